What follows belongs to an exercise in optimizing a design on an open flow for small area, a short achievable clock period and few clock cycles per item; a production flow would make more cautious choices. At most, simulation tests tie the RTL to the original design; equivalence was not proved. The runs stand in the order in which they began. Some may have run side by side, so a run need not build on the results above it, and the first need not be the original design. Not every run is shown, and edits may drop behaviour that the tests do not exercise. For runs 2, 5, 6, 8, 11, 14, 15, 22, 23 and 31, only the layout was checked, not whether the RTL still works. Power figures rest on the tool's default switching activity, not on a simulated workload.

===== design.v =====
`timescale 1ns/1ns
module lcm#(
parameter DATA_W = 16)
(
input [DATA_W-1:0] A,
input [DATA_W-1:0] B,
input 			vld_in,
input			rst_n,
input 			clk,
output	wire	[DATA_W*2-1:0] 	lcm_out,
output	wire 	[DATA_W-1:0]	mcd_out,
output	reg					vld_out
);
reg	[DATA_W*2-1:0]	mcd,a_buf,b_buf;
reg [DATA_W*2-1:0]	mul_buf;
reg					mcd_vld;
reg	[1:0]			cur_st;
parameter IDLE= 2'b00,S0 = 2'b01, S1 = 2'b10, S2 = 2'b11;
always @(posedge clk or negedge rst_n)
	if (!rst_n) begin
		cur_st <= IDLE;
		mcd	  <= 0;
		mcd_vld <= 0;
		a_buf <= 0;
		b_buf <= 0;
		mul_buf <= 0;
		vld_out <= 1'b0;
	end
	else begin	
		case (cur_st)
		IDLE:if(vld_in) begin	
				a_buf <= A;
				b_buf <= B;
				cur_st <= S0;
				mul_buf <= A*B;
				mcd_vld <= 0;
				vld_out <= 1'b0;
				end
				else begin
				cur_st <= IDLE;
				mcd_vld <= 0;
				vld_out <= 1'b0;
				end
		S0:if(a_buf!=b_buf)begin
				if(a_buf>b_buf)begin
					a_buf<=a_buf-b_buf;
					b_buf<=b_buf;
				end
				else begin 
					b_buf <= b_buf - a_buf;
					a_buf <= a_buf;
					vld_out <= 1'b0;
				end
				cur_st <= S0;
				end
				else begin	
					cur_st <=S1;
					vld_out <= 1'b0;
					end
		S1:begin	
			mcd <= b_buf;
			mcd_vld <= 1'b1;
			cur_st	<= IDLE;
			vld_out <= 1'b1;
			end
		default:begin	
			cur_st<=IDLE;
			vld_out <= 1'b0;
			end
		endcase
	end
assign mcd_out = mcd;
assign lcm_out = mul_buf/mcd;
endmodule

===== run.sh =====
#!/bin/bash
# synth_recipe.tcl (not shown) runs the flow's synth.tcl, then flattens the netlist and writes it again
# the make line also repeats each setting of config.mk as NAME=value (left out here)
make -C /OpenROAD-flow-scripts/flow DESIGN_CONFIG=/design/flow/config.mk WORK_HOME=/design/flow/orfs CLKGATE_MAP_FILE= SYNTH_SCRIPT=/design/flow/synth_recipe.tcl finish

===== config.mk =====
export PLATFORM = sky130hd
export DESIGN_NAME = lcm
export DESIGN_NICKNAME = lcm
export VERILOG_FILES = /design/flow/design.v
export SDC_FILE = /design/flow/constraint.sdc
export NUM_CORES = 4
export LEC_CHECK = 0
export CAP_MARGIN = 20
export CORE_MARGIN = 2
export CORE_UTILIZATION = 40
export SLEW_MARGIN = 20

===== constraint.sdc =====
create_clock -name core_clock -period 100.0 [get_ports {clk}]
set_input_delay 20.0000 -clock core_clock [delete_from_list [all_inputs] [get_ports {clk}]]
set_output_delay 20.0000 -clock core_clock [all_outputs]
set_load 0.01 [all_outputs]

==> results.json, run 1 <==
{
  "run_status": "timing/DRC/antenna clean",
  "clockBufferDepth": 2,
  "finalCritPeriodShare_pct": 96.06,
  "path_delay_family": "compound AO/OA/AOI/OAI gates",
  "initial_core_util_pct": 40.43,
  "antenna_found_initial": 4,
  "antenna_left": 0,
  "wl_um": 178100,
  "drtPass1Iterations": 8,
  "cts_max_level": 4,
  "cp_slowest_cell": "clkdlybuf4s50_1",
  "reg2regPathDepth": 17,
  "via_per_inst": 6.094,
  "min_period_ns": 96.06,
  "drive_gt1_share_pct": 7.807,
  "ctsHoldBuffers": 0,
  "drcViolationCount": 0,
  "power_density_nw_per_um2": 9.487,
  "vias": 47550,
  "ios": 84,
  "area_delta_synth_final_pct": 9.131,
  "path_max_fanout": 42,
  "holdCritPathClass": "flop to flop",
  "worstMarginPinSlew_ns": 1.074,
  "grt_pass1_wl_um": 271000,
  "cts_tree": "done",
  "drv_cap": 0,
  "drt_iter0_drc": 4561,
  "fin_skew_ns": 0.01160,
  "crit_path_start_kind": "flop",
  "final_cell_area_um2": 49770,
  "placedCellCount": 7737,
  "synth-xor-area-share_pct": 7.874,
  "synth_edf_count": 0,
  "min_from": "vld_out",
  "insertion_delay_ns": 0.45,
  "rsz0062_at_grt": "false",
  "synthFlopType": "dfrtp_1",
  "yosys_warnings": 1,
  "grtUsageTotal_pct": 29.69,
  "hold_path_end": "vld_out",
  "r2r-end": "b_buf[3]",
  "n_fill_cell": 11500,
  "seqCellArea_um2": 3278,
  "hpwl_um": 139900,
  "crit_buf_inv": 43,
  "multiInputGateArea_um2": 40010,
  "synth_top_family_by_area": "adder cells",
  "synth_compound_area_share_pct": 26.40,
  "arrival_ns": 76.06,
  "grt_pass1_vias": 45170,
  "clk_pin_slew_worst_paths_ns": 0.06,
  "synthAdderAreaFrac_pct": 27.73,
  "final.setup.tns_ns": 0,
  "chipHeight_um": 341.7,
  "cts_sinks": 131,
  "finalSetupViolCount": 0,
  "syn-num-nets": 7202,
  "slew_headroom_pct": 28.36,
  "yosysSeqAreaShare_pct": 7.188,
  "syn_area_um2": 45600,
  "place_congestion": 1.011,
  "crit_required_ns": 80.00,
  "placed_area_um2": 48360,
  "avgSynthCellArea_um2": 7.269,
  "synthSimpleGateAreaFrac_pct": 22.25,
  "ys_seq_elements": 131,
  "final_hold_viol_count": 0,
  "total_leakage_power_uw": 0.02439,
  "netlist_instances": 6274,
  "core_area_um2": 112800,
  "r2r_start": "a_buf[2]",
  "critical_path_class": "flop to primary output",
  "crit_top_cell": "ha_1",
  "async_flop_share_pct": 100.0,
  "max_freq_mhz": 10.41,
  "worstSetupEndpointType": "primary output",
  "root_buffer": "clkbuf_16",
  "gr-total-overflow": 0,
  "critPathMaxStageDelay_ns": 0.51,
  "core.rowCount": 123,
  "rrSetupSlack_ns": 95.15,
  "grt_max_degree": 80,
  "numCtsBuffers": 17,
  "nNetsFinal": 7219,
  "peakVddDrop_v": 0.00003191,
  "synth.area.mux_share_pct": 2.242,
  "synthDistinctLibCells": 104,
  "dieWidth_um": 341.7,
  "port_buffers": 83,
  "hold_depth": 1,
  "layoutNonFillerInstCount": 7803,
  "routedWlPerCell_um": 22.82,
  "dieArea_um2": 116700,
  "drv_slew": 0
}
## cells in the mapped netlist, types with 50 or more instances
cell type	count	area (um^2)
nand2_1	746	2800
ha_1	697	8721
nor2_1	527	1978
a21oi_1	500	2502
inv_1	482	1809
o21ai_0	327	1637
xnor2_1	239	2093
clkbuf_1	212	795.8
fa_1	196	3924
a21o_1	187	1404
xor2_1	171	1498
nor3_1	165	825.8
nand3_1	151	755.7
and2_1	146	913.4
o21a_1	141	1059
dfrtp_1	131	3278
a31oi_1	83	519.3
a211oi_1	79	593.1
o31ai_1	66	495.5
nor2b_1	65	406.6
or3_1	65	406.6
o211ai_1	61	457.9
mux2_2	57	641.9
nand4_1	57	356.6
or2_2	52	325.3
nand2b_1	50	312.8
## logic make-up (layout without fill, tap and decap cells)
logic type | after synthesis | after routing
DFF | 131 | 131
muxes | 95 | 95
buffers and inverters | 749 | 776
xor gates and xnor gates | 410 | 410
and+or+nand+nor | 2169 | 2170
other | 0 | 1
adders and majority gates | 893 | 893
AOI/OAI and AO/OA | 1827 | 1827
## registers in the layout, summed over array words and instances (netlist names)
name,count
a_buf,32
b_buf,32
mcd,32
mul_buf,32
cur_st,2
vld_out,1
## report_power, final
part	switching (uW)	leakage [uW]	internal, uW
Clock	26.4	0.000276	37.1
Sequential	0	0.00165	53.0
Combinational	217	0.0225	139
## routing by layer
metal  track usage (%)  vias to the layer above  share of wire, %
li1                  -                    22440                 -
met1             41.84                    22690                45
met2             46.90                     2057                43
met3             3.633                      363               8.0
met4             9.490                        6               3.7
met5                 0                        -             0.026
## placed cells by master (no fill, tap or decap), types with 24 or more instances in the layout
cell type,count
nand2_1,742
ha_1,697
nor2_1,517
a21oi_1,492
inv_1,476
o21ai_0,317
xnor2_1,239
fa_1,196
a21o_1,187
xor2_1,171
buf_4,159
nor3_1,156
nand3_1,149
and2_1,143
o21a_1,141
dfrtp_1,131
clkdlybuf4s50_1,82
a31oi_1,76
a211oi_1,72
or3_1,64
nor2b_1,64
o211ai_1,61
o31ai_1,60
nand4_1,57
mux2_2,57
or2_2,52
nand2b_1,48
o21bai_1,41
and3_1,39
mux2i_1,36
nor4_1,28
a211o_1,25
o21ai_1,24
## per-stage QoR
stage	total power, uW	hold WS, ns	util, %	setup slack [ns]
after detailed placement	400.0	0.4732	42.87	-1.823
after floorplan	294.7	0.4582	-	9.625
after global placement	398.6	0.4662	42.87	-0.4976
final	472.2	0.4958	44.12	3.943
after CTS	467.0	0.4999	43.47	0.05432
after global routing	512.1	0.5190	44.12	0.03328
## worst max path at each step
stage / from / to / slack, ns / cells past startpoint
after floorplan: mcd[31] / lcm_out[0] / 9.62 / 331
after global placement: mcd[5] / lcm_out[0] / -0.50 / 312
after detailed placement: mcd[5] / lcm_out[0] / -1.82 / 312
after CTS: mcd[19] / lcm_out[0] / 0.05 / 315
after global routing: mcd[30] / lcm_out[0] / 0.03 / 323
final: mcd[30] / lcm_out[0] / 3.94 / 325
## worst reg2reg max path, stage by stage (launching register included)
cell and delay, ns:
dfrtp_1 0.34, inv_1 0.06, ha_1 0.40, nor2b_1 0.18, o21ai_0 0.23, a21oi_1 0.13, o21ai_0 0.16, nand2b_1 0.11
a31oi_1 0.30, o21ai_0 0.27, o41a_1 0.49, a211o_1 0.33, a31oi_1 0.35, o211ai_1 0.29, and2_2 0.28, buf_4 0.34
a211oi_1 0.36, a21oi_1 0.07
## timing repair
item                       4_1_cts  5_1_grt
resized for setup               21      118
setup endpoints to repair        2        3
buffers inserted                 3       29
gates cloned                     0        3
pin swaps                        1       11
## layout make-up
type	count	area share [%]
Clock buffer	18	0.8824
Antenna cell	1	0.005028
Clock inverter	12	0.2715
Sequential cell	131	6.587
Timing Repair inverter	2	0.02011
Timing Repair Buffer	249	4.264
Multi-Input combinational cell	5395	80.40
Tap cell	1500	3.771
Inverter	495	3.801
Testbench counts, summed over its fixed seeds: cycles 118,396, items 1,600.
==> inputs of run 2 (changes only) <==
==> design.v (replaced) <==
`timescale 1ns/1ns
module lcm#(
parameter DATA_W = 16)
(
input [DATA_W-1:0] A,
input [DATA_W-1:0] B,
input 			vld_in,
input			rst_n,
input 			clk,
output	wire	[DATA_W*2-1:0] 	lcm_out,
output	wire 	[DATA_W-1:0]	mcd_out,
output	reg					vld_out
);
localparam W = DATA_W;
localparam P = 2*DATA_W;
reg [W-1:0] u, v;
reg [P-1:0] pu, pv;
reg         busy;
wire [W-1:0] uv = u | v;
wire [W-1:0] m = uv & (~uv + 1'b1);
wire [W-1:0] u0 = u, v0 = v;
wire [P-1:0] pu0 = pu, pv0 = pv;
wire [W-1:0] u1, v1;
wire [P-1:0] pu1, pv1;
wire eu1 = ~|(u0 & m);
wire ev1 = ~eu1 & ~|(v0 & m);
assign u1 = eu1 ? (u0 >> 1) : u0;
assign pu1 = eu1 ? (pu0 << 1) : pu0;
assign v1 = ev1 ? (v0 >> 1) : v0;
assign pv1 = ev1 ? (pv0 << 1) : pv0;
wire [W-1:0] u2, v2;
wire [P-1:0] pu2, pv2;
wire [W-1:0] d2; wire lt2;
rsub #(W) sub2 (.a(u1), .b(v1), .d(d2), .lt(lt2));
wire [W-1:0] ad2;
cneg #(W) neg2 (.x(d2), .n(lt2), .y(ad2));
assign u2 = ad2;
assign v2 = lt2 ? u1 : v1;
assign pu2 = lt2 ? pv1 : pu1;
radd #(P) add2 (.a(pu1), .b(pv1), .s(pv2));
wire [W-1:0] u3, v3;
wire [P-1:0] pu3, pv3;
wire e3 = ~|(u2 & m);
assign u3 = e3 ? (u2 >> 1) : u2;
assign pu3 = e3 ? (pu2 << 1) : pu2;
assign v3 = v2;
assign pv3 = pv2;
wire [W-1:0] u4, v4;
wire [P-1:0] pu4, pv4;
wire [W-1:0] d4; wire lt4;
rsub #(W) sub4 (.a(u3), .b(v3), .d(d4), .lt(lt4));
wire [W-1:0] ad4;
cneg #(W) neg4 (.x(d4), .n(lt4), .y(ad4));
wire z4 = ~|u3;
wire l4 = lt4 & ~z4;
assign u4 = ad4 & {W{~z4}};
assign v4 = l4 ? u3 : v3;
assign pu4 = l4 ? pv3 : pu3;
radd #(P) add4 (.a(pv3), .b(pu3 & {P{~z4}}), .s(pv4));
wire done = ~|u4;
always @(posedge clk) begin
	if (vld_in) begin
		u  <= A;
		v  <= B;
		pu <= {P{1'b0}};
		pv <= {{W{1'b0}}, A};
	end
	else begin
		u  <= u4;
		v  <= v4;
		pu <= pu4;
		pv <= pv4;
	end
end
always @(posedge clk or negedge rst_n)
	if (!rst_n) begin
		busy    <= 1'b0;
		vld_out <= 1'b0;
	end
	else begin
		busy    <= vld_in | (busy & ~done);
		vld_out <= busy & ~vld_in & done;
	end
assign mcd_out = v;
assign lcm_out = pv;
endmodule
module radd #(parameter N = 32) (input [N-1:0] a, input [N-1:0] b, output [N-1:0] s);
wire [N:0] c;
assign c[0] = 1'b0;
genvar i;
generate for (i = 0; i < N; i = i + 1) begin : g
	assign s[i] = a[i] ^ b[i] ^ c[i];
	assign c[i+1] = (a[i] & b[i]) | (c[i] & (a[i] ^ b[i]));
end endgenerate
endmodule
module rsub #(parameter N = 16) (input [N-1:0] a, input [N-1:0] b, output [N-1:0] d, output lt);
wire [N:0] c;
assign c[0] = 1'b1;
genvar i;
generate for (i = 0; i < N; i = i + 1) begin : g
	assign d[i] = a[i] ^ ~b[i] ^ c[i];
	assign c[i+1] = (a[i] & ~b[i]) | (c[i] & (a[i] ^ ~b[i]));
end endgenerate
assign lt = ~c[N];
endmodule
module cneg #(parameter N = 16) (input [N-1:0] x, input n, output [N-1:0] y);
wire [N:0] seen;
assign seen[0] = 1'b0;
genvar i;
generate for (i = 0; i < N; i = i + 1) begin : g
	assign y[i] = x[i] ^ (n & seen[i]);
	assign seen[i+1] = seen[i] | x[i];
end endgenerate
endmodule
--- a/config.mk
+++ b/config.mk
@@ -5,6 +5,7 @@
 export SDC_FILE = /design/flow/constraint.sdc
 export NUM_CORES = 4
 export LEC_CHECK = 0
+export ABC_AREA = 1
 export CAP_MARGIN = 20
 export CORE_MARGIN = 2
 export CORE_UTILIZATION = 40
==> run 2 against run 1 <==
- cell count down 79%
- largest cell class unchanged
- worst hold slack worse by 0.017 ns
- still clean on timing, DRC and antenna
- design area down 80%
==> results.json, run 2 <==
{
  "drcViolationCount": 0,
  "cts_max_level": 3,
  "yosysSeqAreaShare_pct": 22.11,
  "hpwl_um": 19290,
  "min_from": "busy",
  "crit_buf_inv": 13,
  "crit_top_cell": "fa_1",
  "grt_max_degree": 67,
  "r2r_start": "u[0]",
  "critical_path_class": "flop to flop",
  "final_common_cell": "nand2_1",
  "critPathMaxStageDelay_ns": 0.49,
  "via_per_inst": 5.226,
  "clk_pin_slew_worst_paths_ns": 0.08,
  "cts_sinks": 98,
  "ios": 84,
  "synthDistinctLibCells": 41,
  "ctsResizeCount": 0,
  "hold_path_end": "busy",
  "avgSynthCellArea_um2": 6.883,
  "wl_um": 26380,
  "n_fill_cell": 2211,
  "initial_core_util_pct": 40.87,
  "worstSetupEndpointType": "flop",
  "drv_cap": 0,
  "rrSetupSlack_ns": 75.39,
  "crit_required_ns": 100.26,
  "drt_iter0_drc": 517,
  "async_flop_share_pct": 2.041,
  "drive_gt1_share_pct": 4.260,
  "core.rowCount": 54,
  "core_area_um2": 21820,
  "drtPass1Iterations": 6,
  "drv_slew": 0,
  "crit_path_start_kind": "flop",
  "holdCritPathClass": "flop to flop",
  "grtUsageTotal_pct": 23.04,
  "numCtsBuffers": 9,
  "insertedDiodeCount": 0,
  "ys_seq_elements": 98,
  "top_regs": "pu x32, pv x32",
  "max_freq_mhz": 40.64,
  "post_cts_buffers": 0,
  "min_period_ns": 24.61,
  "nNetsFinal": 1463,
  "netlist_instances": 1296,
  "cp_slowest_cell": "fa_1",
  "place_congestion": 0.9102,
  "yosys.area.top_type_share_pct": 21.55,
  "arrival_ns": 24.86,
  "run_status": "timing/DRC/antenna clean",
  "insertion_delay_ns": 0.36,
  "final_cell_mix": "nand2_1, o21ai_0, inv_1",
  "synthFlopType": "dfxtp_1",
  "path_max_fanout": 50,
  "finalCritPeriodShare_pct": 24.61,
  "syn-num-nets": 1426,
  "path_delay_family": "adder cells",
  "synth_most_common_cell": "nand2_1",
  "final_hold_viol_count": 0,
  "vias": 8456,
  "area_delta_synth_final_pct": 13.96,
  "synth_area_leaders": "dfxtp_1, fa_1, nand2_1",
  "syn_area_um2": 8920,
  "dieWidth_um": 153.3,
  "ctsHoldBuffers": 0,
  "antenna_left": 0,
  "yosys_warnings": 1,
  "r2r-end": "pv[31]",
  "finalSetupViolCount": 0,
  "rsz0062_at_grt": "false",
  "grt_pass1_wl_um": 43580,
  "dieArea_um2": 23510,
  "chipHeight_um": 153.3,
  "routedWlPerCell_um": 16.30,
  "placedCellCount": 1602,
  "slew_headroom_pct": 34.72,
  "synth_edf_count": 0,
  "hold_depth": 2,
  "root_buffer": "clkbuf_16",
  "port_buffers": 83,
  "layoutNonFillerInstCount": 1618,
  "clockBufferDepth": 2,
  "yosysTopAreaCell": "dfxtp_1",
  "cts_tree": "done",
  "grt_pass1_vias": 8540,
  "reg2regPathDepth": 91,
  "ys_top_cells_by_count": "nand2_1, o21ai_0, inv_1",
  "worstMarginPinSlew_ns": 0.9780,
  "antenna_found_initial": 0,
  "gr-total-overflow": 0,
  "final.setup.tns_ns": 0,
  "fin_skew_ns": 0.01040
}
-- run 2: cell types whose count changed in the layout (fill, tap and decap cells not counted), sizes merged, moves of 129 or more --
| cell | before | now |
|---|---|---|
| xor2 | 171 | 11 |
| o21a | 141 | 2 |
| a21oi | 502 | 38 |
| a21o | 187 | 0 |
| ha | 697 | 5 |
| nor3 | 168 | 1 |
| dfrtp | 131 | 2 |
| xnor2 | 239 | 7 |
| o21ai | 350 | 211 |
| and2 | 148 | 0 |
| buf | 167 | 13 |
| nand2 | 746 | 392 |
| nor2 | 529 | 100 |
| inv | 488 | 146 |
-- run 2: area by class of cell --
type | count | area (um^2) | area share, %
clock inverter | 5 | 60.06 | 0.5908
sequential | 98 | 1972 | 19.40
clock buffer | 11 | 242.7 | 2.388
inverter | 147 | 553.0 | 5.441
multi-input combinational | 982 | 6071 | 59.72
timing repair buffer | 95 | 915.9 | 9.010
tap | 280 | 350.3 | 3.447
-- run 2: kinds of logic (layout without fill, tap and decap cells) --
family,Yosys count,after routing,synth area share (%)
compound gates,267,267,15.63
flops,98,98,22.11
buf+inv,216,258,9.946
xor+xnor,18,18,1.767
mux,28,28,3.142
fa+ha+maj,95,95,20.90
simple gates,574,574,26.51
-- run 2: worst reg2reg max path, delay by kind of cell (launching register included) --
kind / cells / cell delay, ns
AO/OA/AOI/OAI: 2 / 0.28
XOR/XNOR: 1 / 0.21
adder cells (fa/ha/maj): 46 / 18.15
buffers and inverters: 13 / 1.70
flip-flops: 1 / 0.33
AND/OR/NAND/NOR: 29 / 3.81
-- run 2: stage by stage --
| step | worst slack, ns | hold slack [ns] | utilization [%] | instance area, um^2 |
|---|---|---|---|---|
| 3_3_place_gp | 75.72 | 0.4570 | 45.18 | 9861 |
| 5_1_grt | 74.00 | 0.4979 | 46.58 | 10160 |
| 6_report | 75.39 | 0.4791 | 46.58 | 10160 |
| 3_5_place_dp | 75.38 | 0.4613 | 45.18 | 9861 |
| 4_1_cts | 75.38 | 0.4793 | 46.57 | 10160 |
| 2_1_floorplan | 77.80 | 0.4422 | - | 8920 |
-- run 2: metal layers --
layer / global-route usage (%) / vias to the layer above / routed length [um]
li1: - / 4221 / -
met2: 39.82 / 226 / 12910
met5: 0 / - / 0
met1: 30.25 / 3965 / 11780
met4: 6.422 / 0 / 552
met3: 3.147 / 44 / 1132
-- run 2: worst max path at each step --
stage                     start     end  slack, ns  cells past startpoint
after floorplan            v[2]  pv[31]      77.80                     92
after global placement     u[0]  pv[31]      75.72                     91
after CTS                  u[0]  pv[31]      75.38                     88
final                      u[0]  pv[31]      75.39                     91
after detailed placement   u[0]  pv[31]      75.38                     88
after global routing       u[0]  pv[31]      74.00                     88
Power of run 2 is not shown: default switching activity piles up to over one toggle a cycle in this logic, so the estimate is an artifact.
==> inputs of run 3 (changes only) <==
--- a/design.v
+++ b/design.v
@@ -18,45 +18,67 @@
 reg         busy;
 wire [W-1:0] uv = u | v;
 wire [W-1:0] m = uv & (~uv + 1'b1);
+wire [W-1:0] m2 = {m[W-2:0], 1'b0};
 wire [W-1:0] u0 = u, v0 = v;
 wire [P-1:0] pu0 = pu, pv0 = pv;
+wire ou0 = |(u & m), ov0 = |(v & m);    
+wire z0 = 1'b0;                          
 wire [W-1:0] u1, v1;
 wire [P-1:0] pu1, pv1;
-wire eu1 = ~|(u0 & m);
-wire ev1 = ~eu1 & ~|(v0 & m);
+wire ou1, ov1, z1;
+wire eu1 = ~ou0;
+wire ev1 = ~ov0 & ou0;
 assign u1 = eu1 ? (u0 >> 1) : u0;
 assign pu1 = eu1 ? (pu0 << 1) : pu0;
 assign v1 = ev1 ? (v0 >> 1) : v0;
 assign pv1 = ev1 ? (pv0 << 1) : pv0;
+assign ou1 = eu1 ? |(u0 & m2) : 1'b1;
+assign ov1 = ev1 ? |(v0 & m2) : ov0;
+assign z1 = z0;
 wire [W-1:0] u2, v2;
 wire [P-1:0] pu2, pv2;
-wire [W-1:0] d2; wire lt2;
-rsub #(W) sub2 (.a(u1), .b(v1), .d(d2), .lt(lt2));
+wire ou2, ov2, z2;
+wire [W-1:0] d2; wire bo2, lt2, eq2;
+rsub #(W) sub2 (.a(u1), .b(v1), .d(d2), .lt(bo2));
+fcmp #(W) cmp2 (.a(u1), .b(v1), .lt(lt2), .eq(eq2));
 wire [W-1:0] ad2;
 cneg #(W) neg2 (.x(d2), .n(lt2), .y(ad2));
+wire l2 = lt2;
 assign u2 = ad2;
-assign v2 = lt2 ? u1 : v1;
-assign pu2 = lt2 ? pv1 : pu1;
 radd #(P) add2 (.a(pu1), .b(pv1), .s(pv2));
+assign v2 = l2 ? u1 : v1;
+assign pu2 = l2 ? pv1 : pu1;
+assign ou2 = ou1 ^ ov1;
+assign ov2 = l2 ? ou1 : ov1;
+assign z2 = z1 | eq2;
 wire [W-1:0] u3, v3;
 wire [P-1:0] pu3, pv3;
-wire e3 = ~|(u2 & m);
+wire ou3, ov3, z3;
+wire e3 = ~ou2;
 assign u3 = e3 ? (u2 >> 1) : u2;
 assign pu3 = e3 ? (pu2 << 1) : pu2;
 assign v3 = v2;
 assign pv3 = pv2;
+assign ou3 = e3 ? |(u2 & m2) : 1'b1;
+assign ov3 = ov2;
+assign z3 = z2;
 wire [W-1:0] u4, v4;
 wire [P-1:0] pu4, pv4;
-wire [W-1:0] d4; wire lt4;
-rsub #(W) sub4 (.a(u3), .b(v3), .d(d4), .lt(lt4));
+wire ou4, ov4, z4;
+wire [W-1:0] d4; wire bo4, lt4, eq4;
+rsub #(W) sub4 (.a(u3), .b(v3), .d(d4), .lt(bo4));
+assign lt4 = bo4;
+assign eq4 = ~|d4;
 wire [W-1:0] ad4;
 cneg #(W) neg4 (.x(d4), .n(lt4), .y(ad4));
-wire z4 = ~|u3;
-wire l4 = lt4 & ~z4;
-assign u4 = ad4 & {W{~z4}};
+wire l4 = lt4 & ~z3;
+assign u4 = ad4 & {W{~z3}};
+radd #(P) add4 (.a(pv3), .b(pu3 & {P{~z3}}), .s(pv4));
 assign v4 = l4 ? u3 : v3;
 assign pu4 = l4 ? pv3 : pu3;
-radd #(P) add4 (.a(pv3), .b(pu3 & {P{~z4}}), .s(pv4));
+assign ou4 = ou3 ^ ov3;
+assign ov4 = l4 ? ou3 : ov3;
+assign z4 = z3 | eq4;
 wire done = ~|u4;
 always @(posedge clk) begin
 	if (vld_in) begin
@@ -112,3 +134,18 @@
 	assign seen[i+1] = seen[i] | x[i];
 end endgenerate
 endmodule
+module fcmp #(parameter N = 16) (input [N-1:0] a, input [N-1:0] b, output lt, output eq);
+generate
+if (N == 1) begin : leaf
+	assign lt = ~a[0] & b[0];
+	assign eq = ~(a[0] ^ b[0]);
+end
+else begin : node
+	wire lth, eqh, ltl, eql;
+	fcmp #(N/2) hi (.a(a[N-1:N/2]), .b(b[N-1:N/2]), .lt(lth), .eq(eqh));
+	fcmp #(N/2) lo (.a(a[N/2-1:0]), .b(b[N/2-1:0]), .lt(ltl), .eq(eql));
+	assign lt = lth | (eqh & ltl);
+	assign eq = eqh & eql;
+end
+endgenerate
+endmodule
==> run 3 against run 2 <==
- still clean on timing, DRC and antenna
- global-route usage shrank 0.13 points
- die area grew 15%
- routed wire length grew 12%
- clock skew shrank 0.0010 ns
- register-to-register slack gained 7.3 ns
- synthesized cell count grew 24%
- cell count grew 22%
- non-clock buffer count grew 2
- fmax grew 13%
- first-iteration DRC count grew 35%
- largest cell class unchanged
==> results.json, run 3 <==
{
  "final_cell_mix": "nand2_1, inv_1, nand3_1",
  "dieWidth_um": 164.2,
  "core_area_um2": 25180,
  "dieArea_um2": 26970,
  "yosysTopAreaCell": "nand2_1",
  "post_cts_buffers": 0,
  "drv_cap": 0,
  "worstMarginPinSlew_ns": 0.8496,
  "grt_max_degree": 84,
  "ctsHoldBuffers": 0,
  "ctsResizeCount": 0,
  "arrival_ns": 22.10,
  "synthDistinctLibCells": 37,
  "ios": 84,
  "synth_edf_count": 0,
  "final_hold_viol_count": 0,
  "vias": 9878,
  "initial_core_util_pct": 40.78,
  "place_congestion": 0.8584,
  "avgSynthCellArea_um2": 6.386,
  "cts_tree": "done",
  "finalSetupViolCount": 0,
  "hold_depth": 2,
  "wl_um": 29440,
  "yosys_warnings": 1,
  "crit_required_ns": 100.25,
  "netlist_instances": 1608,
  "holdCritPathClass": "flop to flop",
  "final.setup.tns_ns": 0,
  "antenna_left": 0,
  "drtPass1Iterations": 5,
  "nNetsFinal": 1788,
  "min_from": "busy",
  "via_per_inst": 4.991,
  "grt_pass1_wl_um": 48740,
  "run_status": "timing/DRC/antenna clean",
  "syn-num-nets": 1752,
  "path_max_fanout": 83,
  "drv_slew": 0,
  "antenna_found_initial": 0,
  "gr-total-overflow": 0,
  "yosysSeqAreaShare_pct": 19.20,
  "cts_max_level": 3,
  "numCtsBuffers": 9,
  "yosys.area.top_type_share_pct": 20.62,
  "min_period_ns": 21.85,
  "area_delta_synth_final_pct": 12.29,
  "port_buffers": 83,
  "critical_path_class": "primary input to flop",
  "drcViolationCount": 0,
  "syn_area_um2": 10270,
  "pre_cts_slack_ns": 77.77,
  "synth_most_common_cell": "nand2_1",
  "top_regs": "pu x32, pv x32",
  "grtUsageTotal_pct": 22.91,
  "cts_sinks": 98,
  "max_freq_mhz": 45.77,
  "rrSetupSlack_ns": 82.69,
  "fin_skew_ns": 0.009373,
  "clk_pin_slew_worst_paths_ns": 0.07,
  "root_buffer": "clkbuf_16",
  "hpwl_um": 22170,
  "ys_seq_elements": 98,
  "ys_top_cells_by_count": "nand2_1, inv_1, nand3_1",
  "core.rowCount": 58,
  "rsz0062_at_grt": "false",
  "finalWorstSetupSlack_ns": 78.15,
  "drive_gt1_share_pct": 6.307,
  "worstSetupEndpointType": "flop",
  "crit_path_start_kind": "primary input",
  "insertedDiodeCount": 0,
  "clockBufferDepth": 2,
  "synth_area_leaders": "nand2_1, dfxtp_1, fa_1",
  "hold_path_end": "busy",
  "r2r_start": "u[0]",
  "async_flop_share_pct": 2.041,
  "synthFlopType": "dfxtp_1",
  "final_common_cell": "nand2_1",
  "chipHeight_um": 164.2,
  "insertion_delay_ns": 0.35,
  "drt_iter0_drc": 696,
  "slew_headroom_pct": 43.36,
  "finalCritPeriodShare_pct": 21.85,
  "r2r-end": "pv[31]",
  "grt_pass1_vias": 9594,
  "reg2regPathDepth": 62,
  "routedWlPerCell_um": 14.87
}
run 3: cell count changes after synthesis, moves of 15 or more:
cell / previous run / this run
o21ai_0: 177 / 81
o21ai_1: 34 / 76
nand2_1: 388 / 564
nand3_1: 46 / 118
inv_1: 138 / 227
o21ai_2: 0 / 27
mux2i_1: 28 / 0
ha_1: 5 / 20
run 3: logic make-up after synthesis:
logic type / Yosys count / synth area share, %
xor+xnor: 18 / 1.535
buf+inv: 305 / 12.16
fa+ha+maj: 109 / 19.79
compound gates: 226 / 12.42
simple gates: 852 / 34.90
flops: 98 / 19.20
run 3: worst max-delay path by stage:
| stage | from | depth (start not counted) | endpoint |
|---|---|---|---|
| floorplan | vld_in | 6 | pu[30] |
| global placement | vld_in | 8 | pu[2] |
| detailed placement | vld_in | 8 | pu[13] |
| CTS | vld_in | 8 | pu[13] |
| global route | vld_in | 8 | pu[11] |
| finish | vld_in | 8 | pu[2] |
run 3: area by class of cell:
class	count	area, um^2
well taps	330	412.9
repair buffers	97	930.9
inverters	233	874.6
clock buffers	12	256.5
flip-flops and latches	98	1972
clock inverters	4	27.53
multi-input cells	1205	7057
fillers	2625	13650
run 3: critical path, stage by stage:
cell and delay [ns]:
buf_2 0.07, buf_4 0.66, inv_1 0.65, buf_4 0.42
o21ai_0 0.11, inv_1 0.06, nand2_1 0.06, inv_1 0.03
run 3: per-layer routing:
metal	GRT usage [%]	share of wire (%)	up-vias	wire length, um
li1	-	-	5058	-
met1	31.78	48	4563	14000
met2	37.85	46	223	13510
met3	2.273	4.4	34	1307
met4	6.579	2.1	0	615
met5	0	0	-	0
run 3: through the flow:
stage | area, um^2 | cells | hold WS, ns | util, %
finish | 11530 | 1979 | 0.5058 | 45.79
global route | 11530 | 1979 | 0.5364 | 45.79
CTS | 11530 | 1979 | 0.5087 | 45.79
detailed placement | 11250 | 1963 | 0.4831 | 44.66
global placement | 11250 | 1963 | 0.4824 | 44.66
floorplan | 10270 | 1608 | 0.4629 | -
Testbench counts for the RTL of run 3, summed over its fixed seeds: cycles 13,657, items 1,600.
Power of run 3 is left out for the same reason.
==> inputs of run 4 (changes only) <==
--- a/config.mk
+++ b/config.mk
@@ -5,7 +5,6 @@
 export SDC_FILE = /design/flow/constraint.sdc
 export NUM_CORES = 4
 export LEC_CHECK = 0
-export ABC_AREA = 1
 export CAP_MARGIN = 20
 export CORE_MARGIN = 2
 export CORE_UTILIZATION = 40
==> run 4 against run 3 <==
- design area down 5.4%
- area after synthesis down 7.0%
- non-clock buffer count fell by 2
- setup slack gained 0.23 ns
- routed wire length shrank 2.6%
- clock skew grew 0.00076 ns
- flip-flop and latch count did not move
- synthesized cell count fell by 33%
- sequential share of layout area increased by 0.98 points
- first-iteration DRC count increased by 2.9%
- register-to-register slack got worse by 0.98 ns
- cell count down 27%
- critical path type is now flop to primary output
==> results.json, run 4 <==
{
  "run_status": "timing/DRC/antenna clean",
  "initial_core_util_pct": 40.69,
  "placed_area_um2": 10580,
  "crit_required_ns": 80.00,
  "synth_area_leaders": "dfxtp_1, fa_1, mux2i_1",
  "place_congestion": 0.8469,
  "cts_max_level": 3,
  "r2r_start": "u[9]",
  "post_cts_buffers": 0,
  "insertion_delay_ns": 0.37,
  "final_cell_mix": "mux2i_1, dfxtp_1, nand2_1",
  "critical_path_class": "flop to primary output",
  "syn-num-nets": 1220,
  "clockBufferDepth": 2,
  "hold_depth": 2,
  "finalCritPeriodShare_pct": 21.62,
  "synthFlopType": "dfxtp_1",
  "antenna_left": 0,
  "seqCellArea_um2": 1972,
  "drive_gt1_share_pct": 8.945,
  "fin_skew_ns": 0.01013,
  "vias": 8259,
  "final.setup.tns_ns": 0,
  "worstMarginPinSlew_ns": 0.9837,
  "holdCritPathClass": "flop to flop",
  "drv_slew": 0,
  "syn_area_um2": 9552,
  "crit_buf_inv": 1,
  "hpwl_um": 21010,
  "ctsHoldBuffers": 0,
  "worstSetupEndpointType": "primary output",
  "dieWidth_um": 158.5,
  "cts_tree": "done",
  "synthDistinctLibCells": 83,
  "core_area_um2": 23470,
  "grt_pass1_wl_um": 46040,
  "via_per_inst": 5.747,
  "finalSetupViolCount": 0,
  "ctsResizeCount": 0,
  "grt_max_degree": 77,
  "gr-total-overflow": 0,
  "antenna_found_initial": 0,
  "drt_iter0_drc": 716,
  "chipHeight_um": 158.5,
  "grt_pass1_vias": 8445,
  "netlist_instances": 1076,
  "n_fill_cell": 2286,
  "postLayoutCoreUtil_pct": 46.47,
  "drcViolationCount": 0,
  "min_from": "busy",
  "reg2regPathDepth": 53,
  "routedWlPerCell_um": 19.95,
  "clk_pin_slew_worst_paths_ns": 0.08,
  "final_cell_area_um2": 10910,
  "path_delay_family": "buffers and inverters",
  "crit_path_start_kind": "flop",
  "synth_edf_count": 0,
  "yosysTopAreaCell": "dfxtp_1",
  "async_flop_share_pct": 2.041,
  "critPathMaxStageDelay_ns": 0.63,
  "root_buffer": "clkbuf_16",
  "final_common_cell": "mux2i_1",
  "ys_seq_elements": 98,
  "final_hold_viol_count": 0,
  "grtUsageTotal_pct": 23.85,
  "port_buffers": 83,
  "hold_path_end": "busy",
  "nNetsFinal": 1257,
  "rsz0062_at_grt": "false",
  "top_regs": "pu x32, pv x32",
  "crit_path_cell_trace": "clkdlybuf4s50_1",
  "path_max_fanout": 11,
  "r2r-end": "pv[31]",
  "area_delta_synth_final_pct": 14.19,
  "arrival_ns": 1.62,
  "wl_um": 28670,
  "multiInputGateArea_um2": 7056,
  "synth_most_common_cell": "mux2i_1",
  "insertedDiodeCount": 0,
  "dieArea_um2": 25130,
  "core.rowCount": 56,
  "drtPass1Iterations": 5,
  "cts_sinks": 98,
  "max_freq_mhz": 46.26,
  "ys_top_cells_by_count": "mux2i_1, dfxtp_1, nand2_1",
  "slew_headroom_pct": 34.30,
  "avgSynthCellArea_um2": 8.877,
  "yosys.area.top_type_share_pct": 20.12,
  "drv_cap": 0,
  "yosysSeqAreaShare_pct": 20.64,
  "numCtsBuffers": 9,
  "rrSetupSlack_ns": 81.71,
  "yosys_warnings": 1,
  "cp_slowest_cell": "clkdlybuf4s50_1",
  "ios": 84,
  "min_period_ns": 21.62
}
## run 4: through the flow
| stage | hold slack, ns | worst slack (ns) | cells |
|---|---|---|---|
| CTS | 0.4811 | 78.37 | 1437 |
| finish | 0.4922 | 78.38 | 1437 |
| global placement | 0.4508 | 78.23 | 1421 |
| detailed placement | 0.4656 | 78.19 | 1421 |
| global route | 0.5144 | 78.34 | 1437 |
| floorplan | 0.4389 | 78.92 | 1076 |
## run 4: worst max-delay path by stage
stage	start	to	cells after the start
5_1_grt	v[5]	mcd_out[5]	1
4_1_cts	v[5]	mcd_out[5]	1
3_5_place_dp	vld_in	v[7]	4
6_report	v[5]	mcd_out[5]	1
3_3_place_gp	vld_in	v[7]	4
2_1_floorplan	vld_in	v[5]	6
## run 4: logic make-up (layout without fill, tap and decap cells)
group / count (synthesis) / in the layout / share of synthesized area, %
adder cells (fa/ha/maj): 109 / 109 / 21.27
AND/OR/NAND/NOR: 290 / 290 / 14.97
buffers and inverters: 132 / 174 / 5.737
XOR/XNOR: 20 / 20 / 1.978
multiplexers: 146 / 146 / 15.93
flip-flops: 98 / 98 / 20.64
AO/OA/AOI/OAI: 281 / 281 / 19.47
## run 4: area by class of cell
| type | count | share of cell area [%] |
|---|---|---|
| Sequential cell | 98 | 18.08 |
| Multi-Input combinational cell | 846 | 64.69 |
| Timing Repair Buffer | 95 | 8.420 |
| Inverter | 63 | 2.168 |
| Clock inverter | 7 | 0.9177 |
| Clock buffer | 9 | 2.065 |
| Tap cell | 319 | 3.660 |
## run 4: per-layer routing
layer	wire, um	GRT usage (%)	share of wire, %
met5	0	0	0
met4	722	8.537	2.5
met3	1445	3.157	5.0
met2	13280	38.90	46
met1	13220	32.47	46
Power of run 4 is left out for the same reason.
==> inputs of run 5 (changes only) <==
--- a/design.v
+++ b/design.v
@@ -65,21 +65,43 @@
 wire [W-1:0] u4, v4;
 wire [P-1:0] pu4, pv4;
 wire ou4, ov4, z4;
-wire [W-1:0] d4; wire bo4, lt4, eq4;
-rsub #(W) sub4 (.a(u3), .b(v3), .d(d4), .lt(bo4));
-assign lt4 = bo4;
-assign eq4 = ~|d4;
-wire [W-1:0] ad4;
-cneg #(W) neg4 (.x(d4), .n(lt4), .y(ad4));
-wire l4 = lt4 & ~z3;
-assign u4 = ad4 & {W{~z3}};
-radd #(P) add4 (.a(pv3), .b(pu3 & {P{~z3}}), .s(pv4));
-assign v4 = l4 ? u3 : v3;
-assign pu4 = l4 ? pv3 : pu3;
-assign ou4 = ou3 ^ ov3;
-assign ov4 = l4 ? ou3 : ov3;
-assign z4 = z3 | eq4;
-wire done = ~|u4;
+wire e4 = ~ou3;
+assign u4 = e4 ? (u3 >> 1) : u3;
+assign pu4 = e4 ? (pu3 << 1) : pu3;
+assign v4 = v3;
+assign pv4 = pv3;
+assign ou4 = e4 ? |(u3 & m2) : 1'b1;
+assign ov4 = ov3;
+assign z4 = z3;
+wire [W-1:0] u5, v5;
+wire [P-1:0] pu5, pv5;
+wire ou5, ov5, z5;
+wire [W-1:0] d5; wire bo5, lt5, eq5;
+rsub #(W) sub5 (.a(u4), .b(v4), .d(d5), .lt(bo5));
+assign lt5 = bo5;
+assign eq5 = ~|d5;
+wire [W-1:0] ad5;
+cneg #(W) neg5 (.x(d5), .n(lt5), .y(ad5));
+wire l5 = lt5 & ~z4;
+assign u5 = ad5 & {W{~z4}};
+radd #(P) add5 (.a(pv4), .b(pu4 & {P{~z4}}), .s(pv5));
+assign v5 = l5 ? u4 : v4;
+assign pu5 = l5 ? pv4 : pu4;
+assign ou5 = ou4 ^ ov4;
+assign ov5 = l5 ? ou4 : ov4;
+assign z5 = z4 | eq5;
+wire [W-1:0] u6, v6;
+wire [P-1:0] pu6, pv6;
+wire ou6, ov6, z6;
+wire e6 = ~ou5;
+assign u6 = e6 ? (u5 >> 1) : u5;
+assign pu6 = e6 ? (pu5 << 1) : pu5;
+assign v6 = v5;
+assign pv6 = pv5;
+assign ou6 = e6 ? |(u5 & m2) : 1'b1;
+assign ov6 = ov5;
+assign z6 = z5;
+wire done = ~|u6;
 always @(posedge clk) begin
 	if (vld_in) begin
 		u  <= A;
@@ -88,10 +110,10 @@
 		pv <= {{W{1'b0}}, A};
 	end
 	else begin
-		u  <= u4;
-		v  <= v4;
-		pu <= pu4;
-		pv <= pv4;
+		u  <= u6;
+		v  <= v6;
+		pu <= pu6;
+		pv <= pv6;
 	end
 end
 always @(posedge clk or negedge rst_n)
==> run 5 against run 4 <==
- still clean on timing, DRC and antenna
- global-route usage up 3.0 points
- via count up 26%
- cell count up 22%
- critical path type is now flop to flop
==> results.json, run 5 <==
{
  "synth_edf_count": 0,
  "ios": 84,
  "initial_core_util_pct": 40.66,
  "min_period_ns": 23.05,
  "multiInputGateArea_um2": 8760,
  "max_freq_mhz": 43.39,
  "cp-startpoint": "v[4]",
  "worstMarginPinSlew_ns": 0.9389,
  "drive_gt1_share_pct": 8.538,
  "arrival_ns": 23.35,
  "reg2regPathDepth": 68,
  "synthDistinctLibCells": 87,
  "port_buffers": 83,
  "final.setup.tns_ns": 0,
  "ctsHoldBuffers": 0,
  "vias": 10400,
  "holdCritPathClass": "flop to flop",
  "final_hold_viol_count": 0,
  "async_flop_share_pct": 2.041,
  "root_buffer": "clkbuf_16",
  "hpwl_um": 29590,
  "synth_top_family_by_area": "multiplexers",
  "dieArea_um2": 29680,
  "rsz0062_at_grt": "false",
  "synth_area_leaders": "dfxtp_1, mux2i_1, fa_1",
  "grt_max_degree": 61,
  "via_per_inst": 5.910,
  "cts_sinks": 98,
  "synthSimpleGateAreaFrac_pct": 19.00,
  "netlist_instances": 1349,
  "drtPass1Iterations": 8,
  "post_cts_buffers": 0,
  "postLayoutCoreUtil_pct": 45.67,
  "r2r_start": "v[4]",
  "worstSetupEndpointType": "flop",
  "synth-xor-area-share_pct": 2.706,
  "critical_path_class": "flop to flop",
  "r2r-end": "pv[31]",
  "run_status": "timing/DRC/antenna clean",
  "rrSetupSlack_ns": 76.95,
  "cts_tree": "done",
  "insertion_delay_ns": 0.36,
  "core_area_um2": 27860,
  "top_regs": "pu x32, pv x32",
  "fin_skew_ns": 0.01154,
  "slew_headroom_pct": 36.92,
  "syn_area_um2": 11330,
  "final_common_cell": "mux2i_1",
  "clk_pin_slew_worst_paths_ns": 0.08,
  "cp_slowest_cell": "or4b_1",
  "drv_slew": 0,
  "grt_pass1_wl_um": 60290,
  "chipHeight_um": 172.3,
  "antenna_found_initial": 0,
  "routedWlPerCell_um": 22.20,
  "crit_path_start_kind": "flop",
  "syn-num-nets": 1492,
  "gr-total-overflow": 0,
  "ys_top_cells_by_count": "mux2i_1, nor2_1, nand2_1",
  "synthAdderAreaFrac_pct": 17.83,
  "drcViolationCount": 0,
  "grt_pass1_vias": 10350,
  "yosys_warnings": 1,
  "dieWidth_um": 172.3,
  "nNetsFinal": 1520,
  "synthFlopType": "dfxtp_1",
  "avgSynthCellArea_um2": 8.398,
  "seqCellArea_um2": 1972,
  "finalSetupViolCount": 0,
  "numCtsBuffers": 9,
  "yosys.area.top_type_share_pct": 16.96,
  "drt_iter0_drc": 864,
  "place_congestion": 1.020,
  "synth_most_common_cell": "mux2i_1",
  "finalCritPeriodShare_pct": 23.05,
  "ys_seq_elements": 98,
  "core.rowCount": 61,
  "yosysTopAreaCell": "dfxtp_1",
  "area_delta_synth_final_pct": 12.32,
  "yosysSeqAreaShare_pct": 17.41,
  "crit_path_end": "pv[31]",
  "crit_top_cell": "fa_1",
  "insertedDiodeCount": 0,
  "synth_compound_area_share_pct": 16.28,
  "wl_um": 39080,
  "clockBufferDepth": 2,
  "n_fill_cell": 2739,
  "grtUsageTotal_pct": 26.84,
  "final_cell_mix": "mux2i_1, nor2_1, nand2_1",
  "cts_max_level": 3,
  "synth.area.mux_share_pct": 21.31,
  "crit_required_ns": 100.30,
  "drv_cap": 0,
  "critPathMaxStageDelay_ns": 0.65,
  "path_max_fanout": 52,
  "ctsResizeCount": 0,
  "antenna_left": 0
}
-- run 5: changes by cell type after synthesis, sizes merged, moves of 12 or more --
cell / change
nand2: +24
a21oi: +12
o21a: -28
mux2i: +88
nor2: +67
nand2b: +25
clkbuf: +22
xor2: +13
-- run 5: how the worst min path moves through the flow --
stage,end,startpoint,slack [ns],cells past startpoint
final,vld_out,busy,0.51,2
after global routing,vld_out,busy,0.55,2
after CTS,vld_out,busy,0.51,2
after detailed placement,vld_out,busy,0.50,2
after global placement,vld_out,busy,0.49,2
after floorplan,vld_out,busy,0.48,2
-- run 5: area by class of cell --
class	instances	share of cell area, %
multi-input cells	1101	68.85
flip-flops and latches	98	15.50
inverters	63	1.859
clock buffers	11	1.986
repair buffers	104	7.749
clock inverters	5	0.3442
well taps	378	3.717
-- run 5: metal layers --
metal  global-route usage [%]  part of all wire, %
met5                        0                    0
met4                    10.23                  3.6
met2                    42.78                   45
met1                    36.69                   44
met3                    4.051                  7.6
-- run 5: metrics by stage --
stage	setup slack (ns)	std cells	cell area, um^2	hold slack, ns
2_1_floorplan	77.47	1349	11330	0.4802
3_3_place_gp	77.33	1744	12430	0.4937
3_5_place_dp	77.12	1744	12430	0.5035
4_1_cts	77.03	1760	12720	0.5132
5_1_grt	75.98	1760	12720	0.5513
6_report	76.95	1760	12720	0.5091
-- run 5: logic make-up after synthesis --
family                     Yosys count
AOI/OAI and AO/OA                  282
adders and majority gates          108
buffers and inverters              150
DFF                                 98
muxes                              235
and+or+nand+nor                    441
xor gates and xnor gates            35
-- run 5: critical path, delay by kind of cell, from the launching register on --
family | cells | cell delay (ns)
xor gates and xnor gates | 2 | 0.37
adders and majority gates | 43 | 16.30
buffers and inverters | 7 | 1.28
AOI/OAI and AO/OA | 5 | 1.04
DFF | 1 | 0.37
muxes | 2 | 0.32
and+or+nand+nor | 9 | 3.27
Power of run 5 is left out for the same reason.
==> inputs of run 6 (changes only) <==
--- a/design.v
+++ b/design.v
@@ -101,7 +101,18 @@
 assign ou6 = e6 ? |(u5 & m2) : 1'b1;
 assign ov6 = ov5;
 assign z6 = z5;
-wire done = ~|u6;
+wire [W-1:0] u7, v7;
+wire [P-1:0] pu7, pv7;
+wire ou7, ov7, z7;
+wire e7 = ~ou6;
+assign u7 = e7 ? (u6 >> 1) : u6;
+assign pu7 = e7 ? (pu6 << 1) : pu6;
+assign v7 = v6;
+assign pv7 = pv6;
+assign ou7 = e7 ? |(u6 & m2) : 1'b1;
+assign ov7 = ov6;
+assign z7 = z6;
+wire done = ~|u7;
 always @(posedge clk) begin
 	if (vld_in) begin
 		u  <= A;
@@ -110,10 +121,10 @@
 		pv <= {{W{1'b0}}, A};
 	end
 	else begin
-		u  <= u6;
-		v  <= v6;
-		pu <= pu6;
-		pv <= pv6;
+		u  <= u7;
+		v  <= v7;
+		pu <= pu7;
+		pv <= pv7;
 	end
 end
 always @(posedge clk or negedge rst_n)
==> run 6 against run 5 <==
- setup slack got worse by 0.86 ns
- utilization fell by 0.36 points
- via count rose by 8.7%
- design area rose by 2.8%
- cell count rose by 5.2%
- die area rose by 4.2%
- routed wire length rose by 6.7%
- register-to-register slack got worse by 0.86 ns
- flip-flop and latch count did not move
- first-iteration DRC count rose by 20%
- critical path type unchanged
==> results.json, run 6 <==
{
  "run_status": "timing/DRC/antenna clean",
  "rrSetupSlack_ns": 76.09,
  "fin_skew_ns": 0.01062,
  "ys_seq_elements": 98,
  "crit_buf_inv": 8,
  "critPathMaxStageDelay_ns": 0.74,
  "clockBufferDepth": 2,
  "crit_top_cell": "fa_1",
  "wl_met1_um": 18960,
  "antenna_left": 0,
  "slew_headroom_pct": 23.28,
  "drt_iter0_drc": 1035,
  "synthFlopType": "dfxtp_1",
  "insertion_delay_ns": 0.37,
  "hpwl_um": 32180,
  "yosys.area.top_type_share_pct": 16.27,
  "post_cts_buffers": 0,
  "yosysTopAreaCell": "dfxtp_1",
  "antenna_found_initial": 0,
  "ios": 84,
  "min_from": "busy",
  "top_layer_used": "met4",
  "grt_pass1_wl_um": 64200,
  "drive_gt1_share_pct": 6.476,
  "path_max_fanout": 53,
  "r2r_start": "v[2]",
  "numCtsBuffers": 9,
  "grtUsageTotal_pct": 26.95,
  "n_fill_cell": 2940,
  "gr-total-overflow": 0,
  "cts_sinks": 98,
  "avgSynthCellArea_um2": 8.102,
  "grt_pass1_vias": 10790,
  "synth_most_common_cell": "mux2i_1",
  "ys_top_cells_by_count": "mux2i_1, nand2_1, nor2_1",
  "place_congestion": 0.9989,
  "wl_met2_um": 18460,
  "hold_depth": 1,
  "hold_path_end": "vld_out",
  "netlist_instances": 1458,
  "cp_slowest_cell": "a2111o_2",
  "worstSetupEndpointType": "flop",
  "wl_um": 41680,
  "final_common_cell": "mux2i_1",
  "initial_core_util_pct": 40.93,
  "drtPass1Iterations": 11,
  "path_delay_family": "adder cells",
  "nNetsFinal": 1606,
  "crit_required_ns": 100.30,
  "syn_area_um2": 11810,
  "routedWlPerCell_um": 22.52,
  "yosys_warnings": 1,
  "dieArea_um2": 30920,
  "max_freq_mhz": 41.82,
  "crit_path_start_kind": "flop",
  "drv_slew": 0,
  "async_flop_share_pct": 2.041,
  "drv_cap": 0,
  "area_delta_synth_final_pct": 10.69,
  "grt_max_degree": 69,
  "chipHeight_um": 175.8,
  "min_period_ns": 23.91,
  "insertedDiodeCount": 0,
  "r2r-end": "pv[31]",
  "syn-num-nets": 1601,
  "via_per_inst": 6.110,
  "reg2regPathDepth": 67,
  "arrival_ns": 24.21,
  "dieWidth_um": 175.8,
  "ctsResizeCount": 0,
  "top_regs": "pu x32, pv x32",
  "core.rowCount": 62,
  "ctsHoldBuffers": 0,
  "finalSetupViolCount": 0,
  "root_buffer": "clkbuf_16",
  "holdCritPathClass": "flop to flop",
  "final.setup.tns_ns": 0,
  "finalCritPeriodShare_pct": 23.91,
  "critical_path_class": "flop to flop",
  "vias": 11310,
  "synthDistinctLibCells": 86,
  "core_area_um2": 28860,
  "rsz0062_at_grt": "false",
  "final_cell_mix": "mux2i_1, nand2_1, nor2_1",
  "synth_edf_count": 0,
  "drcViolationCount": 0,
  "cts_tree": "done",
  "port_buffers": 83,
  "route.met3.wl_um": 2735,
  "final_hold_viol_count": 0,
  "worstMarginPinSlew_ns": 1.148,
  "synth_area_leaders": "dfxtp_1, mux2i_1, fa_1",
  "yosysSeqAreaShare_pct": 16.69,
  "clk_pin_slew_worst_paths_ns": 0.08,
  "cts_max_level": 3
}
==> run 6: cell families after synthesis <==
kind of cell / Yosys count / synth area share [%]
AOI/OAI and AO/OA: 358 / 18.90
xor gates and xnor gates: 36 / 2.669
adders and majority gates: 108 / 17.10
buffers and inverters: 166 / 6.048
DFF: 98 / 16.69
muxes: 227 / 19.81
and+or+nand+nor: 465 / 18.79
==> run 6: metrics by stage <==
step | area (um^2) | setup WS, ns | util [%] | std cells | hold WS, ns
after floorplan | 11810 | 78.05 | - | 1458 | 0.5024
after global placement | 12780 | 76.72 | 44.30 | 1836 | 0.5212
after detailed placement | 12780 | 76.27 | 44.30 | 1836 | 0.5242
after CTS | 13080 | 76.22 | 45.31 | 1851 | 0.5399
after global routing | 13080 | 75.15 | 45.31 | 1851 | 0.5745
final | 13080 | 76.09 | 45.31 | 1851 | 0.5331
==> run 6: worst max path at each step <==
stage | slack, ns | cells past startpoint | endpoint | from
5_1_grt | 75.15 | 67 | pv[31] | v[2]
4_1_cts | 76.22 | 67 | pv[31] | v[5]
2_1_floorplan | 78.05 | 77 | pv[31] | v[1]
6_report | 76.09 | 67 | pv[31] | v[2]
3_5_place_dp | 76.27 | 67 | pv[31] | u[5]
3_3_place_gp | 76.72 | 67 | pv[31] | u[5]
==> run 6: metal layers <==
| layer | GRT usage (%) | up-vias |
|---|---|---|
| met3 | 3.918 | 72 |
| met5 | 0 | - |
| met4 | 10.47 | 0 |
| li1 | - | 5238 |
| met1 | 37.93 | 5570 |
| met2 | 41.63 | 429 |
==> run 6: final cells by class <==
| cell class | count | area, um^2 | share of cell area [%] |
|---|---|---|---|
| well taps | 384 | 480.5 | 3.675 |
| clock inverters | 6 | 66.31 | 0.5072 |
| multi-input cells | 1194 | 9154 | 70.01 |
| repair buffers | 99 | 948.4 | 7.254 |
| inverters | 61 | 229.0 | 1.751 |
| flip-flops and latches | 98 | 1972 | 15.08 |
| clock buffers | 9 | 225.2 | 1.722 |
Power of run 6 is left out for the same reason.
==> inputs of run 7 (changes only) <==
==> design.v (replaced) <==
`timescale 1ns/1ns
module lcm#(
parameter DATA_W = 16)
(
input [DATA_W-1:0] A,
input [DATA_W-1:0] B,
input 			vld_in,
input			rst_n,
input 			clk,
output	wire	[DATA_W*2-1:0] 	lcm_out,
output	wire 	[DATA_W-1:0]	mcd_out,
output	reg					vld_out
);
localparam W = DATA_W;
localparam P = 2*DATA_W;
reg [W-1:0] u, v;
reg [P-1:0] pu, pv;
reg         busy;
wire [W-1:0] uv = u | v;
wire [W-1:0] m = uv & (~uv + 1'b1);
wire [W-1:0] u0 = u, v0 = v;
wire [P-1:0] pu0 = pu, pv0 = pv;
wire t1 = |(u0 & (m << 0));
wire t2 = |(u0 & (m << 1));
wire t3 = |(u0 & (m << 2));
wire t4 = |(u0 & (m << 3));
wire t5 = |(u0 & (m << 4));
wire t6 = |(v0 & (m << 0));
wire t7 = |(v0 & (m << 1));
wire t8 = |(v0 & (m << 2));
wire t9 = |(v0 & (m << 3));
wire t10 = |(v0 & (m << 4));
wire [W-1:0] u1, v1;
wire [P-1:0] pu1, pv1;
wire t11 = ~t1;
wire t12 = ~t6 & ~t11;
assign u1 = t11 ? (u0 >> 1) : u0;
assign pu1 = t11 ? (pu0 << 1) : pu0;
assign v1 = t12 ? (v0 >> 1) : v0;
assign pv1 = t12 ? (pv0 << 1) : pv0;
wire t13 = t11 ? t2 : t1;
wire t14 = t11 ? t3 : t2;
wire t15 = t11 ? t4 : t3;
wire t16 = t11 ? t5 : t4;
wire t17 = t12 ? t7 : t6;
wire t18 = t12 ? t8 : t7;
wire t19 = t12 ? t9 : t8;
wire t20 = t12 ? t10 : t9;
wire [W-1:0] u2, v2;
wire [P-1:0] pu2, pv2;
wire [W-1:0] d2; wire bo2, lt2, eq2;
rsub #(W) sub2 (.a(u1), .b(v1), .d(d2), .lt(bo2));
fcmp #(W) cmp2 (.a(u1), .b(v1), .lt(lt2), .eq(eq2));
wire [W-1:0] ad2;
cneg #(W) neg2 (.x(d2), .n(lt2), .y(ad2));
assign u2 = ad2;
radd #(P) add2 (.a(pu1), .b(pv1), .s(pv2));
assign v2 = lt2 ? u1 : v1;
assign pu2 = lt2 ? pv1 : pu1;
wire t21 = t13 ^ t17 ^ 1'b0;
wire t22 = (~t13 & t17) | (~(t13 ^ t17) & 1'b0);
wire t23 = t14 ^ t18 ^ t22;
wire t24 = (~t14 & t18) | (~(t14 ^ t18) & t22);
wire t25 = t15 ^ t19 ^ t24;
wire t26 = (~t15 & t19) | (~(t15 ^ t19) & t24);
wire t27 = t16 ^ t20 ^ t26;
wire t28 = (~t16 & t20) | (~(t16 ^ t20) & t26);
wire t29 = t21 ^ (lt2 & 1'b0);
wire t30 = 1'b0 | t21;
wire t31 = t23 ^ (lt2 & t30);
wire t32 = t30 | t23;
wire t33 = t25 ^ (lt2 & t32);
wire t34 = t32 | t25;
wire t35 = t27 ^ (lt2 & t34);
wire t36 = t34 | t27;
wire t37 = lt2 ? t13 : t17;
wire t38 = lt2 ? t14 : t18;
wire t39 = lt2 ? t15 : t19;
wire t40 = lt2 ? t16 : t20;
wire t41 = 1'b0 | eq2;
wire [W-1:0] u3, v3;
wire [P-1:0] pu3, pv3;
wire t42 = ~t29;
assign u3 = t42 ? (u2 >> 1) : u2;
assign pu3 = t42 ? (pu2 << 1) : pu2;
assign v3 = v2;
assign pv3 = pv2;
wire t43 = t42 ? t31 : t29;
wire t44 = t42 ? t33 : t31;
wire t45 = t42 ? t35 : t33;
wire [W-1:0] u4, v4;
wire [P-1:0] pu4, pv4;
wire t46 = ~t43;
assign u4 = t46 ? (u3 >> 1) : u3;
assign pu4 = t46 ? (pu3 << 1) : pu3;
assign v4 = v3;
assign pv4 = pv3;
wire t47 = t46 ? t44 : t43;
wire t48 = t46 ? t45 : t44;
wire [W-1:0] u5, v5;
wire [P-1:0] pu5, pv5;
wire [W-1:0] d5; wire bo5, lt5, eq5;
rsub #(W) sub5 (.a(u4), .b(v4), .d(d5), .lt(bo5));
assign lt5 = bo5;
assign eq5 = ~|d5;
wire [W-1:0] ad5;
cneg #(W) neg5 (.x(d5), .n(lt5), .y(ad5));
wire t49 = lt5 & ~t41;
assign u5 = ad5 & {W{~t41}};
radd #(P) add5 (.a(pv4), .b(pu4 & {P{~t41}}), .s(pv5));
assign v5 = t49 ? u4 : v4;
assign pu5 = t49 ? pv4 : pu4;
wire t50 = t47 ^ t37 ^ 1'b0;
wire t51 = (~t47 & t37) | (~(t47 ^ t37) & 1'b0);
wire t52 = t48 ^ t38 ^ t51;
wire t53 = (~t48 & t38) | (~(t48 ^ t38) & t51);
wire t54 = t41 | eq5;
wire [W-1:0] u6, v6;
wire [P-1:0] pu6, pv6;
wire t55 = |(u5 & (m << 0));
wire t56 = ~t55;
assign u6 = t56 ? (u5 >> 1) : u5;
assign pu6 = t56 ? (pu5 << 1) : pu5;
assign v6 = v5;
assign pv6 = pv5;
wire done = ~|u6;
always @(posedge clk) begin
	if (vld_in) begin
		u  <= A;
		v  <= B;
		pu <= {P{1'b0}};
		pv <= {{W{1'b0}}, A};
	end
	else begin
		u  <= u6;
		v  <= v6;
		pu <= pu6;
		pv <= pv6;
	end
end
always @(posedge clk or negedge rst_n)
	if (!rst_n) begin
		busy    <= 1'b0;
		vld_out <= 1'b0;
	end
	else begin
		busy    <= vld_in | (busy & ~done);
		vld_out <= busy & ~vld_in & done;
	end
assign mcd_out = v;
assign lcm_out = pv;
endmodule
module radd #(parameter N = 32) (input [N-1:0] a, input [N-1:0] b, output [N-1:0] s);
wire [N:0] c;
assign c[0] = 1'b0;
genvar i;
generate for (i = 0; i < N; i = i + 1) begin : g
	assign s[i] = a[i] ^ b[i] ^ c[i];
	assign c[i+1] = (a[i] & b[i]) | (c[i] & (a[i] ^ b[i]));
end endgenerate
endmodule
module rsub #(parameter N = 16) (input [N-1:0] a, input [N-1:0] b, output [N-1:0] d, output lt);
wire [N:0] c;
assign c[0] = 1'b1;
genvar i;
generate for (i = 0; i < N; i = i + 1) begin : g
	assign d[i] = a[i] ^ ~b[i] ^ c[i];
	assign c[i+1] = (a[i] & ~b[i]) | (c[i] & (a[i] ^ ~b[i]));
end endgenerate
assign lt = ~c[N];
endmodule
module cneg #(parameter N = 16) (input [N-1:0] x, input n, output [N-1:0] y);
wire [N:0] seen;
assign seen[0] = 1'b0;
genvar i;
generate for (i = 0; i < N; i = i + 1) begin : g
	assign y[i] = x[i] ^ (n & seen[i]);
	assign seen[i+1] = seen[i] | x[i];
end endgenerate
endmodule
module fcmp #(parameter N = 16) (input [N-1:0] a, input [N-1:0] b, output lt, output eq);
generate
if (N == 1) begin : leaf
	assign lt = ~a[0] & b[0];
	assign eq = ~(a[0] ^ b[0]);
end
else begin : node
	wire lth, eqh, ltl, eql;
	fcmp #(N/2) hi (.a(a[N-1:N/2]), .b(b[N-1:N/2]), .lt(lth), .eq(eqh));
	fcmp #(N/2) lo (.a(a[N/2-1:0]), .b(b[N/2-1:0]), .lt(ltl), .eq(eql));
	assign lt = lth | (eqh & ltl);
	assign eq = eqh & eql;
end
endgenerate
endmodule
==> flow/run.sh (new file) <==
#!/bin/bash
# The standard layout, with plain buf_1 cells as the port buffers
# (by default buffer_ports picks clkdlybuf4s50_1, which is bigger and slower).
set -o pipefail
export BUFFER_PORTS_ARGS="-buffer_cell sky130_fd_sc_hd__buf_1"
bash standard.sh > standard.log 2>&1
==> standard.sh (new file) <==
#!/bin/bash
# synth_recipe.tcl (not shown) runs the flow's synth.tcl, then flattens the netlist and writes it again
# the make line also repeats each setting of config.mk as NAME=value (left out here)
make -C /OpenROAD-flow-scripts/flow DESIGN_CONFIG=/design/flow/config.mk WORK_HOME=/design/flow/orfs CLKGATE_MAP_FILE= SYNTH_SCRIPT=/design/flow/synth_recipe.tcl "${@:-finish}"
removed: run.sh
==> run 7 against run 6 <==
- still clean on timing, DRC and antenna
- design area decreased by 8.8%
- routed wire length decreased by 9.3%
- critical path depth decreased by 61
- register-to-register slack improved by 5.5 ns
- clock skew increased by 0.012 ns
- cell count decreased by 4.6%
- setup slack improved by 1.6 ns
- area after synthesis decreased by 6.2%
- flip-flop and latch count unchanged
- count of clock-buffer cells in the layout increased by 2
- die area decreased by 6.0%
- sequential share of layout area increased by 1.5 points
==> results.json, run 7 <==
{
  "reg2regPathDepth": 54,
  "final_hold_viol_count": 0,
  "crit_required_ns": 100.25,
  "r2r_start": "u[6]",
  "hold_path_end": "vld_out",
  "synthDistinctLibCells": 82,
  "drtPass1Iterations": 6,
  "ctsHoldBuffers": 0,
  "slew_headroom_pct": 29.35,
  "drv_slew": 0,
  "avgSynthCellArea_um2": 7.975,
  "async_flop_share_pct": 2.041,
  "finalSetupViolCount": 0,
  "final_cell_mix": "nor2_1, mux2i_1, nand2_1",
  "arrival_ns": 22.60,
  "yosysTopAreaCell": "dfxtp_1",
  "post_cts_buffers": 0,
  "finalCritPeriodShare_pct": 22.35,
  "syn-num-nets": 1535,
  "yosys.area.top_type_share_pct": 17.34,
  "ys_top_cells_by_count": "nor2_1, mux2i_1, nand2_1",
  "holdCritPathClass": "flop to flop",
  "via_per_inst": 6.174,
  "final.setup.tns_ns": 0,
  "numCtsBuffers": 9,
  "drv_cap": 0,
  "synthFlopType": "dfxtp_1",
  "ctsResizeCount": 0,
  "worstMarginPinSlew_ns": 1.059,
  "r2r-end": "pv[31]",
  "insertedDiodeCount": 0,
  "netlist_instances": 1390,
  "worstSetupEndpointType": "flop",
  "synth_most_common_cell": "nor2_1",
  "grt_pass1_vias": 10620,
  "drive_gt1_share_pct": 5.599,
  "dieArea_um2": 29060,
  "root_buffer": "clkbuf_16",
  "drt_iter0_drc": 969,
  "chipHeight_um": 170.5,
  "holdWs_ns": 0.4630,
  "top_regs": "pu x32, pv x32",
  "cts_max_level": 3,
  "clockBufferDepth": 2,
  "core.rowCount": 60,
  "core_area_um2": 27100,
  "fin_skew_ns": 0.02221,
  "syn_area_um2": 11090,
  "ys_seq_elements": 98,
  "ios": 84,
  "min_period_ns": 22.35,
  "crit_path_start_kind": "primary input",
  "min_from": "busy",
  "hpwl_um": 28120,
  "critical_path_class": "primary input to flop",
  "antenna_found_initial": 0,
  "cts_tree": "done",
  "initial_core_util_pct": 40.90,
  "synth_edf_count": 0,
  "antenna_left": 0,
  "area_delta_synth_final_pct": 7.551,
  "grt_max_degree": 72,
  "grt_pass1_wl_um": 59440,
  "synth_area_leaders": "dfxtp_1, fa_1, mux2i_1",
  "cts_sinks": 98,
  "grtUsageTotal_pct": 26.24,
  "port_buffers": 83,
  "rrSetupSlack_ns": 81.57,
  "final_common_cell": "nor2_1",
  "insertion_delay_ns": 0.37,
  "routedWlPerCell_um": 21.43,
  "postLayoutCoreUtil_pct": 43.99,
  "hold_depth": 1,
  "vias": 10900,
  "yosysSeqAreaShare_pct": 17.79,
  "clk_pin_slew_worst_paths_ns": 0.09,
  "place_congestion": 0.9696,
  "rsz0062_at_grt": "false",
  "path_max_fanout": 71,
  "gr-total-overflow": 0,
  "run_status": "timing/DRC/antenna clean",
  "yosys_warnings": 1,
  "nNetsFinal": 1533,
  "drcViolationCount": 0,
  "max_freq_mhz": 44.74,
  "dieWidth_um": 170.5,
  "wl_um": 37820
}
-- run 7: changes by cell type after synthesis, sizes merged, moves of 19 or more --
cell	delta
a21oi	-36
a31oi	+19
clkbuf	+22
mux2	-28
mux2i	-50
nand2	-32
o211ai	-35
o22ai	+19
-- run 7: worst max-delay path, stage by stage --
cell and delay, ns:
clkbuf_2 0.07, buf_4 0.57, inv_1 0.71, nand2b_1 0.81, nor2_1 0.08, a221o_1 0.31
-- run 7: worst max-delay path by stage --
| stage | slack, ns | endpoint | from | cells after the start |
|---|---|---|---|---|
| 3_5_place_dp | 77.30 | pu[16] | vld_in | 6 |
| 2_1_floorplan | 78.80 | pu[10] | vld_in | 6 |
| 4_1_cts | 77.69 | pu[16] | vld_in | 6 |
| 3_3_place_gp | 77.33 | pu[16] | vld_in | 6 |
| 6_report | 77.65 | pu[16] | vld_in | 6 |
| 5_1_grt | 77.47 | pu[16] | vld_in | 6 |
-- run 7: metal layers --
layer	GRT usage [%]	share of wire, %
met1	34.49	42
met2	43.78	47
met3	4.023	7.5
met4	9.290	3.2
met5	0	0
-- run 7: kinds of logic (layout without fill, tap and decap cells) --
| group | after synthesis | count (layout) | share of synthesized area [%] |
|---|---|---|---|
| multiplexers | 149 | 149 | 13.75 |
| AO/OA/AOI/OAI | 380 | 380 | 22.35 |
| adder cells (fa/ha/maj) | 110 | 110 | 18.44 |
| flip-flops | 98 | 98 | 17.79 |
| buffers and inverters | 176 | 179 | 6.321 |
| AND/OR/NAND/NOR | 454 | 454 | 19.54 |
| XOR/XNOR | 23 | 23 | 1.817 |
-- run 7: per-stage QoR --
| stage | cells | instance area [um^2] | setup WS (ns) |
|---|---|---|---|
| floorplan | 1390 | 11090 | 78.80 |
| global placement | 1749 | 11590 | 77.33 |
| detailed placement | 1749 | 11590 | 77.30 |
| CTS | 1765 | 11920 | 77.69 |
| global route | 1765 | 11920 | 77.47 |
| finish | 1765 | 11920 | 77.65 |
-- run 7: cell type report --
cell class / count / area (um^2)
clock buffers: 11 / 242.7
flip-flops and latches: 98 / 1972
multi-input cells: 1116 / 8473
clock inverters: 5 / 85.08
well taps: 372 / 465.4
repair buffers: 102 / 455.4
inverters: 61 / 229.0
fillers: 2746 / 15180
Testbench counts for the RTL of run 7, summed over its fixed seeds: cycles 11,369, items 1,600.
Power of run 7 is left out for the same reason.
==> inputs of run 8 (changes only) <==
--- a/design.v
+++ b/design.v
@@ -123,7 +123,15 @@
 assign pu6 = t56 ? (pu5 << 1) : pu5;
 assign v6 = v5;
 assign pv6 = pv5;
-wire done = ~|u6;
+wire [W-1:0] u7, v7;
+wire [P-1:0] pu7, pv7;
+wire t57 = |(u6 & (m << 0));
+wire t58 = ~t57;
+assign u7 = t58 ? (u6 >> 1) : u6;
+assign pu7 = t58 ? (pu6 << 1) : pu6;
+assign v7 = v6;
+assign pv7 = pv6;
+wire done = ~|u7;
 always @(posedge clk) begin
 	if (vld_in) begin
 		u  <= A;
@@ -132,10 +140,10 @@
 		pv <= {{W{1'b0}}, A};
 	end
 	else begin
-		u  <= u6;
-		v  <= v6;
-		pu <= pu6;
-		pv <= pv6;
+		u  <= u7;
+		v  <= v7;
+		pu <= pu7;
+		pv <= pv7;
 	end
 end
 always @(posedge clk or negedge rst_n)
==> run 8 against run 7 <==
- routed wire length is 22% higher
- clock skew shrank 0.0022 ns
- sequential share of layout area is 1.5 points lower
- register-to-register slack better by 0.29 ns
- die area increased by 11%
- utilization shrank 0.99 points
- largest cell class unchanged
- critical path type unchanged
- via count rose by 17%
- area after synthesis is 12% higher
- critical path depth decreased by 1
- flip-flop and latch count unchanged
- still clean on timing, DRC and antenna
- setup slack gained 0.70 ns
==> results.json, run 8 <==
{
  "run_status": "timing/DRC/antenna clean",
  "max_freq_mhz": 46.18,
  "area_delta_synth_final_pct": 5.920,
  "async_flop_share_pct": 2.041,
  "final_cell_mix": "nand2_1, nor2_1, a21oi_1",
  "drt_iter0_drc": 1183,
  "drtPass1Iterations": 5,
  "grt_pass1_vias": 12300,
  "top_layer_used": "met4",
  "drive_gt1_share_pct": 6.633,
  "rsz0062_at_grt": "false",
  "pre_cts_slack_ns": 78.01,
  "yosys_warnings": 1,
  "place_congestion": 0.9511,
  "grt_max_degree": 65,
  "grt_pass1_wl_um": 72150,
  "yosys.area.top_type_share_pct": 15.52,
  "wl_met2_um": 22230,
  "top_regs": "pu x32, pv x32",
  "finalWorstSetupSlack_ns": 78.35,
  "finalCritPeriodShare_pct": 21.65,
  "synth_area_leaders": "dfxtp_1, fa_1, mux2i_1",
  "yosysTopAreaCell": "dfxtp_1",
  "nNetsFinal": 1739,
  "drcViolationCount": 0,
  "core.rowCount": 64,
  "path_max_fanout": 51,
  "port_buffers": 83,
  "routedWlPerCell_um": 23.22,
  "ys_seq_elements": 98,
  "grtUsageTotal_pct": 28.14,
  "post_cts_buffers": 0,
  "crit_path_start_kind": "primary input",
  "syn-num-nets": 1747,
  "initial_core_util_pct": 40.60,
  "cts_max_level": 3,
  "avgSynthCellArea_um2": 7.731,
  "placed_area_um2": 12830,
  "ctsHoldBuffers": 0,
  "vias": 12770,
  "antenna_found_initial": 0,
  "dieWidth_um": 180.0,
  "drv_cap": 0,
  "numCtsBuffers": 9,
  "fin_skew_ns": 0.01998,
  "cts_tree": "done",
  "chipHeight_um": 180.0,
  "final_hold_viol_count": 0,
  "holdCritPathClass": "flop to flop",
  "cts_sinks": 98,
  "ctsResizeCount": 0,
  "n_fill_cell": 3158,
  "ys_top_cells_by_count": "nand2_1, nor2_1, a21oi_1",
  "root_buffer": "clkbuf_16",
  "seqCellArea_um2": 1972,
  "syn_area_um2": 12390,
  "finalSetupViolCount": 0,
  "drv_slew": 0,
  "slew_headroom_pct": 24.82,
  "wl_met1_um": 19460,
  "core_area_um2": 30510,
  "final_cell_area_um2": 13120,
  "final_common_cell": "nand2_1",
  "min_period_ns": 21.65,
  "yosysSeqAreaShare_pct": 15.92,
  "multiInputGateArea_um2": 9600,
  "gr-total-overflow": 0,
  "wl_um": 46330,
  "final.setup.tns_ns": 0,
  "crit_required_ns": 100.29,
  "hpwl_um": 34470,
  "clockBufferDepth": 2,
  "antenna_left": 0,
  "clk_pin_slew_worst_paths_ns": 0.08,
  "netlist_instances": 1602,
  "worstSetupEndpointType": "flop",
  "insertion_delay_ns": 0.39,
  "route.met3.wl_um": 2991,
  "arrival_ns": 21.94,
  "dieArea_um2": 32390,
  "postLayoutCoreUtil_pct": 43.00,
  "critical_path_class": "primary input to flop",
  "synthFlopType": "dfxtp_1",
  "synth_edf_count": 0,
  "ios": 84,
  "worstMarginPinSlew_ns": 1.099,
  "via_per_inst": 6.403,
  "synth_most_common_cell": "nand2_1",
  "synthDistinctLibCells": 104
}
[run 8: layout make-up]
| type | count | area share (%) |
|---|---|---|
| antenna | 1 | 0.01907 |
| multi-input combinational | 1303 | 73.18 |
| timing repair buffer | 105 | 3.662 |
| sequential | 98 | 15.03 |
| tap | 396 | 3.777 |
| inverter | 77 | 2.203 |
| clock buffer | 11 | 1.850 |
| clock inverter | 4 | 0.2766 |
[run 8: critical path, cell delays in order]
cell,delay [ns]
clkbuf_4,0.37
nor2_1,0.65
nand2_1,0.51
o21bai_1,0.31
o221ai_1,0.08
[run 8: kinds of logic (layout without fill, tap and decap cells)]
kind of cell,after synthesis,in the layout,synth area share [%]
AND/OR/NAND/NOR,556,556,21.83
AO/OA/AOI/OAI,502,502,27.68
buffers and inverters,201,197,7.072
multiplexers,113,113,9.435
adder cells (fa/ha/maj),110,110,16.51
flip-flops,98,98,15.92
XOR/XNOR,22,22,1.556
other,0,1,0
[run 8: layer usage]
| metal | global-route usage [%] | vias up |
|---|---|---|
| li1 | - | 5820 |
| met1 | 36.96 | 6253 |
| met2 | 47.25 | 589 |
| met3 | 3.606 | 111 |
| met4 | 10.44 | 0 |
| met5 | 0 | - |
[run 8: metrics by stage]
step / hold slack [ns] / std cells
after floorplan: 0.5024 / 1602
after global placement: 0.5233 / 1979
after detailed placement: 0.5179 / 1979
after CTS: 0.5377 / 1994
after global routing: 0.5855 / 1994
final: 0.5366 / 1995
[run 8: path summary, 6_finish.rpt]
path                       startpoint       to  slack, ns  cells past startpoint
setup / recovery               vld_in   pu[21]      78.35                      5
hold / removal                   busy  vld_out       0.54                      1
setup reg to reg                 u[2]   pu[21]      81.86                     47
hold reg to reg                  busy  vld_out       0.54                      1
max in group asynchronous       rst_n     busy      80.48                      1
min in group asynchronous       rst_n  vld_out      19.40                      1
Power of run 8 is left out for the same reason.
==> inputs of run 9 (changes only) <==
--- a/design.v
+++ b/design.v
@@ -123,15 +123,7 @@
 assign pu6 = t56 ? (pu5 << 1) : pu5;
 assign v6 = v5;
 assign pv6 = pv5;
-wire [W-1:0] u7, v7;
-wire [P-1:0] pu7, pv7;
-wire t57 = |(u6 & (m << 0));
-wire t58 = ~t57;
-assign u7 = t58 ? (u6 >> 1) : u6;
-assign pu7 = t58 ? (pu6 << 1) : pu6;
-assign v7 = v6;
-assign pv7 = pv6;
-wire done = ~|u7;
+wire done = ~|u6;
 always @(posedge clk) begin
 	if (vld_in) begin
 		u  <= A;
@@ -140,10 +132,10 @@
 		pv <= {{W{1'b0}}, A};
 	end
 	else begin
-		u  <= u7;
-		v  <= v7;
-		pu <= pu7;
-		pv <= pv7;
+		u  <= u6;
+		v  <= v6;
+		pu <= pu6;
+		pv <= pv6;
 	end
 end
 always @(posedge clk or negedge rst_n)
--- a/config.mk
+++ b/config.mk
@@ -8,4 +8,4 @@
 export CAP_MARGIN = 20
 export CORE_MARGIN = 2
 export CORE_UTILIZATION = 40
-export SLEW_MARGIN = 20
+export SLEW_MARGIN = 60
==> run 9 against run 8 <==
- count of clock-buffer cells in the layout shrank 2
- synthesized cell count is 13% lower
- utilization rose by 1.4 points
- non-clock buffer count stayed put
- first-iteration DRC count decreased by 12%
- sequential share of layout area up 1.4 points
- critical endpoint is now pu[16]
- largest cell class unchanged
- highest routed layer unchanged
==> results.json, run 9 <==
{
  "ys_top_cells_by_count": "nor2_1, mux2i_1, nand2_1",
  "gr-total-overflow": 0,
  "antenna_left": 0,
  "port_buffers": 83,
  "min_from": "busy",
  "numCtsBuffers": 9,
  "reg2regPathDepth": 56,
  "placedCellCount": 1752,
  "final_cell_area_um2": 12040,
  "final_hold_viol_count": 0,
  "post_cts_buffers": 0,
  "min_period_ns": 21.76,
  "synth_edf_count": 0,
  "avgSynthCellArea_um2": 7.975,
  "grt_max_degree": 72,
  "drt_iter0_drc": 1044,
  "final_common_cell": "nor2_1",
  "synthFlopType": "dfxtp_1",
  "async_flop_share_pct": 2.041,
  "run_status": "timing/DRC/antenna clean",
  "dieWidth_um": 170.5,
  "syn_area_um2": 11090,
  "synthAdderAreaFrac_pct": 18.44,
  "cts_tree": "done",
  "rrSetupSlack_ns": 82.11,
  "drive_gt1_share_pct": 6.882,
  "max_freq_mhz": 45.96,
  "synth.area.mux_share_pct": 13.75,
  "synth_most_common_cell": "nor2_1",
  "root_buffer": "clkbuf_16",
  "initial_core_util_pct": 40.90,
  "final_cell_mix": "nor2_1, mux2i_1, nand2_1",
  "synth_area_leaders": "dfxtp_1, fa_1, mux2i_1",
  "worstMarginPinSlew_ns": 0.6326,
  "yosysSeqAreaShare_pct": 17.79,
  "chipHeight_um": 170.5,
  "hold_depth": 1,
  "holdCritPathClass": "flop to flop",
  "nNetsFinal": 1536,
  "yosys.area.top_type_share_pct": 17.34,
  "path_max_fanout": 71,
  "ctsResizeCount": 0,
  "cp_slowest_cell": "clkinv_2",
  "slew_headroom_pct": 57.77,
  "synth_compound_area_share_pct": 22.35,
  "insertion_delay_ns": 0.37,
  "core.rowCount": 60,
  "hold_path_end": "vld_out",
  "insertedDiodeCount": 0,
  "hpwl_um": 28280,
  "syn-num-nets": 1535,
  "crit_buf_inv": 3,
  "synthDistinctLibCells": 82,
  "drtPass1Iterations": 5,
  "path_delay_family": "buffers and inverters",
  "ios": 84,
  "fin_skew_ns": 0.02091,
  "critical_path_class": "primary input to flop",
  "via_per_inst": 6.182,
  "crit_path_start_kind": "primary input",
  "grt_pass1_wl_um": 59690,
  "r2r-end": "pv[31]",
  "vias": 10920,
  "yosysTopAreaCell": "dfxtp_1",
  "finalSetupViolCount": 0,
  "core_area_um2": 27100,
  "ys_seq_elements": 98,
  "ctsHoldBuffers": 0,
  "placed_area_um2": 11690,
  "rsz0062_at_grt": "false",
  "finalCritPeriodShare_pct": 21.76,
  "crit_path_cell_trace": "clkbuf_2 > clkbuf_8 > clkinv_2 > nand2b_2 > nor2_1 > a221o_1",
  "layoutNonFillerInstCount": 1767,
  "critPathMaxStageDelay_ns": 0.57,
  "yosys_warnings": 1,
  "area_delta_synth_final_pct": 8.612,
  "top_regs": "pu x32, pv x32",
  "synth-xor-area-share_pct": 1.817,
  "place_congestion": 0.9696,
  "worstSetupEndpointType": "flop",
  "netlist_instances": 1390,
  "crit_required_ns": 100.25,
  "final.setup.tns_ns": 0,
  "wl_um": 37900,
  "drcViolationCount": 0,
  "cts_max_level": 3,
  "clockBufferDepth": 2,
  "cts_sinks": 98,
  "dieArea_um2": 29060,
  "holdWs_ns": 0.4945,
  "routedWlPerCell_um": 21.45,
  "drv_cap": 0,
  "antenna_found_initial": 0,
  "clk_pin_slew_worst_paths_ns": 0.07,
  "drv_slew": 0,
  "synth_top_family_by_area": "compound AO/OA/AOI/OAI gates",
  "grtUsageTotal_pct": 26.32,
  "n_fill_cell": 2753,
  "synthSimpleGateAreaFrac_pct": 19.54,
  "arrival_ns": 22.01,
  "r2r_start": "u[5]",
  "grt_pass1_vias": 10680
}
run 9: cell types whose count changed after synthesis, sizes merged, moves of 16 or more:
cell and change:
a211oi -17, a21oi -37, inv -16, mux2i +37, nand2 -44, nor2 -29, o211ai -26, o221ai -19
run 9: metrics by stage:
step,worst slack [ns],utilization (%)
floorplan,78.80,-
global placement,77.33,42.78
detailed placement,78.10,43.13
CTS,78.48,44.30
global route,78.13,44.43
finish,78.24,44.43
run 9: kinds of logic (layout without fill, tap and decap cells):
group | Yosys count | after routing
simple gates | 454 | 454
buf+inv | 176 | 181
xor+xnor | 23 | 23
flops | 98 | 98
mux | 149 | 149
fa+ha+maj | 110 | 110
compound gates | 380 | 380
run 9: worst reg2reg max path: cells and delay by family (launching register included):
kind,cells,cell delay (ns)
flip-flops,1,0.50
AND/OR/NAND/NOR,7,2.20
XOR/XNOR,2,0.32
buffers and inverters,8,1.55
AO/OA/AOI/OAI,5,1.10
multiplexers,3,0.94
adder cells (fa/ha/maj),31,11.15
run 9: worst max-delay path by stage:
stage,startpoint,end,slack (ns),cells past startpoint
floorplan,vld_in,pu[10],78.80,6
finish,vld_in,pu[16],78.24,6
global placement,vld_in,pu[16],77.33,6
global route,vld_in,pu[16],78.13,6
CTS,vld_in,pu[16],78.48,6
detailed placement,vld_in,pu[16],78.10,6
run 9: final cells by class:
cell class | instances | area, um^2 | area share, %
clock buffers | 9 | 225.2 | 1.871
clock inverters | 6 | 90.09 | 0.7482
inverters | 61 | 230.2 | 1.912
multi-input cells | 1116 | 8557 | 71.07
flip-flops and latches | 98 | 1973 | 16.39
well taps | 372 | 465.4 | 3.866
repair buffers | 105 | 499.2 | 4.146
run 9: layer usage:
| metal | global-route usage (%) | wire length [um] | up-vias |
|---|---|---|---|
| met5 | 0 | 0 | - |
| met2 | 44.47 | 17910 | 483 |
| li1 | - | - | 5048 |
| met4 | 8.361 | 1002 | 0 |
| met3 | 3.884 | 2627 | 73 |
| met1 | 34.61 | 16360 | 5320 |
Testbench counts for the RTL of run 9, summed over its fixed seeds: cycles 11,369, items 1,600.
Power of run 9 is left out for the same reason.
==> inputs of run 10 (changes only) <==
--- a/config.mk
+++ b/config.mk
@@ -5,7 +5,8 @@
 export SDC_FILE = /design/flow/constraint.sdc
 export NUM_CORES = 4
 export LEC_CHECK = 0
+export ABC_AREA = 1
 export CAP_MARGIN = 20
 export CORE_MARGIN = 2
 export CORE_UTILIZATION = 40
-export SLEW_MARGIN = 60
+export SLEW_MARGIN = 20
==> run 10 against run 9 <==
- critical path type unchanged
- first-iteration DRC count decreased by 1.9%
- setup slack improved by 0.58 ns
- still clean on timing, DRC and antenna
- critical endpoint is now v[1]
- utilization decreased by 0.93 points
- largest cell class unchanged
- register-to-register slack got worse by 0.50 ns
- flip-flop and latch count unchanged
- global-route usage increased by 1.1 points
- critical path depth increased by 2
- routed wire length increased by 3.6%
- design area decreased by 0.19%
==> results.json, run 10 <==
{
  "run_status": "timing/DRC/antenna clean",
  "drv_slew": 0,
  "worstMarginPinSlew_ns": 0.8596,
  "synth-xor-area-share_pct": 1.333,
  "clockBufferDepth": 2,
  "clk_pin_slew_worst_paths_ns": 0.08,
  "holdCritPathClass": "flop to flop",
  "drcViolationCount": 0,
  "rrSetupSlack_ns": 81.61,
  "synthAdderAreaFrac_pct": 18.31,
  "synth_top_family_by_area": "simple AND/OR/NAND/NOR gates",
  "crit_path_start_kind": "primary input",
  "ios": 84,
  "r2r_start": "v[10]",
  "n_fill_cell": 3028,
  "dieWidth_um": 171.1,
  "synth_edf_count": 0,
  "drive_gt1_share_pct": 3.909,
  "crit_required_ns": 100.26,
  "holdWs_ns": 0.4880,
  "rsz0062_at_grt": "false",
  "insertion_delay_ns": 0.37,
  "yosysSeqAreaShare_pct": 17.66,
  "port_buffers": 83,
  "area_delta_synth_final_pct": 7.631,
  "ctsResizeCount": 0,
  "finalCritPeriodShare_pct": 21.18,
  "root_buffer": "clkbuf_16",
  "final_common_cell": "nand2_1",
  "nNetsFinal": 1982,
  "hpwl_um": 29470,
  "syn-num-nets": 1958,
  "ys_seq_elements": 98,
  "path_delay_family": "buffers and inverters",
  "core.rowCount": 61,
  "yosys_warnings": 1,
  "netlist_instances": 1813,
  "crit_path_cell_trace": "clkbuf_2 > buf_4 > clkinv_1 > buf_4 > o21ai_0 > inv_1 > nand2_1 > nand2_1",
  "place_congestion": 0.9478,
  "final.setup.tns_ns": 0,
  "cts_tree": "done",
  "synth.area.mux_share_pct": 0.3586,
  "core_area_um2": 27630,
  "async_flop_share_pct": 2.041,
  "cts_sinks": 98,
  "max_freq_mhz": 47.21,
  "cts_max_level": 3,
  "vias": 11970,
  "worstSetupEndpointType": "flop",
  "initial_core_util_pct": 40.41,
  "crit_buf_inv": 5,
  "routedWlPerCell_um": 17.69,
  "drtPass1Iterations": 5,
  "yosysTopAreaCell": "nand2_1",
  "syn_area_um2": 11170,
  "avgSynthCellArea_um2": 6.159,
  "slew_headroom_pct": 42.69,
  "numCtsBuffers": 9,
  "synthDistinctLibCells": 50,
  "critical_path_class": "primary input to flop",
  "finalSetupViolCount": 0,
  "antenna_found_initial": 0,
  "dieArea_um2": 29270,
  "grt_pass1_vias": 11410,
  "synthSimpleGateAreaFrac_pct": 39.55,
  "via_per_inst": 5.391,
  "critPathMaxStageDelay_ns": 0.56,
  "ctsHoldBuffers": 0,
  "synth_area_leaders": "nand2_1, dfxtp_1, fa_1",
  "synth_most_common_cell": "nand2_1",
  "min_from": "busy",
  "synthFlopType": "dfxtp_1",
  "gr-total-overflow": 0,
  "post_cts_buffers": 0,
  "grtUsageTotal_pct": 27.37,
  "antenna_left": 0,
  "ys_top_cells_by_count": "nand2_1, inv_1, nand3_1",
  "final_hold_viol_count": 0,
  "top_regs": "pu x32, pv x32",
  "drv_cap": 0,
  "drt_iter0_drc": 1024,
  "path_max_fanout": 65,
  "hold_path_end": "busy",
  "wl_um": 39260,
  "hold_depth": 2,
  "chipHeight_um": 171.1,
  "reg2regPathDepth": 60,
  "synth_compound_area_share_pct": 12.32,
  "grt_pass1_wl_um": 61800,
  "final_cell_mix": "nand2_1, inv_1, nand3_1",
  "yosys.area.top_type_share_pct": 21.99,
  "min_period_ns": 21.18,
  "insertedDiodeCount": 0,
  "grt_max_degree": 73,
  "r2r-end": "pv[31]",
  "fin_skew_ns": 0.01011,
  "arrival_ns": 21.44,
  "cp_slowest_cell": "buf_4"
}
==> run 10: cell count changes in the layout (fill, tap and decap cells not counted), sizes merged, moves of 11 or more <==
cell   before  now
a21o       19    0
a21oi      70   23
a22o       11    0
a31oi      29    3
inv        61  203
mux2       16    0
mux2i     133    4
nand2     131  660
nand3      41  195
nand4      24   42
nor2      141  114
nor3       29   13
nor4       21    1
o21ai     110  183
==> run 10: worst max path at each step <==
stage,start,endpoint,cells past startpoint
2_1_floorplan,vld_in,v[10],5
3_3_place_gp,vld_in,v[1],8
3_5_place_dp,vld_in,v[1],8
4_1_cts,vld_in,v[1],8
5_1_grt,vld_in,v[1],8
6_report,vld_in,v[1],8
==> run 10: stage by stage <==
stage,instance area (um^2),utilization [%],cells,worst slack (ns)
final,12020,43.50,2220,78.82
after global routing,12020,43.50,2220,78.66
after CTS,12020,43.50,2220,78.82
after detailed placement,11710,42.38,2204,78.45
after global placement,11710,42.38,2204,78.48
after floorplan,11170,-,1813,79.05
==> run 10: routing by layer <==
layer,global-route usage (%),vias to the layer above,share of wire (%)
met5,0,-,0
met4,12.79,0,4.3
met3,3.354,84,5.9
met2,44.65,405,46
met1,36.11,5609,44
li1,-,5871,-
==> run 10: area by class of cell <==
| class | instances | area (um^2) | area share, % |
|---|---|---|---|
| Clock buffer | 9 | 225.2 | 1.874 |
| Clock inverter | 7 | 83.83 | 0.6976 |
| Inverter | 205 | 769.5 | 6.403 |
| Multi-Input combinational cell | 1422 | 8046 | 66.95 |
| Sequential cell | 98 | 1972 | 16.41 |
| Tap cell | 378 | 473.0 | 3.935 |
| Timing Repair Buffer | 101 | 447.9 | 3.727 |
==> run 10: worst register-to-register path: cells and delay by family (launching register included) <==
family,cells,cell delay (ns)
fa+ha+maj,30,11.20
flops,1,0.42
buf+inv,7,1.31
simple gates,18,3.80
compound gates,5,1.54
==> run 10: kinds of logic after synthesis <==
family | Yosys count
AOI/OAI and AO/OA | 255
xor gates and xnor gates | 17
adders and majority gates | 110
buffers and inverters | 293
DFF | 98
muxes | 4
and+or+nand+nor | 1036
Power of run 10 is left out for the same reason.
==> inputs of run 11 (changes only) <==
--- a/design.v
+++ b/design.v
@@ -123,7 +123,15 @@
 assign pu6 = t56 ? (pu5 << 1) : pu5;
 assign v6 = v5;
 assign pv6 = pv5;
-wire done = ~|u6;
+wire [W-1:0] u7, v7;
+wire [P-1:0] pu7, pv7;
+wire t57 = |(u6 & (m << 0));
+wire t58 = ~t57;
+assign u7 = t58 ? (u6 >> 1) : u6;
+assign pu7 = t58 ? (pu6 << 1) : pu6;
+assign v7 = v6;
+assign pv7 = pv6;
+wire done = ~|u7;
 always @(posedge clk) begin
 	if (vld_in) begin
 		u  <= A;
@@ -132,10 +140,10 @@
 		pv <= {{W{1'b0}}, A};
 	end
 	else begin
-		u  <= u6;
-		v  <= v6;
-		pu <= pu6;
-		pv <= pv6;
+		u  <= u7;
+		v  <= v7;
+		pu <= pu7;
+		pv <= pv7;
 	end
 end
 always @(posedge clk or negedge rst_n)
==> run 11 against run 10 <==
- still clean on timing, DRC and antenna
- critical path depth shrank 1
- worst hold slack improved by 0.0081 ns
- count of clock-buffer cells in the layout grew 2
- design area is 4.1% higher
- register-to-register slack better by 0.36 ns
- fmax down 3.1%
- flip-flop and latch count did not move
- critical path type unchanged
- largest cell class unchanged
==> results.json, run 11 <==
{
  "critical_path_class": "primary input to flop",
  "gr-total-overflow": 0,
  "syn-num-nets": 2030,
  "netlist_instances": 1885,
  "yosys_warnings": 1,
  "synth_area_leaders": "nand2_1, dfxtp_1, fa_1",
  "min_period_ns": 21.87,
  "cts_sinks": 98,
  "drive_gt1_share_pct": 5.031,
  "drv_slew": 0,
  "final.setup.tns_ns": 0,
  "crit_path_start_kind": "primary input",
  "holdCritPathClass": "flop to flop",
  "yosysSeqAreaShare_pct": 16.89,
  "hpwl_um": 28910,
  "path_max_fanout": 80,
  "dieArea_um2": 30570,
  "drcViolationCount": 0,
  "root_buffer": "clkbuf_16",
  "drt_iter0_drc": 1036,
  "top_regs": "pu x32, pv x32",
  "grt_pass1_vias": 11770,
  "rsz0062_at_grt": "false",
  "cp_slowest_cell": "buf_4",
  "insertedDiodeCount": 0,
  "ios": 84,
  "fin_skew_ns": 0.01456,
  "path_delay_family": "buffers and inverters",
  "crit_path_cell_trace": "buf_2 > buf_4 > inv_1 > nand2_1 > inv_2 > nand2_1 > nand2_1",
  "initial_core_util_pct": 40.68,
  "cts_tree": "done",
  "grtUsageTotal_pct": 25.30,
  "max_freq_mhz": 45.73,
  "clk_pin_slew_worst_paths_ns": 0.07,
  "area_delta_synth_final_pct": 7.159,
  "crit_required_ns": 100.26,
  "grt_pass1_wl_um": 61220,
  "wl_um": 38370,
  "antenna_found_initial": 0,
  "nNetsFinal": 2048,
  "yosysTopAreaCell": "nand2_1",
  "n_fill_cell": 3132,
  "ctsResizeCount": 0,
  "synth_most_common_cell": "nand2_1",
  "placedCellCount": 2275,
  "layoutNonFillerInstCount": 2292,
  "crit_buf_inv": 4,
  "port_buffers": 83,
  "arrival_ns": 22.13,
  "avgSynthCellArea_um2": 6.194,
  "finalWorstSetupSlack_ns": 78.13,
  "core_area_um2": 28700,
  "crit_top_cell": "nand2_1",
  "core.rowCount": 62,
  "synth_edf_count": 0,
  "post_cts_buffers": 0,
  "synthFlopType": "dfxtp_1",
  "run_status": "timing/DRC/antenna clean",
  "worstSetupEndpointType": "flop",
  "syn_area_um2": 11670,
  "cts_max_level": 3,
  "dieWidth_um": 174.8,
  "finalCritPeriodShare_pct": 21.87,
  "worstMarginPinSlew_ns": 0.8930,
  "numCtsBuffers": 9,
  "via_per_inst": 5.373,
  "ys_top_cells_by_count": "nand2_1, inv_1, o21ai_0",
  "async_flop_share_pct": 2.041,
  "place_congestion": 0.9250,
  "yosys.area.top_type_share_pct": 22.06,
  "ctsHoldBuffers": 0,
  "critPathMaxStageDelay_ns": 0.67,
  "routedWlPerCell_um": 16.74,
  "grt_max_degree": 81,
  "ys_seq_elements": 98,
  "rrSetupSlack_ns": 81.97,
  "finalSetupViolCount": 0,
  "synthDistinctLibCells": 51,
  "pre_cts_slack_ns": 77.73,
  "clockBufferDepth": 2,
  "drtPass1Iterations": 8,
  "drv_cap": 0,
  "final_hold_viol_count": 0,
  "insertion_delay_ns": 0.37,
  "slew_headroom_pct": 40.46,
  "final_cell_mix": "nand2_1, inv_1, o21ai_0",
  "antenna_left": 0,
  "vias": 12310,
  "final_common_cell": "nand2_1",
  "chipHeight_um": 174.8
}
## run 11: final cells by class
class | instances | area, um^2 | area share, %
Clock inverter | 5 | 86.33 | 0.6901
Sequential cell | 98 | 1972 | 15.76
Timing Repair Buffer | 99 | 445.4 | 3.560
Multi-Input combinational cell | 1484 | 8499 | 67.94
Inverter | 211 | 794.5 | 6.351
Clock buffer | 11 | 232.7 | 1.860
Tap cell | 384 | 480.5 | 3.840
## run 11: cells by family (layout without fill, tap and decap cells)
| group | count (synthesis) | in the layout | synth area share, % |
|---|---|---|---|
| AOI/OAI and AO/OA | 317 | 317 | 14.55 |
| xor gates and xnor gates | 21 | 21 | 1.575 |
| adders and majority gates | 110 | 110 | 17.51 |
| buffers and inverters | 303 | 326 | 10.45 |
| DFF | 98 | 98 | 16.89 |
| muxes | 12 | 12 | 1.029 |
| and+or+nand+nor | 1024 | 1024 | 37.99 |
## run 11: per-layer routing
metal	track usage (%)	up-vias	part of all wire, %
li1	-	6091	-
met1	33.46	5708	45
met3	3.416	84	6.4
met2	41.81	431	45
met5	0	-	0
met4	10.03	0	3.8
## run 11: final timing paths
check,start,end,cells after the start
min in group asynchronous,rst_n,vld_out,1
min reg2reg,busy,busy,2
min,busy,busy,2
max in group asynchronous,rst_n,busy,1
max reg2reg,v[5],pv[31],62
max,vld_in,pu[15],7
## run 11: per-stage QoR
stage / hold WS [ns] / util, % / instance area (um^2)
2_1_floorplan: 0.4422 / - / 11670
3_3_place_gp: 0.4568 / 42.41 / 12170
5_1_grt: 0.5489 / 43.59 / 12510
4_1_cts: 0.4981 / 43.52 / 12490
6_report: 0.4961 / 43.59 / 12510
3_5_place_dp: 0.4762 / 42.41 / 12170
## run 11: worst reg2reg max path: cells and delay by family (launching register included)
| kind | cells | cell delay, ns |
|---|---|---|
| buf+inv | 10 | 2.70 |
| compound gates | 4 | 0.86 |
| fa+ha+maj | 31 | 11.21 |
| flops | 1 | 0.47 |
| xor+xnor | 2 | 0.35 |
| simple gates | 15 | 2.28 |
Power of run 11 is left out for the same reason.
==> inputs of run 12 (changes only) <==
--- a/design.v
+++ b/design.v
@@ -123,15 +123,7 @@
 assign pu6 = t56 ? (pu5 << 1) : pu5;
 assign v6 = v5;
 assign pv6 = pv5;
-wire [W-1:0] u7, v7;
-wire [P-1:0] pu7, pv7;
-wire t57 = |(u6 & (m << 0));
-wire t58 = ~t57;
-assign u7 = t58 ? (u6 >> 1) : u6;
-assign pu7 = t58 ? (pu6 << 1) : pu6;
-assign v7 = v6;
-assign pv7 = pv6;
-wire done = ~|u7;
+wire done = ~|u6;
 always @(posedge clk) begin
 	if (vld_in) begin
 		u  <= A;
@@ -140,10 +132,10 @@
 		pv <= {{W{1'b0}}, A};
 	end
 	else begin
-		u  <= u7;
-		v  <= v7;
-		pu <= pu7;
-		pv <= pv7;
+		u  <= u6;
+		v  <= v6;
+		pu <= pu6;
+		pv <= pv6;
 	end
 end
 always @(posedge clk or negedge rst_n)
==> flow/run.sh (replaced) <==
#!/bin/bash
# Own layout flow: the standard flow (standard.sh) with two changes:
#  1. synthesis maps the logic with ABC's area mapper (amap, script
#     flow/abc_area_map.script) instead of ORFS's abc_area.script; every other
#     synthesis step, the registers and their names are the standard flow's own
#     (synth_recipe.tcl is used unchanged, with the abc command wrapped);
#  2. the port buffers are plain buf_1 cells (buffer_ports would pick
#     clkdlybuf4s50_1, which is bigger and slower).
# Each tool's output goes to a log in this folder (and ORFS's own logs under
# orfs/logs).
set -euo pipefail
here=$(pwd)
scr="$here/flow/abc_area_map.script"
{
  cat <<EOT
proc abc {args} {
  set i [lsearch -exact \$args -script]
  if {\$i >= 0} { lset args [expr {\$i + 1}] {$scr} }
  yosys abc {*}\$args
}
EOT
  cat synth_recipe.tcl
} > my_synth.tcl
sed "s#SYNTH_SCRIPT=[^ ]*#SYNTH_SCRIPT=$here/my_synth.tcl#" standard.sh > my_standard.sh
grep -q "SYNTH_SCRIPT=$here/my_synth.tcl" my_standard.sh
export BUFFER_PORTS_ARGS="-buffer_cell sky130_fd_sc_hd__buf_1"
bash my_standard.sh > flow.log 2>&1
==> flow/abc_area_map.script (new file) <==
strash
dch
amap
topo
stime -c
buffer -c
upsize -c
dnsize -c
==> run 12 against run 11 <==
- still clean on timing, DRC and antenna
- flip-flop and latch count unchanged
- utilization increased by 0.25 points
- worst hold slack improved by 0.022 ns
- critical path depth decreased by 1
- setup slack got worse by 0.054 ns
- register-to-register slack got worse by 2.8 ns
==> results.json, run 12 <==
{
  "run_status": "timing/DRC/antenna clean",
  "top_regs": "pu x32, pv x32",
  "final.setup.tns_ns": 0,
  "rrSetupSlack_ns": 79.12,
  "crit_path_start_kind": "primary input",
  "finalCritPeriodShare_pct": 21.92,
  "crit_path_end": "pu[6]",
  "chipHeight_um": 157.1,
  "ctsResizeCount": 0,
  "yosys_warnings": 1,
  "nNetsFinal": 1352,
  "synth_area_leaders": "dfxtp_1, fa_1, o22ai_1",
  "slew_headroom_pct": 30.21,
  "insertion_delay_ns": 0.38,
  "via_per_inst": 6.087,
  "drcViolationCount": 0,
  "synth_edf_count": 0,
  "reg2regPathDepth": 81,
  "yosys.area.top_type_share_pct": 20.49,
  "rsz0062_at_grt": "false",
  "hpwl_um": 21800,
  "place_congestion": 0.8972,
  "insertedDiodeCount": 0,
  "initial_core_util_pct": 40.32,
  "r2r-end": "vld_out",
  "routedWlPerCell_um": 19.80,
  "vias": 9319,
  "critical_path_class": "primary input to flop",
  "drv_slew": 0,
  "arrival_ns": 22.20,
  "worstSetupEndpointType": "flop",
  "drtPass1Iterations": 5,
  "antenna_found_initial": 0,
  "synthFlopType": "dfxtp_1",
  "drv_cap": 0,
  "core.rowCount": 56,
  "grt_pass1_wl_um": 47960,
  "grt_max_degree": 63,
  "ys_top_cells_by_count": "o22ai_1, nor2_1, inv_1",
  "dieWidth_um": 157.1,
  "dieArea_um2": 24690,
  "final_hold_viol_count": 0,
  "area_delta_synth_final_pct": 8.725,
  "ys_seq_elements": 98,
  "crit_required_ns": 100.27,
  "async_flop_share_pct": 2.041,
  "r2r_start": "v[0]",
  "yosysTopAreaCell": "dfxtp_1",
  "grtUsageTotal_pct": 24.71,
  "min_period_ns": 21.92,
  "final_cell_mix": "o22ai_1, nor2_1, inv_1",
  "wl_um": 30320,
  "cts_max_level": 3,
  "clk_pin_slew_worst_paths_ns": 0.07,
  "numCtsBuffers": 9,
  "clockBufferDepth": 2,
  "holdCritPathClass": "flop to flop",
  "cp-startpoint": "vld_in",
  "syn-num-nets": 1329,
  "antenna_left": 0,
  "drive_gt1_share_pct": 5.033,
  "syn_area_um2": 9379,
  "port_buffers": 83,
  "avgSynthCellArea_um2": 7.921,
  "max_freq_mhz": 45.62,
  "synthDistinctLibCells": 53,
  "cts_sinks": 98,
  "gr-total-overflow": 0,
  "ctsHoldBuffers": 0,
  "synth_most_common_cell": "o22ai_1",
  "cts_tree": "done",
  "yosysSeqAreaShare_pct": 21.02,
  "netlist_instances": 1184,
  "path_max_fanout": 62,
  "worstMarginPinSlew_ns": 1.044,
  "finalSetupViolCount": 0,
  "ios": 84,
  "grt_pass1_vias": 9092,
  "post_cts_buffers": 0,
  "fin_skew_ns": 0.01691,
  "drt_iter0_drc": 689,
  "root_buffer": "clkbuf_16",
  "core_area_um2": 23260,
  "final_common_cell": "o22ai_1"
}
[run 12: routing by layer]
| layer | GRT usage [%] | up-vias | wire length [um] |
|---|---|---|---|
| met5 | 0 | - | 0 |
| met4 | 8.312 | 0 | 641 |
| met3 | 2.974 | 40 | 2079 |
| met2 | 41.23 | 336 | 14420 |
| met1 | 33.28 | 4525 | 13170 |
| li1 | - | 4418 | - |
[run 12: cell type report]
class | count | area (um^2)
Sequential cell | 98 | 1972
Fill cell | 2447 | 13070
Inverter | 122 | 460.4
Tap cell | 319 | 399.1
Clock inverter | 7 | 82.58
Timing Repair Buffer | 98 | 425.4
Clock buffer | 9 | 225.2
Multi-Input combinational cell | 878 | 6633
[run 12: cell families after synthesis]
group | count (synthesis) | synth area share (%)
DFF | 98 | 21.02
adders and majority gates | 110 | 21.80
buffers and inverters | 208 | 8.631
and+or+nand+nor | 272 | 12.86
AOI/OAI and AO/OA | 496 | 35.69
[run 12: stage by stage]
step                      hold slack [ns]  std cells  instance area [um^2]  util, %  setup slack [ns]
final                              0.5185       1531                 10200    43.84             78.08
after global routing               0.5396       1531                 10200    43.84             77.62
after CTS                          0.5226       1531                 10190    43.83             77.91
after detailed placement           0.5060       1515                  9887    42.50             77.54
after global placement             0.4891       1515                  9887    42.50             77.55
after floorplan                    0.4766       1184                  9379        -             79.02
[run 12: critical path, cell delays in order]
cell	delay [ns]
clkbuf_2	0.08
buf_4	0.30
inv_2	0.10
buf_4	0.51
nand2_1	0.80
o22ai_1	0.33
[run 12: worst min-delay path by stage]
stage | from | end | slack (ns) | cells past startpoint
after detailed placement | busy | vld_out | 0.51 | 1
after CTS | busy | vld_out | 0.52 | 1
after floorplan | busy | vld_out | 0.48 | 1
after global placement | busy | vld_out | 0.49 | 1
after global routing | busy | vld_out | 0.54 | 1
final | busy | vld_out | 0.52 | 1
Testbench counts for the RTL of run 12, summed over its fixed seeds: cycles 11,369, items 1,600.
Power of run 12 is left out for the same reason.
==> inputs of run 13 (changes only) <==
--- a/flow/run.sh
+++ b/flow/run.sh
@@ -5,7 +5,10 @@
 #     synthesis step, the registers and their names are the standard flow's own
 #     (synth_recipe.tcl is used unchanged, with the abc command wrapped);
 #  2. the port buffers are plain buf_1 cells (buffer_ports would pick
-#     clkdlybuf4s50_1, which is bigger and slower).
+#     clkdlybuf4s50_1, which is bigger and slower);
+#  3. before the resizer's repair_design (ORFS's PRE_RESIZE_TCL hook) a
+#     fanout limit is set (flow/fanout.tcl), so high-fanout nets get buffer
+#     trees.
 # Each tool's output goes to a log in this folder (and ORFS's own logs under
 # orfs/logs).
 set -euo pipefail
@@ -23,5 +26,6 @@
 } > my_synth.tcl
 sed "s#SYNTH_SCRIPT=[^ ]*#SYNTH_SCRIPT=$here/my_synth.tcl#" standard.sh > my_standard.sh
 grep -q "SYNTH_SCRIPT=$here/my_synth.tcl" my_standard.sh
+export PRE_RESIZE_TCL="$here/flow/fanout.tcl"
 export BUFFER_PORTS_ARGS="-buffer_cell sky130_fd_sc_hd__buf_1"
 bash my_standard.sh > flow.log 2>&1
==> flow/fanout.tcl (new file) <==
# Limit fanout while the resizer buffers nets, so that high-fanout nets
# (the load select from vld_in in particular) get a buffer tree.
set_max_fanout 12 [current_design]
==> run 13 against run 12 <==
- still clean
- routed wire length grew 11%
- global-route usage grew 3.0 points
- flip-flop and latch count is the same
- clock skew is 0.0079 ns lower
- design area increased by 8.2%
- count of clock-buffer cells in the layout did not move
- first-iteration DRC count rose by 15%
- non-clock buffer count up 84
- utilization rose by 3.6 points
- register-to-register slack got worse by 5.2 ns
==> results.json, run 13 <==
{
  "hpwl_um": 26800,
  "grtUsageTotal_pct": 27.74,
  "drv_slew": 0,
  "final_cell_mix": "o22ai_1, nor2_1, inv_1",
  "route.met3.wl_um": 2942,
  "routedWlPerCell_um": 20.93,
  "hold_path_end": "vld_out",
  "syn_area_um2": 9379,
  "netlist_instances": 1184,
  "ctsResizeCount": 0,
  "yosysTopAreaCell": "dfxtp_1",
  "drt_iter0_drc": 789,
  "cts_max_level": 3,
  "slew_headroom_pct": 49.55,
  "synthDistinctLibCells": 53,
  "clk_pin_slew_worst_paths_ns": 0.08,
  "arrival_ns": 26.35,
  "antenna_found_initial": 0,
  "post_cts_buffers": 0,
  "critical_path_class": "flop to flop",
  "cts_sinks": 98,
  "cts_tree": "done",
  "rsz0062_at_grt": "false",
  "multiInputGateArea_um2": 6630,
  "finalCritPeriodShare_pct": 26.12,
  "min_period_ns": 26.12,
  "core_area_um2": 23260,
  "initial_core_util_pct": 40.32,
  "yosys_warnings": 1,
  "r2r_start": "v[0]",
  "cp_slowest_cell": "clkdlybuf4s50_1",
  "seqCellArea_um2": 1972,
  "drive_gt1_share_pct": 4.630,
  "gr-total-overflow": 0,
  "wl_met1_um": 14000,
  "cp-startpoint": "v[0]",
  "wl_met2_um": 15870,
  "synth_most_common_cell": "o22ai_1",
  "grt_pass1_wl_um": 52580,
  "min_from": "busy",
  "final_hold_viol_count": 0,
  "yosysSeqAreaShare_pct": 21.02,
  "antenna_left": 0,
  "final_common_cell": "o22ai_1",
  "drcViolationCount": 0,
  "top_layer_used": "met4",
  "ys_seq_elements": 98,
  "async_flop_share_pct": 2.041,
  "rrSetupSlack_ns": 73.88,
  "yosys.area.top_type_share_pct": 20.49,
  "top_regs": "pu x32, pv x32",
  "ys_top_cells_by_count": "o22ai_1, nor2_1, inv_1",
  "grt_max_degree": 19,
  "worstMarginPinSlew_ns": 0.7544,
  "run_status": "timing/DRC/antenna clean",
  "worstSetupEndpointType": "flop",
  "drv_cap": 0,
  "root_buffer": "clkbuf_16",
  "synthFlopType": "dfxtp_1",
  "drtPass1Iterations": 5,
  "reg2regPathDepth": 89,
  "place_congestion": 0.8972,
  "insertion_delay_ns": 0.37,
  "insertedDiodeCount": 0,
  "avgSynthCellArea_um2": 7.921,
  "port_buffers": 83,
  "fin_skew_ns": 0.009017,
  "hold_depth": 1,
  "critPathMaxStageDelay_ns": 0.96,
  "synth_edf_count": 0,
  "ios": 84,
  "path_max_fanout": 12,
  "vias": 9776,
  "synth_area_leaders": "dfxtp_1, fa_1, o22ai_1",
  "final.setup.tns_ns": 0,
  "dieWidth_um": 157.1,
  "chipHeight_um": 157.1,
  "crit_path_start_kind": "flop",
  "n_fill_cell": 2368,
  "numCtsBuffers": 9,
  "grt_pass1_vias": 9673,
  "wl_um": 33800,
  "finalSetupViolCount": 0,
  "crit_required_ns": 100.23,
  "clockBufferDepth": 2,
  "syn-num-nets": 1329,
  "via_per_inst": 6.053,
  "area_delta_synth_final_pct": 17.66,
  "max_freq_mhz": 38.29,
  "core.rowCount": 56,
  "ctsHoldBuffers": 0,
  "r2r-end": "pu[3]",
  "dieArea_um2": 24690,
  "nNetsFinal": 1436,
  "holdCritPathClass": "flop to flop"
}
==> run 13: cell counts after synthesis <==
No cell type changed its count.
==> run 13: worst max-delay path by stage <==
stage | endpoint | slack (ns)
CTS | pu[18] | 74.09
detailed placement | pu[25] | 74.12
global placement | pu[31] | 77.55
global route | pu[2] | 72.38
finish | pu[3] | 73.88
floorplan | pu[16] | 79.02
==> run 13: logic make-up (layout without fill, tap and decap cells) <==
kind of cell / Yosys count / count (layout) / share of synthesized area, %
adder cells (fa/ha/maj): 110 / 110 / 21.80
AND/OR/NAND/NOR: 272 / 272 / 12.86
AO/OA/AOI/OAI: 496 / 496 / 35.69
flip-flops: 98 / 98 / 21.02
buffers and inverters: 208 / 320 / 8.631
==> run 13: cell type report <==
type	instances	share of cell area, %
clock buffers	9	2.041
clock inverters	7	0.7483
inverters	122	4.172
multi-input cells	878	60.08
flip-flops and latches	98	17.87
well taps	319	3.617
repair buffers	182	11.47
==> run 13: stage by stage <==
stage / util (%) / setup WS [ns] / hold WS, ns / instance area (um^2) / std cells
after floorplan: - / 79.02 / 0.4766 / 9379 / 1184
after global placement: 42.50 / 77.55 / 0.4891 / 9887 / 1515
after detailed placement: 46.12 / 74.12 / 0.5067 / 10730 / 1599
after CTS: 47.44 / 74.09 / 0.5237 / 11040 / 1615
after global routing: 47.44 / 72.38 / 0.5406 / 11040 / 1615
final: 47.44 / 73.88 / 0.5200 / 11040 / 1615
==> run 13: critical path: cells and delay by family (launching register included) <==
kind / cells / cell delay (ns)
adders and majority gates: 17 / 7.30
buffers and inverters: 30 / 9.46
DFF: 1 / 0.41
and+or+nand+nor: 19 / 4.78
AOI/OAI and AO/OA: 23 / 3.96
==> run 13: layer usage <==
| layer | global-route usage, % | up-vias |
|---|---|---|
| li1 | - | 4594 |
| met1 | 36.64 | 4695 |
| met2 | 46.16 | 432 |
| met3 | 4.708 | 55 |
| met4 | 9.307 | 0 |
| met5 | 0 | - |
Power of run 13 is left out for the same reason.
==> inputs of run 14 (changes only) <==
--- a/design.v
+++ b/design.v
@@ -17,7 +17,9 @@
 reg [P-1:0] pu, pv;
 reg         busy;
 wire [W-1:0] uv = u | v;
-wire [W-1:0] m = uv & (~uv + 1'b1);
+wire [W-1:0] below;    
+pfor #(W) pf (.x({uv[W-2:0], 1'b0}), .y(below));
+wire [W-1:0] m = uv & ~below;
 wire [W-1:0] u0 = u, v0 = v;
 wire [P-1:0] pu0 = pu, pv0 = pv;
 wire t1 = |(u0 & (m << 0));
@@ -123,7 +125,7 @@
 assign pu6 = t56 ? (pu5 << 1) : pu5;
 assign v6 = v5;
 assign pv6 = pv5;
-wire done = ~|u6;
+wire done = t54;    
 always @(posedge clk) begin
 	if (vld_in) begin
 		u  <= A;
@@ -178,6 +180,19 @@
 	assign seen[i+1] = seen[i] | x[i];
 end endgenerate
 endmodule
+module pfor #(parameter N = 16) (input [N-1:0] x, output [N-1:0] y);
+generate
+if (N == 1) begin : leaf
+	assign y = x;
+end
+else begin : node
+	wire [N/2-1:0] yl, yh;
+	pfor #(N/2) lo (.x(x[N/2-1:0]), .y(yl));
+	pfor #(N/2) hi (.x(x[N-1:N/2]), .y(yh));
+	assign y = {yh | {(N/2){yl[N/2-1]}}, yl};
+end
+endgenerate
+endmodule
 module fcmp #(parameter N = 16) (input [N-1:0] a, input [N-1:0] b, output lt, output eq);
 generate
 if (N == 1) begin : leaf
--- a/flow/run.sh
+++ b/flow/run.sh
@@ -5,10 +5,7 @@
 #     synthesis step, the registers and their names are the standard flow's own
 #     (synth_recipe.tcl is used unchanged, with the abc command wrapped);
 #  2. the port buffers are plain buf_1 cells (buffer_ports would pick
-#     clkdlybuf4s50_1, which is bigger and slower);
-#  3. before the resizer's repair_design (ORFS's PRE_RESIZE_TCL hook) a
-#     fanout limit is set (flow/fanout.tcl), so high-fanout nets get buffer
-#     trees.
+#     clkdlybuf4s50_1, which is bigger and slower).
 # Each tool's output goes to a log in this folder (and ORFS's own logs under
 # orfs/logs).
 set -euo pipefail
@@ -26,6 +23,5 @@
 } > my_synth.tcl
 sed "s#SYNTH_SCRIPT=[^ ]*#SYNTH_SCRIPT=$here/my_synth.tcl#" standard.sh > my_standard.sh
 grep -q "SYNTH_SCRIPT=$here/my_synth.tcl" my_standard.sh
-export PRE_RESIZE_TCL="$here/flow/fanout.tcl"
 export BUFFER_PORTS_ARGS="-buffer_cell sky130_fd_sc_hd__buf_1"
 bash my_standard.sh > flow.log 2>&1
removed: flow/fanout.tcl
==> run 14 against run 13 <==
- fmax is 20% higher
- sequential share of layout area is 1.8 points higher
- global-route usage is 2.9 points lower
- synthesized cell count is 1.3% lower
- clock skew is 0.0033 ns higher
- via count is 5.0% lower
- still clean
- design area is 9.0% lower
==> results.json, run 14 <==
{
  "yosys.area.top_type_share_pct": 20.86,
  "drcViolationCount": 0,
  "synth_most_common_cell": "o22ai_1",
  "gr-total-overflow": 0,
  "ctsHoldBuffers": 0,
  "max_freq_mhz": 45.89,
  "met3_usage_pct": 2.417,
  "clk_pin_slew_worst_paths_ns": 0.07,
  "worstSetupEndpointType": "flop",
  "cts_max_level": 3,
  "cts_tree": "done",
  "clockBufferDepth": 2,
  "grtUsageTotal_pct": 24.85,
  "antenna_found_initial": 0,
  "dieArea_um2": 24260,
  "ys_seq_elements": 98,
  "antenna_left": 0,
  "ctsResizeCount": 0,
  "ios": 84,
  "finalSetupViolCount": 0,
  "routedWlPerCell_um": 20.02,
  "synth.area.mux_share_pct": 0,
  "drtPass1Iterations": 6,
  "grt_pass1_wl_um": 48090,
  "synthDistinctLibCells": 46,
  "syn-num-nets": 1314,
  "core.rowCount": 55,
  "top_regs": "pu x32, pv x32",
  "worstMarginPinSlew_ns": 0.9033,
  "holdWs_ns": 0.5316,
  "grt_max_degree": 66,
  "crit_required_ns": 100.18,
  "yosysSeqAreaShare_pct": 21.40,
  "final_common_cell": "o22ai_1",
  "final_hold_viol_count": 0,
  "hold_path_end": "vld_out",
  "busiest_layer": "met2",
  "drv_slew": 0,
  "dieWidth_um": 155.8,
  "synth-xor-area-share_pct": 0.09506,
  "syn_area_um2": 9214,
  "use_met2_pct": 38.58,
  "place_congestion": 0.9109,
  "met1_usage_pct": 36.33,
  "slew_headroom_pct": 38.22,
  "min_from": "busy",
  "arrival_ns": 21.97,
  "rsz0062_at_grt": "false",
  "synth_compound_area_share_pct": 34.59,
  "cts_sinks": 98,
  "critical_path_class": "primary input to flop",
  "initial_core_util_pct": 40.70,
  "netlist_instances": 1169,
  "finalCritPeriodShare_pct": 21.79,
  "synthAdderAreaFrac_pct": 22.19,
  "r2r-end": "pv[31]",
  "final_cell_mix": "o22ai_1, nor2_1, nand2_1",
  "hold_depth": 1,
  "hpwl_um": 22130,
  "insertedDiodeCount": 0,
  "synth_area_leaders": "dfxtp_1, fa_1, o22ai_1",
  "async_flop_share_pct": 2.041,
  "drt_iter0_drc": 746,
  "post_cts_buffers": 0,
  "reg2regPathDepth": 62,
  "core_area_um2": 22640,
  "numCtsBuffers": 9,
  "crit_path_start_kind": "primary input",
  "area_delta_synth_final_pct": 9.044,
  "synth_top_family_by_area": "compound AO/OA/AOI/OAI gates",
  "avgSynthCellArea_um2": 7.882,
  "r2r_start": "u[0]",
  "path_max_fanout": 65,
  "drv_cap": 0,
  "holdCritPathClass": "flop to flop",
  "insertion_delay_ns": 0.35,
  "root_buffer": "clkbuf_16",
  "port_buffers": 83,
  "synthFlopType": "dfxtp_1",
  "drive_gt1_share_pct": 4.330,
  "min_period_ns": 21.79,
  "synthSimpleGateAreaFrac_pct": 13.69,
  "ys_top_cells_by_count": "o22ai_1, nor2_1, nand2_1",
  "final.setup.tns_ns": 0,
  "nNetsFinal": 1341,
  "synth_edf_count": 0,
  "run_status": "timing/DRC/antenna clean",
  "yosysTopAreaCell": "dfxtp_1",
  "via_per_inst": 6.247,
  "chipHeight_um": 155.8,
  "rrSetupSlack_ns": 81.22,
  "yosys_warnings": 1,
  "grt_pass1_vias": 9102,
  "vias": 9283,
  "fin_skew_ns": 0.01237,
  "wl_um": 29750
}
[run 14: cell types whose count changed in the layout (fill, tap and decap cells not counted), moves of 8 or more]
cell,before,now
inv_1,116,99
o21bai_1,8,0
o21ai_1,12,30
o21ai_0,59,49
nor2_1,127,118
clkdlybuf4s50_1,84,0
o22ai_1,207,194
o221ai_1,26,18
a21oi_1,50,60
nand2_1,90,106
[run 14: worst max-delay path by stage]
| stage | startpoint | endpoint | slack, ns | cells after the start |
|---|---|---|---|---|
| 6_report | vld_in | u[13] | 78.21 | 7 |
| 5_1_grt | vld_in | u[13] | 77.96 | 7 |
| 4_1_cts | vld_in | pu[10] | 78.22 | 7 |
| 3_5_place_dp | vld_in | pu[10] | 77.86 | 7 |
| 3_3_place_gp | vld_in | u[0] | 77.89 | 7 |
| 2_1_floorplan | vld_in | pu[23] | 78.78 | 6 |
[run 14: kinds of logic (layout without fill, tap and decap cells)]
| logic type | Yosys count | count (layout) |
|---|---|---|
| flip-flops | 98 | 98 |
| adder cells (fa/ha/maj) | 110 | 110 |
| AO/OA/AOI/OAI | 481 | 481 |
| XOR/XNOR | 1 | 1 |
| AND/OR/NAND/NOR | 290 | 290 |
| buffers and inverters | 189 | 221 |
[run 14: final cells by class]
class	instances	area [um^2]
fill	2290	12590
multi-input combinational	882	6549
sequential	98	1972
timing repair buffer	102	455.4
inverter	103	386.6
tap	285	356.6
clock buffer	11	242.7
clock inverter	5	85.08
[run 14: critical path, cell delays in order]
cell and delay [ns]:
clkbuf_2 0.07, buf_4 0.52, inv_1 0.08, buf_4 0.23, nand2_1 0.42, buf_4 0.43, o221ai_1 0.16
[run 14: through the flow]
step | setup slack, ns | util [%] | area [um^2] | cells
after global routing | 77.96 | 44.38 | 10050 | 1486
after CTS | 78.22 | 44.38 | 10050 | 1486
after detailed placement | 77.86 | 42.93 | 9719 | 1470
after floorplan | 78.78 | - | 9214 | 1169
final | 78.21 | 44.38 | 10050 | 1486
after global placement | 77.89 | 42.93 | 9719 | 1470
[run 14: routing by layer]
| layer | routed length (um) | up-vias |
|---|---|---|
| met3 | 1972 | 49 |
| li1 | - | 4365 |
| met2 | 13070 | 397 |
| met1 | 13960 | 4472 |
| met5 | 0 | - |
| met4 | 745 | 0 |
Power of run 14 is left out for the same reason.
==> inputs of run 15 (changes only) <==
--- a/flow/run.sh
+++ b/flow/run.sh
@@ -1,11 +1,14 @@
 #!/bin/bash
-# Own layout flow: the standard flow (standard.sh) with two changes:
+# Own layout flow: the standard flow (standard.sh) with three changes:
 #  1. synthesis maps the logic with ABC's area mapper (amap, script
 #     flow/abc_area_map.script) instead of ORFS's abc_area.script; every other
 #     synthesis step, the registers and their names are the standard flow's own
 #     (synth_recipe.tcl is used unchanged, with the abc command wrapped);
 #  2. the port buffers are plain buf_1 cells (buffer_ports would pick
-#     clkdlybuf4s50_1, which is bigger and slower).
+#     clkdlybuf4s50_1, which is bigger and slower);
+#  3. before the resizer's repair_design (ORFS's PRE_RESIZE_TCL hook) a
+#     fanout limit is set (flow/fanout.tcl), so high-fanout nets get buffer
+#     trees.
 # Each tool's output goes to a log in this folder (and ORFS's own logs under
 # orfs/logs).
 set -euo pipefail
@@ -23,5 +26,6 @@
 } > my_synth.tcl
 sed "s#SYNTH_SCRIPT=[^ ]*#SYNTH_SCRIPT=$here/my_synth.tcl#" standard.sh > my_standard.sh
 grep -q "SYNTH_SCRIPT=$here/my_synth.tcl" my_standard.sh
+export PRE_RESIZE_TCL="$here/flow/fanout.tcl"
 export BUFFER_PORTS_ARGS="-buffer_cell sky130_fd_sc_hd__buf_1"
 bash my_standard.sh > flow.log 2>&1
==> flow/fanout.tcl (new file) <==
# Limit fanout while the resizer buffers nets, so that high-fanout nets
# (the load select from vld_in in particular) get a buffer tree, and keep
# the resizer off the slow delay buffers.
set_dont_use [get_lib_cells */sky130_fd_sc_hd__clkdlybuf*]
set_dont_use [get_lib_cells */sky130_fd_sc_hd__dlygate*]
set_dont_use [get_lib_cells */sky130_fd_sc_hd__dlymetal*]
set_max_fanout 12 [current_design]
==> run 15 against run 14 <==
- largest cell class unchanged
- clock skew up 0.0027 ns
- flip-flop and latch count unchanged
- still clean
- count of clock-buffer cells in the layout unchanged
==> results.json, run 15 <==
{
  "run_status": "timing/DRC/antenna clean",
  "rsz0062_at_grt": "false",
  "synth_most_common_cell": "o22ai_1",
  "drt_iter0_drc": 1120,
  "top_regs": "pu x32, pv x32",
  "dieWidth_um": 155.8,
  "async_flop_share_pct": 2.041,
  "area_delta_synth_final_pct": 12.28,
  "final_common_cell": "o22ai_1",
  "clockBufferDepth": 2,
  "wl_um": 33170,
  "drv_cap": 0,
  "insertion_delay_ns": 0.36,
  "drtPass1Iterations": 6,
  "wl_met1_um": 14300,
  "numCtsBuffers": 9,
  "final_hold_viol_count": 0,
  "crit_path_start_kind": "primary input",
  "ctsResizeCount": 0,
  "placedCellCount": 1552,
  "fin_skew_ns": 0.01503,
  "cts_max_level": 3,
  "drive_gt1_share_pct": 4.131,
  "top_layer_used": "met4",
  "wl_met2_um": 14270,
  "pre_cts_slack_ns": 76.44,
  "grtUsageTotal_pct": 27.76,
  "ios": 84,
  "route.met3.wl_um": 3319,
  "port_buffers": 83,
  "yosys.area.top_type_share_pct": 20.86,
  "slew_headroom_pct": 37.74,
  "chipHeight_um": 155.8,
  "cts_sinks": 98,
  "synthFlopType": "dfxtp_1",
  "core.rowCount": 55,
  "min_period_ns": 23.25,
  "grt_pass1_wl_um": 52160,
  "synth_area_leaders": "dfxtp_1, fa_1, o22ai_1",
  "drv_slew": 0,
  "ctsHoldBuffers": 0,
  "yosysTopAreaCell": "dfxtp_1",
  "n_fill_cell": 2316,
  "antenna_left": 0,
  "core_area_um2": 22640,
  "via_per_inst": 6.284,
  "arrival_ns": 23.45,
  "crit_required_ns": 100.21,
  "worstSetupEndpointType": "flop",
  "dieArea_um2": 24260,
  "finalWorstSetupSlack_ns": 76.75,
  "ys_top_cells_by_count": "o22ai_1, nor2_1, nand2_1",
  "finalCritPeriodShare_pct": 23.25,
  "nNetsFinal": 1423,
  "cts_tree": "done",
  "yosys_warnings": 1,
  "path_max_fanout": 12,
  "hpwl_um": 26920,
  "holdCritPathClass": "flop to flop",
  "final.setup.tns_ns": 0,
  "syn_area_um2": 9214,
  "netlist_instances": 1169,
  "post_cts_buffers": 0,
  "syn-num-nets": 1314,
  "routedWlPerCell_um": 21.16,
  "finalSetupViolCount": 0,
  "vias": 9853,
  "yosysSeqAreaShare_pct": 21.40,
  "gr-total-overflow": 0,
  "drcViolationCount": 0,
  "initial_core_util_pct": 40.70,
  "worstMarginPinSlew_ns": 0.9339,
  "synthDistinctLibCells": 46,
  "ys_seq_elements": 98,
  "multiInputGateArea_um2": 6549,
  "synth_edf_count": 0,
  "seqCellArea_um2": 1972,
  "avgSynthCellArea_um2": 7.882,
  "max_freq_mhz": 43.02,
  "root_buffer": "clkbuf_16",
  "clk_pin_slew_worst_paths_ns": 0.07,
  "final_cell_mix": "o22ai_1, buf_1, nor2_1",
  "critical_path_class": "primary input to flop",
  "layoutNonFillerInstCount": 1568,
  "place_congestion": 0.9109,
  "grt_max_degree": 18,
  "antenna_found_initial": 0,
  "grt_pass1_vias": 9362,
  "insertedDiodeCount": 0
}
## run 15: cell counts after synthesis
No cell type changed its count.
## run 15: logic make-up after synthesis
family,synth area share (%)
and+or+nand+nor,13.69
DFF,21.40
adders and majority gates,22.19
xor gates and xnor gates,0.09507
buffers and inverters,8.039
AOI/OAI and AO/OA,34.59
## run 15: cell type report
type / instances / share of cell area (%)
Tap cell: 285 / 3.447
Clock buffer: 11 / 2.443
Sequential cell: 98 / 19.06
Inverter: 103 / 3.737
Clock inverter: 5 / 0.6289
Timing Repair Buffer: 184 / 7.378
Multi-Input combinational cell: 882 / 63.30
## run 15: worst paths after layout
path                            slack (ns)  startpoint      end  cells past startpoint
min in group asynchronous            19.42       rst_n  vld_out                      1
worst max register to register       79.03        u[0]   pv[31]                     67
worst max-delay path                 76.75      vld_in   pu[11]                     10
worst min-delay path                  0.53        busy  vld_out                      1
worst min register to register        0.53        busy  vld_out                      1
max in group asynchronous            80.45       rst_n     busy                      1
## run 15: stage by stage
| step | hold WS, ns | utilization, % | cell area [um^2] |
|---|---|---|---|
| 6_report | 0.5320 | 45.69 | 10340 |
| 5_1_grt | 0.5701 | 45.69 | 10340 |
| 4_1_cts | 0.5304 | 45.69 | 10340 |
| 3_5_place_dp | 0.5135 | 44.29 | 10030 |
| 3_3_place_gp | 0.5051 | 42.93 | 9719 |
| 2_1_floorplan | 0.4837 | - | 9214 |
## run 15: routing by layer
metal,GRT usage [%],up-vias
met4,11.84,0
li1,-,4539
met3,3.000,86
met2,42.33,585
met5,0,-
met1,39.96,4643
## run 15: worst max-delay path: stages
cell and delay (ns):
clkbuf_2 0.08, buf_4 0.12, buf_1 0.50, buf_1 0.55, buf_1 0.48, or2_2 0.21, buf_1 0.32, buf_1 0.51
buf_1 0.51, o22ai_1 0.18
Power of run 15 is left out for the same reason.
==> inputs of run 16 (changes only) <==
--- a/design.v
+++ b/design.v
@@ -50,11 +50,9 @@
 wire t20 = t12 ? t10 : t9;
 wire [W-1:0] u2, v2;
 wire [P-1:0] pu2, pv2;
-wire [W-1:0] d2; wire bo2, lt2, eq2;
-rsub #(W) sub2 (.a(u1), .b(v1), .d(d2), .lt(bo2));
+wire [W-1:0] d2, ad2; wire bo2, lt2, eq2;
 fcmp #(W) cmp2 (.a(u1), .b(v1), .lt(lt2), .eq(eq2));
-wire [W-1:0] ad2;
-cneg #(W) neg2 (.x(d2), .n(lt2), .y(ad2));
+rsub #(W) sub2 (.a(lt2 ? v1 : u1), .b(lt2 ? u1 : v1), .d(ad2), .lt(bo2));
 assign u2 = ad2;
 radd #(P) add2 (.a(pu1), .b(pv1), .s(pv2));
 assign v2 = lt2 ? u1 : v1;
@@ -101,11 +99,10 @@
 wire t48 = t46 ? t45 : t44;
 wire [W-1:0] u5, v5;
 wire [P-1:0] pu5, pv5;
-wire [W-1:0] d5; wire bo5, lt5, eq5;
+wire [W-1:0] d5, ad5; wire bo5, lt5, eq5;
 rsub #(W) sub5 (.a(u4), .b(v4), .d(d5), .lt(bo5));
 assign lt5 = bo5;
 assign eq5 = ~|d5;
-wire [W-1:0] ad5;
 cneg #(W) neg5 (.x(d5), .n(lt5), .y(ad5));
 wire t49 = lt5 & ~t41;
 assign u5 = ad5 & {W{~t41}};
@@ -125,19 +122,27 @@
 assign pu6 = t56 ? (pu5 << 1) : pu5;
 assign v6 = v5;
 assign pv6 = pv5;
+wire [W-1:0] u7, v7;
+wire [P-1:0] pu7, pv7;
+wire t57 = |(u6 & (m << 0));
+wire t58 = ~t57;
+assign u7 = t58 ? (u6 >> 1) : u6;
+assign pu7 = t58 ? (pu6 << 1) : pu6;
+assign v7 = v6;
+assign pv7 = pv6;
 wire done = t54;    
 always @(posedge clk) begin
-	if (vld_in) begin
+	if (!busy) begin
 		u  <= A;
 		v  <= B;
 		pu <= {P{1'b0}};
 		pv <= {{W{1'b0}}, A};
 	end
 	else begin
-		u  <= u6;
-		v  <= v6;
-		pu <= pu6;
-		pv <= pv6;
+		u  <= u7;
+		v  <= v7;
+		pu <= pu7;
+		pv <= pv7;
 	end
 end
 always @(posedge clk or negedge rst_n)
==> flow/run.sh (replaced) <==
#!/bin/bash
# Own layout flow: the standard flow (standard.sh) with two changes:
#  1. synthesis maps the logic with ABC's area mapper (amap, script
#     flow/abc_area_map.script) instead of ORFS's abc_area.script; every other
#     synthesis step, the registers and their names are the standard flow's own
#     (synth_recipe.tcl is used unchanged, with the abc command wrapped);
#  2. the port buffers are plain buf_1 cells (buffer_ports would pick
#     clkdlybuf4s50_1, which is bigger and slower).
# Each tool's output goes to a log in this folder (and ORFS's own logs under
# orfs/logs).
set -euo pipefail
here=$(pwd)
scr="$here/flow/abc_area_map.script"
{
  cat <<EOT
proc abc {args} {
  set i [lsearch -exact \$args -script]
  if {\$i >= 0} { lset args [expr {\$i + 1}] {$scr} }
  yosys abc {*}\$args
}
EOT
  cat synth_recipe.tcl
} > my_synth.tcl
sed "s#SYNTH_SCRIPT=[^ ]*#SYNTH_SCRIPT=$here/my_synth.tcl#" standard.sh > my_standard.sh
grep -q "SYNTH_SCRIPT=$here/my_synth.tcl" my_standard.sh
export BUFFER_PORTS_ARGS="-buffer_cell sky130_fd_sc_hd__buf_1"
bash my_standard.sh > flow.log 2>&1
removed: flow/fanout.tcl
==> run 16 against run 15 <==
- still clean on timing, DRC and antenna
- fmax rose by 10%
- design area down 0.93%
- routed wire length down 3.8%
- cell count decreased by 2.6%
- flip-flop and latch count unchanged
- critical path depth is 9 lower
- highest routed layer unchanged
==> results.json, run 16 <==
{
  "drtPass1Iterations": 6,
  "crit_buf_inv": 1,
  "yosys.area.top_type_share_pct": 20.26,
  "syn_area_um2": 9487,
  "finalCritPeriodShare_pct": 21.05,
  "n_fill_cell": 2452,
  "antenna_found_initial": 0,
  "grt_max_degree": 79,
  "holdCritPathClass": "flop to flop",
  "routedWlPerCell_um": 20.89,
  "top_regs": "pu x32, pv x32",
  "worstSetupEndpointType": "primary output",
  "final.setup.tns_ns": 0,
  "drcViolationCount": 0,
  "gr-total-overflow": 0,
  "run_status": "timing/DRC/antenna clean",
  "path_delay_family": "flip-flops",
  "place_congestion": 0.9659,
  "path_max_fanout": 4,
  "cts_tree": "done",
  "antenna_left": 0,
  "drive_gt1_share_pct": 4.136,
  "clk_pin_slew_worst_paths_ns": 0.08,
  "initial_core_util_pct": 40.54,
  "r2r_start": "v[0]",
  "numCtsBuffers": 9,
  "grt_pass1_vias": 9202,
  "worstMarginPinSlew_ns": 0.9295,
  "vias": 9822,
  "crit_cells": 1,
  "post_cts_buffers": 0,
  "max_freq_mhz": 47.51,
  "nNetsFinal": 1348,
  "hpwl_um": 23620,
  "synth_edf_count": 0,
  "crit_path_end": "mcd_out[10]",
  "critPathMaxStageDelay_ns": 0.49,
  "area_delta_synth_final_pct": 8.032,
  "ys_top_cells_by_count": "o22ai_1, o22a_1, inv_1",
  "chipHeight_um": 158,
  "drt_iter0_drc": 883,
  "yosysTopAreaCell": "dfxtp_1",
  "syn-num-nets": 1333,
  "drv_cap": 0,
  "arrival_ns": 1.05,
  "ctsResizeCount": 0,
  "slew_headroom_pct": 37.94,
  "synth_area_leaders": "dfxtp_1, fa_1, o22ai_1",
  "wl_um": 31920,
  "crit_path_start_kind": "flop",
  "synthFlopType": "dfxtp_1",
  "crit_required_ns": 80.00,
  "core_area_um2": 23400,
  "cts_sinks": 98,
  "synthDistinctLibCells": 53,
  "ios": 84,
  "r2r-end": "u[6]",
  "critical_path_class": "flop to primary output",
  "insertion_delay_ns": 0.36,
  "rsz0062_at_grt": "false",
  "grt_pass1_wl_um": 50430,
  "rrSetupSlack_ns": 79.80,
  "final_common_cell": "o22ai_1",
  "final_cell_mix": "o22ai_1, o22a_1, inv_1",
  "reg2regPathDepth": 71,
  "dieArea_um2": 24960,
  "avgSynthCellArea_um2": 7.979,
  "crit_path_cell_trace": "buf_1",
  "final_hold_viol_count": 0,
  "yosysSeqAreaShare_pct": 20.79,
  "root_buffer": "clkbuf_16",
  "port_buffers": 83,
  "cts_max_level": 3,
  "netlist_instances": 1189,
  "ctsHoldBuffers": 0,
  "min_period_ns": 21.05,
  "finalSetupViolCount": 0,
  "grtUsageTotal_pct": 25.75,
  "clockBufferDepth": 2,
  "core.rowCount": 56,
  "yosys_warnings": 1,
  "dieWidth_um": 158,
  "cp_slowest_cell": "dfxtp_1",
  "fin_skew_ns": 0.006931,
  "via_per_inst": 6.428,
  "synth_most_common_cell": "o22ai_1",
  "insertedDiodeCount": 0,
  "cp-startpoint": "v[10]",
  "async_flop_share_pct": 2.041,
  "ys_seq_elements": 98,
  "drv_slew": 0
}
[run 16: cell count changes in the layout (fill, tap and decap cells not counted), sizes merged, moves of 5 or more]
cell	change
a22o	-15
nor2	-38
fa	-14
a21oi	-39
inv	+8
o221ai	+7
a22oi	+12
buf	-81
or3	-5
o22a	+45
o22ai	+19
ha	+13
o21bai	+19
[run 16: area by class of cell]
class                      count  area, um^2  share of cell area, %
tap                          319       399.1                  3.895
clock inverter                 7       61.31                 0.5982
multi-input combinational    881        6716                  65.54
clock buffer                   9       225.2                  2.198
timing repair buffer         102       454.2                  4.432
inverter                     112       420.4                  4.102
sequential                    98        1972                  19.24
[run 16: worst register-to-register path, delay by kind of cell, from the launching register on]
kind | cells | cell delay (ns)
AND/OR/NAND/NOR | 23 | 5.64
adder cells (fa/ha/maj) | 19 | 7.57
flip-flops | 1 | 0.38
AO/OA/AOI/OAI | 19 | 3.48
buffers and inverters | 10 | 2.97
[run 16: kinds of logic after synthesis]
family                     Yosys count  share of synthesized area (%)
buffers and inverters              210                          8.744
adders and majority gates          109                          20.31
and+or+nand+nor                    238                          11.08
AOI/OAI and AO/OA                  532                          38.89
DFF                                 98                          20.79
xor gates and xnor gates             2                         0.1847
[run 16: worst min-delay path by stage]
stage | startpoint | to | cells past startpoint
after floorplan | busy | pv[15] | 3
after global placement | busy | u[15] | 1
after detailed placement | busy | u[15] | 1
after CTS | busy | u[15] | 1
after global routing | busy | u[15] | 1
final | busy | u[15] | 1
[run 16: stage by stage]
stage          instance area, um^2  setup WS [ns]  cells  utilization (%)  hold WS [ns]
2_1_floorplan                 9487          79.58   1189                -        0.6473
4_1_cts                      10250          78.95   1528            43.79        0.7738
3_5_place_dp                  9962          79.34   1512            42.57        0.7559
6_report                     10250          78.95   1528            43.79        0.7586
3_3_place_gp                  9962          79.33   1512            42.57        0.7585
5_1_grt                      10250          78.62   1528            43.79        0.8177
[run 16: routing by layer]
metal  global-route usage [%]  vias up  wire length [um]  part of all wire [%]
li1                         -     4539                 -                     -
met1                    35.73     4746             14010                    44
met2                    40.75      463             14430                    45
met3                    3.641       74              2371                   7.4
met4                    9.524        0              1111                   3.5
met5                        0        -                 0                     0
Testbench counts for the RTL of run 16, summed over its fixed seeds: cycles 10,955, items 1,600.
Power of run 16 is left out for the same reason.
==> inputs of run 17 (changes only) <==
--- a/design.v
+++ b/design.v
@@ -122,14 +122,6 @@
 assign pu6 = t56 ? (pu5 << 1) : pu5;
 assign v6 = v5;
 assign pv6 = pv5;
-wire [W-1:0] u7, v7;
-wire [P-1:0] pu7, pv7;
-wire t57 = |(u6 & (m << 0));
-wire t58 = ~t57;
-assign u7 = t58 ? (u6 >> 1) : u6;
-assign pu7 = t58 ? (pu6 << 1) : pu6;
-assign v7 = v6;
-assign pv7 = pv6;
 wire done = t54;    
 always @(posedge clk) begin
 	if (!busy) begin
@@ -139,10 +131,10 @@
 		pv <= {{W{1'b0}}, A};
 	end
 	else begin
-		u  <= u7;
-		v  <= v7;
-		pu <= pu7;
-		pv <= pv7;
+		u  <= u6;
+		v  <= v6;
+		pu <= pu6;
+		pv <= pv6;
 	end
 end
 always @(posedge clk or negedge rst_n)
==> run 17 against run 16 <==
- utilization grew 0.41 points
- non-clock buffer count shrank 2
- setup slack gained 0.081 ns
- flip-flop and latch count is the same
- die area shrank 3.9%
- area after synthesis shrank 4.0%
- via count shrank 7.2%
- still clean
- critical path type unchanged
- design area shrank 2.9%
- first-iteration DRC count shrank 3.2%
- count of clock-buffer cells in the layout is the same
- sequential share of layout area grew 0.58 points
==> results.json, run 17 <==
{
  "chipHeight_um": 154.9,
  "min_period_ns": 20.97,
  "synth_area_leaders": "dfxtp_1, fa_1, o22ai_1",
  "ctsHoldBuffers": 0,
  "path_delay_family": "flip-flops",
  "netlist_instances": 1147,
  "rsz0062_at_grt": "false",
  "synth_top_family_by_area": "compound AO/OA/AOI/OAI gates",
  "synthFlopType": "dfxtp_1",
  "synth_edf_count": 0,
  "final_hold_viol_count": 0,
  "cts_max_level": 3,
  "insertion_delay_ns": 0.37,
  "initial_core_util_pct": 40.48,
  "cp_slowest_cell": "dfxtp_1",
  "placed_area_um2": 9592,
  "area_delta_synth_final_pct": 9.188,
  "grt_pass1_wl_um": 48630,
  "cp-startpoint": "pv[13]",
  "crit_buf_inv": 1,
  "vias": 9117,
  "yosys.area.top_type_share_pct": 21.10,
  "grtUsageTotal_pct": 25.34,
  "worstMarginPinSlew_ns": 0.9072,
  "synth.area.mux_share_pct": 0,
  "numCtsBuffers": 9,
  "drtPass1Iterations": 6,
  "root_buffer": "clkbuf_16",
  "port_buffers": 83,
  "insertedDiodeCount": 0,
  "final.setup.tns_ns": 0,
  "synth_most_common_cell": "o22ai_1",
  "antenna_left": 0,
  "core_area_um2": 22500,
  "path_max_fanout": 3,
  "routedWlPerCell_um": 20.42,
  "synthSimpleGateAreaFrac_pct": 14.76,
  "drcViolationCount": 0,
  "min_from": "busy",
  "place_congestion": 0.8717,
  "synthAdderAreaFrac_pct": 21.15,
  "top_regs": "pu x32, pv x32",
  "yosysTopAreaCell": "dfxtp_1",
  "holdCritPathClass": "flop to flop",
  "final_cell_area_um2": 9947,
  "ys_seq_elements": 98,
  "crit_path_cell_trace": "buf_1",
  "avgSynthCellArea_um2": 7.942,
  "yosysSeqAreaShare_pct": 21.65,
  "drive_gt1_share_pct": 5.768,
  "cts_tree": "done",
  "r2r_start": "u[0]",
  "clk_pin_slew_worst_paths_ns": 0.08,
  "via_per_inst": 6.227,
  "drv_cap": 0,
  "ys_top_cells_by_count": "o22ai_1, nor2_1, inv_1",
  "gr-total-overflow": 0,
  "max_freq_mhz": 47.69,
  "yosys_warnings": 1,
  "synthDistinctLibCells": 59,
  "critical_path_class": "flop to primary output",
  "finalSetupViolCount": 0,
  "dieArea_um2": 24000,
  "core.rowCount": 55,
  "dieWidth_um": 154.9,
  "crit_path_start_kind": "flop",
  "worstSetupEndpointType": "primary output",
  "syn-num-nets": 1291,
  "run_status": "timing/DRC/antenna clean",
  "syn_area_um2": 9110,
  "final_common_cell": "o22ai_1",
  "antenna_found_initial": 0,
  "clockBufferDepth": 2,
  "post_cts_buffers": 0,
  "multiInputGateArea_um2": 6426,
  "n_fill_cell": 2280,
  "slew_headroom_pct": 39.15,
  "final_cell_mix": "o22ai_1, nor2_1, inv_1",
  "holdWs_ns": 0.6433,
  "synth_compound_area_share_pct": 34.16,
  "seqCellArea_um2": 1972,
  "grt_pass1_vias": 9116,
  "ios": 84,
  "fin_skew_ns": 0.01108,
  "wl_um": 29900,
  "hpwl_um": 21170,
  "drv_slew": 0,
  "arrival_ns": 0.97,
  "critPathMaxStageDelay_ns": 0.42,
  "async_flop_share_pct": 2.041,
  "drt_iter0_drc": 855,
  "ctsResizeCount": 0,
  "cts_sinks": 98,
  "finalCritPeriodShare_pct": 20.97,
  "grt_max_degree": 71,
  "crit_required_ns": 80.00,
  "synth-xor-area-share_pct": 0,
  "nNetsFinal": 1318
}
run 17: changes by cell type in the layout (fill, tap and decap cells not counted), sizes merged, moves of 9 or more:
cell,delta
o22a,-101
nor2,+31
nand2,-26
a22o,+25
nand2b,+23
or2,+14
o211ai,-9
run 17: kinds of logic (layout without fill, tap and decap cells):
family                     after synthesis  count (layout)
AOI/OAI and AO/OA                      462             462
and+or+nand+nor                        288             288
buffers and inverters                  190             222
adders and majority gates              109             109
DFF                                     98              98
run 17: final timing paths:
path                                     to  slack, ns  depth (start not counted)
worst min-delay path                 pv[15]       0.64                          2
min in group asynchronous              busy      19.40                          1
worst max-delay path            lcm_out[13]      79.03                          1
worst max register to register       pv[31]      80.73                         61
max in group asynchronous              busy      80.47                          1
worst min register to register       pv[15]       0.64                          2
run 17: area by class of cell:
| class | instances | area share [%] |
|---|---|---|
| clock buffers | 9 | 2.264 |
| multi-input cells | 859 | 64.60 |
| flip-flops and latches | 98 | 19.82 |
| inverters | 106 | 4.000 |
| clock inverters | 7 | 1.308 |
| repair buffers | 100 | 4.415 |
| well taps | 285 | 3.585 |
run 17: stage by stage:
| step | setup WS [ns] | util [%] | instances |
|---|---|---|---|
| finish | 79.03 | 44.20 | 1464 |
| global route | 78.99 | 44.20 | 1464 |
| CTS | 79.02 | 44.20 | 1464 |
| detailed placement | 79.42 | 42.62 | 1448 |
| global placement | 79.42 | 42.62 | 1448 |
| floorplan | 79.58 | - | 1147 |
run 17: metal layers:
metal / wire length, um / global-route usage (%) / part of all wire, % / vias to the layer above
li1: - / - / - / 4307
met1: 14040 / 36.07 / 47 / 4435
met2: 13500 / 40.51 / 45 / 330
met3: 1745 / 2.981 / 5.8 / 45
met4: 611 / 7.584 / 2.0 / 0
met5: 0 / 0 / 0 / -
Testbench counts for the RTL of run 17, summed over its fixed seeds: cycles 11,369, items 1,600.
Power of run 17 is left out for the same reason.
==> inputs of run 18 (changes only) <==
--- a/design.v
+++ b/design.v
@@ -122,6 +122,14 @@
 assign pu6 = t56 ? (pu5 << 1) : pu5;
 assign v6 = v5;
 assign pv6 = pv5;
+wire [W-1:0] u7, v7;
+wire [P-1:0] pu7, pv7;
+wire t57 = |(u6 & (m << 0));
+wire t58 = ~t57;
+assign u7 = t58 ? (u6 >> 1) : u6;
+assign pu7 = t58 ? (pu6 << 1) : pu6;
+assign v7 = v6;
+assign pv7 = pv6;
 wire done = t54;    
 always @(posedge clk) begin
 	if (!busy) begin
@@ -131,10 +139,10 @@
 		pv <= {{W{1'b0}}, A};
 	end
 	else begin
-		u  <= u6;
-		v  <= v6;
-		pu <= pu6;
-		pv <= pv6;
+		u  <= u7;
+		v  <= v7;
+		pu <= pu7;
+		pv <= pv7;
 	end
 end
 always @(posedge clk or negedge rst_n)
--- a/config.mk
+++ b/config.mk
@@ -8,5 +8,5 @@
 export ABC_AREA = 1
 export CAP_MARGIN = 20
 export CORE_MARGIN = 2
-export CORE_UTILIZATION = 40
+export CORE_UTILIZATION = 65
 export SLEW_MARGIN = 20
==> run 18 against run 17 <==
- fmax grew 0.10%
- setup slack gained 0.021 ns
- routed wire length shrank 2.5%
- cell count shrank 5.0%
- critical path type unchanged
- worst hold slack gained 0.083 ns
- area after synthesis grew 4.1%
- sequential share of layout area shrank 0.29 points
- highest routed layer unchanged
- largest cell class unchanged
==> results.json, run 18 <==
{
  "run_status": "timing/DRC/antenna clean",
  "core.rowCount": 44,
  "r2r_start": "u[0]",
  "post_cts_buffers": 0,
  "top_regs": "pu x32, pv x32",
  "min_period_ns": 20.95,
  "ios": 84,
  "cts_tree": "done",
  "hpwl_um": 20200,
  "arrival_ns": 0.95,
  "ctsHoldBuffers": 0,
  "cp_slowest_cell": "dfxtp_1",
  "finalSetupViolCount": 0,
  "cts_max_level": 3,
  "worstMarginPinSlew_ns": 1.039,
  "avgSynthCellArea_um2": 7.979,
  "final.setup.tns_ns": 0,
  "syn-num-nets": 1333,
  "numCtsBuffers": 9,
  "drt_iter0_drc": 1117,
  "chipHeight_um": 124.8,
  "min_from": "busy",
  "grt_max_degree": 79,
  "critical_path_class": "flop to primary output",
  "r2r-end": "u[1]",
  "hold_depth": 1,
  "path_max_fanout": 4,
  "dieWidth_um": 124.8,
  "routedWlPerCell_um": 20.95,
  "n_fill_cell": 1252,
  "reg2regPathDepth": 72,
  "crit_path_start_kind": "flop",
  "finalCritPeriodShare_pct": 20.95,
  "placed_area_um2": 9778,
  "synth_edf_count": 0,
  "insertion_delay_ns": 0.36,
  "fin_skew_ns": 0.01234,
  "final_cell_area_um2": 10100,
  "rrSetupSlack_ns": 79.20,
  "insertedDiodeCount": 0,
  "grt_pass1_vias": 9740,
  "async_flop_share_pct": 2.041,
  "grtUsageTotal_pct": 38.16,
  "synthDistinctLibCells": 53,
  "vias": 9952,
  "rsz0062_at_grt": "false",
  "yosysTopAreaCell": "dfxtp_1",
  "drive_gt1_share_pct": 3.977,
  "netlist_instances": 1189,
  "via_per_inst": 7.155,
  "dieArea_um2": 15580,
  "pre_cts_slack_ns": 79.43,
  "crit_required_ns": 80.00,
  "yosys_warnings": 1,
  "worstSetupEndpointType": "primary output",
  "grt_pass1_wl_um": 48690,
  "slew_headroom_pct": 30.66,
  "place_congestion": 0.9714,
  "syn_area_um2": 9487,
  "ctsResizeCount": 0,
  "nNetsFinal": 1346,
  "root_buffer": "clkbuf_16",
  "path_delay_family": "flip-flops",
  "port_buffers": 83,
  "final_hold_viol_count": 0,
  "core_area_um2": 14370,
  "finalWorstSetupSlack_ns": 79.05,
  "final_cell_mix": "o22ai_1, o22a_1, inv_1",
  "clockBufferDepth": 2,
  "area_delta_synth_final_pct": 6.423,
  "clk_pin_slew_worst_paths_ns": 0.08,
  "initial_core_util_pct": 66.02,
  "antenna_left": 0,
  "max_freq_mhz": 47.74,
  "yosysSeqAreaShare_pct": 20.79,
  "drv_cap": 0,
  "ys_seq_elements": 98,
  "gr-total-overflow": 0,
  "cts_sinks": 98,
  "synth_area_leaders": "dfxtp_1, fa_1, o22ai_1",
  "hold_path_end": "u[15]",
  "drv_slew": 0,
  "drtPass1Iterations": 6,
  "drcViolationCount": 0,
  "critPathMaxStageDelay_ns": 0.42,
  "holdCritPathClass": "flop to flop",
  "yosys.area.top_type_share_pct": 20.26,
  "crit_buf_inv": 1,
  "ys_top_cells_by_count": "o22ai_1, o22a_1, inv_1",
  "postLayoutCoreUtil_pct": 70.26,
  "antenna_found_initial": 0,
  "final_common_cell": "o22ai_1",
  "synth_most_common_cell": "o22ai_1",
  "wl_um": 29150,
  "synthFlopType": "dfxtp_1",
  "crit_path_cell_trace": "buf_1"
}
[run 18: cell count changes in the layout (fill, tap and decap cells not counted), sizes merged, moves of 14 or more]
cell / previous run / this run
nand2: 80 / 106
a22o: 26 / 1
or2: 16 / 2
nor2: 113 / 82
nand2b: 24 / 1
o22a: 34 / 135
[run 18: logic make-up after synthesis]
kind of cell,share of synthesized area [%]
AO/OA/AOI/OAI,38.89
XOR/XNOR,0.1847
adder cells (fa/ha/maj),20.31
buffers and inverters,8.744
flip-flops,20.79
AND/OR/NAND/NOR,11.08
[run 18: per-layer routing]
layer	share of wire [%]	GRT usage, %	routed length, um
met3	9.7	4.811	2817
met2	47	62.65	13650
met1	39	50.59	11510
met4	4.0	17.39	1168
met5	0	0	0
[run 18: through the flow]
step / hold slack, ns / instances
after global routing: 0.7457 / 1391
after floorplan: 0.6473 / 1189
after CTS: 0.7166 / 1391
after detailed placement: 0.6890 / 1375
after global placement: 0.6870 / 1375
final: 0.7266 / 1391
[run 18: area by class of cell]
| cell class | instances | area (um^2) | area share, % |
|---|---|---|---|
| timing repair buffer | 100 | 439.2 | 4.350 |
| inverter | 112 | 420.4 | 4.164 |
| multi-input combinational | 881 | 6716 | 66.53 |
| tap | 184 | 230.2 | 2.280 |
| sequential | 98 | 1972 | 19.53 |
| clock buffer | 10 | 239.0 | 2.367 |
| clock inverter | 6 | 78.83 | 0.7808 |
[run 18: worst max path at each step]
stage | slack (ns) | endpoint | from | depth (start not counted)
2_1_floorplan | 79.58 | mcd_out[10] | v[10] | 0
3_3_place_gp | 79.45 | mcd_out[10] | v[10] | 1
3_5_place_dp | 79.43 | mcd_out[10] | v[10] | 1
4_1_cts | 79.04 | mcd_out[10] | v[10] | 1
5_1_grt | 77.97 | u[1] | u[0] | 72
6_report | 79.05 | mcd_out[10] | v[10] | 1
Testbench counts for the RTL of run 18, summed over its fixed seeds: cycles 10,955, items 1,600.
Power of run 18 is left out for the same reason.
==> inputs of run 19 (changes only) <==
==> flow/abc_area_map.script (replaced) <==
strash
dc2
dch
amap
topo
stime -c
buffer -c
upsize -c
dnsize -c
--- a/config.mk
+++ b/config.mk
@@ -8,5 +8,5 @@
 export ABC_AREA = 1
 export CAP_MARGIN = 20
 export CORE_MARGIN = 2
-export CORE_UTILIZATION = 65
+export CORE_UTILIZATION = 40
 export SLEW_MARGIN = 20
==> run 19 against run 18 <==
- area after synthesis increased by 0.55%
- highest routed layer unchanged
- still clean on timing, DRC and antenna
- register-to-register slack got worse by 1.1 ns
- global-route usage down 11 points
- setup slack got worse by 0.94 ns
==> results.json, run 19 <==
{
  "top_regs": "pu x32, pv x32",
  "place_congestion": 1.017,
  "post_cts_buffers": 0,
  "finalCritPeriodShare_pct": 21.89,
  "critical_path_class": "flop to flop",
  "synth_area_leaders": "dfxtp_1, fa_1, o22ai_1",
  "cts_tree": "done",
  "finalSetupViolCount": 0,
  "min_period_ns": 21.89,
  "hold_path_end": "v[1]",
  "holdCritPathClass": "flop to flop",
  "synth_most_common_cell": "o22ai_1",
  "async_flop_share_pct": 2.041,
  "run_status": "timing/DRC/antenna clean",
  "clockBufferDepth": 2,
  "yosys.area.top_type_share_pct": 20.15,
  "pre_cts_slack_ns": 78.37,
  "dieWidth_um": 158.4,
  "hpwl_um": 24600,
  "ctsHoldBuffers": 0,
  "core_area_um2": 23470,
  "ys_seq_elements": 98,
  "insertedDiodeCount": 0,
  "min_from": "busy",
  "numCtsBuffers": 9,
  "slew_headroom_pct": 38.61,
  "vias": 9813,
  "grtUsageTotal_pct": 27.27,
  "core.rowCount": 56,
  "drcViolationCount": 0,
  "critPathMaxStageDelay_ns": 0.52,
  "synthFlopType": "dfxtp_1",
  "drv_slew": 0,
  "root_buffer": "clkbuf_16",
  "r2r-end": "u[11]",
  "wl_um": 33560,
  "cts_max_level": 3,
  "drt_iter0_drc": 959,
  "syn-num-nets": 1378,
  "clk_pin_slew_worst_paths_ns": 0.08,
  "netlist_instances": 1234,
  "port_buffers": 83,
  "cp_slowest_cell": "buf_4",
  "drtPass1Iterations": 6,
  "grt_pass1_wl_um": 53130,
  "max_freq_mhz": 45.68,
  "yosysTopAreaCell": "dfxtp_1",
  "rrSetupSlack_ns": 78.11,
  "arrival_ns": 22.17,
  "cts_sinks": 98,
  "antenna_left": 0,
  "syn_area_um2": 9539,
  "rsz0062_at_grt": "false",
  "final_hold_viol_count": 0,
  "finalWorstSetupSlack_ns": 78.11,
  "ctsResizeCount": 0,
  "initial_core_util_pct": 40.64,
  "crit_top_cell": "fa_1",
  "insertion_delay_ns": 0.36,
  "hold_depth": 2,
  "reg2regPathDepth": 87,
  "synthDistinctLibCells": 63,
  "drv_cap": 0,
  "gr-total-overflow": 0,
  "r2r_start": "v[0]",
  "chipHeight_um": 158.4,
  "ys_top_cells_by_count": "o22ai_1, nor2_1, inv_1",
  "final.setup.tns_ns": 0,
  "grt_pass1_vias": 9574,
  "fin_skew_ns": 0.01222,
  "via_per_inst": 6.191,
  "path_max_fanout": 49,
  "antenna_found_initial": 0,
  "grt_max_degree": 63,
  "synth_edf_count": 0,
  "routedWlPerCell_um": 21.18,
  "worstMarginPinSlew_ns": 0.9112,
  "final_common_cell": "o22ai_1",
  "crit_path_start_kind": "flop",
  "worstSetupEndpointType": "flop",
  "drive_gt1_share_pct": 5.924,
  "yosys_warnings": 1,
  "dieArea_um2": 25100,
  "final_cell_mix": "o22ai_1, nor2_1, inv_1",
  "nNetsFinal": 1405,
  "area_delta_synth_final_pct": 8.801,
  "crit_required_ns": 100.28,
  "ios": 84,
  "yosysSeqAreaShare_pct": 20.67,
  "avgSynthCellArea_um2": 7.730
}
-- run 19: cell types whose count changed after synthesis, sizes merged, moves of 9 or more --
| cell | previous run | this run |
|---|---|---|
| a22oi | 14 | 3 |
| nor2 | 82 | 176 |
| nand2 | 106 | 74 |
| a211oi | 3 | 12 |
| o22a | 135 | 47 |
| o22ai | 214 | 232 |
| o32ai | 2 | 18 |
| a21oi | 22 | 53 |
| inv | 111 | 136 |
| o21ai | 82 | 48 |
| clkbuf | 67 | 53 |
-- run 19: logic make-up (layout without fill, tap and decap cells) --
| kind of cell | count (synthesis) | after routing | synth area share, % |
|---|---|---|---|
| buffers and inverters | 225 | 257 | 9.431 |
| adders and majority gates | 109 | 109 | 20.20 |
| xor gates and xnor gates | 1 | 1 | 0.09183 |
| DFF | 98 | 98 | 20.67 |
| and+or+nand+nor | 306 | 306 | 14.40 |
| AOI/OAI and AO/OA | 495 | 495 | 35.20 |
-- run 19: how the worst max path moves through the flow --
stage	start	end	slack [ns]
after detailed placement	v[0]	u[11]	78.37
after global placement	u[0]	u[0]	78.53
final	v[0]	u[11]	78.11
after floorplan	v[13]	mcd_out[13]	79.54
after CTS	v[0]	u[11]	78.35
after global routing	v[0]	u[11]	76.55
-- run 19: critical path, delay by kind of cell (launching register included) --
family / cells / cell delay, ns
buf+inv: 14 / 3.11
flops: 1 / 0.40
compound gates: 24 / 5.39
fa+ha+maj: 19 / 7.63
simple gates: 30 / 5.20
-- run 19: cell type report --
type,instances,area [um^2]
Clock buffer,9,225.2
Clock inverter,7,111.4
Timing Repair Buffer,104,469.2
Multi-Input combinational cell,911,6688
Inverter,137,514.2
Sequential cell,98,1972
Fill cell,2443,13090
Tap cell,319,399.1
-- run 19: metrics by stage --
step	cell area, um^2	util (%)	cells	hold WS (ns)
floorplan	9539	-	1234	0.6365
global placement	10040	42.78	1569	0.7505
detailed placement	10040	42.78	1569	0.7560
CTS	10380	44.22	1585	0.7657
global route	10380	44.22	1585	0.8022
finish	10380	44.22	1585	0.7708
-- run 19: per-layer routing --
layer | vias to the layer above | GRT usage, % | wire [um]
met5 | - | 0 | 0
met4 | 0 | 7.636 | 782
met3 | 55 | 2.940 | 1849
met2 | 396 | 44.82 | 15570
met1 | 4760 | 38.08 | 15370
li1 | 4602 | - | -
Power of run 19 is left out for the same reason.
==> inputs of run 20 (changes only) <==
==> flow/abc_area_map.script (replaced) <==
strash
dch
amap
topo
==> run 20 against run 19 <==
- still clean
- routed wire length down 7.5%
- global-route usage decreased by 1.1 points
- worst hold slack got worse by 0.013 ns
- utilization rose by 2.1 points
- critical path depth is 12 lower
- design area shrank 1.7%
- critical path type unchanged
- largest cell class unchanged
==> results.json, run 20 <==
{
  "finalCritPeriodShare_pct": 21.12,
  "final.setup.tns_ns": 0,
  "hpwl_um": 22300,
  "crit_top_cell": "fa_1",
  "grt_max_degree": 79,
  "n_fill_cell": 2213,
  "cts_sinks": 98,
  "cp_slowest_cell": "buf_4",
  "min_period_ns": 21.12,
  "antenna_found_initial": 0,
  "insertedDiodeCount": 0,
  "drtPass1Iterations": 5,
  "via_per_inst": 6.457,
  "numCtsBuffers": 9,
  "avgSynthCellArea_um2": 8.284,
  "nNetsFinal": 1352,
  "routedWlPerCell_um": 20.80,
  "synthDistinctLibCells": 39,
  "final_cell_mix": "o22ai_1, o22a_1, clkinv_1",
  "top_regs": "pu x32, pv x32",
  "syn-num-nets": 1235,
  "yosys_warnings": 1,
  "netlist_instances": 1091,
  "synth_area_leaders": "dfxtp_1, fa_1, o22ai_1",
  "path_max_fanout": 50,
  "max_freq_mhz": 47.36,
  "vias": 9640,
  "worstMarginPinSlew_ns": 0.8182,
  "drive_gt1_share_pct": 3.462,
  "grt_pass1_vias": 9549,
  "port_buffers": 83,
  "top_layer_used": "met4",
  "ios": 84,
  "dieWidth_um": 154.3,
  "cts_tree": "done",
  "dieArea_um2": 23810,
  "gr-total-overflow": 0,
  "synth_edf_count": 0,
  "run_status": "timing/DRC/antenna clean",
  "yosys.area.top_type_share_pct": 21.27,
  "wl_um": 31050,
  "drv_slew": 0,
  "fin_skew_ns": 0.007999,
  "critPathMaxStageDelay_ns": 0.55,
  "cts_max_level": 3,
  "root_buffer": "clkbuf_16",
  "drv_cap": 0,
  "async_flop_share_pct": 2.041,
  "synth_most_common_cell": "o22ai_1",
  "worstSetupEndpointType": "flop",
  "crit_required_ns": 100.27,
  "rsz0062_at_grt": "false",
  "final_common_cell": "o22ai_1",
  "grt_pass1_wl_um": 49880,
  "finalSetupViolCount": 0,
  "slew_headroom_pct": 45.22,
  "initial_core_util_pct": 41.03,
  "synthFlopType": "dfxtp_1",
  "place_congestion": 0.9362,
  "wl_met1_um": 12880,
  "yosysTopAreaCell": "dfxtp_1",
  "antenna_left": 0,
  "ys_seq_elements": 98,
  "wl_met2_um": 14600,
  "holdCritPathClass": "flop to flop",
  "clk_pin_slew_worst_paths_ns": 0.07,
  "arrival_ns": 21.38,
  "chipHeight_um": 154.3,
  "critical_path_class": "flop to flop",
  "area_delta_synth_final_pct": 12.90,
  "grtUsageTotal_pct": 26.13,
  "ctsResizeCount": 0,
  "syn_area_um2": 9037,
  "final_hold_viol_count": 0,
  "crit_path_start_kind": "flop",
  "clockBufferDepth": 2,
  "drcViolationCount": 0,
  "yosysSeqAreaShare_pct": 21.82,
  "drt_iter0_drc": 793,
  "core_area_um2": 22030,
  "core.rowCount": 54,
  "route.met3.wl_um": 2368,
  "insertion_delay_ns": 0.36,
  "placed_area_um2": 9910,
  "post_cts_buffers": 0,
  "ys_top_cells_by_count": "o22ai_1, o22a_1, clkinv_1",
  "ctsHoldBuffers": 0,
  "final_cell_area_um2": 10200
}
-- run 20: changes by cell type after synthesis, sizes merged, moves of 18 or more --
cell    change
o22ai      -18
buf        -35
clkinv    +111
clkbuf     -53
inv       -136
o21ai      +34
nand2      +32
a21oi      -31
nor2       -94
o22a       +88
-- run 20: stage by stage --
step	instances	setup slack, ns	hold WS (ns)	utilization (%)
after floorplan	1091	70.02	0.5439	-
after global placement	1477	79.27	0.7591	44.99
after detailed placement	1477	79.08	0.7616	44.99
after CTS	1493	79.00	0.7679	46.32
after global routing	1493	77.39	0.7851	46.32
final	1493	78.88	0.7580	46.32
-- run 20: path summary, 6_finish.rpt --
kind,start,to,slack [ns],cells past startpoint
worst max-delay path,v[0],u[2],78.88,75
worst min-delay path,busy,pv[14],0.76,2
worst max register to register,v[0],u[2],78.88,75
worst min register to register,busy,pv[14],0.76,2
max in group asynchronous,rst_n,busy,80.47,1
min in group asynchronous,rst_n,vld_out,19.41,1
-- run 20: final cells by class --
class                      count  area, um^2  share of cell area [%]
timing repair buffer         106       484.2                   4.746
multi-input combinational    881        6683                   65.49
clock inverter                 5       61.31                  0.6009
tap                          280       350.3                   3.433
clock buffer                  11       232.7                   2.281
sequential                    98        1972                   19.33
inverter                     112       420.4                   4.120
-- run 20: kinds of logic after synthesis --
logic type | after synthesis | synth area share (%)
AO/OA/AOI/OAI | 532 | 40.72
XOR/XNOR | 2 | 0.1939
adder cells (fa/ha/maj) | 109 | 21.32
buffers and inverters | 112 | 4.652
flip-flops | 98 | 21.82
AND/OR/NAND/NOR | 238 | 11.30
-- run 20: metal layers --
| metal | GRT usage, % | vias to the layer above |
|---|---|---|
| li1 | - | 4533 |
| met3 | 4.175 | 80 |
| met1 | 33.49 | 4596 |
| met5 | 0 | - |
| met4 | 10.58 | 0 |
| met2 | 44.16 | 431 |
-- run 20: worst max-delay path, delay by kind of cell (launching register included) --
| kind | cells | cell delay [ns] |
|---|---|---|
| compound gates | 20 | 4.25 |
| simple gates | 21 | 4.70 |
| fa+ha+maj | 18 | 7.25 |
| flops | 1 | 0.34 |
| buf+inv | 16 | 4.44 |
Power of run 20 is left out for the same reason.
==> inputs of run 21 (changes only) <==
==> flow/abc_area_map.script (replaced) <==
strash
dch
amap
topo
stime -c
buffer -c
upsize -c
dnsize -c
--- a/config.mk
+++ b/config.mk
@@ -9,4 +9,5 @@
 export CAP_MARGIN = 20
 export CORE_MARGIN = 2
 export CORE_UTILIZATION = 40
+export CTS_BUF_LIST = sky130_fd_sc_hd__clkbuf_8
 export SLEW_MARGIN = 20
==> run 21 against run 20 <==
- critical path depth shrank 74
- sequential share of layout area up 0.11 points
- global-route usage shrank 0.42 points
- clock skew is 0.0027 ns higher
- register-to-register slack gained 0.94 ns
- cell count rose by 2.3%
- synthesized cell count is 9.0% higher
- non-clock buffer count is 4 lower
- via count up 2.0%
- utilization decreased by 3.0 points
- setup slack better by 0.028 ns
- worst hold slack better by 0.012 ns
- critical path type is now flop to primary output
==> results.json, run 21 <==
{
  "run_status": "timing/DRC/antenna clean",
  "synthDistinctLibCells": 53,
  "clockBufferDepth": 2,
  "min_period_ns": 21.09,
  "area_delta_synth_final_pct": 6.964,
  "wl_met2_um": 14380,
  "reg2regPathDepth": 70,
  "netlist_instances": 1189,
  "ctsHoldBuffers": 0,
  "core_area_um2": 23400,
  "ys_top_cells_by_count": "o22ai_1, o22a_1, inv_1",
  "yosysSeqAreaShare_pct": 20.79,
  "min_from": "busy",
  "worstMarginPinSlew_ns": 0.9477,
  "antenna_left": 0,
  "drcViolationCount": 0,
  "finalSetupViolCount": 0,
  "cp_slowest_cell": "dfxtp_1",
  "hold_depth": 1,
  "drt_iter0_drc": 843,
  "yosys.area.top_type_share_pct": 20.26,
  "numCtsBuffers": 9,
  "finalWorstSetupSlack_ns": 78.91,
  "rsz0062_at_grt": "false",
  "final_cell_mix": "o22ai_1, o22a_1, inv_1",
  "drive_gt1_share_pct": 4.136,
  "avgSynthCellArea_um2": 7.979,
  "pre_cts_slack_ns": 79.34,
  "async_flop_share_pct": 2.041,
  "clk_pin_slew_worst_paths_ns": 0.11,
  "yosysTopAreaCell": "dfxtp_1",
  "n_fill_cell": 2459,
  "cts_sinks": 98,
  "root_buffer": "clkbuf_8",
  "drtPass1Iterations": 5,
  "holdWs_ns": 0.7702,
  "final_hold_viol_count": 0,
  "slew_headroom_pct": 36.73,
  "critPathMaxStageDelay_ns": 0.50,
  "ctsResizeCount": 0,
  "worstSetupEndpointType": "primary output",
  "drv_cap": 0,
  "hold_path_end": "u[15]",
  "synth_edf_count": 0,
  "synthFlopType": "dfxtp_1",
  "cts_max_level": 3,
  "hpwl_um": 23620,
  "nNetsFinal": 1348,
  "drv_slew": 0,
  "crit_required_ns": 80.00,
  "top_layer_used": "met4",
  "place_congestion": 0.9659,
  "insertedDiodeCount": 0,
  "routedWlPerCell_um": 20.84,
  "postLayoutCoreUtil_pct": 43.36,
  "crit_path_start_kind": "flop",
  "r2r-end": "u[11]",
  "synth_area_leaders": "dfxtp_1, fa_1, o22ai_1",
  "r2r_start": "v[0]",
  "via_per_inst": 6.434,
  "core.rowCount": 56,
  "grtUsageTotal_pct": 25.71,
  "chipHeight_um": 158,
  "route.met3.wl_um": 2490,
  "wl_um": 31840,
  "holdCritPathClass": "flop to flop",
  "wl_met1_um": 13880,
  "post_cts_buffers": 0,
  "yosys_warnings": 1,
  "dieArea_um2": 24960,
  "ys_seq_elements": 98,
  "dieWidth_um": 158,
  "cts_tree": "done",
  "antenna_found_initial": 0,
  "port_buffers": 83,
  "ios": 84,
  "synth_most_common_cell": "o22ai_1",
  "path_delay_family": "flip-flops",
  "path_max_fanout": 4,
  "initial_core_util_pct": 40.54,
  "gr-total-overflow": 0,
  "syn_area_um2": 9487,
  "crit_buf_inv": 1,
  "max_freq_mhz": 47.42,
  "crit_path_cell_trace": "buf_1",
  "grt_pass1_wl_um": 50310,
  "rrSetupSlack_ns": 79.82,
  "vias": 9831,
  "final_common_cell": "o22ai_1",
  "syn-num-nets": 1333,
  "arrival_ns": 1.09,
  "critical_path_class": "flop to primary output",
  "finalCritPeriodShare_pct": 21.09,
  "grt_max_degree": 79,
  "insertion_delay_ns": 0.40,
  "final.setup.tns_ns": 0,
  "grt_pass1_vias": 9200,
  "fin_skew_ns": 0.01067,
  "top_regs": "pu x32, pv x32"
}
run 21: through the flow:
| step | cell area, um^2 | cells |
|---|---|---|
| 2_1_floorplan | 9487 | 1189 |
| 3_3_place_gp | 9962 | 1512 |
| 3_5_place_dp | 9962 | 1512 |
| 4_1_cts | 10150 | 1528 |
| 5_1_grt | 10150 | 1528 |
| 6_report | 10150 | 1528 |
run 21: per-layer routing:
| layer | up-vias | GRT usage, % |
|---|---|---|
| met5 | - | 0 |
| met3 | 71 | 3.668 |
| met2 | 479 | 40.62 |
| li1 | 4540 | - |
| met4 | 0 | 9.695 |
| met1 | 4741 | 35.64 |
run 21: kinds of logic (layout without fill, tap and decap cells):
group	after synthesis	after routing	share of synthesized area [%]
AO/OA/AOI/OAI	532	532	38.89
XOR/XNOR	2	2	0.1847
adder cells (fa/ha/maj)	109	109	20.31
buffers and inverters	210	230	8.744
flip-flops	98	98	20.79
AND/OR/NAND/NOR	238	238	11.08
run 21: layout make-up:
cell class                 instances  area [um^2]  area share, %
clock inverter                     7        61.31         0.6042
tap                              319        399.1          3.933
clock buffer                       9        123.9          1.221
inverter                         112        420.4          4.143
timing repair buffer             102        454.2          4.476
sequential                        98         1972          19.43
multi-input combinational        881         6716          66.19
run 21: how the worst max path moves through the flow:
stage / cells after the start / end / from / slack [ns]
after floorplan: 0 / mcd_out[10] / v[10] / 79.58
after global placement: 1 / mcd_out[10] / v[10] / 79.33
after detailed placement: 1 / mcd_out[10] / v[10] / 79.34
after CTS: 1 / mcd_out[10] / v[10] / 78.89
after global routing: 70 / pu[9] / v[0] / 78.61
final: 1 / mcd_out[10] / v[10] / 78.91
Power of run 21 is left out for the same reason.
==> inputs of run 22 (changes only) <==
--- a/design.v
+++ b/design.v
@@ -99,37 +99,43 @@
 wire t48 = t46 ? t45 : t44;
 wire [W-1:0] u5, v5;
 wire [P-1:0] pu5, pv5;
-wire [W-1:0] d5, ad5; wire bo5, lt5, eq5;
-rsub #(W) sub5 (.a(u4), .b(v4), .d(d5), .lt(bo5));
-assign lt5 = bo5;
-assign eq5 = ~|d5;
-cneg #(W) neg5 (.x(d5), .n(lt5), .y(ad5));
-wire t49 = lt5 & ~t41;
-assign u5 = ad5 & {W{~t41}};
-radd #(P) add5 (.a(pv4), .b(pu4 & {P{~t41}}), .s(pv5));
-assign v5 = t49 ? u4 : v4;
-assign pu5 = t49 ? pv4 : pu4;
-wire t50 = t47 ^ t37 ^ 1'b0;
-wire t51 = (~t47 & t37) | (~(t47 ^ t37) & 1'b0);
-wire t52 = t48 ^ t38 ^ t51;
-wire t53 = (~t48 & t38) | (~(t48 ^ t38) & t51);
-wire t54 = t41 | eq5;
+wire t49 = ~t47;
+assign u5 = t49 ? (u4 >> 1) : u4;
+assign pu5 = t49 ? (pu4 << 1) : pu4;
+assign v5 = v4;
+assign pv5 = pv4;
+wire t50 = t49 ? t48 : t47;
 wire [W-1:0] u6, v6;
 wire [P-1:0] pu6, pv6;
-wire t55 = |(u5 & (m << 0));
-wire t56 = ~t55;
-assign u6 = t56 ? (u5 >> 1) : u5;
-assign pu6 = t56 ? (pu5 << 1) : pu5;
-assign v6 = v5;
-assign pv6 = pv5;
+wire [W-1:0] d6, ad6; wire bo6, lt6, eq6;
+rsub #(W) sub6 (.a(u5), .b(v5), .d(d6), .lt(bo6));
+assign lt6 = bo6;
+assign eq6 = ~|d6;
+cneg #(W) neg6 (.x(d6), .n(lt6), .y(ad6));
+wire t51 = lt6 & ~t41;
+assign u6 = ad6 & {W{~t41}};
+radd #(P) add6 (.a(pv5), .b(pu5 & {P{~t41}}), .s(pv6));
+assign v6 = t51 ? u5 : v5;
+assign pu6 = t51 ? pv5 : pu5;
+wire t52 = t50 ^ t37 ^ 1'b0;
+wire t53 = (~t50 & t37) | (~(t50 ^ t37) & 1'b0);
+wire t54 = t41 | eq6;
 wire [W-1:0] u7, v7;
 wire [P-1:0] pu7, pv7;
-wire t57 = |(u6 & (m << 0));
-wire t58 = ~t57;
-assign u7 = t58 ? (u6 >> 1) : u6;
-assign pu7 = t58 ? (pu6 << 1) : pu6;
+wire t55 = |(u6 & (m << 0));
+wire t56 = ~t55;
+assign u7 = t56 ? (u6 >> 1) : u6;
+assign pu7 = t56 ? (pu6 << 1) : pu6;
 assign v7 = v6;
 assign pv7 = pv6;
+wire [W-1:0] u8, v8;
+wire [P-1:0] pu8, pv8;
+wire t57 = |(u7 & (m << 0));
+wire t58 = ~t57;
+assign u8 = t58 ? (u7 >> 1) : u7;
+assign pu8 = t58 ? (pu7 << 1) : pu7;
+assign v8 = v7;
+assign pv8 = pv7;
 wire done = t54;    
 always @(posedge clk) begin
 	if (!busy) begin
@@ -139,10 +145,10 @@
 		pv <= {{W{1'b0}}, A};
 	end
 	else begin
-		u  <= u7;
-		v  <= v7;
-		pu <= pu7;
-		pv <= pv7;
+		u  <= u8;
+		v  <= v8;
+		pu <= pu8;
+		pv <= pv8;
 	end
 end
 always @(posedge clk or negedge rst_n)
--- a/config.mk
+++ b/config.mk
@@ -9,5 +9,5 @@
 export CAP_MARGIN = 20
 export CORE_MARGIN = 2
 export CORE_UTILIZATION = 40
-export CTS_BUF_LIST = sky130_fd_sc_hd__clkbuf_8
+export CTS_BUF_LIST = sky130_fd_sc_hd__clkbuf_4 sky130_fd_sc_hd__clkbuf_8
 export SLEW_MARGIN = 20
==> run 22 against run 21 <==
- still clean
- die area rose by 4.9%
- sequential share of layout area fell by 0.89 points
- via count up 9.9%
- routed wire length is 19% higher
==> results.json, run 22 <==
{
  "drv_cap": 0,
  "worstSetupEndpointType": "flop",
  "synth_most_common_cell": "o22ai_1",
  "path_delay_family": "adder cells",
  "syn_area_um2": 9967,
  "slew_headroom_pct": 18.74,
  "arrival_ns": 21.77,
  "grtUsageTotal_pct": 28.71,
  "cts_sinks": 98,
  "critPathMaxStageDelay_ns": 0.70,
  "crit_path_start_kind": "flop",
  "post_cts_buffers": 0,
  "insertedDiodeCount": 0,
  "antenna_found_initial": 0,
  "ys_seq_elements": 98,
  "port_buffers": 83,
  "rsz0062_at_grt": "false",
  "critical_path_class": "flop to flop",
  "place_congestion": 0.9640,
  "ctsHoldBuffers": 0,
  "final_cell_mix": "o22ai_1, inv_1, nor2_1",
  "core_area_um2": 24390,
  "run_status": "timing/DRC/antenna clean",
  "async_flop_share_pct": 2.041,
  "insertion_delay_ns": 0.41,
  "fin_skew_ns": 0.02460,
  "finalSetupViolCount": 0,
  "drv_slew": 0,
  "nNetsFinal": 1425,
  "chipHeight_um": 161.9,
  "root_buffer": "clkbuf_8",
  "dieWidth_um": 161.9,
  "crit_buf_inv": 15,
  "synthAdderAreaFrac_pct": 19.53,
  "synth-xor-area-share_pct": 0.2511,
  "holdCritPathClass": "flop to flop",
  "cts_max_level": 3,
  "synthDistinctLibCells": 60,
  "wl_um": 38040,
  "min_period_ns": 21.52,
  "final_cell_area_um2": 10630,
  "initial_core_util_pct": 40.86,
  "drcViolationCount": 0,
  "grt_max_degree": 52,
  "grt_pass1_wl_um": 59190,
  "antenna_left": 0,
  "yosys_warnings": 1,
  "drtPass1Iterations": 6,
  "synth.area.mux_share_pct": 0,
  "yosys.area.top_type_share_pct": 19.28,
  "via_per_inst": 6.712,
  "vias": 10800,
  "synth_area_leaders": "dfxtp_1, fa_1, o22ai_1",
  "yosysSeqAreaShare_pct": 19.78,
  "final.setup.tns_ns": 0,
  "finalCritPeriodShare_pct": 21.52,
  "yosysTopAreaCell": "dfxtp_1",
  "routedWlPerCell_um": 23.64,
  "clk_pin_slew_worst_paths_ns": 0.13,
  "gr-total-overflow": 0,
  "final_common_cell": "o22ai_1",
  "holdWs_ns": 0.8847,
  "placedCellCount": 1593,
  "final_hold_viol_count": 0,
  "synthSimpleGateAreaFrac_pct": 12.45,
  "numCtsBuffers": 9,
  "core.rowCount": 57,
  "synthFlopType": "dfxtp_1",
  "top_regs": "pu x32, pv x32",
  "area_delta_synth_final_pct": 6.690,
  "drt_iter0_drc": 1316,
  "ctsResizeCount": 0,
  "grt_pass1_vias": 10500,
  "netlist_instances": 1268,
  "synth_edf_count": 0,
  "worstMarginPinSlew_ns": 1.208,
  "syn-num-nets": 1413,
  "drive_gt1_share_pct": 6.381,
  "synth_top_family_by_area": "compound AO/OA/AOI/OAI gates",
  "path_max_fanout": 49,
  "crit_required_ns": 100.26,
  "layoutNonFillerInstCount": 1609,
  "avgSynthCellArea_um2": 7.860,
  "crit_top_cell": "fa_1",
  "dieArea_um2": 26200,
  "ios": 84,
  "placed_area_um2": 10450,
  "clockBufferDepth": 2,
  "cts_tree": "done",
  "ys_top_cells_by_count": "o22ai_1, inv_1, nor2_1",
  "max_freq_mhz": 46.48,
  "synth_compound_area_share_pct": 38.68,
  "cp_slowest_cell": "inv_2",
  "hpwl_um": 27380
}
## run 22: cell types whose count changed after synthesis, sizes merged, moves of 9 or more
| cell | before | now |
|---|---|---|
| o221ai | 26 | 46 |
| a222oi | 0 | 9 |
| nor2 | 82 | 122 |
| a22o | 1 | 30 |
| nand2 | 106 | 71 |
| or2 | 2 | 28 |
| o22ai | 214 | 241 |
| o21ai | 82 | 61 |
| o22a | 135 | 65 |
| inv | 111 | 129 |
| a21oi | 22 | 37 |
## run 22: cells by family (layout without fill, tap and decap cells)
logic type,count (synthesis),after routing
AO/OA/AOI/OAI,554,554
AND/OR/NAND/NOR,272,272
buffers and inverters,232,249
adder cells (fa/ha/maj),110,110
flip-flops,98,98
XOR/XNOR,2,2
## run 22: cell type report
class                   instances  area (um^2)
clock buffers                  12        152.6
fillers                      2545        13760
repair buffers                102        454.2
clock inverters                 4        36.28
well taps                     324        405.4
multi-input cells             938         7122
inverters                     131        491.7
flip-flops and latches         98         1972
## run 22: tightest hold or removal path, cell delays in order, from the launching register on
cell	delay [ns]
dfrtp_1	0.66
nand2_1	0.15
nand2_1	0.04
## run 22: path summary, 6_finish.rpt
| kind | startpoint | to | slack, ns | depth (start not counted) |
|---|---|---|---|---|
| worst max-delay path | u[0] | pu[21] | 78.48 | 75 |
| worst min-delay path | busy | pv[14] | 0.88 | 2 |
| worst max register to register | u[0] | pu[21] | 78.48 | 75 |
| worst min register to register | busy | pv[14] | 0.88 | 2 |
| max in group asynchronous | rst_n | busy | 80.52 | 1 |
| min in group asynchronous | rst_n | vld_out | 19.36 | 1 |
## run 22: per-stage QoR
| stage | worst slack [ns] | utilization (%) |
|---|---|---|
| 6_report | 78.48 | 43.60 |
| 5_1_grt | 77.17 | 43.60 |
| 4_1_cts | 78.83 | 43.60 |
| 3_5_place_dp | 78.90 | 42.82 |
| 3_3_place_gp | 79.15 | 42.82 |
| 2_1_floorplan | 79.61 | - |
## run 22: layer usage
metal	global-route usage [%]	vias up	wire, um
met5	0	-	0
met4	12.79	0	1750
met3	4.648	125	3128
met2	46.36	639	17640
met1	37.95	5202	15530
li1	-	4834	-
Power of run 22 is left out for the same reason.
==> inputs of run 23 (changes only) <==
==> design.v (replaced) <==
`timescale 1ns/1ns
module lcm#(
parameter DATA_W = 16)
(
input [DATA_W-1:0] A,
input [DATA_W-1:0] B,
input 			vld_in,
input			rst_n,
input 			clk,
output	wire	[DATA_W*2-1:0] 	lcm_out,
output	wire 	[DATA_W-1:0]	mcd_out,
output	reg					vld_out
);
localparam W = DATA_W;
localparam P = 2*DATA_W;
reg [W-1:0] u, v;
reg [P-1:0] pu, pv;
reg         busy;
wire [W-1:0] uv = u | v;
wire [W-1:0] below;    
pfor #(W) pf (.x({uv[W-2:0], 1'b0}), .y(below));
wire [W-1:0] m = uv & ~below;
wire [W-1:0] u0 = u, v0 = v;
wire [P-1:0] pu0 = pu, pv0 = pv;
wire t1 = |(u0 & (m << 0));
wire t2 = |(u0 & (m << 1));
wire t3 = |(u0 & (m << 2));
wire t4 = |(u0 & (m << 3));
wire t5 = |(u0 & (m << 4));
wire t6 = |(v0 & (m << 0));
wire t7 = |(v0 & (m << 1));
wire t8 = |(v0 & (m << 2));
wire t9 = |(v0 & (m << 3));
wire t10 = |(v0 & (m << 4));
wire [W-1:0] u1, v1;
wire [P-1:0] pu1, pv1;
wire [W-1:0] d1, ad1; wire bo1, lt1, eq1;
fcmp #(W) cmp1 (.a(u0), .b(v0), .lt(lt1), .eq(eq1));
rsub #(W) sub1 (.a(lt1 ? v0 : u0), .b(lt1 ? u0 : v0), .d(ad1), .lt(bo1));
assign u1 = ad1;
radd #(P) add1 (.a(pu0), .b(pv0), .s(pv1));
assign v1 = lt1 ? u0 : v0;
assign pu1 = lt1 ? pv0 : pu0;
wire t11 = t1 ^ t6 ^ 1'b0;
wire t12 = (~t1 & t6) | (~(t1 ^ t6) & 1'b0);
wire t13 = t2 ^ t7 ^ t12;
wire t14 = (~t2 & t7) | (~(t2 ^ t7) & t12);
wire t15 = t3 ^ t8 ^ t14;
wire t16 = (~t3 & t8) | (~(t3 ^ t8) & t14);
wire t17 = t4 ^ t9 ^ t16;
wire t18 = (~t4 & t9) | (~(t4 ^ t9) & t16);
wire t19 = t5 ^ t10 ^ t18;
wire t20 = (~t5 & t10) | (~(t5 ^ t10) & t18);
wire t21 = t11 ^ (lt1 & 1'b0);
wire t22 = 1'b0 | t11;
wire t23 = t13 ^ (lt1 & t22);
wire t24 = t22 | t13;
wire t25 = t15 ^ (lt1 & t24);
wire t26 = t24 | t15;
wire t27 = t17 ^ (lt1 & t26);
wire t28 = t26 | t17;
wire t29 = t19 ^ (lt1 & t28);
wire t30 = t28 | t19;
wire t31 = lt1 ? t1 : t6;
wire t32 = lt1 ? t2 : t7;
wire t33 = lt1 ? t3 : t8;
wire t34 = lt1 ? t4 : t9;
wire t35 = lt1 ? t5 : t10;
wire t36 = 1'b0 | eq1;
wire [W-1:0] u2, v2;
wire [P-1:0] pu2, pv2;
wire t37 = ~t21;
assign u2 = t37 ? (u1 >> 1) : u1;
assign pu2 = t37 ? (pu1 << 1) : pu1;
assign v2 = v1;
assign pv2 = pv1;
wire t38 = t37 ? t23 : t21;
wire t39 = t37 ? t25 : t23;
wire t40 = t37 ? t27 : t25;
wire t41 = t37 ? t29 : t27;
wire [W-1:0] u3, v3;
wire [P-1:0] pu3, pv3;
wire t42 = ~t38;
assign u3 = t42 ? (u2 >> 1) : u2;
assign pu3 = t42 ? (pu2 << 1) : pu2;
assign v3 = v2;
assign pv3 = pv2;
wire t43 = t42 ? t39 : t38;
wire t44 = t42 ? t40 : t39;
wire t45 = t42 ? t41 : t40;
wire [W-1:0] u4, v4;
wire [P-1:0] pu4, pv4;
wire [W-1:0] d4, ad4; wire bo4, lt4, eq4;
rsub #(W) sub4 (.a(u3), .b(v3), .d(d4), .lt(bo4));
assign lt4 = bo4;
assign eq4 = ~|d4;
cneg #(W) neg4 (.x(d4), .n(lt4), .y(ad4));
wire t46 = lt4 & ~t36;
assign u4 = ad4 & {W{~t36}};
radd #(P) add4 (.a(pv3), .b(pu3 & {P{~t36}}), .s(pv4));
assign v4 = t46 ? u3 : v3;
assign pu4 = t46 ? pv3 : pu3;
wire t47 = t43 ^ t31 ^ 1'b0;
wire t48 = (~t43 & t31) | (~(t43 ^ t31) & 1'b0);
wire t49 = t44 ^ t32 ^ t48;
wire t50 = (~t44 & t32) | (~(t44 ^ t32) & t48);
wire t51 = t45 ^ t33 ^ t50;
wire t52 = (~t45 & t33) | (~(t45 ^ t33) & t50);
wire t53 = t47 & ~t36;
wire t54 = t49 & ~t36;
wire t55 = t51 & ~t36;
wire t56 = t46 ? t43 : t31;
wire t57 = t46 ? t44 : t32;
wire t58 = t46 ? t45 : t33;
wire t59 = t36 | eq4;
wire [W-1:0] u5, v5;
wire [P-1:0] pu5, pv5;
wire t60 = ~t53;
assign u5 = t60 ? (u4 >> 1) : u4;
assign pu5 = t60 ? (pu4 << 1) : pu4;
assign v5 = v4;
assign pv5 = pv4;
wire t61 = t60 ? t54 : t53;
wire t62 = t60 ? t55 : t54;
wire [W-1:0] u6, v6;
wire [P-1:0] pu6, pv6;
wire t63 = ~t61;
assign u6 = t63 ? (u5 >> 1) : u5;
assign pu6 = t63 ? (pu5 << 1) : pu5;
assign v6 = v5;
assign pv6 = pv5;
wire t64 = t63 ? t62 : t61;
wire [W-1:0] u7, v7;
wire [P-1:0] pu7, pv7;
wire t65 = ~t64;
wire t66 = ~t56 & ~t65;
assign u7 = t65 ? (u6 >> 1) : u6;
assign pu7 = t65 ? (pu6 << 1) : pu6;
assign v7 = t66 ? (v6 >> 1) : v6;
assign pv7 = t66 ? (pv6 << 1) : pv6;
wire t67 = t66 ? t57 : t56;
wire t68 = t66 ? t58 : t57;
wire done = t59;    
always @(posedge clk) begin
	if (!busy) begin
		u  <= A;
		v  <= B;
		pu <= {P{1'b0}};
		pv <= {{W{1'b0}}, A};
	end
	else begin
		u  <= u7;
		v  <= v7;
		pu <= pu7;
		pv <= pv7;
	end
end
always @(posedge clk or negedge rst_n)
	if (!rst_n) begin
		busy    <= 1'b0;
		vld_out <= 1'b0;
	end
	else begin
		busy    <= vld_in | (busy & ~done);
		vld_out <= busy & ~vld_in & done;
	end
assign mcd_out = v;
assign lcm_out = pv;
endmodule
module radd #(parameter N = 32) (input [N-1:0] a, input [N-1:0] b, output [N-1:0] s);
wire [N:0] c;
assign c[0] = 1'b0;
genvar i;
generate for (i = 0; i < N; i = i + 1) begin : g
	assign s[i] = a[i] ^ b[i] ^ c[i];
	assign c[i+1] = (a[i] & b[i]) | (c[i] & (a[i] ^ b[i]));
end endgenerate
endmodule
module rsub #(parameter N = 16) (input [N-1:0] a, input [N-1:0] b, output [N-1:0] d, output lt);
wire [N:0] c;
assign c[0] = 1'b1;
genvar i;
generate for (i = 0; i < N; i = i + 1) begin : g
	assign d[i] = a[i] ^ ~b[i] ^ c[i];
	assign c[i+1] = (a[i] & ~b[i]) | (c[i] & (a[i] ^ ~b[i]));
end endgenerate
assign lt = ~c[N];
endmodule
module cneg #(parameter N = 16) (input [N-1:0] x, input n, output [N-1:0] y);
wire [N:0] seen;
assign seen[0] = 1'b0;
genvar i;
generate for (i = 0; i < N; i = i + 1) begin : g
	assign y[i] = x[i] ^ (n & seen[i]);
	assign seen[i+1] = seen[i] | x[i];
end endgenerate
endmodule
module pfor #(parameter N = 16) (input [N-1:0] x, output [N-1:0] y);
generate
if (N == 1) begin : leaf
	assign y = x;
end
else begin : node
	wire [N/2-1:0] yl, yh;
	pfor #(N/2) lo (.x(x[N/2-1:0]), .y(yl));
	pfor #(N/2) hi (.x(x[N-1:N/2]), .y(yh));
	assign y = {yh | {(N/2){yl[N/2-1]}}, yl};
end
endgenerate
endmodule
module fcmp #(parameter N = 16) (input [N-1:0] a, input [N-1:0] b, output lt, output eq);
generate
if (N == 1) begin : leaf
	assign lt = ~a[0] & b[0];
	assign eq = ~(a[0] ^ b[0]);
end
else begin : node
	wire lth, eqh, ltl, eql;
	fcmp #(N/2) hi (.a(a[N-1:N/2]), .b(b[N-1:N/2]), .lt(lth), .eq(eqh));
	fcmp #(N/2) lo (.a(a[N/2-1:0]), .b(b[N/2-1:0]), .lt(ltl), .eq(eql));
	assign lt = lth | (eqh & ltl);
	assign eq = eqh & eql;
end
endgenerate
endmodule
==> run 23 against run 22 <==
- sequential share of layout area down 0.80 points
- global-route usage down 3.8 points
- non-clock buffer count down 4
- worst hold slack worse by 0.078 ns
- clock skew down 0.0089 ns
- synthesized cell count up 6.5%
- area after synthesis up 5.9%
- via count down 4.2%
- first-iteration DRC count down 17%
- flip-flop and latch count unchanged
- utilization down 0.84 points
- highest routed layer is now met5
- count of clock-buffer cells in the layout down 2
==> results.json, run 23 <==
{
  "rsz0062_at_grt": "false",
  "n_fill_cell": 2712,
  "root_buffer": "clkbuf_8",
  "synth_most_common_cell": "o22ai_1",
  "grtUsageTotal_pct": 24.90,
  "slew_headroom_pct": 36.91,
  "fin_skew_ns": 0.01565,
  "nNetsFinal": 1504,
  "vias": 10350,
  "avgSynthCellArea_um2": 7.816,
  "final_hold_viol_count": 0,
  "numCtsBuffers": 9,
  "worstSetupEndpointType": "primary output",
  "insertedDiodeCount": 0,
  "postLayoutCoreUtil_pct": 42.76,
  "run_status": "timing/DRC/antenna clean",
  "max_freq_mhz": 47.49,
  "wl_um": 34930,
  "cts_sinks": 98,
  "port_buffers": 83,
  "chipHeight_um": 166.4,
  "arrival_ns": 1.06,
  "via_per_inst": 6.163,
  "antenna_left": 0,
  "crit_path_start_kind": "flop",
  "area_delta_synth_final_pct": 5.312,
  "cp_slowest_cell": "dfxtp_1",
  "dieWidth_um": 166.4,
  "path_max_fanout": 5,
  "hpwl_um": 25250,
  "clk_pin_slew_worst_paths_ns": 0.10,
  "crit_path_cell_trace": "buf_1",
  "syn-num-nets": 1515,
  "crit_required_ns": 80.00,
  "yosys_warnings": 1,
  "critPathMaxStageDelay_ns": 0.48,
  "async_flop_share_pct": 2.041,
  "synthDistinctLibCells": 60,
  "drcViolationCount": 0,
  "drv_slew": 0,
  "r2r_start": "v[0]",
  "finalCritPeriodShare_pct": 21.06,
  "yosysSeqAreaShare_pct": 18.69,
  "final_common_cell": "o22ai_1",
  "clockBufferDepth": 2,
  "routedWlPerCell_um": 20.80,
  "drtPass1Iterations": 6,
  "finalSetupViolCount": 0,
  "reg2regPathDepth": 56,
  "critical_path_class": "flop to primary output",
  "grt_pass1_vias": 10020,
  "ctsHoldBuffers": 0,
  "syn_area_um2": 10550,
  "cts_max_level": 3,
  "rrSetupSlack_ns": 81.96,
  "yosys.area.top_type_share_pct": 18.21,
  "synth_area_leaders": "dfxtp_1, fa_1, o22ai_1",
  "min_from": "pu[0]",
  "path_delay_family": "flip-flops",
  "netlist_instances": 1350,
  "post_cts_buffers": 0,
  "final_cell_mix": "o22ai_1, inv_1, nor2_1",
  "hold_path_end": "pu[0]",
  "final.setup.tns_ns": 0,
  "core_area_um2": 25980,
  "gr-total-overflow": 0,
  "ys_seq_elements": 98,
  "ctsResizeCount": 0,
  "core.rowCount": 59,
  "drive_gt1_share_pct": 6.771,
  "ios": 84,
  "yosysTopAreaCell": "dfxtp_1",
  "top_regs": "pu x32, pv x32",
  "insertion_delay_ns": 0.40,
  "drt_iter0_drc": 1093,
  "ys_top_cells_by_count": "o22ai_1, inv_1, nor2_1",
  "drv_cap": 0,
  "synthFlopType": "dfxtp_1",
  "cts_tree": "done",
  "initial_core_util_pct": 40.61,
  "grt_max_degree": 52,
  "finalWorstSetupSlack_ns": 78.94,
  "grt_pass1_wl_um": 55550,
  "synth_edf_count": 0,
  "dieArea_um2": 27690,
  "antenna_found_initial": 1,
  "worstMarginPinSlew_ns": 0.9225,
  "pre_cts_slack_ns": 79.35,
  "holdCritPathClass": "flop to flop",
  "min_period_ns": 21.06,
  "crit_buf_inv": 1,
  "hold_depth": 3,
  "r2r-end": "pv[31]",
  "place_congestion": 0.8902
}
-- run 23: cell types whose count changed in the layout (fill, tap and decap cells not counted), sizes merged, moves of 10 or more --
cell    previous run  this run
o21bai            19        39
ha                34        51
a22oi             22        49
a22o              30         9
o22ai            241       189
inv              130       160
a221oi             4        20
nor4              17         7
a21oi             37        49
nor2             122       138
o221ai            46        20
-- run 23: how the worst max path moves through the flow --
stage / from / to / slack, ns / cells past startpoint
global placement: A[0] / u[0] / 79.36 / 3
floorplan: v[1] / mcd_out[1] / 79.51 / 1
CTS: v[14] / mcd_out[14] / 78.94 / 1
detailed placement: A[0] / u[0] / 79.35 / 3
global route: v[14] / mcd_out[14] / 78.90 / 1
finish: v[14] / mcd_out[14] / 78.94 / 1
-- run 23: tightest hold or removal path: cells and delay by family, from the launching register on --
kind | cells | cell delay [ns]
compound gates | 1 | 0.11
fa+ha+maj | 1 | 0.16
flops | 1 | 0.36
simple gates | 1 | 0.13
-- run 23: stage by stage --
step / cell area [um^2] / instances / hold slack (ns)
2_1_floorplan: 10550 / 1350 / 0.6774
3_3_place_gp: 10870 / 1663 / 0.7431
3_5_place_dp: 10870 / 1663 / 0.7534
4_1_cts: 11110 / 1679 / 0.7712
5_1_grt: 11110 / 1679 / 0.8434
6_report: 11110 / 1679 / 0.8067
-- run 23: area by class of cell --
cell class / count / area [um^2] / area share (%)
inverters: 165 / 621.8 / 5.596
repair buffers: 98 / 424.2 / 3.817
multi-input cells: 967 / 7436 / 66.92
flip-flops and latches: 98 / 1972 / 17.75
well taps: 335 / 419.2 / 3.772
clock buffers: 10 / 137.6 / 1.239
clock inverters: 6 / 101.3 / 0.9121
-- run 23: cell families (layout without fill, tap and decap cells) --
group                    Yosys count  after routing  synth area share [%]
flip-flops                        98             98                 18.69
buffers and inverters            285            279                 11.38
AND/OR/NAND/NOR                  297            297                 12.75
AO/OA/AOI/OAI                    538            538                 35.98
adder cells (fa/ha/maj)          130            130                 21.04
XOR/XNOR                           2              2                0.1660
-- run 23: metal layers --
layer | part of all wire (%) | up-vias | track usage [%]
li1 | - | 4882 | -
met5 | 0.026 | - | 0
met2 | 44 | 463 | 37.75
met4 | 2.7 | 2 | 8.321
met3 | 7.7 | 63 | 4.515
met1 | 46 | 4938 | 35.75
Power of run 23 is left out for the same reason.
==> inputs of run 24 (changes only) <==
==> design.v: back to that of run 16 <==
--- a/config.mk
+++ b/config.mk
@@ -6,8 +6,8 @@
 export NUM_CORES = 4
 export LEC_CHECK = 0
 export ABC_AREA = 1
-export CAP_MARGIN = 20
+export CAP_MARGIN = 0
 export CORE_MARGIN = 2
 export CORE_UTILIZATION = 40
 export CTS_BUF_LIST = sky130_fd_sc_hd__clkbuf_4 sky130_fd_sc_hd__clkbuf_8
-export SLEW_MARGIN = 20
+export SLEW_MARGIN = 0
==> run 24 against run 23 <==
- global-route usage rose by 0.82 points
- critical path depth did not move
- first-iteration DRC count fell by 23%
- worst hold slack got worse by 0.037 ns
- critical path type unchanged
- largest cell class unchanged
==> results.json, run 24 <==
{
  "finalWorstSetupSlack_ns": 78.91,
  "pre_cts_slack_ns": 79.34,
  "hpwl_um": 23620,
  "critical_path_class": "flop to primary output",
  "drv_slew": 0,
  "initial_core_util_pct": 40.54,
  "grt_max_degree": 79,
  "ctsResizeCount": 0,
  "synth_most_common_cell": "o22ai_1",
  "worstSetupEndpointType": "primary output",
  "nNetsFinal": 1348,
  "ys_top_cells_by_count": "o22ai_1, o22a_1, inv_1",
  "synthFlopType": "dfxtp_1",
  "antenna_left": 0,
  "yosysTopAreaCell": "dfxtp_1",
  "path_delay_family": "flip-flops",
  "n_fill_cell": 2459,
  "cts_max_level": 3,
  "area_delta_synth_final_pct": 6.964,
  "critPathMaxStageDelay_ns": 0.50,
  "dieArea_um2": 24960,
  "antenna_found_initial": 0,
  "netlist_instances": 1189,
  "insertedDiodeCount": 0,
  "routedWlPerCell_um": 20.84,
  "min_period_ns": 21.09,
  "ys_seq_elements": 98,
  "run_status": "timing/DRC/antenna clean",
  "synth_edf_count": 0,
  "cp_slowest_cell": "dfxtp_1",
  "final_cell_mix": "o22ai_1, o22a_1, inv_1",
  "numCtsBuffers": 9,
  "place_congestion": 0.9659,
  "holdCritPathClass": "flop to flop",
  "min_from": "busy",
  "layoutNonFillerInstCount": 1528,
  "yosysSeqAreaShare_pct": 20.79,
  "fin_skew_ns": 0.01067,
  "yosys.area.top_type_share_pct": 20.26,
  "max_freq_mhz": 47.42,
  "async_flop_share_pct": 2.041,
  "r2r_start": "v[0]",
  "drtPass1Iterations": 5,
  "drcViolationCount": 0,
  "postLayoutCoreUtil_pct": 43.36,
  "avgSynthCellArea_um2": 7.979,
  "met1_usage_pct": 35.64,
  "cp-startpoint": "v[10]",
  "worstMarginPinSlew_ns": 0.9477,
  "grt_pass1_vias": 9200,
  "busiest_layer": "met2",
  "crit_buf_inv": 1,
  "port_buffers": 83,
  "final_hold_viol_count": 0,
  "final.setup.tns_ns": 0,
  "core_area_um2": 23400,
  "finalCritPeriodShare_pct": 21.09,
  "drive_gt1_share_pct": 4.136,
  "chipHeight_um": 158,
  "synth_area_leaders": "dfxtp_1, fa_1, o22ai_1",
  "crit_path_cell_trace": "buf_1",
  "path_max_fanout": 4,
  "drv_cap": 0,
  "syn_area_um2": 9487,
  "cts_tree": "done",
  "drt_iter0_drc": 843,
  "use_met2_pct": 40.62,
  "cts_sinks": 98,
  "rsz0062_at_grt": "false",
  "clk_pin_slew_worst_paths_ns": 0.11,
  "crit_path_start_kind": "flop",
  "ctsHoldBuffers": 0,
  "clockBufferDepth": 2,
  "top_regs": "pu x32, pv x32",
  "core.rowCount": 56,
  "dieWidth_um": 158,
  "yosys_warnings": 1,
  "met3_usage_pct": 3.668,
  "grt_pass1_wl_um": 50310,
  "placedCellCount": 1512,
  "gr-total-overflow": 0,
  "wl_um": 31840,
  "insertion_delay_ns": 0.40,
  "grtUsageTotal_pct": 25.71,
  "root_buffer": "clkbuf_8",
  "syn-num-nets": 1333,
  "final_common_cell": "o22ai_1",
  "ios": 84,
  "finalSetupViolCount": 0,
  "synthDistinctLibCells": 53,
  "slew_headroom_pct": 36.73,
  "vias": 9831,
  "via_per_inst": 6.434,
  "post_cts_buffers": 0,
  "crit_required_ns": 80.00,
  "arrival_ns": 1.09
}
run 24: per-layer routing:
layer | routed length (um) | part of all wire (%) | up-vias
met3 | 2490 | 7.8 | 71
met5 | 0 | 0 | -
li1 | - | - | 4540
met4 | 1089 | 3.4 | 0
met1 | 13880 | 44 | 4741
met2 | 14380 | 45 | 479
run 24: kinds of logic after synthesis:
kind of cell               Yosys count  synth area share [%]
buffers and inverters              210                 8.744
AOI/OAI and AO/OA                  532                 38.89
and+or+nand+nor                    238                 11.08
DFF                                 98                 20.79
adders and majority gates          109                 20.31
xor gates and xnor gates             2                0.1847
run 24: final timing paths:
check,cells past startpoint,slack (ns),end
setup / recovery,1,78.91,mcd_out[10]
hold / removal,1,0.77,u[15]
setup reg to reg,70,79.82,u[11]
hold reg to reg,1,0.77,u[15]
max in group asynchronous,1,80.51,busy
min in group asynchronous,1,19.36,vld_out
run 24: final cells by class:
cell class / instances / area [um^2] / area share (%)
Tap cell: 319 / 399.1 / 3.933
Timing Repair Buffer: 102 / 454.2 / 4.476
Sequential cell: 98 / 1972 / 19.43
Clock inverter: 7 / 61.31 / 0.6042
Clock buffer: 9 / 123.9 / 1.221
Inverter: 112 / 420.4 / 4.143
Multi-Input combinational cell: 881 / 6716 / 66.19
run 24: through the flow:
| stage | hold slack, ns | instance area, um^2 |
|---|---|---|
| 2_1_floorplan | 0.6473 | 9487 |
| 3_3_place_gp | 0.7585 | 9962 |
| 3_5_place_dp | 0.7559 | 9962 |
| 4_1_cts | 0.7835 | 10150 |
| 5_1_grt | 0.8292 | 10150 |
| 6_report | 0.7702 | 10150 |
Testbench counts for the RTL of run 24, summed over its fixed seeds: cycles 10,955, items 1,600.
Power of run 24 is left out for the same reason.
==> inputs of run 25 (changes only) <==
--- a/config.mk
+++ b/config.mk
@@ -6,8 +6,8 @@
 export NUM_CORES = 4
 export LEC_CHECK = 0
 export ABC_AREA = 1
-export CAP_MARGIN = 0
+export CAP_MARGIN = 20
 export CORE_MARGIN = 2
 export CORE_UTILIZATION = 40
 export CTS_BUF_LIST = sky130_fd_sc_hd__clkbuf_4 sky130_fd_sc_hd__clkbuf_8
-export SLEW_MARGIN = 0
+export SLEW_MARGIN = 20
==> run 25 against run 24 <==
- critical path depth did not move
- flip-flop and latch count did not move
- register-to-register slack barely moved
- critical path type unchanged
==> results.json, run 25 <==
{
  "rsz0062_at_grt": "false",
  "gr-total-overflow": 0,
  "place_congestion": 0.9659,
  "core_area_um2": 23400,
  "yosys_warnings": 1,
  "port_buffers": 83,
  "ctsHoldBuffers": 0,
  "min_period_ns": 21.09,
  "path_delay_family": "flip-flops",
  "final.setup.tns_ns": 0,
  "crit_path_start_kind": "flop",
  "fin_skew_ns": 0.01067,
  "netlist_instances": 1189,
  "area_delta_synth_final_pct": 6.964,
  "drv_slew": 0,
  "synth_area_leaders": "dfxtp_1, fa_1, o22ai_1",
  "synth_most_common_cell": "o22ai_1",
  "path_max_fanout": 4,
  "initial_core_util_pct": 40.54,
  "finalSetupViolCount": 0,
  "numCtsBuffers": 9,
  "cp_slowest_cell": "dfxtp_1",
  "ios": 84,
  "yosysTopAreaCell": "dfxtp_1",
  "crit_buf_inv": 1,
  "critPathMaxStageDelay_ns": 0.50,
  "holdCritPathClass": "flop to flop",
  "yosys.area.top_type_share_pct": 20.26,
  "slew_headroom_pct": 36.73,
  "final_hold_viol_count": 0,
  "critical_path_class": "flop to primary output",
  "ys_seq_elements": 98,
  "antenna_found_initial": 0,
  "max_freq_mhz": 47.42,
  "grt_pass1_vias": 9200,
  "routedWlPerCell_um": 20.84,
  "n_fill_cell": 2459,
  "nNetsFinal": 1348,
  "drcViolationCount": 0,
  "root_buffer": "clkbuf_8",
  "wl_um": 31840,
  "worstMarginPinSlew_ns": 0.9477,
  "final_common_cell": "o22ai_1",
  "dieArea_um2": 24960,
  "rrSetupSlack_ns": 79.82,
  "finalCritPeriodShare_pct": 21.09,
  "grt_max_degree": 79,
  "avgSynthCellArea_um2": 7.979,
  "post_cts_buffers": 0,
  "syn-num-nets": 1333,
  "synth_edf_count": 0,
  "synthFlopType": "dfxtp_1",
  "drive_gt1_share_pct": 4.136,
  "worstSetupEndpointType": "primary output",
  "cts_sinks": 98,
  "vias": 9831,
  "hpwl_um": 23620,
  "ctsResizeCount": 0,
  "core.rowCount": 56,
  "clk_pin_slew_worst_paths_ns": 0.11,
  "ys_top_cells_by_count": "o22ai_1, o22a_1, inv_1",
  "insertedDiodeCount": 0,
  "synthDistinctLibCells": 53,
  "crit_required_ns": 80.00,
  "crit_path_cell_trace": "buf_1",
  "insertion_delay_ns": 0.40,
  "arrival_ns": 1.09,
  "antenna_left": 0,
  "final_cell_mix": "o22ai_1, o22a_1, inv_1",
  "async_flop_share_pct": 2.041,
  "postLayoutCoreUtil_pct": 43.36,
  "dieWidth_um": 158,
  "top_regs": "pu x32, pv x32",
  "grt_pass1_wl_um": 50310,
  "via_per_inst": 6.434,
  "cts_tree": "done",
  "drt_iter0_drc": 843,
  "clockBufferDepth": 2,
  "drtPass1Iterations": 5,
  "grtUsageTotal_pct": 25.71,
  "yosysSeqAreaShare_pct": 20.79,
  "syn_area_um2": 9487,
  "drv_cap": 0,
  "cts_max_level": 3,
  "run_status": "timing/DRC/antenna clean",
  "chipHeight_um": 158
}
## run 25: cell counts after synthesis
No cell type changed its count.
## run 25: final cells by class
cell class / count / area [um^2] / area share [%]
inverters: 112 / 420.4 / 4.143
clock buffers: 9 / 123.9 / 1.221
multi-input cells: 881 / 6716 / 66.19
flip-flops and latches: 98 / 1972 / 19.43
well taps: 319 / 399.1 / 3.933
repair buffers: 102 / 454.2 / 4.476
clock inverters: 7 / 61.31 / 0.6042
## run 25: final timing paths
kind	start	endpoint	cells past startpoint
setup / recovery	v[10]	mcd_out[10]	1
hold / removal	busy	u[15]	1
setup reg to reg	v[0]	u[11]	70
hold reg to reg	busy	u[15]	1
max in group asynchronous	rst_n	busy	1
min in group asynchronous	rst_n	vld_out	1
## run 25: cell families after synthesis
group	Yosys count	synth area share, %
compound gates	532	38.89
xor+xnor	2	0.1847
fa+ha+maj	109	20.31
buf+inv	210	8.744
flops	98	20.79
simple gates	238	11.08
## run 25: routing by layer
| metal | wire (um) | share of wire (%) | global-route usage, % | up-vias |
|---|---|---|---|---|
| met4 | 1089 | 3.4 | 9.695 | 0 |
| met5 | 0 | 0 | 0 | - |
| met2 | 14380 | 45 | 40.62 | 479 |
| met3 | 2490 | 7.8 | 3.668 | 71 |
| met1 | 13880 | 44 | 35.64 | 4741 |
| li1 | - | - | - | 4540 |
## run 25: through the flow
stage / cells / hold WS [ns] / area (um^2) / setup slack (ns)
final: 1528 / 0.7702 / 10150 / 78.91
after global routing: 1528 / 0.8292 / 10150 / 78.61
after CTS: 1528 / 0.7835 / 10150 / 78.89
after detailed placement: 1512 / 0.7559 / 9962 / 79.34
after global placement: 1512 / 0.7585 / 9962 / 79.33
after floorplan: 1189 / 0.6473 / 9487 / 79.58
Power of run 25 is left out for the same reason.
==> inputs of run 26 (changes only) <==
==> flow/abc_area_map.script (replaced) <==
strash
dch -f
amap
topo
stime -c
buffer -c
upsize -c
dnsize -c
==> run 26 against run 25 <==
- setup slack better by 0.0034 ns
- still clean
- routed wire length is 0.82% higher
- highest routed layer unchanged
- flip-flop and latch count stayed put
- synthesized cell count is 2.2% lower
- count of clock-buffer cells in the layout is 2 higher
==> results.json, run 26 <==
{
  "final_cell_mix": "o22ai_1, inv_1, dfxtp_1",
  "netlist_instances": 1163,
  "max_freq_mhz": 47.43,
  "ios": 84,
  "port_buffers": 83,
  "syn_area_um2": 9393,
  "synthDistinctLibCells": 55,
  "initial_core_util_pct": 40.38,
  "grtUsageTotal_pct": 26.44,
  "avgSynthCellArea_um2": 8.076,
  "worstSetupEndpointType": "primary output",
  "final_hold_viol_count": 0,
  "gr-total-overflow": 0,
  "crit_buf_inv": 1,
  "antenna_found_initial": 0,
  "synthFlopType": "dfxtp_1",
  "cp_slowest_cell": "dfxtp_1",
  "cp-startpoint": "v[1]",
  "synth_most_common_cell": "o22ai_1",
  "ys_seq_elements": 98,
  "cts_sinks": 98,
  "post_cts_buffers": 0,
  "async_flop_share_pct": 2.041,
  "routedWlPerCell_um": 21.29,
  "crit_cells": 1,
  "grt_pass1_wl_um": 51900,
  "syn-num-nets": 1307,
  "nNetsFinal": 1328,
  "yosys_warnings": 1,
  "drv_cap": 0,
  "place_congestion": 0.9812,
  "critical_path_class": "flop to primary output",
  "fin_skew_ns": 0.01139,
  "ctsHoldBuffers": 0,
  "ctsResizeCount": 0,
  "yosysTopAreaCell": "dfxtp_1",
  "final.setup.tns_ns": 0,
  "grt_max_degree": 80,
  "dieWidth_um": 157.2,
  "finalSetupViolCount": 0,
  "clk_pin_slew_worst_paths_ns": 0.11,
  "synth_area_leaders": "dfxtp_1, o22ai_1, fa_1",
  "critPathMaxStageDelay_ns": 0.50,
  "numCtsBuffers": 9,
  "drt_iter0_drc": 1037,
  "run_status": "timing/DRC/antenna clean",
  "slew_headroom_pct": 36.47,
  "r2r-end": "pu[9]",
  "finalCritPeriodShare_pct": 21.09,
  "r2r_start": "v[1]",
  "path_delay_family": "flip-flops",
  "hpwl_um": 23000,
  "synth_edf_count": 0,
  "insertedDiodeCount": 0,
  "clockBufferDepth": 2,
  "grt_pass1_vias": 9641,
  "drcViolationCount": 0,
  "holdCritPathClass": "flop to flop",
  "arrival_ns": 1.09,
  "dieArea_um2": 24720,
  "insertion_delay_ns": 0.39,
  "core_area_um2": 23260,
  "cts_max_level": 3,
  "crit_path_end": "mcd_out[1]",
  "rrSetupSlack_ns": 79.10,
  "cts_tree": "done",
  "wl_um": 32110,
  "chipHeight_um": 157.2,
  "yosysSeqAreaShare_pct": 20.99,
  "min_period_ns": 21.09,
  "reg2regPathDepth": 72,
  "crit_path_start_kind": "flop",
  "rsz0062_at_grt": "false",
  "drtPass1Iterations": 6,
  "antenna_left": 0,
  "crit_path_cell_trace": "buf_1",
  "core.rowCount": 56,
  "drive_gt1_share_pct": 6.812,
  "worstMarginPinSlew_ns": 0.9516,
  "yosys.area.top_type_share_pct": 20.46,
  "top_regs": "pu x32, pv x32",
  "vias": 9757,
  "area_delta_synth_final_pct": 7.167,
  "min_from": "busy",
  "via_per_inst": 6.470,
  "final_common_cell": "o22ai_1",
  "root_buffer": "clkbuf_8",
  "path_max_fanout": 6,
  "drv_slew": 0,
  "ys_top_cells_by_count": "o22ai_1, inv_1, dfxtp_1",
  "crit_required_ns": 80.00
}
==> run 26: cell count changes after synthesis, moves of 13 or more <==
cell,before,now
o21ai_1,43,16
nand2_1,105,57
o22a_1,135,89
clkbuf_1,67,54
o22ai_1,213,269
or2_2,2,27
==> run 26: worst min path at each step <==
stage	slack (ns)	depth (start not counted)	endpoint
floorplan	0.65	3	pv[14]
global placement	0.75	1	vld_out
detailed placement	0.76	2	pv[14]
CTS	0.78	2	pv[14]
global route	0.80	1	vld_out
finish	0.77	1	vld_out
==> run 26: cell type report <==
| type | count | area [um^2] |
|---|---|---|
| clock buffers | 11 | 151.4 |
| clock inverters | 5 | 61.31 |
| fillers | 2400 | 13200 |
| inverters | 114 | 427.9 |
| multi-input cells | 862 | 6623 |
| flip-flops and latches | 98 | 1972 |
| well taps | 319 | 399.1 |
| repair buffers | 99 | 431.7 |
==> run 26: worst register-to-register path, delay by kind of cell (launching register included) <==
kind	cells	cell delay, ns
AOI/OAI and AO/OA	21	4.39
adders and majority gates	19	7.43
and+or+nand+nor	22	5.57
buffers and inverters	10	2.93
DFF	1	0.40
==> run 26: logic make-up (layout without fill, tap and decap cells) <==
group / Yosys count / in the layout / synth area share [%]
flops: 98 / 98 / 20.99
fa+ha+maj: 109 / 109 / 20.51
simple gates: 222 / 222 / 11.12
buf+inv: 203 / 229 / 8.845
compound gates: 531 / 531 / 38.52
==> run 26: routing by layer <==
layer | vias to the layer above | GRT usage (%) | routed length (um)
met5 | - | 0 | 0
met4 | 0 | 9.091 | 947
met3 | 64 | 4.295 | 2678
met2 | 512 | 42.73 | 14600
met1 | 4697 | 35.87 | 13880
li1 | 4484 | - | -
==> run 26: metrics by stage <==
step / std cells / hold WS, ns / utilization (%) / area [um^2] / worst slack (ns)
after floorplan: 1163 / 0.6502 / - / 9393 / 79.58
after global placement: 1492 / 0.7548 / 42.36 / 9853 / 79.33
after detailed placement: 1492 / 0.7552 / 42.36 / 9853 / 79.33
after CTS: 1508 / 0.7770 / 43.27 / 10070 / 78.89
after global routing: 1508 / 0.8046 / 43.27 / 10070 / 77.76
final: 1508 / 0.7704 / 43.27 / 10070 / 78.91
Power of run 26 is left out for the same reason.
==> inputs of run 27 (changes only) <==
==> flow/abc_area_map.script (replaced) <==
strash
ifraig
scorr
dc2
strash
dch -f
amap -m
topo
stime -c
buffer -c
upsize -c
dnsize -c
==> run 27 against run 26 <==
- area after synthesis up 3.0%
- sequential share of layout area is 0.67 points lower
- clock skew up 0.011 ns
- setup slack better by 0.0095 ns
- non-clock buffer count unchanged
- design area increased by 3.6%
- still clean on timing, DRC and antenna
- die area rose by 2.9%
- critical path type unchanged
- first-iteration DRC count is 2.0% higher
==> results.json, run 27 <==
{
  "run_status": "timing/DRC/antenna clean",
  "critPathMaxStageDelay_ns": 0.49,
  "gr-total-overflow": 0,
  "chipHeight_um": 159.5,
  "synth_compound_area_share_pct": 34.23,
  "ios": 84,
  "insertedDiodeCount": 0,
  "synth_area_leaders": "dfxtp_1, fa_1, o22ai_1",
  "ys_seq_elements": 98,
  "rrSetupSlack_ns": 79.23,
  "hold_depth": 3,
  "place_congestion": 0.8805,
  "post_cts_buffers": 0,
  "yosysSeqAreaShare_pct": 20.38,
  "synth_edf_count": 0,
  "finalSetupViolCount": 0,
  "insertion_delay_ns": 0.40,
  "cts_tree": "done",
  "crit_path_end": "mcd_out[15]",
  "drive_gt1_share_pct": 7.132,
  "grt_pass1_wl_um": 53430,
  "crit_required_ns": 80.00,
  "ctsResizeCount": 0,
  "nNetsFinal": 1415,
  "arrival_ns": 1.08,
  "grt_max_degree": 64,
  "drv_slew": 0,
  "synth_top_family_by_area": "compound AO/OA/AOI/OAI gates",
  "grtUsageTotal_pct": 26.14,
  "crit_cells": 1,
  "final.setup.tns_ns": 0,
  "holdCritPathClass": "flop to flop",
  "antenna_found_initial": 0,
  "yosysTopAreaCell": "dfxtp_1",
  "synthSimpleGateAreaFrac_pct": 16.75,
  "yosys_warnings": 1,
  "core_area_um2": 23610,
  "synthAdderAreaFrac_pct": 19.91,
  "cts_max_level": 3,
  "antenna_left": 0,
  "vias": 10020,
  "synth-xor-area-share_pct": 0,
  "crit_path_cell_trace": "buf_1",
  "r2r_start": "u[0]",
  "async_flop_share_pct": 2.041,
  "clockBufferDepth": 2,
  "critical_path_class": "flop to primary output",
  "avgSynthCellArea_um2": 7.759,
  "via_per_inst": 6.283,
  "fin_skew_ns": 0.02286,
  "port_buffers": 83,
  "top_regs": "pu x32, pv x32",
  "n_fill_cell": 2445,
  "final_common_cell": "nor2_1",
  "min_period_ns": 21.08,
  "ys_top_cells_by_count": "nor2_1, o22ai_1, inv_1",
  "yosys.area.top_type_share_pct": 19.86,
  "routedWlPerCell_um": 21.08,
  "cp_slowest_cell": "dfxtp_1",
  "syn-num-nets": 1391,
  "drcViolationCount": 0,
  "synthFlopType": "dfxtp_1",
  "slew_headroom_pct": 29.51,
  "max_freq_mhz": 47.45,
  "rsz0062_at_grt": "false",
  "ctsHoldBuffers": 0,
  "syn_area_um2": 9676,
  "synth.area.mux_share_pct": 0,
  "final_hold_viol_count": 0,
  "dieArea_um2": 25450,
  "reg2regPathDepth": 76,
  "drt_iter0_drc": 1058,
  "r2r-end": "u[6]",
  "numCtsBuffers": 9,
  "grt_pass1_vias": 9548,
  "crit_path_start_kind": "flop",
  "area_delta_synth_final_pct": 7.746,
  "finalCritPeriodShare_pct": 21.08,
  "cp-startpoint": "v[15]",
  "path_max_fanout": 4,
  "final_cell_mix": "nor2_1, o22ai_1, inv_1",
  "core.rowCount": 56,
  "dieWidth_um": 159.5,
  "worstSetupEndpointType": "primary output",
  "hpwl_um": 23820,
  "root_buffer": "clkbuf_8",
  "synth_most_common_cell": "nor2_1",
  "worstMarginPinSlew_ns": 1.046,
  "drtPass1Iterations": 10,
  "drv_cap": 0,
  "synthDistinctLibCells": 60,
  "netlist_instances": 1247,
  "clk_pin_slew_worst_paths_ns": 0.12,
  "cts_sinks": 98,
  "path_delay_family": "flip-flops",
  "wl_um": 33620,
  "initial_core_util_pct": 40.98,
  "crit_buf_inv": 1
}
[run 27: cell count changes after synthesis, sizes merged, moves of 17 or more]
cell	delta
nor2	+112
a31oi	+20
a22oi	-17
o22ai	-113
nand2	+18
a22o	+17
[run 27: final cells by class]
| class | count | area [um^2] | share of cell area, % |
|---|---|---|---|
| Timing Repair Buffer | 99 | 431.7 | 4.141 |
| Clock buffer | 10 | 137.6 | 1.320 |
| Inverter | 127 | 478.0 | 4.585 |
| Multi-Input combinational cell | 936 | 6913 | 66.31 |
| Tap cell | 319 | 399.1 | 3.829 |
| Sequential cell | 98 | 1972 | 18.92 |
| Clock inverter | 6 | 93.84 | 0.9001 |
[run 27: how the worst min path moves through the flow]
stage	to	slack (ns)	start
after detailed placement	v[2]	0.78	busy
after global routing	pv[14]	0.84	busy
after global placement	v[6]	0.78	busy
final	pv[14]	0.79	busy
after CTS	pv[14]	0.80	busy
after floorplan	u[15]	0.66	busy
[run 27: kinds of logic after synthesis]
logic type | after synthesis
AO/OA/AOI/OAI | 467
buffers and inverters | 213
adder cells (fa/ha/maj) | 109
AND/OR/NAND/NOR | 360
flip-flops | 98
[run 27: per-layer routing]
| layer | GRT usage [%] | part of all wire, % | vias to the layer above |
|---|---|---|---|
| met1 | 36.47 | 44 | 4798 |
| met2 | 40.73 | 45 | 526 |
| met5 | 0 | 0 | - |
| met3 | 3.855 | 7.8 | 77 |
| met4 | 10.25 | 3.4 | 0 |
| li1 | - | - | 4620 |
[run 27: stage by stage]
step | hold WS [ns] | area [um^2] | utilization, % | instances | setup slack [ns]
6_report | 0.7866 | 10430 | 44.15 | 1595 | 78.92
5_1_grt | 0.8384 | 10430 | 44.15 | 1595 | 77.91
4_1_cts | 0.7973 | 10430 | 44.15 | 1595 | 78.92
3_5_place_dp | 0.7824 | 10190 | 43.17 | 1579 | 79.37
3_3_place_gp | 0.7791 | 10190 | 43.17 | 1579 | 79.36
2_1_floorplan | 0.6644 | 9676 | - | 1247 | 79.58
Power of run 27 is left out for the same reason.
==> inputs of run 28 (changes only) <==
==> flow/abc_area_map.script (replaced) <==
strash
dch
amap
topo
stime -c
buffer -c
upsize -c
dnsize -c
--- a/config.mk
+++ b/config.mk
@@ -10,4 +10,5 @@
 export CORE_MARGIN = 2
 export CORE_UTILIZATION = 40
 export CTS_BUF_LIST = sky130_fd_sc_hd__clkbuf_4 sky130_fd_sc_hd__clkbuf_8
+export PLACE_DENSITY = 0.8
 export SLEW_MARGIN = 20
==> run 28 against run 27 <==
- synthesized cell count fell by 4.7%
- worst hold slack improved by 0.043 ns
- critical path depth did not move
- routed wire length shrank 6.5%
- design area down 2.8%
- critical endpoint unchanged
- global-route usage fell by 0.71 points
==> results.json, run 28 <==
{
  "nNetsFinal": 1346,
  "insertion_delay_ns": 0.40,
  "crit_required_ns": 80.00,
  "final_common_cell": "o22ai_1",
  "post_cts_buffers": 0,
  "fin_skew_ns": 0.01206,
  "cts_max_level": 3,
  "crit_path_start_kind": "flop",
  "vias": 10100,
  "drv_cap": 0,
  "rrSetupSlack_ns": 79.33,
  "drcViolationCount": 0,
  "final.setup.tns_ns": 0,
  "synth_compound_area_share_pct": 38.89,
  "root_buffer": "clkbuf_8",
  "synth_most_common_cell": "o22ai_1",
  "arrival_ns": 1.15,
  "drive_gt1_share_pct": 3.977,
  "syn-num-nets": 1333,
  "hold_depth": 2,
  "yosysTopAreaCell": "dfxtp_1",
  "ctsHoldBuffers": 0,
  "area_delta_synth_final_pct": 6.832,
  "path_max_fanout": 3,
  "synthSimpleGateAreaFrac_pct": 11.08,
  "core_area_um2": 23400,
  "grt_max_degree": 79,
  "synthDistinctLibCells": 53,
  "final_cell_mix": "o22ai_1, o22a_1, inv_1",
  "final_hold_viol_count": 0,
  "finalCritPeriodShare_pct": 21.15,
  "via_per_inst": 6.617,
  "yosys.area.top_type_share_pct": 20.26,
  "gr-total-overflow": 0,
  "slew_headroom_pct": 36.78,
  "netlist_instances": 1189,
  "top_regs": "pu x32, pv x32",
  "grtUsageTotal_pct": 25.42,
  "run_status": "timing/DRC/antenna clean",
  "antenna_left": 0,
  "grt_pass1_wl_um": 50310,
  "synthAdderAreaFrac_pct": 20.31,
  "synth_top_family_by_area": "compound AO/OA/AOI/OAI gates",
  "holdCritPathClass": "flop to flop",
  "crit_buf_inv": 1,
  "r2r-end": "u[4]",
  "ctsResizeCount": 0,
  "initial_core_util_pct": 40.54,
  "grt_pass1_vias": 9890,
  "r2r_start": "u[0]",
  "drtPass1Iterations": 8,
  "hold_path_end": "pv[14]",
  "max_freq_mhz": 47.27,
  "pre_cts_slack_ns": 79.32,
  "critPathMaxStageDelay_ns": 0.56,
  "drv_slew": 0,
  "cts_tree": "done",
  "reg2regPathDepth": 74,
  "synth.area.mux_share_pct": 0,
  "numCtsBuffers": 9,
  "rsz0062_at_grt": "false",
  "finalWorstSetupSlack_ns": 78.85,
  "worstMarginPinSlew_ns": 0.9472,
  "cp_slowest_cell": "dfxtp_1",
  "async_flop_share_pct": 2.041,
  "finalSetupViolCount": 0,
  "synth-xor-area-share_pct": 0.1846,
  "synth_area_leaders": "dfxtp_1, fa_1, o22ai_1",
  "syn_area_um2": 9487,
  "antenna_found_initial": 0,
  "ys_top_cells_by_count": "o22ai_1, o22a_1, inv_1",
  "dieWidth_um": 158,
  "place_congestion": 0.9406,
  "ios": 84,
  "min_period_ns": 21.15,
  "crit_path_cell_trace": "buf_1",
  "critical_path_class": "flop to primary output",
  "hpwl_um": 22650,
  "yosysSeqAreaShare_pct": 20.79,
  "synthFlopType": "dfxtp_1",
  "insertedDiodeCount": 0,
  "port_buffers": 83,
  "wl_um": 31440,
  "routedWlPerCell_um": 20.60,
  "avgSynthCellArea_um2": 7.979,
  "path_delay_family": "flip-flops",
  "yosys_warnings": 1,
  "chipHeight_um": 158,
  "min_from": "busy",
  "worstSetupEndpointType": "primary output",
  "core.rowCount": 56,
  "cts_sinks": 98,
  "clk_pin_slew_worst_paths_ns": 0.10,
  "drt_iter0_drc": 1238,
  "ys_seq_elements": 98,
  "clockBufferDepth": 2,
  "dieArea_um2": 24960,
  "synth_edf_count": 0
}
run 28: cell families (layout without fill, tap and decap cells):
group	count (synthesis)	in the layout
AO/OA/AOI/OAI	532	532
AND/OR/NAND/NOR	238	238
buffers and inverters	210	228
adder cells (fa/ha/maj)	109	109
flip-flops	98	98
XOR/XNOR	2	2
run 28: area by class of cell:
cell class	count	area [um^2]
clock buffers	12	152.6
clock inverters	4	33.78
fillers	2365	13270
inverters	112	421.7
multi-input cells	881	6716
flip-flops and latches	98	1972
well taps	319	399.1
repair buffers	100	439.2
run 28: metrics by stage:
step                      hold slack [ns]  std cells  instance area (um^2)  utilization [%]
after floorplan                    0.6473       1189                  9487                -
after global placement             0.8042       1510                  9947            42.50
after detailed placement           0.8163       1510                  9947            42.50
after CTS                          0.8235       1526                 10130            43.30
after global routing               0.8832       1526                 10130            43.31
final                              0.8298       1526                 10130            43.31
run 28: worst max path at each step:
| stage | from | endpoint | slack, ns | depth (start not counted) |
|---|---|---|---|---|
| 2_1_floorplan | v[10] | mcd_out[10] | 79.58 | 0 |
| 3_3_place_gp | v[15] | mcd_out[15] | 79.32 | 1 |
| 3_5_place_dp | v[15] | mcd_out[15] | 79.32 | 1 |
| 4_1_cts | v[15] | mcd_out[15] | 78.89 | 1 |
| 5_1_grt | u[0] | u[4] | 78.20 | 72 |
| 6_report | v[15] | mcd_out[15] | 78.85 | 1 |
run 28: layer usage:
| layer | global-route usage (%) | share of wire, % | vias to the layer above |
|---|---|---|---|
| met1 | 31.80 | 38 | 4776 |
| met3 | 6.132 | 11 | 154 |
| met2 | 40.56 | 45 | 646 |
| met5 | 0 | 0 | - |
| met4 | 13.56 | 5.3 | 0 |
| li1 | - | - | 4521 |
Power of run 28 is left out for the same reason.
==> inputs of run 29 (changes only) <==
--- a/config.mk
+++ b/config.mk
@@ -8,7 +8,7 @@
 export ABC_AREA = 1
 export CAP_MARGIN = 20
 export CORE_MARGIN = 2
-export CORE_UTILIZATION = 40
+export CORE_UTILIZATION = 55
 export CTS_BUF_LIST = sky130_fd_sc_hd__clkbuf_4 sky130_fd_sc_hd__clkbuf_8
-export PLACE_DENSITY = 0.8
+export PLACE_DENSITY = 0.75
 export SLEW_MARGIN = 20
==> run 29 against run 28 <==
- register-to-register slack better by 0.53 ns
- global-route usage is 7.9 points higher
- sequential share of layout area is 0.17 points higher
- cell count is 6.0% lower
- via count is 2.0% lower
- utilization is 16 points higher
- setup slack better by 0.13 ns
- critical path type unchanged
- highest routed layer unchanged
==> results.json, run 29 <==
{
  "numCtsBuffers": 9,
  "syn_area_um2": 9487,
  "placedCellCount": 1419,
  "synth_edf_count": 0,
  "core.rowCount": 48,
  "drcViolationCount": 0,
  "synth.area.mux_share_pct": 0,
  "drv_cap": 0,
  "min_period_ns": 21.03,
  "avgSynthCellArea_um2": 7.979,
  "async_flop_share_pct": 2.041,
  "vias": 9898,
  "crit_buf_inv": 1,
  "path_delay_family": "flip-flops",
  "ys_top_cells_by_count": "o22ai_1, o22a_1, inv_1",
  "grtUsageTotal_pct": 33.33,
  "cts_sinks": 98,
  "port_buffers": 83,
  "synthDistinctLibCells": 53,
  "clockBufferDepth": 2,
  "top_regs": "pu x32, pv x32",
  "gr-total-overflow": 0,
  "holdCritPathClass": "flop to flop",
  "ios": 84,
  "finalSetupViolCount": 0,
  "synth-xor-area-share_pct": 0.1846,
  "antenna_found_initial": 0,
  "grt_pass1_wl_um": 48510,
  "place_congestion": 0.9502,
  "synth_top_family_by_area": "compound AO/OA/AOI/OAI gates",
  "netlist_instances": 1189,
  "yosysSeqAreaShare_pct": 20.79,
  "arrival_ns": 1.03,
  "insertedDiodeCount": 0,
  "hpwl_um": 21350,
  "cp_slowest_cell": "dfxtp_1",
  "hold_depth": 2,
  "core_area_um2": 17060,
  "ctsResizeCount": 0,
  "insertion_delay_ns": 0.40,
  "chipHeight_um": 135.3,
  "worstSetupEndpointType": "primary output",
  "crit_path_cell_trace": "buf_1",
  "grt_max_degree": 79,
  "clk_pin_slew_worst_paths_ns": 0.11,
  "yosys.area.top_type_share_pct": 20.26,
  "slew_headroom_pct": 42.19,
  "final_cell_mix": "o22ai_1, o22a_1, inv_1",
  "grt_pass1_vias": 9646,
  "yosys_warnings": 1,
  "critPathMaxStageDelay_ns": 0.45,
  "max_freq_mhz": 47.56,
  "reg2regPathDepth": 69,
  "final.setup.tns_ns": 0,
  "synth_area_leaders": "dfxtp_1, fa_1, o22ai_1",
  "worstMarginPinSlew_ns": 0.8672,
  "syn-num-nets": 1333,
  "rsz0062_at_grt": "false",
  "dieWidth_um": 135.3,
  "rrSetupSlack_ns": 79.86,
  "drv_slew": 0,
  "hold_path_end": "pv[14]",
  "drtPass1Iterations": 6,
  "yosysTopAreaCell": "dfxtp_1",
  "drt_iter0_drc": 928,
  "via_per_inst": 6.898,
  "cts_tree": "done",
  "root_buffer": "clkbuf_8",
  "synth_most_common_cell": "o22ai_1",
  "antenna_left": 0,
  "wl_um": 29820,
  "final_hold_viol_count": 0,
  "area_delta_synth_final_pct": 5.882,
  "finalCritPeriodShare_pct": 21.03,
  "ys_seq_elements": 98,
  "r2r_start": "u[0]",
  "min_from": "busy",
  "post_cts_buffers": 0,
  "initial_core_util_pct": 55.62,
  "fin_skew_ns": 0.01107,
  "dieArea_um2": 18320,
  "crit_path_start_kind": "flop",
  "path_max_fanout": 4,
  "critical_path_class": "flop to primary output",
  "drive_gt1_share_pct": 4.215,
  "synth_compound_area_share_pct": 38.89,
  "r2r-end": "u[4]",
  "cts_max_level": 3,
  "final_common_cell": "o22ai_1",
  "synthFlopType": "dfxtp_1",
  "ctsHoldBuffers": 0,
  "run_status": "timing/DRC/antenna clean",
  "synthSimpleGateAreaFrac_pct": 11.08,
  "synthAdderAreaFrac_pct": 20.31,
  "layoutNonFillerInstCount": 1435,
  "routedWlPerCell_um": 20.78,
  "crit_required_ns": 80.00,
  "nNetsFinal": 1349
}
[run 29: cell count changes in the layout (fill, tap and decap cells not counted), sizes merged]
cell | previous run | this run
buf | 100 | 103
[run 29: final cells by class]
| type | instances | area, um^2 |
|---|---|---|
| Fill cell | 1631 | 7012 |
| Clock buffer | 12 | 158.9 |
| Timing Repair Buffer | 103 | 461.7 |
| Tap cell | 225 | 281.5 |
| Clock inverter | 4 | 33.78 |
| Multi-Input combinational cell | 881 | 6716 |
| Inverter | 112 | 420.4 |
| Sequential cell | 98 | 1972 |
[run 29: worst max path at each step]
| stage | startpoint | endpoint | cells after the start |
|---|---|---|---|
| 2_1_floorplan | v[10] | mcd_out[10] | 0 |
| 3_3_place_gp | pv[12] | lcm_out[12] | 1 |
| 3_5_place_dp | v[0] | mcd_out[0] | 1 |
| 4_1_cts | v[0] | mcd_out[0] | 1 |
| 5_1_grt | u[0] | u[6] | 71 |
| 6_report | v[10] | mcd_out[10] | 1 |
[run 29: per-stage QoR]
stage / cell area (um^2) / hold slack, ns / worst slack (ns) / util, %
2_1_floorplan: 9487 / 0.6473 / 79.58 / -
3_3_place_gp: 9852 / 0.7428 / 79.44 / 57.76
3_5_place_dp: 9852 / 0.7616 / 79.41 / 57.76
4_1_cts: 10040 / 0.7858 / 78.96 / 58.89
5_1_grt: 10040 / 0.8248 / 78.82 / 58.89
6_report: 10040 / 0.7895 / 78.97 / 58.89
[run 29: per-layer routing]
layer	vias up	share of wire [%]	global-route usage [%]
li1	4520	-	-
met3	109	8.6	4.639
met2	547	46	53.27
met4	0	5.1	19.50
met1	4722	40	43.23
met5	-	0	0
[run 29: cells by family (layout without fill, tap and decap cells)]
kind of cell | Yosys count | after routing
compound gates | 532 | 532
simple gates | 238 | 238
buf+inv | 210 | 231
fa+ha+maj | 109 | 109
flops | 98 | 98
xor+xnor | 2 | 2
Power of run 29 is left out for the same reason.
==> inputs of run 30 (changes only) <==
--- a/design.v
+++ b/design.v
@@ -99,35 +99,33 @@
 wire t48 = t46 ? t45 : t44;
 wire [W-1:0] u5, v5;
 wire [P-1:0] pu5, pv5;
-wire [W-1:0] d5, ad5; wire bo5, lt5, eq5;
-rsub #(W) sub5 (.a(u4), .b(v4), .d(d5), .lt(bo5));
-assign lt5 = bo5;
-assign eq5 = ~|d5;
-cneg #(W) neg5 (.x(d5), .n(lt5), .y(ad5));
-wire t49 = lt5 & ~t41;
-assign u5 = ad5 & {W{~t41}};
-radd #(P) add5 (.a(pv4), .b(pu4 & {P{~t41}}), .s(pv5));
-assign v5 = t49 ? u4 : v4;
-assign pu5 = t49 ? pv4 : pu4;
-wire t50 = t47 ^ t37 ^ 1'b0;
-wire t51 = (~t47 & t37) | (~(t47 ^ t37) & 1'b0);
-wire t52 = t48 ^ t38 ^ t51;
-wire t53 = (~t48 & t38) | (~(t48 ^ t38) & t51);
-wire t54 = t41 | eq5;
+wire t49 = ~t47;
+assign u5 = t49 ? (u4 >> 1) : u4;
+assign pu5 = t49 ? (pu4 << 1) : pu4;
+assign v5 = v4;
+assign pv5 = pv4;
+wire t50 = t49 ? t48 : t47;
 wire [W-1:0] u6, v6;
 wire [P-1:0] pu6, pv6;
-wire t55 = |(u5 & (m << 0));
-wire t56 = ~t55;
-assign u6 = t56 ? (u5 >> 1) : u5;
-assign pu6 = t56 ? (pu5 << 1) : pu5;
-assign v6 = v5;
-assign pv6 = pv5;
+wire [W-1:0] d6, ad6; wire bo6, lt6, eq6;
+rsub #(W) sub6 (.a(u5), .b(v5), .d(d6), .lt(bo6));
+assign lt6 = bo6;
+assign eq6 = ~|d6;
+cneg #(W) neg6 (.x(d6), .n(lt6), .y(ad6));
+wire t51 = lt6 & ~t41;
+assign u6 = ad6 & {W{~t41}};
+radd #(P) add6 (.a(pv5), .b(pu5 & {P{~t41}}), .s(pv6));
+assign v6 = t51 ? u5 : v5;
+assign pu6 = t51 ? pv5 : pu5;
+wire t52 = t50 ^ t37 ^ 1'b0;
+wire t53 = (~t50 & t37) | (~(t50 ^ t37) & 1'b0);
+wire t54 = t41 | eq6;
 wire [W-1:0] u7, v7;
 wire [P-1:0] pu7, pv7;
-wire t57 = |(u6 & (m << 0));
-wire t58 = ~t57;
-assign u7 = t58 ? (u6 >> 1) : u6;
-assign pu7 = t58 ? (pu6 << 1) : pu6;
+wire t55 = |(u6 & (m << 0));
+wire t56 = ~t55;
+assign u7 = t56 ? (u6 >> 1) : u6;
+assign pu7 = t56 ? (pu6 << 1) : pu6;
 assign v7 = v6;
 assign pv7 = pv6;
 wire done = t54;    
--- a/config.mk
+++ b/config.mk
@@ -8,7 +8,6 @@
 export ABC_AREA = 1
 export CAP_MARGIN = 20
 export CORE_MARGIN = 2
-export CORE_UTILIZATION = 55
+export CORE_UTILIZATION = 40
 export CTS_BUF_LIST = sky130_fd_sc_hd__clkbuf_4 sky130_fd_sc_hd__clkbuf_8
-export PLACE_DENSITY = 0.75
 export SLEW_MARGIN = 20
==> run 30 against run 29 <==
- count of clock-buffer cells in the layout fell by 2
- global-route usage fell by 7.3 points
- area after synthesis increased by 0.21%
- critical path depth stayed put
- via count shrank 0.45%
- fmax hardly changed
- critical endpoint is now lcm_out[7]
- non-clock buffer count fell by 1
- critical path type unchanged
- first-iteration DRC count is 12% lower
- utilization down 15 points
- routed wire length rose by 6.9%
==> results.json, run 30 <==
{
  "run_status": "timing/DRC/antenna clean",
  "ctsHoldBuffers": 0,
  "synth_most_common_cell": "o22ai_1",
  "yosys.area.top_type_share_pct": 20.22,
  "arrival_ns": 1.02,
  "via_per_inst": 6.276,
  "root_buffer": "clkbuf_8",
  "max_freq_mhz": 47.57,
  "final.setup.tns_ns": 0,
  "top_layer_used": "met4",
  "grt_pass1_vias": 9890,
  "place_congestion": 0.9844,
  "rrSetupSlack_ns": 81.05,
  "routedWlPerCell_um": 20.29,
  "min_from": "busy",
  "drtPass1Iterations": 8,
  "hold_path_end": "vld_out",
  "cts_max_level": 3,
  "synth_area_leaders": "dfxtp_1, fa_1, o22ai_1",
  "synthDistinctLibCells": 63,
  "dieWidth_um": 158.2,
  "cts_tree": "done",
  "antenna_found_initial": 0,
  "rsz0062_at_grt": "false",
  "holdCritPathClass": "flop to flop",
  "grt_max_degree": 78,
  "vias": 9853,
  "path_max_fanout": 3,
  "critPathMaxStageDelay_ns": 0.45,
  "final_hold_viol_count": 0,
  "worstMarginPinSlew_ns": 0.8433,
  "nNetsFinal": 1392,
  "yosys_warnings": 1,
  "clockBufferDepth": 2,
  "reg2regPathDepth": 59,
  "yosysTopAreaCell": "dfxtp_1",
  "placed_area_um2": 9973,
  "grt_pass1_wl_um": 50830,
  "drv_slew": 0,
  "crit_required_ns": 80.00,
  "dieArea_um2": 25020,
  "fin_skew_ns": 0.01361,
  "netlist_instances": 1228,
  "area_delta_synth_final_pct": 7.002,
  "drive_gt1_share_pct": 5.596,
  "top_regs": "pu x32, pv x32",
  "synth_edf_count": 0,
  "finalSetupViolCount": 0,
  "core_area_um2": 23400,
  "hold_depth": 1,
  "ctsResizeCount": 0,
  "r2r_start": "u[0]",
  "async_flop_share_pct": 2.041,
  "drcViolationCount": 0,
  "gr-total-overflow": 0,
  "final_cell_mix": "o22ai_1, nand2_1, inv_1",
  "finalCritPeriodShare_pct": 21.02,
  "crit_buf_inv": 1,
  "port_buffers": 83,
  "numCtsBuffers": 9,
  "syn-num-nets": 1373,
  "synthFlopType": "dfxtp_1",
  "critical_path_class": "flop to primary output",
  "grtUsageTotal_pct": 26.03,
  "initial_core_util_pct": 40.62,
  "core.rowCount": 56,
  "n_fill_cell": 2443,
  "clk_pin_slew_worst_paths_ns": 0.11,
  "post_cts_buffers": 0,
  "path_delay_family": "flip-flops",
  "route.met3.wl_um": 2140,
  "chipHeight_um": 158.2,
  "wl_met2_um": 15380,
  "holdWs_ns": 0.7933,
  "drv_cap": 0,
  "min_period_ns": 21.02,
  "slew_headroom_pct": 43.07,
  "ios": 84,
  "crit_path_cell_trace": "buf_1",
  "final_common_cell": "o22ai_1",
  "ys_top_cells_by_count": "o22ai_1, nand2_1, inv_1",
  "cts_sinks": 98,
  "syn_area_um2": 9507,
  "yosysSeqAreaShare_pct": 20.74,
  "hpwl_um": 22880,
  "insertion_delay_ns": 0.40,
  "antenna_left": 0,
  "wl_met1_um": 13150,
  "wl_um": 31860,
  "insertedDiodeCount": 0,
  "avgSynthCellArea_um2": 7.742,
  "cp_slowest_cell": "dfxtp_1",
  "drt_iter0_drc": 816,
  "ys_seq_elements": 98,
  "worstSetupEndpointType": "primary output",
  "r2r-end": "pv[31]",
  "final_cell_area_um2": 10170,
  "crit_path_start_kind": "flop"
}
-- run 30: cell types whose count changed in the layout (fill, tap and decap cells not counted), moves of 8 or more --
cell,previous run,this run
a21oi_1,21,35
a22o_1,1,11
nor2_1,81,110
nand2_1,105,124
a22oi_1,14,22
o22a_1,135,24
a222oi_1,0,19
-- run 30: metrics by stage --
stage	worst slack, ns	util (%)	cells
3_5_place_dp	79.41	42.62	1555
5_1_grt	78.90	43.47	1570
4_1_cts	78.95	43.47	1570
6_report	78.98	43.47	1570
3_3_place_gp	79.42	42.62	1555
2_1_floorplan	79.61	-	1228
-- run 30: kinds of logic after synthesis --
| logic type | synth area share, % |
|---|---|
| buffers and inverters | 9.318 |
| DFF | 20.74 |
| and+or+nand+nor | 13.89 |
| adders and majority gates | 20.48 |
| AOI/OAI and AO/OA | 35.48 |
| xor gates and xnor gates | 0.09215 |
-- run 30: area by class of cell --
class / count / area (um^2) / share of cell area [%]
clock buffer: 10 / 137.6 / 1.353
clock inverter: 5 / 61.31 / 0.6027
inverter: 125 / 470.5 / 4.625
multi-input combinational: 911 / 6678 / 65.65
sequential: 98 / 1972 / 19.38
tap: 319 / 399.1 / 3.924
timing repair buffer: 102 / 454.2 / 4.465
-- run 30: worst max path at each step --
stage           from  depth (start not counted)          end  slack (ns)
2_1_floorplan  v[15]                          0  mcd_out[15]       79.61
3_3_place_gp   pv[7]                          1   lcm_out[7]       79.42
3_5_place_dp   pv[6]                          1   lcm_out[6]       79.41
4_1_cts        pv[6]                          1   lcm_out[6]       78.95
5_1_grt        pv[6]                          1   lcm_out[6]       78.90
6_report       pv[7]                          1   lcm_out[7]       78.98
-- run 30: worst register-to-register path: cells and delay by family (launching register included) --
kind,cells,cell delay [ns]
fa+ha+maj,30,11.03
buf+inv,8,1.93
compound gates,11,2.72
simple gates,10,2.82
flops,1,0.36
-- run 30: routing by layer --
metal	vias to the layer above	GRT usage (%)
li1	4618	-
met1	4754	32.39
met2	393	44.89
met3	88	3.723
met4	0	11.28
met5	-	0
Testbench counts for the RTL of run 30, summed over its fixed seeds: cycles 10,853, items 1,600.
Power of run 30 is left out for the same reason.
==> inputs of run 31 (changes only) <==
--- a/design.v
+++ b/design.v
@@ -119,16 +119,24 @@
 assign pu6 = t51 ? pv5 : pu5;
 wire t52 = t50 ^ t37 ^ 1'b0;
 wire t53 = (~t50 & t37) | (~(t50 ^ t37) & 1'b0);
-wire t54 = t41 | eq6;
+wire t54 = t52 & ~t41;
+wire t55 = t41 | eq6;
 wire [W-1:0] u7, v7;
 wire [P-1:0] pu7, pv7;
-wire t55 = |(u6 & (m << 0));
-wire t56 = ~t55;
+wire t56 = ~t54;
 assign u7 = t56 ? (u6 >> 1) : u6;
 assign pu7 = t56 ? (pu6 << 1) : pu6;
 assign v7 = v6;
 assign pv7 = pv6;
-wire done = t54;    
+wire [W-1:0] u8, v8;
+wire [P-1:0] pu8, pv8;
+wire t57 = |(u7 & (m << 0));
+wire t58 = ~t57;
+assign u8 = t58 ? (u7 >> 1) : u7;
+assign pu8 = t58 ? (pu7 << 1) : pu7;
+assign v8 = v7;
+assign pv8 = pv7;
+wire done = t55;    
 always @(posedge clk) begin
 	if (!busy) begin
 		u  <= A;
@@ -137,10 +145,10 @@
 		pv <= {{W{1'b0}}, A};
 	end
 	else begin
-		u  <= u7;
-		v  <= v7;
-		pu <= pu7;
-		pv <= pv7;
+		u  <= u8;
+		v  <= v8;
+		pu <= pu8;
+		pv <= pv8;
 	end
 end
 always @(posedge clk or negedge rst_n)
==> run 31 against run 30 <==
- worst hold slack improved by 0.0066 ns
- critical endpoint is now lcm_out[14]
- routed wire length increased by 12%
- via count increased by 13%
- fmax decreased by 0.15%
- register-to-register slack got worse by 0.44 ns
- global-route usage increased by 0.55 points
- flip-flop and latch count unchanged
==> results.json, run 31 <==
{
  "run_status": "timing/DRC/antenna clean",
  "reg2regPathDepth": 63,
  "antenna_left": 0,
  "post_cts_buffers": 0,
  "critical_path_class": "flop to primary output",
  "grt_pass1_wl_um": 56550,
  "drv_slew": 0,
  "chipHeight_um": 163.8,
  "grt_pass1_vias": 10570,
  "cp_slowest_cell": "dfxtp_1",
  "max_freq_mhz": 47.50,
  "core.rowCount": 58,
  "slew_headroom_pct": 37.78,
  "worstMarginPinSlew_ns": 0.9333,
  "path_max_fanout": 3,
  "place_congestion": 0.9423,
  "rsz0062_at_grt": "false",
  "grt_max_degree": 69,
  "r2r-end": "pv[31]",
  "final.setup.tns_ns": 0,
  "avgSynthCellArea_um2": 7.433,
  "ctsResizeCount": 0,
  "synthFlopType": "dfxtp_1",
  "ctsHoldBuffers": 0,
  "port_buffers": 83,
  "synth_most_common_cell": "o22ai_1",
  "clk_pin_slew_worst_paths_ns": 0.11,
  "drv_cap": 0,
  "top_regs": "pu x32, pv x32",
  "holdWs_ns": 0.7999,
  "netlist_instances": 1375,
  "ys_top_cells_by_count": "o22ai_1, nor2_1, inv_1, nand2_1, dfxtp_1",
  "initial_core_util_pct": 40.70,
  "yosysTopAreaCell": "dfxtp_1",
  "cts_tree": "done",
  "hold_path_end": "pv[2]",
  "yosysSeqAreaShare_pct": 19.29,
  "root_buffer": "clkbuf_8",
  "finalSetupViolCount": 0,
  "rrSetupSlack_ns": 80.61,
  "synth_edf_count": 0,
  "crit_buf_inv": 1,
  "fin_skew_ns": 0.01295,
  "cts_max_level": 3,
  "clockBufferDepth": 2,
  "layoutNonFillerInstCount": 1717,
  "area_delta_synth_final_pct": 6.721,
  "synthDistinctLibCells": 64,
  "min_period_ns": 21.05,
  "min_from": "busy",
  "nNetsFinal": 1528,
  "drt_iter0_drc": 1348,
  "wl_um": 35780,
  "grtUsageTotal_pct": 26.58,
  "syn-num-nets": 1521,
  "placedCellCount": 1701,
  "ys_seq_elements": 98,
  "ios": 84,
  "dieWidth_um": 163.8,
  "async_flop_share_pct": 2.041,
  "drcViolationCount": 0,
  "synth_area_leaders": "dfxtp_1, o22ai_1, fa_1",
  "crit_path_start_kind": "flop",
  "insertedDiodeCount": 0,
  "r2r_start": "u[0]",
  "critPathMaxStageDelay_ns": 0.46,
  "insertion_delay_ns": 0.41,
  "final_hold_viol_count": 0,
  "dieArea_um2": 26840,
  "hpwl_um": 25190,
  "drive_gt1_share_pct": 4.542,
  "antenna_found_initial": 0,
  "yosys_warnings": 1,
  "numCtsBuffers": 9,
  "syn_area_um2": 10220,
  "arrival_ns": 1.05,
  "via_per_inst": 6.482,
  "path_delay_family": "flip-flops",
  "final_cell_mix": "o22ai_1, nor2_1, nand2_1",
  "drtPass1Iterations": 6,
  "yosys.area.top_type_share_pct": 18.81,
  "holdCritPathClass": "flop to flop",
  "postLayoutCoreUtil_pct": 43.44,
  "cts_sinks": 98,
  "vias": 11130,
  "gr-total-overflow": 0,
  "core_area_um2": 25110,
  "routedWlPerCell_um": 20.84,
  "final_common_cell": "o22ai_1",
  "worstSetupEndpointType": "primary output",
  "hold_depth": 3,
  "crit_required_ns": 80.00,
  "crit_path_cell_trace": "buf_1",
  "finalCritPeriodShare_pct": 21.05
}
run 31: cell types whose count changed after synthesis, sizes merged, moves of 5 or more:
| cell | before | now |
|---|---|---|
| o221ai | 29 | 22 |
| nor2 | 113 | 163 |
| a222oi | 19 | 12 |
| a22oi | 22 | 61 |
| inv | 120 | 129 |
| clkbuf | 69 | 82 |
| nor4 | 14 | 9 |
| o22ai | 225 | 272 |
| a2111oi | 0 | 5 |
run 31: through the flow:
stage | worst slack (ns) | area [um^2]
after floorplan | 79.59 | 10220
after global placement | 79.38 | 10670
after detailed placement | 79.39 | 10670
after CTS | 78.93 | 10910
after global routing | 78.90 | 10910
final | 78.95 | 10910
run 31: logic make-up after synthesis:
kind of cell | count (synthesis) | synth area share [%]
xor gates and xnor gates | 2 | 0.1714
adders and majority gates | 111 | 19.25
and+or+nand+nor | 355 | 14.91
buffers and inverters | 244 | 9.513
DFF | 98 | 19.29
AOI/OAI and AO/OA | 565 | 36.86
run 31: layout make-up:
| class | instances | area [um^2] |
|---|---|---|
| flip-flops and latches | 98 | 1972 |
| clock inverters | 7 | 113.9 |
| inverters | 135 | 511.7 |
| clock buffers | 9 | 123.9 |
| fillers | 2692 | 14200 |
| repair buffers | 105 | 476.7 |
| well taps | 330 | 412.9 |
| multi-input cells | 1033 | 7296 |
run 31: how the worst max path moves through the flow:
stage,start,endpoint,slack [ns],cells past startpoint
floorplan,v[10],mcd_out[10],79.59,0
global placement,v[15],mcd_out[15],79.38,1
detailed placement,v[15],mcd_out[15],79.39,1
CTS,v[15],mcd_out[15],78.93,1
global route,v[15],mcd_out[15],78.90,1
finish,pv[14],lcm_out[14],78.95,1
run 31: routing by layer:
layer  part of all wire [%]  up-vias  wire length (um)  GRT usage [%]
li1                       -     5111                 -              -
met4                    2.5        0               895          8.692
met5                      0        -                 0              0
met1                     44     5315             15750          37.62
met3                    9.8       62              3513          4.697
met2                     44      641             15620          40.97
Power of run 31 is left out for the same reason.

-- re-timing with driven ports --
The flow's constraints put no driver on any port. The routed layouts listed below were extracted and timed again, unchanged, in two steps.
Step 1 (the two cells are an assumption about what drives the block):
set clk [get_ports {clk}]
set_driving_cell -lib_cell sky130_fd_sc_hd__clkbuf_16 $clk
set_driving_cell -lib_cell sky130_fd_sc_hd__buf_2 [delete_from_list [all_inputs] $clk]
Step 2 times the ports against the registers' clock, not the clock port: input delays grow and output delays shrink by t, the midpoint of the rising clock arrivals with the driver on.
a / b / c = ideal / step 1 / step 2; a / b = the first two.
run | t (ns) | slack for setup (ns) | clock arrival spread, ns | cell pins on the clock port's net
run 1 | 0.510 | 3.943 / 3.878 / 4.388 | 0.017 / 0.017 | 1
run 2 | 0.400 | 75.393 / 75.393 / 75.393 | 0.010 / 0.010 | 1
run 3 | 0.396 | 78.152 / 78.175 / 77.780 | 0.009 / 0.009 | 1
run 4 | 0.408 | 78.381 / 78.335 / 78.141 | 0.011 / 0.010 | 1
run 5 | 0.402 | 76.951 / 76.951 / 76.951 | 0.012 / 0.012 | 1
run 6 | 0.411 | 76.091 / 76.091 / 76.091 | 0.011 / 0.011 | 1
run 7 | 0.412 | 77.651 / 77.680 / 77.268 | 0.022 / 0.022 | 1
run 8 | 0.427 | 78.346 / 78.377 / 77.950 | 0.020 / 0.020 | 1
run 9 | 0.411 | 78.243 / 78.271 / 77.860 | 0.020 / 0.021 | 1
run 10 | 0.414 | 78.819 / 78.838 / 78.424 | 0.010 / 0.010 | 1
run 11 | 0.411 | 78.132 / 78.159 / 77.748 | 0.015 / 0.015 | 1
run 12 | 0.413 | 78.078 / 78.102 / 77.689 | 0.017 / 0.017 | 1
run 13 | 0.410 | 73.883 / 73.883 / 73.883 | 0.009 / 0.010 | 1
run 14 | 0.387 | 78.206 / 78.230 / 77.843 | 0.012 / 0.012 | 1
run 15 | 0.403 | 76.753 / 76.779 / 76.375 | 0.015 / 0.015 | 1
run 16 | 0.406 | 78.951 / 78.903 / 79.310 | 0.007 / 0.007 | 1
run 17 | 0.408 | 79.032 / 78.986 / 79.395 | 0.011 / 0.011 | 1
run 18 | 0.400 | 79.053 / 79.005 / 79.198 | 0.013 / 0.012 | 1
run 19 | 0.400 | 78.109 / 78.109 / 78.109 | 0.012 / 0.013 | 1
run 20 | 0.406 | 78.883 / 78.883 / 78.883 | 0.008 / 0.008 | 1
run 21 | 0.432 | 78.911 / 78.868 / 79.301 | 0.010 / 0.011 | 1
run 22 | 0.442 | 78.484 / 78.484 / 78.484 | 0.024 / 0.024 | 1
run 23 | 0.436 | 78.941 / 78.898 / 79.334 | 0.016 / 0.016 | 1
run 24 | 0.432 | 78.911 / 78.868 / 79.301 | 0.010 / 0.011 | 1
run 25 | 0.432 | 78.911 / 78.868 / 79.301 | 0.010 / 0.011 | 1
run 26 | 0.424 | 78.914 / 78.871 / 79.097 | 0.011 / 0.012 | 1
run 27 | 0.436 | 78.924 / 78.879 / 79.231 | 0.023 / 0.023 | 1
run 28 | 0.440 | 78.846 / 78.804 / 79.244 | 0.012 / 0.012 | 1
run 29 | 0.436 | 78.974 / 78.935 / 79.372 | 0.012 / 0.011 | 1
run 30 | 0.437 | 78.979 / 78.936 / 79.373 | 0.014 / 0.014 | 1
run 31 | 0.456 | 78.947 / 78.900 / 79.356 | 0.013 / 0.013 | 1
After both steps every run listed still meets setup and hold. For run 8, which loses most, drivers alone change the setup slack by +0.031 ns; drivers and shift together by -0.396 ns.
